From an optimization exercise on the open Yosys and OpenROAD flow, aimed at small area; shortcuts taken in it are not production practice. At most, simulation tests tie the RTL to the original design; equivalence was not proved. Order is by start time. A run may have started before the one above it ended, and the first run may already hold edits. The series may have gaps, and a smaller design here may also do less where the tests do not look. Function not checked in run 3: the RTL went through the layout flow alone. The clock port is modelled as an ideal driver; clocking choices that lean on that would not hold on a real chip. No activity file was given, so power comes from the tool's default toggle rates.

==> design/flow/design.v <==
module divider(
    input CP,            
    input _CR,           
    output en_1Hz,       
    output en_1KHz,      
    output en_10Hz       
    );
  reg CP_1Hz;    
  reg CP_1KHz;   
  reg CP_10Hz;   
  reg [31:0] counter_1Hz;   
  reg [31:0] counter_1KHz;  
  reg [31:0] counter_10Hz;  
  parameter CLK_Freq_1Hz = 4000, CLK_Freq_1KHz = 4, CLK_Freq_10Hz = 600;
  assign en_1Hz  = (counter_1Hz  == CLK_Freq_1Hz/2 - 1)  & ~CP_1Hz;
  assign en_1KHz = (counter_1KHz == CLK_Freq_1KHz/2 - 1) & ~CP_1KHz;
  assign en_10Hz = (counter_10Hz == CLK_Freq_10Hz/2 - 1) & ~CP_10Hz;
  always @(posedge CP or negedge _CR) begin
    if (~_CR) begin       
      counter_1Hz <= 32'h0;
      counter_10Hz <= 32'h0;
      counter_1KHz <= 32'h0;
      CP_1Hz <= 0;
      CP_1KHz <= 0;
      CP_10Hz <= 0;
    end else begin
      if (counter_1Hz == CLK_Freq_1Hz/2 - 1) begin
        CP_1Hz <= ~CP_1Hz;
        counter_1Hz <= 32'h0;
      end else begin
        counter_1Hz <= counter_1Hz + 1;  
      end
      if (counter_10Hz == CLK_Freq_10Hz/2 - 1) begin
        CP_10Hz <= ~CP_10Hz;
        counter_10Hz <= 32'h0;
      end else begin
        counter_10Hz <= counter_10Hz + 1;  
      end
      if (counter_1KHz == CLK_Freq_1KHz/2 - 1) begin
        CP_1KHz <= ~CP_1KHz;
        counter_1KHz <= 32'h0;
      end else begin
        counter_1KHz <= counter_1KHz + 1;  
      end
    end
  end
endmodule
module counter_sec(
    input CP,
    input en_1Hz,
    input adjust,
    input _CR,
    input mode,
    input PE,
    input [7:0] pre_sec,
    output reg [7:0] show_sec,
    output reg cin_sec,
    output tick_min          
    );
    wire [7:0] next_sec = show_sec + 8'd1;
    wire count = en_1Hz & ~PE & (~adjust | mode);
    assign tick_min = count & (next_sec == 8'd60);
    always @(posedge CP, negedge _CR) begin
        if(~_CR) begin   
            show_sec <= 0;
            cin_sec <= 0;
        end
        else if(PE) begin    
            show_sec <= pre_sec;
            cin_sec <= 0;
        end
        else if(count)begin    
            if(next_sec == 8'd60) begin
                show_sec <= 0;
                cin_sec <= 1;
            end
            else begin
                show_sec <= next_sec;
                cin_sec <= 0;
            end
        end
    end
endmodule
module counter_min(
    input CP,
    input tick_min,          
    input [7:0] pre_min,
    input _CR,
    input PE,
    output reg cin_min,
    output reg [7:0] show_min,
    output tick_hour         
    );
    wire [7:0] next_min = show_min + 8'd1;
    assign tick_hour = tick_min & ~PE & (next_min == 8'd60);
    always@(posedge CP, negedge _CR) begin
        if(~_CR) begin   
            show_min <= 0;
            cin_min <= 0;
        end
        else if(PE) begin    
            show_min <= pre_min;
            cin_min <= 0;
        end
        else if(tick_min) begin           
            if(next_min == 8'd60) begin
                show_min <= 0;
                cin_min <= 1;
            end
            else begin
                show_min <= next_min;
                cin_min <= 0;
            end
        end
    end
endmodule
module counter_hour(
    input CP,
    input tick_hour,         
    input PE,
    input _CR,
    input [7:0] pre_hour,
    output reg [7:0] show_hour
    );
    wire [7:0] next_hour = show_hour + 8'd1;
    always@(posedge CP, negedge _CR)begin
        if(~_CR) begin   
            show_hour <= 0;
        end
        else if(PE) begin    
            show_hour <= pre_hour;
        end
        else if(tick_hour) begin           
            if(next_hour == 8'd24) show_hour <= 0;
            else show_hour <= next_hour;
        end
    end
endmodule
module alarm(
    input CP,
    input _CR,
    input PE,
    input [7:0] pre_min,
    input [7:0] pre_hour,
    input active_alarm,
    input [7:0] show_hour,
    input [7:0] show_min,
    input [7:0] show_sec,
    output start_light_alarm,
    output reg [31:0] alarm_time
    );
    always@(posedge CP, negedge _CR)begin
        if(~_CR) alarm_time <= 0;
        else if(PE) alarm_time <= {pre_hour,pre_min,16'b0};
    end
    assign start_light_alarm = ~PE & active_alarm & (alarm_time == {show_hour,show_min,show_sec,8'b0});
endmodule
module select_control(
    input _CR,
    input mode,
    input CP,
    input en_10Hz,
    input adjust,
    input [31:0] show_time,
    input [31:0] alarm_time,
    input left,
    input right,
    input up,
    input down,
    input apply,
    input time_mode,
    output reg [63:0] display_time,
    output reg [31:0] set_time,
    output reg [3:0]index,
    output reg PE
    );
    parameter s0 = 4'b0000,
              s1 = 4'b0001,
              s2 = 4'b0010,
              s3 = 4'b0011,
              s4 = 4'b0100,
              s5 = 4'b0101,
              s6 = 4'b0110,
              s7 = 4'b0111,
              s8 = 4'b1000,
              s9 = 4'b1001,
              sA = 4'b1010,
              sP = 4'b1011,
              sB = 4'b1100,
              sE = 4'b1101,
              sL = 4'b1110,
              sExcept = 4'b1111;
    parameter L0 = 8'b11000000,
              L1 = 8'b11111001,
              L2 = 8'b10100100,
              L3 = 8'b10110000,
              L4 = 8'b10011001,
              L5 = 8'b10010010,
              L6 = 8'b10000010,
              L7 = 8'b11111000,
              L8 = 8'b10000000,
              L9 = 8'b10010000,
              LA = 8'b10001000,
              LP = 8'b10001100,
              LB = 8'b10000011,
              LE = 8'b10000110,
              LL = 8'b11000111,
              LExcept = 8'b11111111;
    reg[31:0] temp_time;
    reg [31:0] n_temp_time;
    reg [63:0] n_display_time;
    reg [31:0] n_set_time;
    reg [3:0] n_index;
    reg n_PE;
    always@(*) begin
        n_display_time = display_time;
        n_set_time = set_time;
        n_index = index;
        n_temp_time = temp_time;
        n_PE = PE;
        begin
            if(adjust) begin     
                if(left) begin
                    case(n_index)
                        4'd0: begin if(mode) n_index = 4'd4; else n_index = time_mode ? 4'd5 : 4'd7; end
                        4'd1: begin n_index = 4'd0; end
                        4'd2: begin n_index = 4'd1; end
                        4'd3: begin n_index = 4'd2;  end
                        4'd4: begin n_index = 4'd3;  end
                        4'd5: begin n_index = 4'd4;  end
                        4'd7: begin n_index = 4'd5;  end
                        default begin n_index = 0; end
                    endcase
                end
                else if(right) begin
                    case(n_index)
                        4'd0: begin n_index = 4'd1; end
                        4'd1: begin n_index = 4'd2; end
                        4'd2: begin n_index = 4'd3; end
                        4'd3: begin if(mode) n_index = 4'd0; else n_index = 4'd4;  end
                        4'd4: begin n_index = 4'd5;  end
                        4'd5: begin n_index = time_mode ? 4'd0 : 4'd7;  end
                        4'd7: begin n_index = 4'd0;  end
                        default begin n_index = 0; end
                    endcase
                end
                else if(up) begin
                    case(n_index)
                        4'd0:begin  if(mode || time_mode)begin
                                        if(n_temp_time[27:24] < 4) n_temp_time[31:28] = n_temp_time[31:28] == s2 ? s0 : n_temp_time[31:28] +1; 
                                        else n_temp_time[31:28] = n_temp_time[31:28] == s1 ? s0 : n_temp_time[31:28] +1; 
                                    end
                                    else begin
                                        if(n_temp_time[27:24] > 2) n_temp_time[31:28] = 0;
                                        else n_temp_time[31:28] = n_temp_time[31:28] == s1 ? s0 : s1; 
                                    end 
                            end
                        4'd1:begin 
                            if(mode || time_mode) begin
                                if(n_temp_time[31:28] == 4'd2)begin n_temp_time[27:24] = n_temp_time[27:24] == s3 ? s0 : n_temp_time[27:24] + 4'd1;end 
                                else n_temp_time[27:24] = n_temp_time[27:24] == s9 ? s0 : n_temp_time[27:24] +4'd1;
                            end
                            else begin
                                if(n_temp_time[31:28] == 4'd1)begin 
                                    n_temp_time[27:24] = n_temp_time[27:24] == s2 ? s0 : n_temp_time[27:24] + 1;
                                end 
                                else n_temp_time[27:24] = n_temp_time[27:24] == s9 ? s0 : n_temp_time[27:24] +1;
                            end
                            end
                        4'd2:begin n_temp_time[23:20] = n_temp_time[23:20] == s5 ? s0 : n_temp_time[23:20] +1;end 
                        4'd3:begin n_temp_time[19:16] = n_temp_time[19:16] == s9 ? s0 : n_temp_time[19:16] +1;end
                        4'd4:if(~mode)begin n_temp_time[15:12] = n_temp_time[15:12] == s5 ? s0 : n_temp_time[15:12] +1;end
                        4'd5:if(~mode)begin n_temp_time[11:8]  = n_temp_time[11:8]  == s9 ? s0 : n_temp_time[11:8]  +1;end
                        4'd7:begin n_temp_time[3:0] = n_temp_time[3:0] == sA ? sP : sA;end
                        default: ;
                    endcase
                end
                else if(down) begin
                    case(n_index)
                        4'd0:begin  if(mode || time_mode)begin
                                        if(n_temp_time[27:24] < 4) n_temp_time[31:28] = n_temp_time[31:28] == s0 ? s2 : n_temp_time[31:28] - 1; 
                                        else n_temp_time[31:28] = n_temp_time[31:28] == s0 ? s1 : n_temp_time[31:28] - 1; 
                                    end
                                    else begin
                                        if(n_temp_time[27:24] > 2) n_temp_time[31:28] = 0;
                                        else n_temp_time[31:28] = n_temp_time[31:28] == s1 ? s0 : s1; 
                                    end 
                            end
                        4'd1:begin 
                            if(mode || time_mode) begin
                                if(n_temp_time[31:28] == 4'd2)begin n_temp_time[27:24] = n_temp_time[27:24] == s0 ? s3 : n_temp_time[27:24] - 4'd1;end 
                                else n_temp_time[27:24] = n_temp_time[27:24] == s0 ? s9 : n_temp_time[27:24] - 4'd1;
                            end
                            else begin
                                if(n_temp_time[31:28] == 4'd1)begin 
                                    n_temp_time[27:24] = n_temp_time[27:24] == s0 ? s2 : n_temp_time[27:24] - 1;
                                end 
                                else n_temp_time[27:24] = n_temp_time[27:24] == s0 ? s9 : n_temp_time[27:24] - 1;
                            end
                            end
                        4'd2:begin n_temp_time[23:20] = n_temp_time[23:20] == s0 ? s5 : n_temp_time[23:20] -1;end 
                        4'd3:begin n_temp_time[19:16] = n_temp_time[19:16] == s0 ? s9 : n_temp_time[19:16] -1;end
                        4'd4:if(~mode)begin n_temp_time[15:12] = n_temp_time[15:12] == s0 ? s5 : n_temp_time[15:12] -1;end
                        4'd5:if(~mode)begin n_temp_time[11:8]  = n_temp_time[11:8]  == s0 ? s9 : n_temp_time[11:8]  -1;end
                        4'd7:begin n_temp_time[3:0] = n_temp_time[3:0] == sA ? sP : sA;end
                        default: ;
                    endcase
                end
            if(mode) begin   
                    case(n_temp_time[31:28]) 
                        s0:begin n_set_time[31:28] = s0; n_display_time[63:56] = L0; end
                        s1:begin n_set_time[31:28] = s1; n_display_time[63:56] = L1; end
                        s2:begin n_set_time[31:28] = s2; n_display_time[63:56] = L2; end
                        default:begin n_set_time[31:28] = s0; n_display_time[63:56] = L0; end
                    endcase
                    case(n_temp_time[27:24]) 
                        s0:begin n_set_time[27:24] = s0; n_display_time[55:48] = L0; end
                        s1:begin n_set_time[27:24] = s1; n_display_time[55:48] = L1; end
                        s2:begin n_set_time[27:24] = s2; n_display_time[55:48] = L2; end
                        s3:begin n_set_time[27:24] = s3; n_display_time[55:48] = L3; end
                        s4:begin n_set_time[27:24] = s4; n_display_time[55:48] = L4; end
                        s5:begin n_set_time[27:24] = s5; n_display_time[55:48] = L5; end
                        s6:begin n_set_time[27:24] = s6; n_display_time[55:48] = L6; end
                        s7:begin n_set_time[27:24] = s7; n_display_time[55:48] = L7; end
                        s8:begin n_set_time[27:24] = s8; n_display_time[55:48] = L8; end
                        s9:begin n_set_time[27:24] = s9; n_display_time[55:48] = L9; end
                        default:begin n_set_time[27:24] = s0; n_display_time[55:48] = L0; end
                    endcase
                    case(n_temp_time[23:20]) 
                        s0:begin n_set_time[23:20] = s0; n_display_time[47:40] = L0; end
                        s1:begin n_set_time[23:20] = s1; n_display_time[47:40] = L1; end
                        s2:begin n_set_time[23:20] = s2; n_display_time[47:40] = L2; end
                        s3:begin n_set_time[23:20] = s3; n_display_time[47:40] = L3; end
                        s4:begin n_set_time[23:20] = s4; n_display_time[47:40] = L4; end
                        s5:begin n_set_time[23:20] = s5; n_display_time[47:40] = L5; end
                        default:begin n_set_time[23:20] = s0; n_display_time[47:40] = L0; end
                    endcase
                    case(n_temp_time[19:16]) 
                        s0:begin n_set_time[19:16] = s0; n_display_time[39:32] = L0; end
                        s1:begin n_set_time[19:16] = s1; n_display_time[39:32] = L1; end
                        s2:begin n_set_time[19:16] = s2; n_display_time[39:32] = L2; end
                        s3:begin n_set_time[19:16] = s3; n_display_time[39:32] = L3; end
                        s4:begin n_set_time[19:16] = s4; n_display_time[39:32] = L4; end
                        s5:begin n_set_time[19:16] = s5; n_display_time[39:32] = L5; end
                        s6:begin n_set_time[19:16] = s6; n_display_time[39:32] = L6; end
                        s7:begin n_set_time[19:16] = s7; n_display_time[39:32] = L7; end
                        s8:begin n_set_time[19:16] = s8; n_display_time[39:32] = L8; end
                        s9:begin n_set_time[19:16] = s9; n_display_time[39:32] = L9; end
                        default:begin n_set_time[19:16] = s0; n_display_time[39:32] = L0; end
                    endcase
                    n_set_time[15:0] = {sB,sE,sL,sL};
                    n_display_time[31:0] = {LB,LE,LL,LL};
            end
            else begin       
                    if(time_mode) n_display_time[15:0] = {LExcept,LExcept};
                    else  begin
                        n_set_time[7:0] = n_temp_time[7:0];
                        n_display_time[16:0] = {LExcept,n_temp_time[3:0] == sA ? LA : LP};
                    end
                    case(n_temp_time[31:28]) 
                        s0:begin n_set_time[31:28] = s0; n_display_time[63:56] = L0; end
                        s1:begin n_set_time[31:28] = s1; n_display_time[63:56] = L1; end
                        s2:begin n_set_time[31:28] = s2; n_display_time[63:56] = L2; end
                        default:begin n_set_time[31:28] = s0; n_display_time[63:56] = L0; end
                    endcase
                    case(n_temp_time[27:24]) 
                        s0:begin n_set_time[27:24] = s0; n_display_time[55:48] = L0; end
                        s1:begin n_set_time[27:24] = s1; n_display_time[55:48] = L1; end
                        s2:begin n_set_time[27:24] = s2; n_display_time[55:48] = L2; end
                        s3:begin n_set_time[27:24] = s3; n_display_time[55:48] = L3; end
                        s4:begin n_set_time[27:24] = s4; n_display_time[55:48] = L4; end
                        s5:begin n_set_time[27:24] = s5; n_display_time[55:48] = L5; end
                        s6:begin n_set_time[27:24] = s6; n_display_time[55:48] = L6; end
                        s7:begin n_set_time[27:24] = s7; n_display_time[55:48] = L7; end
                        s8:begin n_set_time[27:24] = s8; n_display_time[55:48] = L8; end
                        s9:begin n_set_time[27:24] = s9; n_display_time[55:48] = L9; end
                        default:begin n_set_time[27:24] = s0; n_display_time[55:48] = L0; end
                    endcase
                    case(n_temp_time[23:20]) 
                        s0:begin n_set_time[23:20] = s0; n_display_time[47:40] = L0; end
                        s1:begin n_set_time[23:20] = s1; n_display_time[47:40] = L1; end
                        s2:begin n_set_time[23:20] = s2; n_display_time[47:40] = L2; end
                        s3:begin n_set_time[23:20] = s3; n_display_time[47:40] = L3; end
                        s4:begin n_set_time[23:20] = s4; n_display_time[47:40] = L4; end
                        s5:begin n_set_time[23:20] = s5; n_display_time[47:40] = L5; end
                        default:begin n_set_time[23:20] = s0; n_display_time[47:40] = L0; end
                    endcase
                    case(n_temp_time[19:16]) 
                        s0:begin n_set_time[19:16] = s0; n_display_time[39:32] = L0; end
                        s1:begin n_set_time[19:16] = s1; n_display_time[39:32] = L1; end
                        s2:begin n_set_time[19:16] = s2; n_display_time[39:32] = L2; end
                        s3:begin n_set_time[19:16] = s3; n_display_time[39:32] = L3; end
                        s4:begin n_set_time[19:16] = s4; n_display_time[39:32] = L4; end
                        s5:begin n_set_time[19:16] = s5; n_display_time[39:32] = L5; end
                        s6:begin n_set_time[19:16] = s6; n_display_time[39:32] = L6; end
                        s7:begin n_set_time[19:16] = s7; n_display_time[39:32] = L7; end
                        s8:begin n_set_time[19:16] = s8; n_display_time[39:32] = L8; end
                        s9:begin n_set_time[19:16] = s9; n_display_time[39:32] = L9; end
                        default:begin n_set_time[19:16] = s0; n_display_time[39:32] = L0; end
                    endcase
                    case(n_temp_time[15:12]) 
                        s0:begin n_set_time[15:12] = s0; n_display_time[31:24] = L0; end
                        s1:begin n_set_time[15:12] = s1; n_display_time[31:24] = L1; end
                        s2:begin n_set_time[15:12] = s2; n_display_time[31:24] = L2; end
                        s3:begin n_set_time[15:12] = s3; n_display_time[31:24] = L3; end
                        s4:begin n_set_time[15:12] = s4; n_display_time[31:24] = L4; end
                        s5:begin n_set_time[15:12] = s5; n_display_time[31:24] = L5; end
                        default:begin n_set_time[15:12] = s0; n_display_time[31:24] = L0; end
                    endcase
                    case(n_temp_time[11:8]) 
                        s0:begin n_set_time[11:8] = s0; n_display_time[23:16] = L0; end
                        s1:begin n_set_time[11:8] = s1; n_display_time[23:16] = L1; end
                        s2:begin n_set_time[11:8] = s2; n_display_time[23:16] = L2; end
                        s3:begin n_set_time[11:8] = s3; n_display_time[23:16] = L3; end
                        s4:begin n_set_time[11:8] = s4; n_display_time[23:16] = L4; end
                        s5:begin n_set_time[11:8] = s5; n_display_time[23:16] = L5; end
                        s6:begin n_set_time[11:8] = s6; n_display_time[23:16] = L6; end
                        s7:begin n_set_time[11:8] = s7; n_display_time[23:16] = L7; end
                        s8:begin n_set_time[11:8] = s8; n_display_time[23:16] = L8; end
                        s9:begin n_set_time[11:8] = s9; n_display_time[23:16] = L9; end
                        default:begin n_set_time[11:8] = s0; n_display_time[23:16] = L0; end
                    endcase
                end    
            end
            else begin
                n_index = 0;          
                if(mode) begin   
                    n_temp_time = n_set_time;
                    case(alarm_time[31:24] / 10) 
                        s0:begin n_set_time[31:28] = s0; n_display_time[63:56] = L0; end
                        s1:begin n_set_time[31:28] = s1; n_display_time[63:56] = L1; end
                        s2:begin n_set_time[31:28] = s2; n_display_time[63:56] = L2; end
                        default:begin n_set_time[31:28] = s0; n_display_time[63:56] = L0; end
                    endcase
                    case(alarm_time[31:24] % 10) 
                        s0:begin n_set_time[27:24] = s0; n_display_time[55:48] = L0; end
                        s1:begin n_set_time[27:24] = s1; n_display_time[55:48] = L1; end
                        s2:begin n_set_time[27:24] = s2; n_display_time[55:48] = L2; end
                        s3:begin n_set_time[27:24] = s3; n_display_time[55:48] = L3; end
                        s4:begin n_set_time[27:24] = s4; n_display_time[55:48] = L4; end
                        s5:begin n_set_time[27:24] = s5; n_display_time[55:48] = L5; end
                        s6:begin n_set_time[27:24] = s6; n_display_time[55:48] = L6; end
                        s7:begin n_set_time[27:24] = s7; n_display_time[55:48] = L7; end
                        s8:begin n_set_time[27:24] = s8; n_display_time[55:48] = L8; end
                        s9:begin n_set_time[27:24] = s9; n_display_time[55:48] = L9; end
                        default:begin n_set_time[27:24] = s0; n_display_time[55:48] = L0; end
                    endcase
                    case(alarm_time[23:16] / 10) 
                        s0:begin n_set_time[23:20] = s0; n_display_time[47:40] = L0; end
                        s1:begin n_set_time[23:20] = s1; n_display_time[47:40] = L1; end
                        s2:begin n_set_time[23:20] = s2; n_display_time[47:40] = L2; end
                        s3:begin n_set_time[23:20] = s3; n_display_time[47:40] = L3; end
                        s4:begin n_set_time[23:20] = s4; n_display_time[47:40] = L4; end
                        s5:begin n_set_time[23:20] = s5; n_display_time[47:40] = L5; end
                        default:begin n_set_time[23:20] = s0; n_display_time[47:40] = L0; end
                    endcase
                    case(alarm_time[23:16] % 10) 
                        s0:begin n_set_time[19:16] = s0; n_display_time[39:32] = L0; end
                        s1:begin n_set_time[19:16] = s1; n_display_time[39:32] = L1; end
                        s2:begin n_set_time[19:16] = s2; n_display_time[39:32] = L2; end
                        s3:begin n_set_time[19:16] = s3; n_display_time[39:32] = L3; end
                        s4:begin n_set_time[19:16] = s4; n_display_time[39:32] = L4; end
                        s5:begin n_set_time[19:16] = s5; n_display_time[39:32] = L5; end
                        s6:begin n_set_time[19:16] = s6; n_display_time[39:32] = L6; end
                        s7:begin n_set_time[19:16] = s7; n_display_time[39:32] = L7; end
                        s8:begin n_set_time[19:16] = s8; n_display_time[39:32] = L8; end
                        s9:begin n_set_time[19:16] = s9; n_display_time[39:32] = L9; end
                        default:begin n_set_time[19:16] = s0; n_display_time[39:32] = L0; end
                    endcase
                    n_set_time[15:0] = {sB,sE,sL,sL};
                    n_display_time[31:0] = {LB,LE,LL,LL};
                end
                else begin       
                    if(time_mode) begin
                        n_display_time[15:0] = {LExcept,LExcept};
                        n_set_time[7:0] = 0;
                        case(show_time[31:24] / 10) 
                            s0:begin n_set_time[31:28] = s0; n_display_time[63:56] = L0; end
                            s1:begin n_set_time[31:28] = s1; n_display_time[63:56] = L1; end
                            s2:begin n_set_time[31:28] = s2; n_display_time[63:56] = L2; end
                            default:begin n_set_time[31:28] = s0; n_display_time[63:56] = L0; end
                        endcase
                        case(show_time[31:24] % 10) 
                            s0:begin n_set_time[27:24] = s0; n_display_time[55:48] = L0; end
                            s1:begin n_set_time[27:24] = s1; n_display_time[55:48] = L1; end
                            s2:begin n_set_time[27:24] = s2; n_display_time[55:48] = L2; end
                            s3:begin n_set_time[27:24] = s3; n_display_time[55:48] = L3; end
                            s4:begin n_set_time[27:24] = s4; n_display_time[55:48] = L4; end
                            s5:begin n_set_time[27:24] = s5; n_display_time[55:48] = L5; end
                            s6:begin n_set_time[27:24] = s6; n_display_time[55:48] = L6; end
                            s7:begin n_set_time[27:24] = s7; n_display_time[55:48] = L7; end
                            s8:begin n_set_time[27:24] = s8; n_display_time[55:48] = L8; end
                            s9:begin n_set_time[27:24] = s9; n_display_time[55:48] = L9; end
                            default:begin n_set_time[27:24] = s0; n_display_time[55:48] = L0; end
                        endcase
                    end
                    else begin
                        if(show_time[31:24] == 8'd12) begin n_set_time[31:24] = {s1,s2}; n_display_time[63:48] = {L1,L2}; n_display_time[7:0] = LP; n_set_time[7:0] = {s0,sP}; end
                        else if(show_time[31:24] == 8'd0) begin n_set_time[31:24] = {s1,s2}; n_display_time[63:48] = {L1,L2}; n_display_time[7:0] = LA; n_set_time[7:0] = {s0,sA};end
                        else begin
                            n_display_time[7:0] = show_time[31:24] > 8'd12 ? LP : LA;
                            n_set_time[7:0] = {s0,show_time[31:24] > 8'd12 ? sP : sA};
                        case((show_time[31:24] % 12) / 10) 
                            s0:begin n_set_time[31:28] = s0; n_display_time[63:56] = L0; end
                            s1:begin n_set_time[31:28] = s1; n_display_time[63:56] = L1; end
                            default:begin n_set_time[31:28] = s0; n_display_time[63:56] = L0; end
                        endcase
                        case((show_time[31:24] % 12) % 10) 
                            s0:begin n_set_time[27:24] = s0; n_display_time[55:48] = L0; end
                            s1:begin n_set_time[27:24] = s1; n_display_time[55:48] = L1; end
                            s2:begin n_set_time[27:24] = s2; n_display_time[55:48] = L2; end
                            s3:begin n_set_time[27:24] = s3; n_display_time[55:48] = L3; end
                            s4:begin n_set_time[27:24] = s4; n_display_time[55:48] = L4; end
                            s5:begin n_set_time[27:24] = s5; n_display_time[55:48] = L5; end
                            s6:begin n_set_time[27:24] = s6; n_display_time[55:48] = L6; end
                            s7:begin n_set_time[27:24] = s7; n_display_time[55:48] = L7; end
                            s8:begin n_set_time[27:24] = s8; n_display_time[55:48] = L8; end
                            s9:begin n_set_time[27:24] = s9; n_display_time[55:48] = L9; end
                            default:begin n_set_time[27:24] = s0; n_display_time[55:48] = L0; end
                        endcase
                        end
                    end
                    case(show_time[23:16] / 10) 
                        s0:begin n_set_time[23:20] = s0; n_display_time[47:40] = L0; end
                        s1:begin n_set_time[23:20] = s1; n_display_time[47:40] = L1; end
                        s2:begin n_set_time[23:20] = s2; n_display_time[47:40] = L2; end
                        s3:begin n_set_time[23:20] = s3; n_display_time[47:40] = L3; end
                        s4:begin n_set_time[23:20] = s4; n_display_time[47:40] = L4; end
                        s5:begin n_set_time[23:20] = s5; n_display_time[47:40] = L5; end
                        default:begin n_set_time[23:20] = s0; n_display_time[47:40] = L0; end
                    endcase
                    case(show_time[23:16] % 10) 
                        s0:begin n_set_time[19:16] = s0; n_display_time[39:32] = L0; end
                        s1:begin n_set_time[19:16] = s1; n_display_time[39:32] = L1; end
                        s2:begin n_set_time[19:16] = s2; n_display_time[39:32] = L2; end
                        s3:begin n_set_time[19:16] = s3; n_display_time[39:32] = L3; end
                        s4:begin n_set_time[19:16] = s4; n_display_time[39:32] = L4; end
                        s5:begin n_set_time[19:16] = s5; n_display_time[39:32] = L5; end
                        s6:begin n_set_time[19:16] = s6; n_display_time[39:32] = L6; end
                        s7:begin n_set_time[19:16] = s7; n_display_time[39:32] = L7; end
                        s8:begin n_set_time[19:16] = s8; n_display_time[39:32] = L8; end
                        s9:begin n_set_time[19:16] = s9; n_display_time[39:32] = L9; end
                        default:begin n_set_time[19:16] = s0; n_display_time[39:32] = L0; end
                    endcase
                    case(show_time[15:8] / 10) 
                        s0:begin n_set_time[15:12] = s0; n_display_time[31:24] = L0; end
                        s1:begin n_set_time[15:12] = s1; n_display_time[31:24] = L1; end
                        s2:begin n_set_time[15:12] = s2; n_display_time[31:24] = L2; end
                        s3:begin n_set_time[15:12] = s3; n_display_time[31:24] = L3; end
                        s4:begin n_set_time[15:12] = s4; n_display_time[31:24] = L4; end
                        s5:begin n_set_time[15:12] = s5; n_display_time[31:24] = L5; end
                        default:begin n_set_time[15:12] = s0; n_display_time[31:24] = L0; end
                    endcase
                    case(show_time[15:8] % 10) 
                        s0:begin n_set_time[11:8] = s0; n_display_time[23:16] = L0; end
                        s1:begin n_set_time[11:8] = s1; n_display_time[23:16] = L1; end
                        s2:begin n_set_time[11:8] = s2; n_display_time[23:16] = L2; end
                        s3:begin n_set_time[11:8] = s3; n_display_time[23:16] = L3; end
                        s4:begin n_set_time[11:8] = s4; n_display_time[23:16] = L4; end
                        s5:begin n_set_time[11:8] = s5; n_display_time[23:16] = L5; end
                        s6:begin n_set_time[11:8] = s6; n_display_time[23:16] = L6; end
                        s7:begin n_set_time[11:8] = s7; n_display_time[23:16] = L7; end
                        s8:begin n_set_time[11:8] = s8; n_display_time[23:16] = L8; end
                        s9:begin n_set_time[11:8] = s9; n_display_time[23:16] = L9; end
                        default:begin n_set_time[11:8] = s0; n_display_time[23:16] = L0; end
                    endcase
                    n_display_time[15:8] = LExcept;
                    n_temp_time = n_set_time;
                end
            end
            n_PE = adjust & apply;
        end
    end
    always@(posedge CP, negedge _CR) begin
        if(~_CR) begin
            PE <= 0;
            display_time <= 64'hffffffff;
            set_time <= 0;
            index <= 0;
            temp_time <= 0;
        end
        else if(en_10Hz) begin
            PE <= n_PE;
            display_time <= n_display_time;
            set_time <= n_set_time;
            index <= n_index;
            temp_time <= n_temp_time;
        end
    end
endmodule
module splitter(
    input [31:0] display_time,
    input time_mode,
    input mode,
    input PE,
    output reg [7:0] pre_sec,
    output reg [7:0] pre_min,
    output reg [7:0] pre_hour,
    output reg PE_alarm,
    output reg PE_counter
    );
    parameter s0 = 4'b0000,
              s1 = 4'b0001,
              s2 = 4'b0010,
              s3 = 4'b0011,
              s4 = 4'b0100,
              s5 = 4'b0101,
              s6 = 4'b0110,
              s7 = 4'b0111,
              s8 = 4'b1000,
              s9 = 4'b1001,
              sA = 4'b1010,
              sP = 4'b1011,
              sB = 4'b1100,
              sE = 4'b1101,
              sL = 4'b1110,
              sExcept = 4'b1111;
    always @(*) begin
        pre_sec = 0;
        pre_min = 0;
        pre_hour = 0;
        PE_alarm = 0;
        PE_counter = 0;
        if(PE) begin
            if(mode) begin   
                pre_hour = display_time[31:28]*10 + display_time[27:24];
                pre_min = display_time[23:20]*10 + display_time[19:16];
                PE_counter = 0;
                PE_alarm = 1;
            end
            else begin       
                if(time_mode) begin      
                    pre_hour = display_time[31:28]*10 + display_time[27:24];
                end
                else begin               
                    if(display_time[31:24] == {s1,s2}) begin
                        pre_hour = display_time[3:0] == sP ? 4'd12 : 4'd0;
                    end
                    else begin
                        pre_hour = display_time[31:28]*10 + display_time[27:24] + (display_time[3:0] == sP ? 4'd12 : 4'd0);
                    end
                end
                pre_min = display_time[23:20]*10 + display_time[19:16];
                pre_sec = display_time[15:12]*10 + display_time[11:8];
                PE_alarm = 0;
                PE_counter = 1;
            end
        end
    end
endmodule
module decoder(
    input _CR,
    input [63:0] display_time,
    input [3:0]index,    
    input adjust,
    input CP,
    input en_1KHz,
    output reg [7:0] select_light,
    output reg [7:0] display_char
    );
    reg [3:0] cnt_normal;
    reg [31:0] cnt_adjust;
    reg twinkle;
    always@(posedge CP, negedge _CR)begin
        if(~_CR) begin
            select_light = 8'hff;
            display_char = 8'hff;
            cnt_normal = 0;
            cnt_adjust = 0;
            twinkle = 0;
        end 
        else if(en_1KHz) begin
            if(adjust) begin    
                cnt_adjust = cnt_adjust + 1;
                if(cnt_adjust == 9'd500) begin
                    cnt_adjust = 0;
                    twinkle = ~twinkle;
                end 
            end
            else twinkle = 0;
            cnt_normal = cnt_normal + 1;
            if(cnt_normal == 4'd8) cnt_normal = 0; 
            if(cnt_normal == index & twinkle) cnt_normal = cnt_normal + 1;
            case(cnt_normal)
                4'd0:begin select_light = 8'b01111111; display_char = display_time[63:56]; end
                4'd1:begin select_light = 8'b10111111; display_char = display_time[55:48]; end
                4'd2:begin select_light = 8'b11011111; display_char = display_time[47:40]; end
                4'd3:begin select_light = 8'b11101111; display_char = display_time[39:32]; end
                4'd4:begin select_light = 8'b11110111; display_char = display_time[31:24]; end
                4'd5:begin select_light = 8'b11111011; display_char = display_time[23:16]; end
                4'd6:begin select_light = 8'b11111101; display_char = display_time[15:8]; end
                4'd7:begin select_light = 8'b11111110; display_char = display_time[7:0]; end
                default:begin select_light = 8'b11111111; display_char = 8'b11111111; end
            endcase
        end
   end
endmodule
module reminder(
    input _CR,
    input CP,
    input en_1Hz,
    input start_light_hour,
    input start_light_alarm,
    input [7:0] show_sec,
    input[7:0] show_hour,
    input active_alarm,
    output reg [15:0] start_light    
);
    reg[7:0] clock_cnt;
    reg[4:0] alarm_cnt;
    always @(posedge CP, negedge _CR) begin
        if(~_CR) begin
            start_light = 0;    
            clock_cnt = 0;
            alarm_cnt = 0;
        end
        else if(en_1Hz) begin
            if(((start_light_hour && show_sec == 0) | clock_cnt) && (show_hour != 0))begin
                if(clock_cnt == show_hour) begin clock_cnt = 0; start_light[1:0] = 0; end
                else if(clock_cnt % 2 == 0)begin start_light[1:0] = 2'b01; clock_cnt = clock_cnt + 1; end
                else if(clock_cnt % 2 == 1)begin start_light[1:0] = 2'b10; clock_cnt = clock_cnt + 1; end
            end
            else begin clock_cnt = 0; start_light[1:0] = 0; end
            if(active_alarm & (start_light_alarm || (alarm_cnt != 0))) begin
                    alarm_cnt = alarm_cnt + 1;
                case (alarm_cnt)
                    5'd1: start_light[15:2] = 16'b10000000000001;
                    5'd2: start_light[15:2] = 16'b11000000000011;
                    5'd3: start_light[15:2] = 16'b11100000000111;
                    5'd4: start_light[15:2] = 16'b11110000001111;
                    5'd5: start_light[15:2] = 16'b11111000011111;
                    5'd6: start_light[15:2] = 16'b11111100111111;
                    5'd7: start_light[15:2] = 16'b11111111111111;
                    5'd8: start_light[15:2] = 16'b10111111111101;
                    5'd9: start_light[15:2] = 16'b10011111111001;
                    5'd10: start_light[15:2] =16'b10001111110001; 
                    5'd11: start_light[15:2] = 16'b10001111000001;
                    5'd12: start_light[15:2] = 16'b10000110000001;
                    5'd13: start_light[15:2] = 16'b11001100110011;
                    5'd14: start_light[15:2] = 16'b00110011001100;
                    5'd15: start_light[15:2] = 16'b01010101010101;
                    5'd16: start_light[15:2] = 16'b10101010101010;
                    5'd17: start_light[15:2] = 16'b00000011111100;
                    5'd18: start_light[15:2] = 16'b11111100000011;
                    5'd19: start_light[15:2] = 16'b10101001111101;
                    5'd20: start_light[15:2] = 16'b01010110000010;
                    5'd21: start_light[15:2] = 16'b00001111110000;
                    5'd22: start_light[15:2] = 16'b11110000001111;
                    5'd23: start_light[15:2] = 16'b11000011100001;
                    5'd24: start_light[15:2] = 16'b01100110011000;
                    5'd25: start_light[15:2] = 16'b10011001100111;
                    5'd26: start_light[15:2] = 16'b00011110000011;
                    5'd27: start_light[15:2] = 16'b11100001111100;
                    5'd28: start_light[15:2] = 16'b01010111101010;
                    5'd29: start_light[15:2] = 16'b10101000010101;
                    5'd30: start_light[15:2] = 16'b01111100000111;
                    5'd31: start_light[15:2] = 16'b11111111111111;
                    default: begin start_light[15:2] = 0; alarm_cnt = 0; end
                endcase
            end
            else begin
                alarm_cnt = 0;
                start_light[15:2] = 0;
            end 
        end
    end
endmodule
module clock(
    input CP,                    
    input _CR,                   
    input mode,                  
    input adjust,                
    input time_mode,             
    input active_alarm,          
    input left,                  
    input right,                 
    input up,                    
    input down,                  
    input apply,                 
    output [15:0] start_light,   
    output [7:0] select_light,   
    output [7:0] display_char    
    );
    wire en_1Hz, en_1KHz, en_10Hz;      
    wire PE;                             
    wire cin_sec, cin_min;               
    wire tick_min, tick_hour;            
    wire PE_alarm, PE_counter;           
    wire [3:0]index;                     
    wire [7:0] pre_sec;
    wire [7:0] pre_min;
    wire [7:0] pre_hour;     
    wire [7:0] show_sec;
    wire [7:0] show_min;
    wire [7:0] show_hour;    
    wire[31:0] alarm_time;   
    wire[63:0] display_time; 
    wire[31:0] set_time;     
    wire start_light_alarm;    
    divider divider_u0(         
        ._CR(_CR),
        .CP(CP),
        .en_1Hz(en_1Hz),
        .en_1KHz(en_1KHz),
        .en_10Hz(en_10Hz)
    );
    counter_sec counter_sec_u0(
        .CP(CP),
        .en_1Hz(en_1Hz),
        .adjust(adjust),
        ._CR(_CR),
        .mode(mode),
        .PE(PE_counter),
        .pre_sec(pre_sec),
        .show_sec(show_sec),
        .cin_sec(cin_sec),
        .tick_min(tick_min)
    );
    counter_min counter_min_u0(
        .CP(CP),
        .tick_min(tick_min),
        .pre_min(pre_min),
        ._CR(_CR),
        .PE(PE_counter),
        .cin_min(cin_min),
        .show_min(show_min),
        .tick_hour(tick_hour)
    );
    counter_hour counter_hour_u0(
        .CP(CP),
        .tick_hour(tick_hour),
        .pre_hour(pre_hour),
        .PE(PE_counter),
        ._CR(_CR),
        .show_hour(show_hour)
    );
    alarm alarm_u0(
        .CP(CP),
        ._CR(_CR),
        .PE(PE_alarm),
        .pre_min(pre_min),
        .pre_hour(pre_hour),
        .active_alarm(active_alarm),
        .show_hour(show_hour),
        .show_min(show_min),
        .show_sec(show_sec),
        .start_light_alarm(start_light_alarm),
        .alarm_time(alarm_time)
    );
    select_control select_control_u0(
        ._CR(_CR),
        .mode(mode),
        .CP(CP),
        .en_10Hz(en_10Hz),
        .adjust(adjust),
        .show_time({show_hour,show_min,show_sec,8'b0}),
        .alarm_time(alarm_time),
        .left(left),
        .right(right),
        .up(up),
        .down(down),
        .apply(apply),
        .time_mode(time_mode),
        .display_time(display_time),
        .set_time(set_time),
        .index(index),
        .PE(PE)
    );
    splitter splitter_u0(
        .display_time(set_time),
        .time_mode(time_mode),
        .mode(mode),
        .PE(PE),
        .pre_sec(pre_sec),
        .pre_min(pre_min),
        .pre_hour(pre_hour),
        .PE_alarm(PE_alarm),
        .PE_counter(PE_counter)
    );
    decoder decoder_u0(
        ._CR(_CR),
        .display_time(display_time),
        .index(index),
        .adjust(adjust),
        .CP(CP),
        .en_1KHz(en_1KHz),
        .select_light(select_light),
        .display_char(display_char)
    );
    reminder reminder_u0(
        ._CR(_CR),
        .CP(CP),
        .en_1Hz(en_1Hz),
        .start_light_hour(cin_min),
        .start_light_alarm(start_light_alarm),
        .show_hour(show_hour),
        .show_sec(show_sec),
        .active_alarm(active_alarm),
        .start_light(start_light)
    );
endmodule
==> design/flow/run.sh <==
#!/bin/bash
# synth_recipe.tcl (not shown) runs the flow's synth.tcl, then flattens the netlist and writes it again
# the make line also repeats each setting of config.mk as NAME=value (left out here)
make -C /OpenROAD-flow-scripts/flow DESIGN_CONFIG=/design/flow/config.mk WORK_HOME=/design/flow/orfs CLKGATE_MAP_FILE= SYNTH_SCRIPT=/design/flow/synth_recipe.tcl finish
==> design/flow/config.mk <==
export PLATFORM = sky130hd
export DESIGN_NAME = clock
export DESIGN_NICKNAME = clock
export VERILOG_FILES = /design/flow/design.v
export SDC_FILE = /design/flow/constraint.sdc
export NUM_CORES = 4
export LEC_CHECK = 0
export CAP_MARGIN = 20
export CORE_MARGIN = 2
export CORE_UTILIZATION = 40
export SLEW_MARGIN = 20
==> design/flow/constraint.sdc <==
create_clock -name core_clock -period 10.0 [get_ports {CP}]
set_input_delay 2.0000 -clock core_clock [delete_from_list [all_inputs] [get_ports {CP}]]
set_output_delay 2.0000 -clock core_clock [all_outputs]
set_load 0.01 [all_outputs]
==> metrics.yaml, run 1 <==
outcome:
  outcome: "finished clean"
yosys:
  async_flop_share_pct: 100.0
  synth.cell_area_um2: 27850
  ys_seq_area_share_pct: 28.82
  yosysWarningCount: 9
  synthFlopType: "dfrtp_1"
  synth_most_common_cell: "nand2_1"
  yosys.area.top_type: "dfrtp_1"
  syn-mean-instance-area_um2: 7.918
  synth_edf_count: 0
  netlist_instances: 3517
  ys_seq_elements: 319
  synth_common_cells: "nand2_1 (359), nor2_1 (312), dfrtp_1 (285)"
  yosysTopAreaCellShare_pct: 25.61
  synth_nets: 3638
  synth.distinct_cells: 120
  netlist_top_cells_area: "dfrtp_1 (26%), xnor2_1 (5.8%), nand2_1 (4.8%), ha_1 (4.7%), nor2_1 (4.2%)"
setup_path:
  critPathCapture: "select_control_u0.display_time[36]"
  startpoint_type: "flip-flop"
  critPathCaptureType: "flip-flop"
  crit_path_start: "counter_min_u0.show_min[6]"
  critPathArrivalTime_ns: 6.50
  reg2reg_depth: 18
  reg2reg_from: "counter_min_u0.show_min[6]"
  path_class: "flip-flop to flip-flop"
  r2r_end: "select_control_u0.display_time[36]"
  crit_fanout: 16
  worstPathRequired_ns: 10.51
  r2r_setup_slack_ns: 4.02
placed_design:
  io_buffers: 42
  placedInstanceArea_um2: 28850
  hpwlAfterDp_mm: 57.62
  place_congestion: 0.9341
drt:
  top_layer: "met5"
  wl_met1_mm: 38.51
  drc: 0
  wl_per_cell_um: 18.62
  routed_wl_mm: 81.69
  routed-via-count: 26470
  postRouteAntennaNets: 0
  route.met2.wl_mm: 36.30
  dr_wl_met3_mm: 4.595
  drt-initial-drc-count: 2350
  viasPerCell: 6.034
  dr.pass1.iters: 6
power:
  power.internal_mw: 2.873
  p_leak_nw: 12.06
  finalPower_mw: 4.434
  peakVddDrop_v: 0.00009815
  powerDensity_nw_per_um2: 146.2
  pwr-share-comb_pct: 30.7
  p_sw_mw: 1.560
  swShare_pct: 35.20
  clkPwrFrac_pct: 36.1
  seq_power_share_pct: 33.2
floorplanning:
  ios: 43
  row_count: 96
  core_area_um2: 68710
  start_util_pct: 40.53
  dieArea_um2: 71740
  die_y_um: 267.9
  die_w_um: 267.9
cells_and_area:
  area_growth_pct: 8.901
  drive_gt1_share_pct: 7.670
  finalNetCount: 3543
  finalInstanceArea_um2: 30330
  postLayoutCoreUtil_pct: 44.14
timing:
  fmax_mhz: 167.1
  fin_crit_ns: 5.984
  rsz0062_at_grt: "no"
  fin_crit_sh_pct: 59.84
  tightest_slew_ns: 1.044
  fin_skew_ns: 0.04570
  hold_slack_ns: 0.4660
  setup_viol: 0
  hold_viol: 0
  fin_setup_tns_ns: 0
  slew_violations: 0
  slew-limit-headroom_pct: 30.23
clocking:
  numCtsBuffers: 42
  root_buffer: "clkbuf_16"
  clkSinkCount: 319
  cts_tree: "yes"
  clk_path_buf_depth: 3
  h-tree-depth: 2
  postCtsSetupBuffers: 0
  holdBufCountCts: 0
  clk_latency_ns: 0.59
  clkTransAtPathRegs_ns: 0.06
  ctsResizeCount: 0
global_route:
  grt_max_degree: 140
  grt_pass1_wl_mm: 132.7
  antenna_found_initial: 1
  gr-usage-all-layers_pct: 22.40
  grt_pass1_vias: 24030
  overflow: 0
job:
  max_cap_violations: 0
hold_path:
  hold_path.class: "flip-flop to flip-flop"
[cells in the final DEF, fill, tap and decap left out, types with 28 or more instances in the layout]
cell,n
xnor2_1,185
o22ai_1,30
ha_1,105
a21oi_1,206
o211ai_1,38
xor2_1,53
nor2_1,311
nor4_1,49
mux2_2,28
o31ai_1,39
clkbuf_16,44
nor2b_1,44
buf_4,43
nand2b_1,44
a21o_1,37
a211oi_1,55
nand2_1,359
and2_1,36
o21ai_0,229
or3_1,37
clkdlybuf4s50_1,39
inv_1,108
nand4_1,68
mux2i_1,35
nor3_1,103
a31oi_1,71
and3_1,41
nand3_1,154
dfrtp_1,285
dfstp_2,34
[worst min path at each step]
stage	start	endpoint	depth (start not counted)
floorplan	divider_u0.counter_1Hz[0]	divider_u0.counter_1Hz[0]	1
global placement	divider_u0.counter_1Hz[0]	divider_u0.counter_1Hz[0]	1
detailed placement	divider_u0.counter_1Hz[0]	divider_u0.counter_1Hz[0]	1
CTS	divider_u0.counter_1Hz[0]	divider_u0.counter_1Hz[0]	1
global route	select_control_u0.display_time[29]	select_control_u0.display_time[29]	2
finish	select_control_u0.display_time[29]	select_control_u0.display_time[29]	2
[power by group through the flow]
stage	Sequential (mW)	Clock, mW	Combinational, mW
CTS	1.47	1.65	1.35
global placement	1.49	0	1.35
global route	1.48	1.69	1.51
finish	1.47	1.60	1.36
detailed placement	1.49	0	1.35
floorplan	1.46	0	0.999
[registers in the layout, summed over array words and instances, names as in the netlist, 16 cells and up]
| name | flops |
|---|---|
| decoder_u0.cnt_adjust | 32 |
| divider_u0.counter_10Hz | 32 |
| divider_u0.counter_1Hz | 32 |
| divider_u0.counter_1KHz | 32 |
| reminder_u0.start_light | 16 |
| select_control_u0.display_time | 42 |
| select_control_u0.set_time | 24 |
| select_control_u0.temp_time | 28 |
[cells by family after synthesis]
logic type / Yosys count / share of synthesized area, %
xor+xnor: 240 / 7.625
flops: 319 / 28.82
mux: 64 / 2.440
compound gates: 1033 / 25.37
buf+inv: 337 / 4.871
simple gates: 1408 / 25.58
fa+ha+maj: 116 / 5.297
[per-stage QoR]
step	std cells	setup slack [ns]
final	4387	4.016
after global routing	4386	3.456
after CTS	4386	4.075
after detailed placement	4309	3.973
after global placement	4309	4.065
after floorplan	3517	5.264
[final cells by class]
type / instances / area, um2
tap: 931 / 1165
clock buffer: 56 / 1216
clock inverter: 21 / 252.7
sequential: 319 / 8025
antenna: 1 / 2.502
inverter: 112 / 420.4
fill: 6906 / 38380
timing repair buffer: 86 / 758.2
multi-input combinational: 2861 / 18490
[critical path, stage by stage, from the launching register on]
cell and delay (ns):
dfrtp_1 0.56, or2_1 0.37, ha_1 0.32, nor2b_1 0.25, o21ai_0 0.16, o21ai_1 0.66, nor4_1 0.19, a311oi_2 0.45
and2_0 0.41, xor2_1 0.35, ha_1 0.25, maj3_1 0.16, nand4_1 0.11, a31oi_1 0.19, a211oi_1 0.09, nor4_1 0.60
nand3_1 0.32, o221ai_1 0.30, o22a_1 0.15
[routing by layer]
layer / GRT usage [%] / vias up
met1: 32.49 / 12720
met5: 0 / -
met4: 6.628 / 2
li1: - / 12830
met2: 34.81 / 794
met3: 2.722 / 127
==> inputs of run 2 (changes only) <==
==> design/flow/design.v (replaced) <==
module divider(
    input CP,
    input _CR,
    output en_1Hz,
    output en_1KHz,
    output en_10Hz,
    output reg early,
    output init
    );
    reg [7:0] c;     
    reg [4:0] a;     
    reg [1:0] b;     
    wire c_199 = c[7] & c[6] & c[2] & c[1] & c[0];
    wire c_99  = c[6] & c[5] & ~c[4] & ~c[3] & ~c[2] & c[1] & c[0];
    wire c_101 = c[6] & c[5] & ~c[4] & ~c[3] & c[2] & ~c[1] & c[0];
    assign en_1KHz = ~c[1] & c[0];
    assign en_10Hz = c_99 & b[0];
    assign en_1Hz  = c_199 & a[3] & ~a[2] & ~a[1] & a[0];
    assign init    = early & ~b[0] & (c[7:1] == 7'd0);
    always @(posedge CP or negedge _CR) begin
        if (~_CR) begin
            c <= 0;
            a <= 0;
            b <= 0;
            early <= 1'b1;
        end else begin
            if (c_199) begin
                c <= 0;
                a <= (a[4] & a[1] & a[0]) ? 5'd0 : a + 5'd1;
                b <= b[1] ? 2'd0 : b + 2'd1;
            end else begin
                c <= c + 8'd1;
            end
            if (c_101 & b[0]) early <= 1'b0;
        end
    end
endmodule
module counter_sec(
    input CP,
    input _CR,
    input count,             
    input PE,                
    input [4:0] pre_st,
    input [3:0] pre_su,
    output reg [4:0] st,
    output reg [3:0] su,
    output tick_min          
    );
    wire is59  = (st == 5'd5) & (su == 4'd9);
    wire is255 = (st == 5'd25) & (su == 4'd5);
    assign tick_min = count & is59;
    always @(posedge CP, negedge _CR) begin
        if (~_CR) begin
            st <= 0;
            su <= 0;
        end else if (PE) begin
            st <= pre_st;
            su <= pre_su;
        end else if (count) begin
            if (is59 | is255) begin
                st <= 0;
                su <= 0;
            end else if (su == 4'd9) begin
                st <= st + 5'd1;
                su <= 0;
            end else begin
                su <= su + 4'd1;
            end
        end
    end
endmodule
module counter_min(
    input CP,
    input _CR,
    input tick_min,          
    input PE,
    input [2:0] pre_mt,
    input [3:0] pre_mu,
    output reg cin_min,
    output reg [2:0] mt,
    output reg [3:0] mu,
    output tick_hour         
    );
    wire is59 = (mt == 3'd5) & (mu == 4'd9);
    assign tick_hour = tick_min & is59;
    always @(posedge CP, negedge _CR) begin
        if (~_CR) begin
            mt <= 0;
            mu <= 0;
            cin_min <= 0;
        end else if (PE) begin
            mt <= pre_mt;
            mu <= pre_mu;
            cin_min <= 0;
        end else if (tick_min) begin
            cin_min <= is59;
            if (is59) begin
                mt <= 0;
                mu <= 0;
            end else if (mu == 4'd9) begin
                mt <= mt + 3'd1;
                mu <= 0;
            end else begin
                mu <= mu + 4'd1;
            end
        end
    end
endmodule
module counter_hour(
    input CP,
    input _CR,
    input tick_hour,         
    input PE,
    input [4:0] pre_ht,
    input [3:0] pre_hu,
    output reg [4:0] ht,
    output reg [3:0] hu
    );
    wire is23  = (ht == 5'd2) & (hu == 4'd3);
    wire is255 = (ht == 5'd25) & (hu == 4'd5);
    always @(posedge CP, negedge _CR) begin
        if (~_CR) begin
            ht <= 0;
            hu <= 0;
        end else if (PE) begin
            ht <= pre_ht;
            hu <= pre_hu;
        end else if (tick_hour) begin
            if (is23 | is255) begin
                ht <= 0;
                hu <= 0;
            end else if (hu == 4'd9) begin
                ht <= ht + 5'd1;
                hu <= 0;
            end else begin
                hu <= hu + 4'd1;
            end
        end
    end
endmodule
module alarm(
    input CP,
    input _CR,
    input PE,                
    input en_10Hz,
    input adjust,
    input [1:0] pre_h1,      
    input [3:0] pre_h0,
    input [2:0] pre_m1,
    input [3:0] pre_m0,
    input active_alarm,
    input [4:0] ht,
    input [3:0] hu,
    input [2:0] mt,
    input [3:0] mu,
    input [4:0] st,
    input [3:0] su,
    output start_light_alarm,
    output reg [1:0] ah1,
    output reg [3:0] ah0,
    output reg [2:0] am1,
    output reg [3:0] am0
    );
    reg pending;
    wire hold = en_10Hz & ~adjust;
    always @(posedge CP, negedge _CR) begin
        if (~_CR) begin
            ah1 <= 0;
            ah0 <= 0;
            am1 <= 0;
            am0 <= 0;
            pending <= 0;
        end else begin
            if ((PE & ~hold) | (en_10Hz & pending)) begin
                ah1 <= pre_h1;
                ah0 <= pre_h0;
                am1 <= pre_m1;
                am0 <= pre_m0;
            end
            if (en_10Hz) pending <= PE & ~adjust;
        end
    end
    wire [1:0] eh1 = pending ? pre_h1 : ah1;
    wire [3:0] eh0 = pending ? pre_h0 : ah0;
    wire [2:0] em1 = pending ? pre_m1 : am1;
    wire [3:0] em0 = pending ? pre_m0 : am0;
    assign start_light_alarm = ~PE & active_alarm &
        (ht == {3'b000, eh1}) & (hu == eh0) & (mt == em1) & (mu == em0) &
        (st == 5'd0) & (su == 4'd0);
endmodule
module select_control(
    input _CR,
    input mode,
    input CP,
    input en_10Hz,
    input adjust,
    input [4:0] ht,          
    input [3:0] hu,
    input [2:0] mt,
    input [3:0] mu,
    input [4:0] st,
    input [3:0] su,
    input [1:0] ah1,         
    input [3:0] ah0,
    input [2:0] am1,
    input [3:0] am0,
    input left,
    input right,
    input up,
    input down,
    input apply,
    input time_mode,
    output [31:0] disp,      
    output [1:0] set_h1,     
    output [3:0] set_h0,
    output [2:0] set_m1,
    output [3:0] set_m0,
    output set_bell,         
    output [2:0] set_s1,
    output [3:0] set_s0,
    output set_p,            
    output reg [2:0] index,
    output reg PE
    );
    localparam SA = 4'd10, SP = 4'd11, SB = 4'd12, SE = 4'd13, SL = 4'd14, SX = 4'd15;
    reg [3:0] th1, th0;      
    reg [2:0] tm1;           
    reg [3:0] tm0;           
    reg [3:0] ts1, ts0;      
    reg [1:0] tap;           
    reg [1:0] sap;           
    reg lmode, ltm, ladj;    
    wire naa = lmode & ~ladj;    
    wire [1:0] ch1 = (th1 == 4'd1) ? 2'd1 : (th1 == 4'd2) ? 2'd2 : 2'd0;
    wire [3:0] ch0 = (th0 > 4'd9) ? 4'd0 : th0;
    wire [2:0] cs1 = (ts1 > 4'd5) ? 3'd0 : ts1[2:0];
    wire [3:0] cs0 = (ts0 > 4'd9) ? 4'd0 : ts0;
    assign set_h1 = ch1;
    assign set_h0 = ch0;
    assign set_m1 = tm1;
    assign set_m0 = tm0;
    assign set_bell = lmode;
    assign set_s1 = cs1;
    assign set_s0 = cs0;
    assign set_p = sap[1];
    wire [1:0] g_h1 = naa ? ah1 : ch1;
    wire [3:0] g_h0 = naa ? ah0 : ch0;
    wire [2:0] g_m1 = naa ? am1 : tm1;
    wire [3:0] g_m0 = naa ? am0 : tm0;
    assign disp[31:28] = {2'b00, g_h1};
    assign disp[27:24] = g_h0;
    assign disp[23:20] = {1'b0, g_m1};
    assign disp[19:16] = g_m0;
    assign disp[15:12] = lmode ? SB : {1'b0, cs1};
    assign disp[11:8]  = lmode ? SE : cs0;
    assign disp[7:4]   = lmode ? SL : SX;
    assign disp[3:0]   = lmode ? SL : ltm ? SX : (sap == 2'd1) ? SA : SP;
    reg [3:0] b10;
    always @(*) begin
        case (ht)
            5'd0, 5'd6, 5'd12, 5'd18, 5'd24: b10 = 4'd0;
            5'd1, 5'd7, 5'd13, 5'd19, 5'd25: b10 = 4'd10;
            5'd2, 5'd8, 5'd14, 5'd20:        b10 = 4'd8;
            5'd3, 5'd9, 5'd15, 5'd21:        b10 = 4'd6;
            5'd4, 5'd10, 5'd16, 5'd22:       b10 = 4'd4;
            default:                         b10 = 4'd2;
        endcase
    end
    wire [4:0] rs = b10 + hu;
    wire [3:0] r12 = (rs >= 5'd12) ? rs - 5'd12 : rs[3:0];
    wire h_is0  = (ht == 5'd0) & (hu == 4'd0);
    wire h_is12 = (ht == 5'd1) & (hu == 4'd2);
    wire h_gt12 = (ht > 5'd1) | ((ht == 5'd1) & (hu > 4'd2));
    reg [3:0] n_th1, n_th0, n_ts1, n_ts0, n_tm0;
    reg [2:0] n_tm1, n_index;
    reg [1:0] n_tap, n_sap;
    always @(*) begin
        n_th1 = th1; n_th0 = th0; n_tm1 = tm1; n_tm0 = tm0;
        n_ts1 = ts1; n_ts0 = ts0; n_tap = tap; n_sap = sap;
        n_index = index;
        if (adjust) begin
            if (left) begin
                case (index)
                    3'd0: n_index = mode ? 3'd4 : time_mode ? 3'd5 : 3'd7;
                    3'd1: n_index = 3'd0;
                    3'd2: n_index = 3'd1;
                    3'd3: n_index = 3'd2;
                    3'd4: n_index = 3'd3;
                    3'd5: n_index = 3'd4;
                    3'd7: n_index = 3'd5;
                    default: n_index = 3'd0;
                endcase
            end else if (right) begin
                case (index)
                    3'd0: n_index = 3'd1;
                    3'd1: n_index = 3'd2;
                    3'd2: n_index = 3'd3;
                    3'd3: n_index = mode ? 3'd0 : 3'd4;
                    3'd4: n_index = 3'd5;
                    3'd5: n_index = time_mode ? 3'd0 : 3'd7;
                    3'd7: n_index = 3'd0;
                    default: n_index = 3'd0;
                endcase
            end else if (up) begin
                case (index)
                    3'd0: if (mode | time_mode) begin
                              if (th0 < 4'd4) n_th1 = (th1 == 4'd2) ? 4'd0 : th1 + 4'd1;
                              else            n_th1 = (th1 == 4'd1) ? 4'd0 : th1 + 4'd1;
                          end else begin
                              if (th0 > 4'd2) n_th1 = 4'd0;
                              else            n_th1 = (th1 == 4'd1) ? 4'd0 : 4'd1;
                          end
                    3'd1: if (mode | time_mode) begin
                              if (th1 == 4'd2) n_th0 = (th0 == 4'd3) ? 4'd0 : th0 + 4'd1;
                              else             n_th0 = (th0 == 4'd9) ? 4'd0 : th0 + 4'd1;
                          end else begin
                              if (th1 == 4'd1) n_th0 = (th0 == 4'd2) ? 4'd0 : th0 + 4'd1;
                              else             n_th0 = (th0 == 4'd9) ? 4'd0 : th0 + 4'd1;
                          end
                    3'd2: n_tm1 = (tm1 == 3'd5) ? 3'd0 : tm1 + 3'd1;
                    3'd3: n_tm0 = (tm0 == 4'd9) ? 4'd0 : tm0 + 4'd1;
                    3'd4: if (~mode) n_ts1 = (ts1 == 4'd5) ? 4'd0 : ts1 + 4'd1;
                    3'd5: if (~mode) n_ts0 = (ts0 == 4'd9) ? 4'd0 : ts0 + 4'd1;
                    3'd7: n_tap = (tap == 2'd1) ? 2'd2 : 2'd1;
                    default: ;
                endcase
            end else if (down) begin
                case (index)
                    3'd0: if (mode | time_mode) begin
                              if (th0 < 4'd4) n_th1 = (th1 == 4'd0) ? 4'd2 : th1 - 4'd1;
                              else            n_th1 = (th1 == 4'd0) ? 4'd1 : th1 - 4'd1;
                          end else begin
                              if (th0 > 4'd2) n_th1 = 4'd0;
                              else            n_th1 = (th1 == 4'd1) ? 4'd0 : 4'd1;
                          end
                    3'd1: if (mode | time_mode) begin
                              if (th1 == 4'd2) n_th0 = (th0 == 4'd0) ? 4'd3 : th0 - 4'd1;
                              else             n_th0 = (th0 == 4'd0) ? 4'd9 : th0 - 4'd1;
                          end else begin
                              if (th1 == 4'd1) n_th0 = (th0 == 4'd0) ? 4'd2 : th0 - 4'd1;
                              else             n_th0 = (th0 == 4'd0) ? 4'd9 : th0 - 4'd1;
                          end
                    3'd2: n_tm1 = (tm1 == 3'd0) ? 3'd5 : tm1 - 3'd1;
                    3'd3: n_tm0 = (tm0 == 4'd0) ? 4'd9 : tm0 - 4'd1;
                    3'd4: if (~mode) n_ts1 = (ts1 == 4'd0) ? 4'd5 : ts1 - 4'd1;
                    3'd5: if (~mode) n_ts0 = (ts0 == 4'd0) ? 4'd9 : ts0 - 4'd1;
                    3'd7: n_tap = (tap == 2'd1) ? 2'd2 : 2'd1;
                    default: ;
                endcase
            end
            if (mode) n_sap = 2'd0;
            else if (~time_mode) n_sap = n_tap;
        end else begin
            n_index = 3'd0;
            if (mode) begin
                n_th1 = {2'b00, g_h1};
                n_th0 = g_h0;
                n_tm1 = g_m1;
                n_tm0 = g_m0;
                n_ts1 = lmode ? SB : {1'b0, cs1};
                n_ts0 = lmode ? SE : cs0;
                n_tap = sap;
                n_sap = 2'd0;
            end else begin
                if (time_mode) begin
                    n_th1 = (ht > 5'd2) ? 4'd0 : {2'b00, ht[1:0]};
                    n_th0 = hu;
                    n_sap = 2'd0;
                end else if (h_is12 | h_is0) begin
                    n_th1 = 4'd1;
                    n_th0 = 4'd2;
                    n_sap = h_is12 ? 2'd2 : 2'd1;
                end else begin
                    n_th1 = (r12 >= 4'd10) ? 4'd1 : 4'd0;
                    n_th0 = (r12 >= 4'd10) ? r12 - 4'd10 : r12;
                    n_sap = h_gt12 ? 2'd2 : 2'd1;
                end
                n_tm1 = mt;
                n_tm0 = mu;
                n_ts1 = (st > 5'd5) ? 4'd0 : {1'b0, st[2:0]};
                n_ts0 = su;
                n_tap = n_sap;
            end
        end
    end
    always @(posedge CP, negedge _CR) begin
        if (~_CR) begin
            PE <= 0;
            index <= 0;
            th1 <= 0; th0 <= 0; tm1 <= 0; tm0 <= 0; ts1 <= 0; ts0 <= 0;
            tap <= 0; sap <= 0;
            lmode <= 0; ltm <= 0; ladj <= 0;
        end else if (en_10Hz) begin
            PE <= adjust & apply;
            index <= n_index;
            th1 <= n_th1; th0 <= n_th0; tm1 <= n_tm1; tm0 <= n_tm0;
            ts1 <= n_ts1; ts0 <= n_ts0;
            tap <= n_tap; sap <= n_sap;
            lmode <= mode; ltm <= time_mode; ladj <= adjust;
        end
    end
endmodule
module splitter(
    input time_mode,
    input mode,
    input PE,
    input [1:0] set_h1,
    input [3:0] set_h0,
    input [2:0] set_m1,
    input [3:0] set_m0,
    input set_bell,
    input [2:0] set_s1,
    input [3:0] set_s0,
    input set_p,
    output reg [4:0] pre_st,
    output reg [3:0] pre_su,
    output [2:0] pre_mt,
    output [3:0] pre_mu,
    output reg [4:0] pre_ht,
    output reg [3:0] pre_hu,
    output PE_alarm,
    output PE_counter
    );
    assign PE_alarm = PE & mode;
    assign PE_counter = PE & ~mode;
    assign pre_mt = set_m1;
    assign pre_mu = set_m0;
    always @(*) begin
        if (set_bell) begin
            pre_st = 5'd13;
            pre_su = 4'd3;
        end else begin
            pre_st = {2'b00, set_s1};
            pre_su = set_s0;
        end
        if (time_mode | ~set_p) begin
            if (~time_mode & (set_h1 == 2'd1) & (set_h0 == 4'd2)) begin
                pre_ht = 5'd0;       
                pre_hu = 4'd0;
            end else begin
                pre_ht = {3'b000, set_h1};
                pre_hu = set_h0;
            end
        end else begin
            if ((set_h1 == 2'd1) & (set_h0 == 4'd2)) begin
                pre_ht = 5'd1;       
                pre_hu = 4'd2;
            end else if (set_h0 > 4'd7) begin
                pre_ht = set_h1 + 5'd2;
                pre_hu = set_h0 - 4'd8;
            end else begin
                pre_ht = set_h1 + 5'd1;
                pre_hu = set_h0 + 4'd2;
            end
        end
    end
endmodule
module decoder(
    input _CR,
    input [31:0] disp,
    input [2:0] index,
    input adjust,
    input CP,
    input en_1KHz,
    input early,
    input init,
    output [7:0] select_light,
    output [7:0] display_char
    );
    reg [3:0] cnt_normal;
    reg [8:0] cnt_adjust;
    reg twinkle;
    reg [3:0] code;
    wire [8:0] ca_inc = cnt_adjust + 9'd1;
    wire ca_wrap = ca_inc == 9'd500;
    wire n_twinkle = adjust ? twinkle ^ ca_wrap : 1'b0;
    wire [3:0] cn_inc = (cnt_normal == 4'd7) ? 4'd0 : cnt_normal + 4'd1;
    wire [3:0] n_cnt = cn_inc + {3'b000, (cn_inc == {1'b0, index}) & n_twinkle};
    reg [3:0] n_code;
    always @(*) begin
        case (n_cnt)
            4'd0: n_code = disp[31:28];
            4'd1: n_code = disp[27:24];
            4'd2: n_code = disp[23:20];
            4'd3: n_code = disp[19:16];
            4'd4: n_code = disp[15:12];
            4'd5: n_code = disp[11:8];
            4'd6: n_code = disp[7:4];
            4'd7: n_code = disp[3:0];
            default: n_code = 4'd15;
        endcase
    end
    always @(posedge CP, negedge _CR) begin
        if (~_CR) begin
            cnt_normal <= 0;
            cnt_adjust <= 0;
            twinkle <= 0;
        end else if (en_1KHz) begin
            if (adjust) cnt_adjust <= ca_wrap ? 9'd0 : ca_inc;
            twinkle <= n_twinkle;
            cnt_normal <= n_cnt;
        end
    end
    always @(posedge CP) begin
        if (en_1KHz) code <= n_code;
    end
    assign select_light = (init | cnt_normal[3]) ? 8'hff : ~(8'h80 >> cnt_normal[2:0]);
    reg [7:0] seg;
    always @(*) begin
        case (code)
            4'd0:  seg = 8'b11000000;
            4'd1:  seg = 8'b11111001;
            4'd2:  seg = 8'b10100100;
            4'd3:  seg = 8'b10110000;
            4'd4:  seg = 8'b10011001;
            4'd5:  seg = 8'b10010010;
            4'd6:  seg = 8'b10000010;
            4'd7:  seg = 8'b11111000;
            4'd8:  seg = 8'b10000000;
            4'd9:  seg = 8'b10010000;
            4'd10: seg = 8'b10001000;
            4'd11: seg = 8'b10001100;
            4'd12: seg = 8'b10000011;
            4'd13: seg = 8'b10000110;
            4'd14: seg = 8'b11000111;
            default: seg = 8'b11111111;
        endcase
    end
    assign display_char = early ? ((~init & (cnt_normal[3:2] == 2'b00)) ? 8'h00 : 8'hff) : seg;
endmodule
module reminder(
    input _CR,
    input CP,
    input en_1Hz,
    input start_light_hour,
    input start_light_alarm,
    input [4:0] st,
    input [3:0] su,
    input [4:0] ht,
    input [3:0] hu,
    input active_alarm,
    output [15:0] start_light    
);
    reg [4:0] ct;
    reg [3:0] cu;
    reg lit1;
    reg [4:0] alarm_cnt;
    reg [13:0] pattern;
    wire sec0  = (st == 5'd0) & (su == 4'd0);
    wire hour0 = (ht == 5'd0) & (hu == 4'd0);
    wire cnt0  = (ct == 5'd0) & (cu == 4'd0);
    always @(posedge CP, negedge _CR) begin
        if (~_CR) begin
            ct <= 0;
            cu <= 0;
            lit1 <= 0;
            alarm_cnt <= 0;
        end else if (en_1Hz) begin
            if (((start_light_hour & sec0) | ~cnt0) & ~hour0) begin
                if ((ct == ht) & (cu == hu)) begin
                    ct <= 0; cu <= 0; lit1 <= 0;
                end else begin
                    lit1 <= cu[0];
                    if ((ct == 5'd25) & (cu == 4'd5)) begin
                        ct <= 0; cu <= 0;
                    end else if (cu == 4'd9) begin
                        ct <= ct + 5'd1; cu <= 0;
                    end else begin
                        cu <= cu + 4'd1;
                    end
                end
            end else begin
                ct <= 0; cu <= 0; lit1 <= 0;
            end
            if (active_alarm & (start_light_alarm | (alarm_cnt != 0)))
                alarm_cnt <= alarm_cnt + 5'd1;
            else
                alarm_cnt <= 0;
        end
    end
    always @(*) begin
        case (alarm_cnt)
            5'd1:  pattern = 14'b10000000000001;
            5'd2:  pattern = 14'b11000000000011;
            5'd3:  pattern = 14'b11100000000111;
            5'd4:  pattern = 14'b11110000001111;
            5'd5:  pattern = 14'b11111000011111;
            5'd6:  pattern = 14'b11111100111111;
            5'd7:  pattern = 14'b11111111111111;
            5'd8:  pattern = 14'b10111111111101;
            5'd9:  pattern = 14'b10011111111001;
            5'd10: pattern = 14'b10001111110001;
            5'd11: pattern = 14'b10001111000001;
            5'd12: pattern = 14'b10000110000001;
            5'd13: pattern = 14'b11001100110011;
            5'd14: pattern = 14'b00110011001100;
            5'd15: pattern = 14'b01010101010101;
            5'd16: pattern = 14'b10101010101010;
            5'd17: pattern = 14'b00000011111100;
            5'd18: pattern = 14'b11111100000011;
            5'd19: pattern = 14'b10101001111101;
            5'd20: pattern = 14'b01010110000010;
            5'd21: pattern = 14'b00001111110000;
            5'd22: pattern = 14'b11110000001111;
            5'd23: pattern = 14'b11000011100001;
            5'd24: pattern = 14'b01100110011000;
            5'd25: pattern = 14'b10011001100111;
            5'd26: pattern = 14'b00011110000011;
            5'd27: pattern = 14'b11100001111100;
            5'd28: pattern = 14'b01010111101010;
            5'd29: pattern = 14'b10101000010101;
            5'd30: pattern = 14'b01111100000111;
            5'd31: pattern = 14'b11111111111111;
            default: pattern = 14'b0;
        endcase
    end
    assign start_light = {pattern, lit1, cu[0]};
endmodule
module clock(
    input CP,                    
    input _CR,                   
    input mode,                  
    input adjust,                
    input time_mode,             
    input active_alarm,          
    input left,                  
    input right,                 
    input up,                    
    input down,                  
    input apply,                 
    output [15:0] start_light,   
    output [7:0] select_light,   
    output [7:0] display_char    
    );
    wire en_1Hz, en_1KHz, en_10Hz;       
    wire early, init;                    
    wire PE, PE_alarm, PE_counter;       
    wire cin_min;                        
    wire tick_min, tick_hour;            
    wire [2:0] index;                    
    wire [4:0] ht, st;
    wire [3:0] hu, mu, su;
    wire [2:0] mt;
    wire [1:0] ah1;
    wire [3:0] ah0, am0;
    wire [2:0] am1;
    wire [1:0] set_h1;
    wire [3:0] set_h0, set_m0, set_s0;
    wire [2:0] set_m1, set_s1;
    wire set_bell, set_p;
    wire [4:0] pre_ht, pre_st;
    wire [3:0] pre_hu, pre_mu, pre_su;
    wire [2:0] pre_mt;
    wire [31:0] disp;
    wire start_light_alarm;
    divider divider_u0(
        ._CR(_CR),
        .CP(CP),
        .en_1Hz(en_1Hz),
        .en_1KHz(en_1KHz),
        .en_10Hz(en_10Hz),
        .early(early),
        .init(init)
    );
    counter_sec counter_sec_u0(
        .CP(CP),
        ._CR(_CR),
        .count(en_1Hz & ~PE_counter & (~adjust | mode)),
        .PE(PE_counter),
        .pre_st(pre_st),
        .pre_su(pre_su),
        .st(st),
        .su(su),
        .tick_min(tick_min)
    );
    counter_min counter_min_u0(
        .CP(CP),
        ._CR(_CR),
        .tick_min(tick_min),
        .PE(PE_counter),
        .pre_mt(pre_mt),
        .pre_mu(pre_mu),
        .cin_min(cin_min),
        .mt(mt),
        .mu(mu),
        .tick_hour(tick_hour)
    );
    counter_hour counter_hour_u0(
        .CP(CP),
        ._CR(_CR),
        .tick_hour(tick_hour),
        .PE(PE_counter),
        .pre_ht(pre_ht),
        .pre_hu(pre_hu),
        .ht(ht),
        .hu(hu)
    );
    alarm alarm_u0(
        .CP(CP),
        ._CR(_CR),
        .PE(PE_alarm),
        .en_10Hz(en_10Hz),
        .adjust(adjust),
        .pre_h1(set_h1),
        .pre_h0(set_h0),
        .pre_m1(set_m1),
        .pre_m0(set_m0),
        .active_alarm(active_alarm),
        .ht(ht), .hu(hu), .mt(mt), .mu(mu), .st(st), .su(su),
        .start_light_alarm(start_light_alarm),
        .ah1(ah1), .ah0(ah0), .am1(am1), .am0(am0)
    );
    select_control select_control_u0(
        ._CR(_CR),
        .mode(mode),
        .CP(CP),
        .en_10Hz(en_10Hz),
        .adjust(adjust),
        .ht(ht), .hu(hu), .mt(mt), .mu(mu), .st(st), .su(su),
        .ah1(ah1), .ah0(ah0), .am1(am1), .am0(am0),
        .left(left),
        .right(right),
        .up(up),
        .down(down),
        .apply(apply),
        .time_mode(time_mode),
        .disp(disp),
        .set_h1(set_h1), .set_h0(set_h0), .set_m1(set_m1), .set_m0(set_m0),
        .set_bell(set_bell), .set_s1(set_s1), .set_s0(set_s0), .set_p(set_p),
        .index(index),
        .PE(PE)
    );
    splitter splitter_u0(
        .time_mode(time_mode),
        .mode(mode),
        .PE(PE),
        .set_h1(set_h1), .set_h0(set_h0), .set_m1(set_m1), .set_m0(set_m0),
        .set_bell(set_bell), .set_s1(set_s1), .set_s0(set_s0), .set_p(set_p),
        .pre_st(pre_st), .pre_su(pre_su),
        .pre_mt(pre_mt), .pre_mu(pre_mu),
        .pre_ht(pre_ht), .pre_hu(pre_hu),
        .PE_alarm(PE_alarm),
        .PE_counter(PE_counter)
    );
    decoder decoder_u0(
        ._CR(_CR),
        .disp(disp),
        .index(index),
        .adjust(adjust),
        .CP(CP),
        .en_1KHz(en_1KHz),
        .early(early),
        .init(init),
        .select_light(select_light),
        .display_char(display_char)
    );
    reminder reminder_u0(
        ._CR(_CR),
        .CP(CP),
        .en_1Hz(en_1Hz),
        .start_light_hour(cin_min),
        .start_light_alarm(start_light_alarm),
        .st(st), .su(su),
        .ht(ht), .hu(hu),
        .active_alarm(active_alarm),
        .start_light(start_light)
    );
endmodule
==> run 2 against run 1 <==
- clock skew down 0.039 ns
- via count down 63%
- core utilization up 1.1 points
- critical path type is now flip-flop to output pin
- highest routed layer is now met4
==> metrics.yaml, run 2 <==
outcome:
  outcome: "finished clean"
global_route:
  grt_max_degree: 66  # -53%
  grt_pass1_wl_mm: 46.78  # -65%
  gr-usage-all-layers_pct: 20.33  # -2.1 points
  overflow: 0  # unchanged
  grt_pass1_vias: 8987  # -63%
  antenna_found_initial: 0  # -1
hold_path:
  hold_path.class: "flip-flop to flip-flop"
  hold_depth: 2  # unchanged
clocking:
  cts_tree: "yes"
  ctsResizeCount: 0  # unchanged
  clk_latency_ns: 0.43  # -0.16 ns
  holdBufCountCts: 0  # unchanged
  clk_path_buf_depth: 2  # -1
  postCtsSetupBuffers: 0  # unchanged
  clkSinkCount: 130  # -59%
  h-tree-depth: 4  # +2
  clkTransAtPathRegs_ns: 0.06  # about the same
  root_buffer: "clkbuf_16"
  numCtsBuffers: 17  # -60%
timing:
  rsz0062_at_grt: "no"
  tightest_slew_ns: 0.9079  # -0.1361 ns
  setup_viol: 0  # unchanged
  fmax_mhz: 189.3  # +13%
  hold_slack_ns: 0.4787  # +0.01267 ns
  fin_crit_sh_pct: 52.84  # -7.0 points
  slew_violations: 0  # unchanged
  fin_skew_ns: 0.007124  # -0.03858 ns
  fin_setup_tns_ns: 0  # unchanged
  hold_viol: 0  # unchanged
  slew-limit-headroom_pct: 38.62  # +8.4 points
  fin_crit_ns: 5.284  # -0.7000 ns
yosys:
  synth.distinct_cells: 83  # -31%
  synth_edf_count: 4  # +4
  netlist_top_cells_area: "dfrtp_1 (28%), ha_1 (7.4%), o21ai_0 (6.1%), nand2_1 (5.3%), a21oi_1 (3.7%)"
  synth_most_common_cell: "nand2_1"
  synth_nets: 1414  # -61%
  synth.cell_area_um2: 10720  # -62%
  netlist_instances: 1339  # -62%
  synthFlopType: "dfrtp_1"
  async_flop_share_pct: 91.54  # -8.5 points
  ys_seq_area_share_pct: 30.23  # +1.4 points
  synth_common_cells: "nand2_1 (150), o21ai_0 (130), dfrtp_1 (118)"
  syn-mean-instance-area_um2: 8.003  # +1.1%
  yosysTopAreaCellShare_pct: 27.55  # +1.9 points
  yosysWarningCount: 9  # unchanged
  yosys.area.top_type: "dfrtp_1"
  ys_seq_elements: 130  # -59%
cells_and_area:
  largest_register: "decoder_u0.cnt_adjust"
  largest_reg_flops: 9  # -79%
  drive_gt1_share_pct: 6.787  # -0.88 points
  postLayoutCoreUtil_pct: 45.24  # +1.1 points
  final_cells: 1661  # -62%
  finalInstanceArea_um2: 11860  # -61%
  antenna_cells: 0  # -1
  final_cell_mix: "nand2_1 (150), o21ai_0 (130), dfrtp_1 (118), nor2_1 (103), a21oi_1 (80)"
  finalNetCount: 1388  # -61%
  area_growth_pct: 10.64
  final_common_cell: "nand2_1"
  fillers: 2533  # -63%
setup_path:
  worstPathRequired_ns: 8.00  # -2.51 ns
  startpoint_type: "flip-flop"
  path_cells: "clkinv_1 > ha_1 > nor2b_1 > a31oi_1 > nor2_1 > a21oi_1 > clkdlybuf4s50_1"
  cp.depth: 7  # -11
  critPathMaxStageDelay_ns: 0.93  # +0.27 ns
  critPathArrivalTime_ns: 3.28  # -3.22 ns
  slowest_stage: "dfrtp_1"
  crit_buf_inv: 2  # +2
  reg2reg_depth: 14  # -4
  critPathCaptureType: "output pin"
  crit_fanout: 32  # +16
  path_class: "flip-flop to output pin"
  cp_top_family: "buffers and inverters"
drt:
  drc: 0  # unchanged
  dr.pass1.iters: 7  # +1
  routed-via-count: 9754  # -63%
  drt-initial-drc-count: 769  # -67%
  wl_per_cell_um: 17.12  # -8.0%
  viasPerCell: 5.872  # -2.7%
  postRouteAntennaNets: 0  # unchanged
  routed_wl_mm: 28.44  # -65%
floorplanning:
  dieArea_um2: 28120  # -61%
  core_area_um2: 26210  # -62%
  ios: 43  # unchanged
  die_y_um: 167.7  # -37%
  die_w_um: 167.7  # -37%
  row_count: 59  # -39%
  start_util_pct: 40.89  # +0.36 points
placed_design:
  io_buffers: 42  # unchanged
  place_inst: 1629  # -62%
  placedInstanceArea_um2: 11220  # -61%
  hpwlAfterDp_mm: 20.11  # -65%
  place_congestion: 0.8574  # -8.2%
power:
  powerDensity_nw_per_um2: 138.7  # -5.1%
  p_leak_nw: 4.937  # -59%
  peakVddDrop_v: 0.0001260  # +28%
job:
  max_cap_violations: 0  # unchanged
-- run 2: cell types whose count changed in the layout (fill, tap and decap cells not counted), moves of 40 or more --
| cell | before | now |
|---|---|---|
| a21oi_1 | 206 | 80 |
| xnor2_1 | 185 | 32 |
| dfrtp_1 | 285 | 118 |
| nor2_1 | 311 | 103 |
| ha_1 | 105 | 63 |
| nand3_1 | 154 | 38 |
| o21ai_0 | 229 | 130 |
| nand4_1 | 68 | 19 |
| a31oi_1 | 71 | 30 |
| nor3_1 | 103 | 27 |
| nand2_1 | 359 | 150 |
| nor4_1 | 49 | 9 |
-- run 2: tightest hold or removal path, stage by stage (launching register included) --
cell     delay [ns]
dfrtp_1        0.34
nand2_1        0.05
nand2_1        0.05
-- run 2: through the flow --
stage	setup slack, ns	power (mW)
2_1_floorplan	4.505	0.8650
4_1_cts	4.729	1.650
6_report	4.716	1.644
3_3_place_gp	4.796	0.9541
3_5_place_dp	4.738	0.9578
5_1_grt	4.451	1.724
-- run 2: cell type report --
cell class / instances / area (um2) / share of cell area, %
multi-input cells: 1040 / 6804 / 57.39
flip-flops and latches: 130 / 3239 / 27.32
repair buffers: 51 / 480.5 / 4.052
clock buffers: 19 / 442.9 / 3.736
well taps: 335 / 419.2 / 3.535
inverters: 73 / 274.0 / 2.311
clock inverters: 13 / 196.4 / 1.657
-- run 2: cell families (layout without fill, tap and decap cells) --
family                   count (synthesis)  after routing  share of synthesized area, %
flip-flops                             130            130                         30.23
XOR/XNOR                                47             47                         3.841
AO/OA/AOI/OAI                          424            424                         25.46
multiplexers                            66             66                         6.795
AND/OR/NAND/NOR                        439            439                         19.85
adder cells (fa/ha/maj)                 64             64                         7.542
buffers and inverters                  169            156                         6.281
-- run 2: final timing paths --
| check | startpoint | endpoint | slack, ns |
|---|---|---|---|
| max in group asynchronous | _CR | select_control_u0.index[0] | 6.98 |
| worst max-delay path | reminder_u0.alarm_cnt[2] | start_light[4] | 4.72 |
| min in group asynchronous | _CR | divider_u0.a[4] | 1.70 |
| worst min-delay path | divider_u0.b[1] | divider_u0.b[1] | 0.48 |
| worst min register to register | divider_u0.b[1] | divider_u0.b[1] | 0.48 |
| worst max register to register | decoder_u0.cnt_adjust[0] | decoder_u0.seg[4] | 5.10 |
-- run 2: per-layer routing --
metal | share of wire (%) | GRT usage, %
met5 | 0 | 0
met4 | 1.8 | 6.389
met3 | 3.6 | 2.954
met2 | 46 | 33.41
met1 | 48 | 27.69
-- run 2: power by group --
group / switching [mW] / leakage, nW / internal [mW]
Combinational: 0.198 / 3.07 / 0.135
Sequential: 0.0626 / 1.56 / 0.558
Clock: 0.262 / 0.306 / 0.429
Total: 0.522 / 4.94 / 1.12
==> inputs of run 3 (changes only) <==
--- a/design/flow/design.v
+++ b/design/flow/design.v
@@ -273,2 +273,25 @@
     wire h_gt12 = (ht > 5'd1) | ((ht == 5'd1) & (hu > 4'd2));
+    wire mt24 = mode | time_mode;
+    reg [3:0] x, lim;
+    always @(*) begin
+        case (index)
+            3'd0: begin x = th1; lim = (th0 < 4'd4) ? 4'd2 : 4'd1; end
+            3'd1: begin x = th0; lim = (mt24 ? (th1 == 4'd2) : (th1 == 4'd1)) ? (mt24 ? 4'd3 : 4'd2) : 4'd9; end
+            3'd2: begin x = {1'b0, tm1}; lim = 4'd5; end
+            3'd3: begin x = tm0; lim = 4'd9; end
+            3'd4: begin x = ts1; lim = 4'd5; end
+            default: begin x = ts0; lim = 4'd9; end
+        endcase
+    end
+    wire [3:0] step = up ? ((x == lim) ? 4'd0 : x + 4'd1)
+                         : ((x == 4'd0) ? lim : x - 4'd1);
+    wire [3:0] h1_12 = ((th0 > 4'd2) | (th1 == 4'd1)) ? 4'd0 : 4'd1;
+    wire edit = adjust & ~left & ~right & (up | down);
+    wire e_h1 = edit & (index == 3'd0);
+    wire e_h0 = edit & (index == 3'd1);
+    wire e_m1 = edit & (index == 3'd2);
+    wire e_m0 = edit & (index == 3'd3);
+    wire e_s1 = edit & (index == 3'd4) & ~mode;
+    wire e_s0 = edit & (index == 3'd5) & ~mode;
+    wire e_ap = edit & (index == 3'd7);
     reg [3:0] n_th1, n_th0, n_ts1, n_ts0, n_tm0;
@@ -303,49 +326,10 @@
                 endcase
-            end else if (up) begin
-                case (index)
-                    3'd0: if (mode | time_mode) begin
-                              if (th0 < 4'd4) n_th1 = (th1 == 4'd2) ? 4'd0 : th1 + 4'd1;
-                              else            n_th1 = (th1 == 4'd1) ? 4'd0 : th1 + 4'd1;
-                          end else begin
-                              if (th0 > 4'd2) n_th1 = 4'd0;
-                              else            n_th1 = (th1 == 4'd1) ? 4'd0 : 4'd1;
-                          end
-                    3'd1: if (mode | time_mode) begin
-                              if (th1 == 4'd2) n_th0 = (th0 == 4'd3) ? 4'd0 : th0 + 4'd1;
-                              else             n_th0 = (th0 == 4'd9) ? 4'd0 : th0 + 4'd1;
-                          end else begin
-                              if (th1 == 4'd1) n_th0 = (th0 == 4'd2) ? 4'd0 : th0 + 4'd1;
-                              else             n_th0 = (th0 == 4'd9) ? 4'd0 : th0 + 4'd1;
-                          end
-                    3'd2: n_tm1 = (tm1 == 3'd5) ? 3'd0 : tm1 + 3'd1;
-                    3'd3: n_tm0 = (tm0 == 4'd9) ? 4'd0 : tm0 + 4'd1;
-                    3'd4: if (~mode) n_ts1 = (ts1 == 4'd5) ? 4'd0 : ts1 + 4'd1;
-                    3'd5: if (~mode) n_ts0 = (ts0 == 4'd9) ? 4'd0 : ts0 + 4'd1;
-                    3'd7: n_tap = (tap == 2'd1) ? 2'd2 : 2'd1;
-                    default: ;
-                endcase
-            end else if (down) begin
-                case (index)
-                    3'd0: if (mode | time_mode) begin
-                              if (th0 < 4'd4) n_th1 = (th1 == 4'd0) ? 4'd2 : th1 - 4'd1;
-                              else            n_th1 = (th1 == 4'd0) ? 4'd1 : th1 - 4'd1;
-                          end else begin
-                              if (th0 > 4'd2) n_th1 = 4'd0;
-                              else            n_th1 = (th1 == 4'd1) ? 4'd0 : 4'd1;
-                          end
-                    3'd1: if (mode | time_mode) begin
-                              if (th1 == 4'd2) n_th0 = (th0 == 4'd0) ? 4'd3 : th0 - 4'd1;
-                              else             n_th0 = (th0 == 4'd0) ? 4'd9 : th0 - 4'd1;
-                          end else begin
-                              if (th1 == 4'd1) n_th0 = (th0 == 4'd0) ? 4'd2 : th0 - 4'd1;
-                              else             n_th0 = (th0 == 4'd0) ? 4'd9 : th0 - 4'd1;
-                          end
-                    3'd2: n_tm1 = (tm1 == 3'd0) ? 3'd5 : tm1 - 3'd1;
-                    3'd3: n_tm0 = (tm0 == 4'd0) ? 4'd9 : tm0 - 4'd1;
-                    3'd4: if (~mode) n_ts1 = (ts1 == 4'd0) ? 4'd5 : ts1 - 4'd1;
-                    3'd5: if (~mode) n_ts0 = (ts0 == 4'd0) ? 4'd9 : ts0 - 4'd1;
-                    3'd7: n_tap = (tap == 2'd1) ? 2'd2 : 2'd1;
-                    default: ;
-                endcase
             end
+            if (e_h1) n_th1 = mt24 ? step : h1_12;
+            if (e_h0) n_th0 = step;
+            if (e_m1) n_tm1 = step[2:0];
+            if (e_m0) n_tm0 = step;
+            if (e_s1) n_ts1 = step;
+            if (e_s0) n_ts0 = step;
+            if (e_ap) n_tap = (tap == 2'd1) ? 2'd2 : 2'd1;
             if (mode) n_sap = 2'd0;
--- a/design/flow/config.mk
+++ b/design/flow/config.mk
@@ -10,2 +10,5 @@
 export CORE_UTILIZATION = 40
+export CTS_BUF_LIST = sky130_fd_sc_hd__clkbuf_2 sky130_fd_sc_hd__clkbuf_4 sky130_fd_sc_hd__clkbuf_8
+export CTS_CLUSTER_DIAMETER = 200
+export CTS_CLUSTER_SIZE = 40
 export SLEW_MARGIN = 20
==> run 3 against run 2 <==
- register-to-register slack lost 0.04 ns
- clock skew is 0.0040 ns higher
- largest cell class unchanged
- core utilization down 0.91 points
- maximum frequency fell by 11%
- final cell count is 1.5% lower
- wire length is 3.8% higher
==> metrics.yaml, run 3 <==
clocking:
  ctsResizeCount: 0  # unchanged
  clk_latency_ns: 0.46  # +0.03 ns
  postCtsSetupBuffers: 0  # unchanged
  clk_path_buf_depth: 2  # unchanged
  clkSinkCount: 130  # unchanged
  holdBufCountCts: 0  # unchanged
  numCtsBuffers: 17  # unchanged
  clkTransAtPathRegs_ns: 0.08  # +0.02 ns
  h-tree-depth: 4  # unchanged
  cts_tree: "yes"
  root_buffer: "clkbuf_8"
floorplanning:
  row_count: 59  # unchanged
  die_y_um: 166.1  # -0.97%
  dieArea_um2: 27570  # -1.9%
  ios: 43  # unchanged
  core_area_um2: 25910  # -1.1%
  die_w_um: 166.1  # -0.97%
  start_util_pct: 40.54  # -0.35 points
setup_path:
  path_class: "input pin to flip-flop"
  worstPathRequired_ns: 10.37  # +2.37 ns
  critPathCaptureType: "flip-flop"
  crit_top_cell: "mux2i_1"
  critPathArrivalTime_ns: 6.29  # +3.01 ns
  critPathMaxStageDelay_ns: 0.83  # -0.10 ns
  slowest_stage: "mux2i_1"
  startpoint_type: "input pin"
  crit_fanout: 36  # +13%
  path_cells: "clkdlybuf4s50_1 > buf_4 > a21bo_2 > nor4_1 > ha_1 > xor2_1 > nor2_1 > nor4b_1 > a221oi_1 > o311ai_1 > mux2i_1 > mux2i_1 > a221oi_2"
placed_design:
  io_buffers: 42  # unchanged
  place_congestion: 0.8970  # +4.6%
  place_inst: 1603  # -1.6%
  hpwlAfterDp_mm: 21.23  # +5.6%
drt:
  routed_wl_mm: 29.53  # +3.8%
  dr.pass1.iters: 5  # -2
  drt-initial-drc-count: 999  # +30%
  viasPerCell: 5.919  # +0.80%
  postRouteAntennaNets: 0  # unchanged
  wl_per_cell_um: 18.05  # +5.4%
  drc: 0  # unchanged
  routed-via-count: 9684  # -0.72%
power:
  power.internal_mw: 1.117  # -0.44%
  clkPwrFrac_pct: 23.2  # -19 points
  p_leak_nw: 4.796  # -2.9%
  powerDensity_nw_per_um2: 164.7  # +19%
  p_sw_mw: 0.7742  # +48%
  swShare_pct: 40.93  # +9.2 points
  pwr-share-comb_pct: 43.1  # +23 points
  peakVddDrop_v: 0.0001016  # -19%
  seq_power_share_pct: 33.6  # -4.2 points
cells_and_area:
  final_cell_mix: "nand2_1 (137), dfrtp_1 (118), o21ai_0 (113), nor2_1 (109), a21oi_1 (73)"
  area_growth_pct: 9.351
  finalNetCount: 1357  # -2.2%
  final_cells: 1636  # -1.5%
  drive_gt1_share_pct: 7.763  # +0.98 points
  largest_register: "decoder_u0.cnt_adjust"
  final_common_cell: "nand2_1"
  largest_reg_flops: 9  # unchanged
  antenna_cells: 0  # unchanged
yosys:
  synthFlopType: "dfrtp_1"
  ys_seq_area_share_pct: 30.84  # +0.61 points
  async_flop_share_pct: 91.54  # unchanged
  synth_most_common_cell: "nand2_1"
  synth_common_cells: "nand2_1 (137), dfrtp_1 (118), o21ai_0 (113)"
  syn-mean-instance-area_um2: 8.130  # +1.6%
  synth_edf_count: 4  # unchanged
  synth_nets: 1361  # -3.7%
  yosysTopAreaCellShare_pct: 28.11  # +0.56 points
  ys_seq_elements: 130  # unchanged
  netlist_top_cells_area: "dfrtp_1 (28%), ha_1 (6.8%), o21ai_0 (5.4%), nand2_1 (4.9%), nor2_1 (3.9%)"
  netlist_instances: 1292  # -3.5%
  synth.distinct_cells: 94  # +13%
  yosys.area.top_type: "dfrtp_1"
  synth.cell_area_um2: 10500  # -2.0%
  yosysWarningCount: 9  # unchanged
outcome:
  outcome: "finished clean"
timing:
  rsz0062_at_grt: "no"
  fin_setup_tns_ns: 0  # unchanged
  fin_skew_ns: 0.01115  # +0.004023 ns
  hold_viol: 0  # unchanged
  fin_crit_sh_pct: 59.22  # +6.4 points
  fin_crit_ns: 5.922  # +0.6386 ns
  tightest_slew_ns: 1.009  # +0.1009 ns
  slew_violations: 0  # unchanged
  fmax_mhz: 168.9  # -11%
  setup_viol: 0  # unchanged
  slew-limit-headroom_pct: 30.83  # -7.8 points
global_route:
  antenna_found_initial: 0  # unchanged
  grt_pass1_vias: 9036  # +0.55%
  gr-usage-all-layers_pct: 21.47  # +1.1 points
  grt_max_degree: 70  # +6.1%
  overflow: 0  # unchanged
  grt_pass1_wl_mm: 48.55  # +3.8%
job:
  max_cap_violations: 0  # unchanged
hold_path:
  hold_path.class: "flip-flop to flip-flop"
==> run 3: layer usage <==
metal  global-route usage (%)  vias to the layer above  part of all wire [%]  wire [um]
li1                         -                     4722                     -          -
met1                    30.70                     4632                    48      14040
met2                    33.29                      291                    45      13300
met3                    3.670                       39                   5.6       1650
met4                    6.503                        0                   1.8        533
met5                        0                        -                     0          0
==> run 3: power groups by stage <==
stage                     Clock (mW)  Combinational [mW]  Sequential [mW]
after floorplan                    0               0.645            0.619
after global placement             0               0.789            0.645
after detailed placement           0               0.802            0.645
after CTS                      0.453               0.807            0.635
after global routing           0.473               0.919            0.644
final                          0.440               0.816            0.636
==> run 3: stage by stage <==
stage                     util, %  power (mW)  setup slack [ns]  hold WS [ns]  cell area, um2
after floorplan                 -       1.264             5.054        0.4400           10500
after global placement      42.84       1.433             3.826        0.4577           11100
after detailed placement    42.84       1.447             3.679        0.4635           11100
after CTS                   44.29       1.895             4.168        0.4816           11480
after global routing        44.33       2.036             3.758        0.5013           11490
final                       44.33       1.892             4.078        0.4722           11490
==> run 3: cell families (layout without fill, tap and decap cells) <==
group                      after synthesis  in the layout  share of synthesized area, %
AOI/OAI and AO/OA                      394            394                         24.25
xor gates and xnor gates                45             45                         3.752
adders and majority gates               58             58                         6.980
buffers and inverters                  137            146                         5.289
DFF                                    130            130                         30.84
muxes                                   63             63                         6.897
and+or+nand+nor                        465            465                         21.99
==> run 3: critical path: cells and delay by family <==
family | cells | cell delay [ns]
xor+xnor | 1 | 0.45
fa+ha+maj | 1 | 0.26
compound gates | 4 | 1.09
mux | 2 | 1.03
buf+inv | 2 | 0.81
simple gates | 3 | 0.64
==> run 3: final timing paths <==
path | startpoint | to | slack, ns | cells after the start
worst min-delay path | reminder_u0.lit1 | reminder_u0.lit1 | 0.47 | 2
worst max register to register | decoder_u0.cnt_normal[0] | decoder_u0.seg[6] | 5.06 | 14
worst max-delay path | adjust | decoder_u0.seg[6] | 4.08 | 13
min in group asynchronous | _CR | counter_hour_u0.ht[1] | 1.58 | 1
worst min register to register | reminder_u0.lit1 | reminder_u0.lit1 | 0.47 | 2
max in group asynchronous | _CR | divider_u0.c[1] | 7.03 | 2
==> run 3: final cells by class <==
cell class                      count  area [um2]
Inverter                           60       225.2
Timing Repair Buffer               54       503.0
Tap cell                          335       419.2
Multi-Input combinational cell   1025        6723
Clock buffer                       18       247.7
Fill cell                        2552       14430
Clock inverter                     14       128.9
Sequential cell                   130        3239
==> inputs of run 4 (changes only) <==
--- a/design/flow/design.v
+++ b/design/flow/design.v
@@ -491,23 +491,8 @@
     assign select_light = (init | cnt_normal[3]) ? 8'hff : ~(8'h80 >> cnt_normal[2:0]);
-    reg [7:0] seg;
-    always @(*) begin
-        case (code)
-            4'd0:  seg = 8'b11000000;
-            4'd1:  seg = 8'b11111001;
-            4'd2:  seg = 8'b10100100;
-            4'd3:  seg = 8'b10110000;
-            4'd4:  seg = 8'b10011001;
-            4'd5:  seg = 8'b10010010;
-            4'd6:  seg = 8'b10000010;
-            4'd7:  seg = 8'b11111000;
-            4'd8:  seg = 8'b10000000;
-            4'd9:  seg = 8'b10010000;
-            4'd10: seg = 8'b10001000;
-            4'd11: seg = 8'b10001100;
-            4'd12: seg = 8'b10000011;
-            4'd13: seg = 8'b10000110;
-            4'd14: seg = 8'b11000111;
-            default: seg = 8'b11111111;
-        endcase
-    end
+    localparam [127:0] SEGS = {
+        8'b11111111, 8'b11000111, 8'b10000110, 8'b10000011,    
+        8'b10001100, 8'b10001000, 8'b10010000, 8'b10000000,    
+        8'b11111000, 8'b10000010, 8'b10010010, 8'b10011001,    
+        8'b10110000, 8'b10100100, 8'b11111001, 8'b11000000};   
+    wire [7:0] seg = SEGS[{code, 3'b000} +: 8];
     assign display_char = early ? ((~init & (cnt_normal[3:2] == 2'b00)) ? 8'h00 : 8'hff) : seg;
@@ -531,3 +516,2 @@
     reg [4:0] alarm_cnt;
-    reg [13:0] pattern;
     wire sec0  = (st == 5'd0) & (su == 4'd0);
@@ -564,38 +548,12 @@
     end
-    always @(*) begin
-        case (alarm_cnt)
-            5'd1:  pattern = 14'b10000000000001;
-            5'd2:  pattern = 14'b11000000000011;
-            5'd3:  pattern = 14'b11100000000111;
-            5'd4:  pattern = 14'b11110000001111;
-            5'd5:  pattern = 14'b11111000011111;
-            5'd6:  pattern = 14'b11111100111111;
-            5'd7:  pattern = 14'b11111111111111;
-            5'd8:  pattern = 14'b10111111111101;
-            5'd9:  pattern = 14'b10011111111001;
-            5'd10: pattern = 14'b10001111110001;
-            5'd11: pattern = 14'b10001111000001;
-            5'd12: pattern = 14'b10000110000001;
-            5'd13: pattern = 14'b11001100110011;
-            5'd14: pattern = 14'b00110011001100;
-            5'd15: pattern = 14'b01010101010101;
-            5'd16: pattern = 14'b10101010101010;
-            5'd17: pattern = 14'b00000011111100;
-            5'd18: pattern = 14'b11111100000011;
-            5'd19: pattern = 14'b10101001111101;
-            5'd20: pattern = 14'b01010110000010;
-            5'd21: pattern = 14'b00001111110000;
-            5'd22: pattern = 14'b11110000001111;
-            5'd23: pattern = 14'b11000011100001;
-            5'd24: pattern = 14'b01100110011000;
-            5'd25: pattern = 14'b10011001100111;
-            5'd26: pattern = 14'b00011110000011;
-            5'd27: pattern = 14'b11100001111100;
-            5'd28: pattern = 14'b01010111101010;
-            5'd29: pattern = 14'b10101000010101;
-            5'd30: pattern = 14'b01111100000111;
-            5'd31: pattern = 14'b11111111111111;
-            default: pattern = 14'b0;
-        endcase
-    end
+    localparam [447:0] PATS = {
+        14'b11111111111111, 14'b01111100000111, 14'b10101000010101, 14'b01010111101010,
+        14'b11100001111100, 14'b00011110000011, 14'b10011001100111, 14'b01100110011000,
+        14'b11000011100001, 14'b11110000001111, 14'b00001111110000, 14'b01010110000010,
+        14'b10101001111101, 14'b11111100000011, 14'b00000011111100, 14'b10101010101010,
+        14'b01010101010101, 14'b00110011001100, 14'b11001100110011, 14'b10000110000001,
+        14'b10001111000001, 14'b10001111110001, 14'b10011111111001, 14'b10111111111101,
+        14'b11111111111111, 14'b11111100111111, 14'b11111000011111, 14'b11110000001111,
+        14'b11100000000111, 14'b11000000000011, 14'b10000000000001, 14'b00000000000000};
+    wire [13:0] pattern = PATS[alarm_cnt * 14 +: 14];
     assign start_light = {pattern, lit1, cu[0]};
==> design/flow/config.mk (replaced) <==
export PLATFORM = sky130hd
export DESIGN_NAME = clock
export DESIGN_NICKNAME = clock
export VERILOG_FILES = /design/flow/design.v
export SDC_FILE = /design/flow/constraint.sdc
export NUM_CORES = 4
export LEC_CHECK = 0
export ABC_AREA = 1
export CAP_MARGIN = 20
export CORE_MARGIN = 2
export CORE_UTILIZATION = 40
export CTS_BUF_LIST = sky130_fd_sc_hd__clkbuf_4 sky130_fd_sc_hd__clkbuf_8
export CTS_CLUSTER_DIAMETER = 50
export CTS_CLUSTER_SIZE = 20
export SLEW_MARGIN = 20
==> run 4 against run 3 <==
- flip-flop and latch count down 7
- core utilization up 0.73 points
- global-route usage up 0.38 points
- power down 13%
- final cell count up 11%
- non-clock buffer count down 9
- clock power up 4%
- clock skew up 0.0055 ns
- sequential power down 4.7%
- sequential share of layout area up 0.077 points
- via count down 0.36%
- die area down 5.4%
==> metrics.yaml, run 4 <==
outcome:
  outcome: "finished clean"
drt:
  wl_per_cell_um: 15.36  # -15%
  dr.pass1.iters: 5  # unchanged
  routed_wl_mm: 27.81  # -5.8%
  drc: 0  # unchanged
  routed-via-count: 9649  # -0.36%
  drt-initial-drc-count: 883  # -12%
  viasPerCell: 5.328  # -10%
  postRouteAntennaNets: 0  # unchanged
timing:
  fin_skew_ns: 0.01668  # +0.005531 ns
  fin_crit_ns: 5.338  # -0.5844 ns
  rsz0062_at_grt: "no"
  fin_crit_sh_pct: 53.38  # -5.8 points
  hold_viol: 0  # unchanged
  slew_violations: 0  # unchanged
  tightest_slew_ns: 0.9665  # -0.04226 ns
  fin_setup_tns_ns: 0  # unchanged
  setup_viol: 0  # unchanged
  fin_ws_ns: 4.662  # +0.5844 ns
  fmax_mhz: 187.3  # +11%
  slew-limit-headroom_pct: 35.57  # +4.7 points
floorplanning:
  dieArea_um2: 26100  # -5.4%
  core_area_um2: 24320  # -6.1%
  start_util_pct: 40.82  # +0.29 points
  die_w_um: 161.5  # -2.7%
  ios: 43  # unchanged
  die_y_um: 161.5  # -2.7%
  row_count: 57  # -3.4%
global_route:
  gr-usage-all-layers_pct: 21.85  # +0.38 points
  use_met2_pct: 34.91  # +1.6 points
  use_met3_pct: 2.773  # -0.90 points
  overflow: 0  # unchanged
  grt_max_degree: 70  # unchanged
  grt_pass1_wl_mm: 46.27  # -4.7%
  grt_pass1_vias: 9055  # +0.21%
  gr-usage-met1_pct: 30.82  # +0.12 points
  antenna_found_initial: 0  # unchanged
  top_usage_layer: "met2"
yosys:
  ys_seq_elements: 123  # -5.4%
  netlist_top_cells_area: "dfrtp_1 (30%), nand2_1 (11%), o21ai_0 (7.4%), inv_1 (7.4%), ha_1 (7.3%)"
  synthAdderAreaFrac_pct: 7.511  # +0.53 points
  yosysTopAreaCellShare_pct: 29.74  # +1.6 points
  syn-mean-instance-area_um2: 6.833  # -16%
  synthFlopType: "dfrtp_1"
  netlist_instances: 1453  # +12%
  ys_seq_area_share_pct: 31.22  # +0.38 points
  synth_common_cells: "nand2_1 (294), inv_1 (195), nor2_1 (161)"
  synth_top_family_by_area: "simple AND/OR/NAND/NOR gates"
  synth_compound_area_share_pct: 18.58  # -5.7 points
  synth_nets: 1523  # +12%
  synth.cell_area_um2: 9928  # -5.5%
  synth_xor_area_share_pct: 3.869  # +0.12 points
  synth.distinct_cells: 62  # -34%
  muxShareOfSynthArea_pct: 0  # -6.9 points
  yosys.area.top_type: "dfrtp_1"
  async_flop_share_pct: 96.75  # +5.2 points
  synth_most_common_cell: "nand2_1"
  yosysWarningCount: 9  # unchanged
  yosys.area_share.simple_pct: 28.80  # +6.8 points
  synth_edf_count: 4  # unchanged
job:
  max_cap_violations: 0  # unchanged
cells_and_area:
  area_growth_pct: 10.38
  antenna_cells: 0  # unchanged
  final_cells: 1811  # +11%
  final_cell_mix: "nand2_1 (294), inv_1 (195), nor2_1 (161), o21ai_0 (147), dfrtp_1 (118)"
  drive_gt1_share_pct: 5.245  # -2.5 points
  final_common_cell: "nand2_1"
  largest_reg_flops: 9  # unchanged
  largest_register: "decoder_u0.cnt_adjust"
  finalNetCount: 1544  # +14%
clocking:
  numCtsBuffers: 17  # unchanged
  clk_path_buf_depth: 2  # unchanged
  ctsResizeCount: 0  # unchanged
  clkTransAtPathRegs_ns: 0.08  # about the same
  h-tree-depth: 4  # unchanged
  postCtsSetupBuffers: 0  # unchanged
  cts_tree: "yes"
  clk_latency_ns: 0.45  # about the same
  root_buffer: "clkbuf_8"
  holdBufCountCts: 0  # unchanged
  clkSinkCount: 123  # -5.4%
power:
  peakVddDrop_v: 0.00007032  # -31%
  finalPower_mw: 1.652  # -13%
  powerDensity_nw_per_um2: 150.7  # -8.5%
  p_leak_nw: 5.268  # +9.9%
setup_path:
  path_class: "flip-flop to output pin"
  crit_path_start: "reminder_u0.alarm_cnt[3]"
  critPathArrivalTime_ns: 3.34  # -2.95 ns
  worstPathRequired_ns: 8.00  # -2.37 ns
  reg2reg_from: "decoder_u0.cnt_adjust[0]"
  startpoint_type: "flip-flop"
  critPathCaptureType: "output pin"
  crit_fanout: 22  # -39%
placed_design:
  dp_slack_ns: 5.054  # +1.375 ns
  hpwlAfterDp_mm: 21.41  # +0.84%
  place_congestion: 0.9171  # +2.2%
  place_inst: 1779  # +11%
  io_buffers: 42  # unchanged
hold_path:
  hold_path.class: "flip-flop to flip-flop"
  min_from: "select_control_u0.ltm"
run 4: final timing paths:
| check | endpoint | slack (ns) | depth (start not counted) |
|---|---|---|---|
| worst min-delay path | select_control_u0.ltm | 0.49 | 2 |
| max in group asynchronous | alarm_u0.ah0[0] | 7.07 | 2 |
| worst min register to register | select_control_u0.ltm | 0.49 | 2 |
| worst max register to register | decoder_u0.code[3] | 6.47 | 21 |
| min in group asynchronous | decoder_u0.cnt_adjust[4] | 1.56 | 1 |
| worst max-delay path | start_light[2] | 4.66 | 7 |
run 4: power by group:
part           switching [mW]  internal (mW)
Clock                   0.227          0.230
Sequential             0.0582          0.548
Combinational           0.375          0.213
run 4: cell families (layout without fill, tap and decap cells):
| logic type | after synthesis | count (layout) |
|---|---|---|
| AND/OR/NAND/NOR | 658 | 658 |
| buffers and inverters | 250 | 284 |
| XOR/XNOR | 43 | 43 |
| adder cells (fa/ha/maj) | 59 | 59 |
| flip-flops | 123 | 123 |
| AO/OA/AOI/OAI | 320 | 320 |
run 4: metal layers:
layer | vias to the layer above | routed length, um
met2 | 257 | 12600
met5 | - | 0
met4 | 0 | 659
met3 | 44 | 1441
li1 | 4887 | -
met1 | 4461 | 13120
run 4: final cells by class:
type,count,area (um2)
Clock inverter,14,160.2
Clock buffer,18,241.5
Timing Repair Buffer,45,440.4
Fill cell,2513,13360
Multi-Input combinational cell,1080,5833
Inverter,207,779.5
Sequential cell,123,3099
Tap cell,324,405.4
run 4: critical path: stages, from the launching register on:
cell and delay (ns):
dfrtp_1 0.74, clkinv_1 0.57, o21ai_0 0.54, o21ai_0 0.23
o21ai_0 0.13, a21oi_1 0.09, inv_1 0.07, clkdlybuf4s50_1 0.52
run 4: metrics by stage:
stage                     area, um2  util [%]  hold WS [ns]
after floorplan                9928         -        0.4520
after global placement        10560     43.41        0.4683
after detailed placement      10560     43.41        0.4793
after CTS                     10960     45.06        0.4997
after global routing          10960     45.06        0.5302
final                         10960     45.06        0.4939
==> inputs of run 5 (changes only) <==
--- a/design/flow/config.mk
+++ b/design/flow/config.mk
@@ -11,5 +11,3 @@
 export CORE_UTILIZATION = 40
-export CTS_BUF_LIST = sky130_fd_sc_hd__clkbuf_4 sky130_fd_sc_hd__clkbuf_8
-export CTS_CLUSTER_DIAMETER = 50
-export CTS_CLUSTER_SIZE = 20
+export CTS_BUF_LIST = sky130_fd_sc_hd__clkbuf_8
 export SLEW_MARGIN = 20
==> run 5 against run 4 <==
- power shrank 0.20%
- count of clock-buffer cells in the layout shrank 1
- first-iteration DRC count is the same
- final area is essentially flat
- maximum frequency is essentially flat
- combinational power is essentially flat
- clock skew is essentially flat
- core utilization is essentially flat
- clock power is essentially flat
- wire length is essentially flat
- hold slack is essentially flat
- area after synthesis is the same
- highest routed layer unchanged
==> metrics.yaml, run 5 <==
yosys:
  yosysTopAreaCellShare_pct: 29.74  # unchanged
  synth.cell_area_um2: 9928  # unchanged
  async_flop_share_pct: 96.75  # unchanged
  ys_seq_elements: 123  # unchanged
  synth_common_cells: "nand2_1 (294), inv_1 (195), nor2_1 (161)"
  yosys.area.top_type: "dfrtp_1"
  syn-mean-instance-area_um2: 6.833  # unchanged
  ys_seq_area_share_pct: 31.22  # unchanged
  synth.distinct_cells: 62  # unchanged
  synth_most_common_cell: "nand2_1"
  synth_nets: 1523  # unchanged
  netlist_top_cells_area: "dfrtp_1 (30%), nand2_1 (11%), o21ai_0 (7.4%), inv_1 (7.4%), ha_1 (7.3%)"
  synth_edf_count: 4  # unchanged
  yosysWarningCount: 9  # unchanged
  netlist_instances: 1453  # unchanged
  synthFlopType: "dfrtp_1"
timing:
  fin_crit_sh_pct: 53.43  # about the same
  rsz0062_at_grt: "no"
  tightest_slew_ns: 0.9674  # +0.0008905 ns
  hold_viol: 0  # unchanged
  setup_viol: 0  # unchanged
  slew-limit-headroom_pct: 35.51  # -0.059 points
  fin_setup_tns_ns: 0  # unchanged
  slew_violations: 0  # unchanged
  fin_skew_ns: 0.01677  # +0.00009670 ns
  fin_crit_ns: 5.343  # +0.005060 ns
  fmax_mhz: 187.2  # about the same
setup_path:
  startpoint_type: "flip-flop"
  crit_buf_inv: 3  # unchanged
  cp_top_family: "buffers and inverters"
  crit_top_cell: "o21ai_0"
  critPathCaptureType: "output pin"
  path_class: "flip-flop to output pin"
  critPathArrivalTime_ns: 3.34  # about the same
  critPathMaxStageDelay_ns: 0.74  # about the same
  worstPathRequired_ns: 8.00  # about the same
  crit_fanout: 22  # unchanged
  path_cells: "clkinv_1 > o21ai_0 > o21ai_0 > o21ai_0 > a21oi_1 > inv_1 > clkdlybuf4s50_1"
  slowest_stage: "dfrtp_1"
power:
  powerDensity_nw_per_um2: 150.4  # -0.17%
  p_leak_nw: 5.269  # about the same
  peakVddDrop_v: 0.00007037  # about the same
drt:
  routed_wl_mm: 27.82  # about the same
  drc: 0  # unchanged
  dr.pass1.iters: 5  # unchanged
  routed-via-count: 9699  # +0.52%
  viasPerCell: 5.356  # +0.52%
  wl_per_cell_um: 15.36  # about the same
  postRouteAntennaNets: 0  # unchanged
  drt-initial-drc-count: 883  # unchanged
floorplanning:
  die_w_um: 161.5  # unchanged
  start_util_pct: 40.82  # unchanged
  row_count: 57  # unchanged
  die_y_um: 161.5  # unchanged
  core_area_um2: 24320  # unchanged
  dieArea_um2: 26100  # unchanged
  ios: 43  # unchanged
cells_and_area:
  antenna_cells: 0  # unchanged
  drive_gt1_share_pct: 5.178  # -0.067 points
  largest_reg_flops: 9  # unchanged
  final_cell_mix: "nand2_1 (294), inv_1 (196), nor2_1 (161), o21ai_0 (147), dfrtp_1 (118)"
  final_common_cell: "nand2_1"
  largest_register: "decoder_u0.cnt_adjust"
  final_cells: 1811  # unchanged
  finalNetCount: 1544  # unchanged
  area_growth_pct: 10.35  # about the same
  postLayoutCoreUtil_pct: 45.05  # about the same
global_route:
  antenna_found_initial: 0  # unchanged
  grt_pass1_wl_mm: 46.27  # unchanged
  grt_max_degree: 70  # unchanged
  gr-usage-all-layers_pct: 21.85  # unchanged
  grt_pass1_vias: 9055  # unchanged
  overflow: 0  # unchanged
outcome:
  outcome: "finished clean"
placed_design:
  hpwlAfterDp_mm: 21.41  # unchanged
  io_buffers: 42  # unchanged
  place_congestion: 0.9171  # unchanged
  place_inst: 1779  # unchanged
clocking:
  h-tree-depth: 4  # unchanged
  root_buffer: "clkbuf_8"
  ctsResizeCount: 0  # unchanged
  cts_tree: "yes"
  postCtsSetupBuffers: 0  # unchanged
  clk_path_buf_depth: 2  # unchanged
  holdBufCountCts: 0  # unchanged
  numCtsBuffers: 17  # unchanged
  clkSinkCount: 123  # unchanged
  clk_latency_ns: 0.46  # about the same
  clkTransAtPathRegs_ns: 0.08  # about the same
job:
  max_cap_violations: 0  # unchanged
hold_path:
  hold_path.class: "flip-flop to flip-flop"
==> run 5: layout make-up <==
type / count / area [um2]
fillers: 2512 / 13360
inverters: 207 / 779.5
clock inverters: 15 / 163.9
multi-input cells: 1080 / 5833
repair buffers: 45 / 440.4
flip-flops and latches: 123 / 3099
clock buffers: 17 / 234.0
well taps: 324 / 405.4
==> run 5: logic make-up after synthesis <==
group,Yosys count,synth area share [%]
DFF,123,31.22
buffers and inverters,250,10.03
and+or+nand+nor,658,28.80
xor gates and xnor gates,43,3.869
AOI/OAI and AO/OA,320,18.58
adders and majority gates,59,7.511
==> run 5: per-layer routing <==
| layer | GRT usage (%) | routed length [um] | vias up |
|---|---|---|---|
| met2 | 34.91 | 12600 | 274 |
| met4 | 6.899 | 667 | 0 |
| met1 | 30.82 | 13090 | 4484 |
| met5 | 0 | 0 | - |
| li1 | - | - | 4891 |
| met3 | 2.773 | 1465 | 50 |
==> run 5: final timing paths <==
path	startpoint	to	slack, ns	depth (start not counted)
setup / recovery	reminder_u0.alarm_cnt[3]	start_light[2]	4.66	7
hold / removal	select_control_u0.ltm	select_control_u0.ltm	0.49	2
setup reg to reg	decoder_u0.cnt_adjust[0]	decoder_u0.code[3]	6.47	21
hold reg to reg	select_control_u0.ltm	select_control_u0.ltm	0.49	2
max in group asynchronous	_CR	alarm_u0.ah0[0]	7.07	2
min in group asynchronous	_CR	decoder_u0.cnt_adjust[4]	1.56	1
==> run 5: tightest hold or removal path, cell delays in order, from the launching register on <==
cell and delay [ns]:
dfrtp_1 0.35, nand2_1 0.05, o21ai_0 0.06
==> run 5: stage by stage <==
stage / hold WS (ns) / power [mW] / area [um2] / setup WS, ns
after CTS: 0.4997 / 1.657 / 10960 / 4.687
after global placement: 0.4683 / 1.196 / 10560 / 5.140
after detailed placement: 0.4793 / 1.202 / 10560 / 5.054
after floorplan: 0.4520 / 1.042 / 9928 / 5.863
final: 0.4939 / 1.648 / 10960 / 4.657
after global routing: 0.5302 / 1.778 / 10960 / 4.384
==> run 5: where the power goes <==
part | switching, mW | internal [mW]
combinational | 0.375 | 0.213
sequential | 0.0582 | 0.548
clock | 0.228 | 0.226
total | 0.661 | 0.987
==> inputs of run 6 (changes only) <==
--- a/design/flow/design.v
+++ b/design/flow/design.v
@@ -548,12 +548,12 @@
     end
-    localparam [447:0] PATS = {
-        14'b11111111111111, 14'b01111100000111, 14'b10101000010101, 14'b01010111101010,
-        14'b11100001111100, 14'b00011110000011, 14'b10011001100111, 14'b01100110011000,
-        14'b11000011100001, 14'b11110000001111, 14'b00001111110000, 14'b01010110000010,
-        14'b10101001111101, 14'b11111100000011, 14'b00000011111100, 14'b10101010101010,
-        14'b01010101010101, 14'b00110011001100, 14'b11001100110011, 14'b10000110000001,
-        14'b10001111000001, 14'b10001111110001, 14'b10011111111001, 14'b10111111111101,
-        14'b11111111111111, 14'b11111100111111, 14'b11111000011111, 14'b11110000001111,
-        14'b11100000000111, 14'b11000000000011, 14'b10000000000001, 14'b00000000000000};
-    wire [13:0] pattern = PATS[alarm_cnt * 14 +: 14];
+    localparam [511:0] PATS = {
+        16'b0011111111111111, 16'b0001111100000111, 16'b0010101000010101, 16'b0001010111101010,
+        16'b0011100001111100, 16'b0000011110000011, 16'b0010011001100111, 16'b0001100110011000,
+        16'b0011000011100001, 16'b0011110000001111, 16'b0000001111110000, 16'b0001010110000010,
+        16'b0010101001111101, 16'b0011111100000011, 16'b0000000011111100, 16'b0010101010101010,
+        16'b0001010101010101, 16'b0000110011001100, 16'b0011001100110011, 16'b0010000110000001,
+        16'b0010001111000001, 16'b0010001111110001, 16'b0010011111111001, 16'b0010111111111101,
+        16'b0011111111111111, 16'b0011111100111111, 16'b0011111000011111, 16'b0011110000001111,
+        16'b0011100000000111, 16'b0011000000000011, 16'b0010000000000001, 16'b0000000000000000};
+    wire [13:0] pattern = PATS[{alarm_cnt, 4'b0000} +: 14];
     assign start_light = {pattern, lit1, cu[0]};
==> design/flow/flow/run.sh (new file) <==
#!/bin/bash
# Own flow: the standard layout (standard.sh) with these ORFS changes:
#  - synthesis maps logic with an area-only ABC script (flow/area.abc) and
#    without the half/full adder cell extraction (ADDER_MAP_FILE empty);
#  - ports are buffered with sky130_fd_sc_hd__buf_1;
#  - CTS without dummy loads.
# Each tool's output stays in orfs/logs; make's output goes to standard.log.
set -euo pipefail
here=$(pwd)
rm -rf "$here/scripts"
cp -r "$FLOW_HOME/scripts" "$here/scripts"
cp "$here/flow/area.abc" "$here/scripts/abc_area.script"
export SCRIPTS_DIR="$here/scripts"
export ADDER_MAP_FILE=
export BUFFER_PORTS_ARGS="-buffer_cell sky130_fd_sc_hd__buf_1"
export CTS_ARGS="-sink_clustering_enable -repair_clock_nets -buf_list sky130_fd_sc_hd__clkbuf_8 -dont_use_dummy_load"
bash standard.sh > "$here/standard.log" 2>&1
==> design/flow/flow/area.abc (new file) <==
strash
dch -f
amap
topo
==> design/flow/standard.sh (new file) <==
#!/bin/bash
# synth_recipe.tcl (not shown) runs the flow's synth.tcl, then flattens the netlist and writes it again
# the make line also repeats each setting of config.mk as NAME=value (left out here)
make -C /OpenROAD-flow-scripts/flow DESIGN_CONFIG=/design/flow/config.mk WORK_HOME=/design/flow/orfs CLKGATE_MAP_FILE= SYNTH_SCRIPT=/design/flow/synth_recipe.tcl "${@:-finish}"
--- a/design/flow/config.mk
+++ b/design/flow/config.mk
@@ -11,3 +11,2 @@
 export CORE_UTILIZATION = 40
-export CTS_BUF_LIST = sky130_fd_sc_hd__clkbuf_8
 export SLEW_MARGIN = 20
removed: design/flow/run.sh
==> run 6 against run 5 <==
- final area decreased by 19%
- maximum frequency rose by 9.4%
- wire length decreased by 8.0%
- non-clock buffer count grew 6
- largest cell class unchanged
- largest power group unchanged
==> metrics.yaml, run 6 <==
floorplanning:
  start_util_pct: 41.12  # +0.29 points
  row_count: 51  # -11%
  ios: 43  # unchanged
  core_area_um2: 19590  # -19%
  die_w_um: 145.9  # -9.7%
  dieArea_um2: 21290  # -18%
  die_y_um: 145.9  # -9.7%
outcome:
  outcome: "finished clean"
yosys:
  async_flop_share_pct: 96.75  # unchanged
  synth_xor_area_share_pct: 0.1087  # -3.8 points
  synth_top_family_by_area: "compound AO/OA/AOI/OAI gates"
  ys_seq_elements: 123  # unchanged
  ys_seq_area_share_pct: 38.47  # +7.3 points
  synth.cell_area_um2: 8055  # -19%
  yosys.area_share.simple_pct: 22.12  # -6.7 points
  synth.distinct_cells: 43  # -31%
  synth_edf_count: 4  # unchanged
  synth_most_common_cell: "nor2_1"
  yosys.area.top_type: "dfrtp_1"
  netlist_instances: 1097  # -25%
  syn-mean-instance-area_um2: 7.343  # +7.5%
  synth_nets: 1108  # -27%
  synthFlopType: "dfrtp_1"
  yosysTopAreaCellShare_pct: 36.66  # +6.9 points
  yosysWarningCount: 9  # unchanged
  synth_compound_area_share_pct: 31.52  # +13 points
  synth_common_cells: "nor2_1 (218), clkinv_1 (163), dfrtp_1 (118)"
  muxShareOfSynthArea_pct: 0  # unchanged
  synthAdderAreaFrac_pct: 0  # -7.5 points
  netlist_top_cells_area: "dfrtp_1 (37%), nor2_1 (10%), o22ai_1 (7.7%), clkinv_1 (7.6%), a21oi_1 (5.1%)"
setup_path:
  worstPathRequired_ns: 10.36  # +2.36 ns
  crit_fanout: 16  # -27%
  critPathArrivalTime_ns: 5.25  # +1.91 ns
  startpoint_type: "input pin"
  critPathMaxStageDelay_ns: 0.68  # -0.06 ns
  slowest_stage: "buf_1"
  critPathCaptureType: "flip-flop"
  path_class: "input pin to flip-flop"
  path_cells: "buf_1 > clkinv_1 > nor3_1 > o21ai_0 > or2_0 > o21ai_0 > clkinv_1 > a32oi_1"
timing:
  tightest_slew_ns: 1.094  # +0.1270 ns
  fin_skew_ns: 0.02471  # +0.007932 ns
  slew_violations: 0  # unchanged
  slew-limit-headroom_pct: 26.60  # -8.9 points
  fin_setup_tns_ns: 0  # unchanged
  fin_crit_ns: 4.883  # -0.4598 ns
  rsz0062_at_grt: "no"
  hold_slack_ns: 0.4547  # -0.03924 ns
  fmax_mhz: 204.8  # +9.4%
  setup_viol: 0  # unchanged
  fin_crit_sh_pct: 48.83  # -4.6 points
  hold_viol: 0  # unchanged
clocking:
  postCtsSetupBuffers: 0  # unchanged
  clk_path_buf_depth: 2  # unchanged
  clk_latency_ns: 0.46  # about the same
  holdBufCountCts: 0  # unchanged
  cts_tree: "yes"
  h-tree-depth: 4  # unchanged
  clkSinkCount: 123  # unchanged
  ctsResizeCount: 0  # unchanged
  numCtsBuffers: 17  # unchanged
  root_buffer: "clkbuf_8"
  clkTransAtPathRegs_ns: 0.06  # -0.02 ns
cells_and_area:
  drive_gt1_share_pct: 2.408  # -2.8 points
  area_growth_pct: 9.677
  final_cells: 1428  # -21%
  final_cell_mix: "nor2_1 (218), clkinv_1 (163), dfrtp_1 (118), o22ai_1 (99), nand2_1 (85)"
  final_common_cell: "nor2_1"
  largest_reg_flops: 9  # unchanged
  finalNetCount: 1176  # -24%
  finalInstanceArea_um2: 8835  # -19%
  largest_register: "decoder_u0.cnt_adjust"
  antenna_cells: 0  # unchanged
global_route:
  grt_max_degree: 65  # -7.1%
  use_met3_pct: 5.078  # +2.3 points
  gr-usage-met1_pct: 31.92  # +1.1 points
  overflow: 0  # unchanged
  gr-usage-all-layers_pct: 24.02  # +2.2 points
  grt_pass1_wl_mm: 41.04  # -11%
  top_usage_layer: "met2"
  use_met2_pct: 38.35  # +3.4 points
  grt_pass1_vias: 7963  # -12%
  antenna_found_initial: 0  # unchanged
drt:
  dr.pass1.iters: 6  # +1
  postRouteAntennaNets: 0  # unchanged
  viasPerCell: 6.041  # +13%
  routed_wl_mm: 25.61  # -8.0%
  wl_per_cell_um: 17.93  # +17%
  drc: 0  # unchanged
  drt-initial-drc-count: 680  # -23%
  routed-via-count: 8627  # -11%
placed_design:
  hpwlAfterDp_mm: 19.39  # -9.5%
  io_buffers: 42  # unchanged
  place_inst: 1411  # -21%
  placedInstanceArea_um2: 8601  # -19%
  place_congestion: 0.9949  # +8.5%
power:
  powerDensity_nw_per_um2: 183.9  # +22%
  peakVddDrop_v: 0.00007726  # +9.8%
  finalPower_mw: 1.624  # -1.4%
  p_leak_nw: 3.155  # -40%
hold_path:
  hold_path.class: "flip-flop to flip-flop"
job:
  max_cap_violations: 0  # unchanged
[run 6: through the flow]
stage | util (%) | setup WS [ns]
2_1_floorplan | - | 5.356
3_3_place_gp | 43.90 | 4.838
3_5_place_dp | 43.90 | 4.741
4_1_cts | 45.10 | 5.211
5_1_grt | 45.10 | 4.797
6_report | 45.10 | 5.117
[run 6: worst paths after layout]
kind,from,endpoint,slack [ns],cells past startpoint
max in group asynchronous,_CR,counter_min_u0.cin_min,6.97,2
worst min-delay path,divider_u0.c[0],divider_u0.c[1],0.45,1
worst max-delay path,adjust,select_control_u0.th1[0],5.12,8
worst max register to register,counter_hour_u0.ht[0],select_control_u0.th1[0],5.66,21
min in group asynchronous,_CR,decoder_u0.cnt_adjust[7],1.65,1
worst min register to register,divider_u0.c[0],divider_u0.c[1],0.45,1
[run 6: cell families (layout without fill, tap and decap cells)]
| family | Yosys count | after routing |
|---|---|---|
| AOI/OAI and AO/OA | 391 | 391 |
| xor gates and xnor gates | 1 | 1 |
| buffers and inverters | 165 | 231 |
| DFF | 123 | 123 |
| and+or+nand+nor | 417 | 417 |
[run 6: final cells by class]
type,count,area (um2)
Clock buffer,17,234.0
Timing Repair Buffer,51,229.0
Multi-Input combinational cell,809,4329
Tap cell,265,331.6
Fill cell,2055,10760
Sequential cell,123,3099
Inverter,163,611.8
[run 6: metal layers]
metal,share of wire (%),vias up
li1,-,4185
met1,44,4018
met2,46,353
met3,7.7,71
met4,2.6,0
met5,0,-
[run 6: where the power goes]
part / total, mW / leakage [nW] / switching (mW) / internal [mW]
logic: 0.637 / 1.57 / 0.419 / 0.218
registers: 0.659 / 1.46 / 0.0864 / 0.572
clock network: 0.329 / 0.122 / 0.180 / 0.149
total: 1.62 / 3.16 / 0.685 / 0.939
[run 6: worst max-delay path: cells and delay by family]
| kind | cells | cell delay (ns) |
|---|---|---|
| and+or+nand+nor | 2 | 0.68 |
| AOI/OAI and AO/OA | 3 | 1.02 |
| buffers and inverters | 3 | 1.54 |
==> inputs of run 7 (changes only) <==
--- a/design/flow/flow/run.sh
+++ b/design/flow/flow/run.sh
@@ -15,3 +15,3 @@
 export BUFFER_PORTS_ARGS="-buffer_cell sky130_fd_sc_hd__buf_1"
-export CTS_ARGS="-sink_clustering_enable -repair_clock_nets -buf_list sky130_fd_sc_hd__clkbuf_8 -dont_use_dummy_load"
+export CTS_ARGS="-sink_clustering_enable -repair_clock_nets -buf_list sky130_fd_sc_hd__clkbuf_4 -root_buf sky130_fd_sc_hd__clkbuf_8 -dont_use_dummy_load"
 bash standard.sh > "$here/standard.log" 2>&1
==> design/flow/flow/area.abc (replaced) <==
strash
dc2
dch -f
amap
strash
dc2
dch -f
amap
topo
==> run 7 against run 6 <==
- power fell by 14%
- final cell count grew 0.14%
- global-route usage up 0.36 points
- clock skew grew 0.012 ns
- combinational power shrank 16%
==> metrics.yaml, run 7 <==
outcome:
  outcome: "finished clean"
setup_path:
  worstPathRequired_ns: 10.26  # -0.10 ns
  r2r_end: "decoder_u0.code[0]"
  reg2reg_depth: 16  # -24%
  critPathCaptureType: "flip-flop"
  slowest_stage: "clkinv_1"
  critPathArrivalTime_ns: 6.16  # +0.91 ns
  critPathMaxStageDelay_ns: 0.67  # about the same
  reg2reg_from: "decoder_u0.cnt_adjust[3]"
  crit_path_start: "adjust"
  r2r_setup_slack_ns: 5.20  # -0.46 ns
  path_cells: "buf_1 > clkinv_1 > or4_1 > a2111oi_0 > nor2_1 > a21oi_1 > clkinv_1 > or3_1 > or3_1 > a31oi_1 > nor3_1 > o221ai_1"
  crit_fanout: 15  # -1
  path_class: "input pin to flip-flop"
  startpoint_type: "input pin"
yosys:
  synth.distinct_cells: 48  # +12%
  yosysTopAreaCellShare_pct: 36.63  # about the same
  synth_common_cells: "nor2_1 (223), clkinv_1 (177), dfrtp_1 (118)"
  yosysWarningCount: 9  # unchanged
  async_flop_share_pct: 96.75  # unchanged
  synthFlopType: "dfrtp_1"
  yosys.area.top_type: "dfrtp_1"
  netlist_top_cells_area: "dfrtp_1 (37%), nor2_1 (10%), clkinv_1 (8.2%), o22ai_1 (7.5%), o21ai_0 (4.2%)"
  netlist_instances: 1099  # +0.18%
  ys_seq_area_share_pct: 38.45  # about the same
  syn-mean-instance-area_um2: 7.334  # -0.12%
  synth_edf_count: 4  # unchanged
  ys_seq_elements: 123  # unchanged
  synth_nets: 1110  # +0.18%
  synth.cell_area_um2: 8060  # about the same
  synth_most_common_cell: "nor2_1"
clocking:
  postCtsSetupBuffers: 0  # unchanged
  numCtsBuffers: 17  # unchanged
  clkSinkCount: 123  # unchanged
  holdBufCountCts: 0  # unchanged
  clk_path_buf_depth: 2  # unchanged
  ctsResizeCount: 0  # unchanged
  h-tree-depth: 4  # unchanged
  root_buffer: "clkbuf_8"
  clk_latency_ns: 0.43  # -0.03 ns
  clkTransAtPathRegs_ns: 0.10  # +0.04 ns
  cts_tree: "yes"
cells_and_area:
  drive_gt1_share_pct: 2.403  # -0.0041 points
  largest_reg_flops: 9  # unchanged
  finalNetCount: 1178  # +0.17%
  area_growth_pct: 8.429
  postLayoutCoreUtil_pct: 44.61  # -0.49 points
  regArea_um2: 3099  # unchanged
  final_common_cell: "nor2_1"
  fillers: 2046  # -0.44%
  largest_register: "decoder_u0.cnt_adjust"
  multi_input_area_um2: 4282  # -1.1%
  antenna_cells: 0  # unchanged
  final_cell_mix: "nor2_1 (223), clkinv_1 (177), dfrtp_1 (118), o22ai_1 (97), o21ai_0 (68)"
drt:
  dr.pass1.iters: 6  # unchanged
  dr_wl_met3_mm: 1.855  # -6.1%
  top_layer: "met4"
  postRouteAntennaNets: 0  # unchanged
  routed-via-count: 8528  # -1.1%
  wl_per_cell_um: 18.08  # +0.80%
  viasPerCell: 5.964  # -1.3%
  wl_met1_mm: 12.06  # +7.6%
  route.met2.wl_mm: 11.20  # -4.7%
  drc: 0  # unchanged
  routed_wl_mm: 25.85  # +0.94%
  drt-initial-drc-count: 977  # +44%
placed_design:
  place_congestion: 0.9378  # -5.7%
  io_buffers: 42  # unchanged
  hpwlAfterDp_mm: 19.70  # +1.6%
  dp_slack_ns: 3.745  # -0.9961 ns
power:
  finalPower_mw: 1.394  # -14%
  pwr-share-comb_pct: 38.2  # -1.0 points
  powerDensity_nw_per_um2: 159.5  # -13%
  swShare_pct: 41.44  # -0.74 points
  p_leak_nw: 3.131  # -0.78%
  power.internal_mw: 0.8166  # -13%
  seq_power_share_pct: 44.1  # +3.6 points
  clkPwrFrac_pct: 17.8  # -2.5 points
  p_sw_mw: 0.5778  # -16%
  peakVddDrop_v: 0.00007609  # -1.5%
floorplanning:
  ios: 43  # unchanged
  die_y_um: 146.0  # about the same
  dieArea_um2: 21300  # about the same
  core_area_um2: 19590  # unchanged
  row_count: 51  # unchanged
  die_w_um: 146.0  # about the same
  start_util_pct: 41.14  # about the same
global_route:
  gr-usage-all-layers_pct: 24.38  # +0.36 points
  grt_pass1_vias: 7730  # -2.9%
  grt_max_degree: 44  # -32%
  overflow: 0  # unchanged
  antenna_found_initial: 0  # unchanged
  grt_pass1_wl_mm: 41.85  # +2.0%
timing:
  fin_skew_ns: 0.03713  # +0.01242 ns
  fin_ws_ns: 4.099  # -1.017 ns
  setup_viol: 0  # unchanged
  tightest_slew_ns: 1.122  # +0.02789 ns
  fin_crit_ns: 5.901  # +1.017 ns
  slew-limit-headroom_pct: 24.20  # -2.4 points
  fin_setup_tns_ns: 0  # unchanged
  hold_slack_ns: 0.4858  # +0.03112 ns
  hold_viol: 0  # unchanged
  slew_violations: 0  # unchanged
  rsz0062_at_grt: "no"
  fin_crit_sh_pct: 59.01  # +10 points
  fmax_mhz: 169.5  # -17%
job:
  max_cap_violations: 0  # unchanged
hold_path:
  hold_end: "divider_u0.c[0]"
  hold_path.class: "flip-flop to flip-flop"
  min_from: "divider_u0.c[0]"
  hold_depth: 1  # unchanged
run 7: cell count changes in the layout (fill, tap and decap cells not counted), sizes merged, moves of 6 or more:
cell,change
or3,+8
o21ai,-10
clkinv,+14
nor3,+15
o21a,+7
a31oi,+7
o32a,-8
a21oi,-15
nand2,-19
o31ai,-6
run 7: area by class of cell:
class	count	area share [%]
clock buffers	17	1.532
multi-input cells	797	48.99
inverters	177	7.602
well taps	265	3.794
repair buffers	51	2.620
flip-flops and latches	123	35.46
run 7: through the flow:
step                      instance area [um2]  cells
final                                    8740   1430
after global routing                     8740   1430
after CTS                                8740   1430
after detailed placement                 8606   1413
after global placement                   8606   1413
after floorplan                          8060   1099
run 7: worst max-delay path: cells and delay by family:
kind	cells	cell delay (ns)
AND/OR/NAND/NOR	5	1.58
buffers and inverters	3	1.40
AO/OA/AOI/OAI	4	1.18
run 7: worst max-delay path by stage:
stage | end | slack, ns | cells after the start
global route | decoder_u0.code[0] | 3.76 | 12
global placement | decoder_u0.code[0] | 3.87 | 12
floorplan | decoder_u0.code[0] | 5.01 | 11
detailed placement | decoder_u0.code[0] | 3.74 | 12
CTS | decoder_u0.code[0] | 4.18 | 12
finish | decoder_u0.code[0] | 4.10 | 12
run 7: power by group through the flow:
| stage | logic, mW | registers [mW] | clock network (mW) |
|---|---|---|---|
| after global placement | 0.517 | 0.622 | 0 |
| after CTS | 0.524 | 0.612 | 0.255 |
| after detailed placement | 0.522 | 0.622 | 0 |
| final | 0.532 | 0.614 | 0.248 |
| after floorplan | 0.381 | 0.603 | 0 |
| after global routing | 0.594 | 0.621 | 0.278 |
run 7: cells by family after synthesis:
group	Yosys count	share of synthesized area, %
simple gates	430	23.27
compound gates	367	29.85
buf+inv	179	8.429
flops	123	38.45
run 7: routing by layer:
metal	global-route usage [%]	up-vias
met5	0	-
met4	8.627	0
met3	4.890	42
met2	35.64	346
met1	35.75	3980
li1	-	4160
==> inputs of run 8 (changes only) <==
--- a/design/flow/design.v
+++ b/design/flow/design.v
@@ -257,15 +257,15 @@
     assign disp[3:0]   = lmode ? SL : ltm ? SX : (sap == 2'd1) ? SA : SP;
-    reg [3:0] b10;
+    reg [2:0] m6;
     always @(*) begin
         case (ht)
-            5'd0, 5'd6, 5'd12, 5'd18, 5'd24: b10 = 4'd0;
-            5'd1, 5'd7, 5'd13, 5'd19, 5'd25: b10 = 4'd10;
-            5'd2, 5'd8, 5'd14, 5'd20:        b10 = 4'd8;
-            5'd3, 5'd9, 5'd15, 5'd21:        b10 = 4'd6;
-            5'd4, 5'd10, 5'd16, 5'd22:       b10 = 4'd4;
-            default:                         b10 = 4'd2;
+            5'd0, 5'd6, 5'd12, 5'd18, 5'd24: m6 = 3'd0;
+            5'd1, 5'd7, 5'd13, 5'd19, 5'd25: m6 = 3'd1;
+            5'd2, 5'd8, 5'd14, 5'd20:        m6 = 3'd2;
+            5'd3, 5'd9, 5'd15, 5'd21:        m6 = 3'd3;
+            5'd4, 5'd10, 5'd16, 5'd22:       m6 = 3'd4;
+            default:                         m6 = 3'd5;
         endcase
     end
-    wire [4:0] rs = b10 + hu;
-    wire [3:0] r12 = (rs >= 5'd12) ? rs - 5'd12 : rs[3:0];
+    wire [4:0] rd = {1'b0, hu} - {1'b0, m6, 1'b0};
+    wire [3:0] r12 = rd[4] ? rd[3:0] + 4'd12 : rd[3:0];
     wire h_is0  = (ht == 5'd0) & (hu == 4'd0);
--- a/design/flow/flow/run.sh
+++ b/design/flow/flow/run.sh
@@ -5,3 +5,3 @@
 #  - ports are buffered with sky130_fd_sc_hd__buf_1;
-#  - CTS without dummy loads.
+#  - CTS with clkbuf_4 (clkbuf_8 at the root) and without dummy loads.
 # Each tool's output stays in orfs/logs; make's output goes to standard.log.
==> design/flow/flow/area.abc (replaced) <==
strash
&get -n
&deepsyn -T 60
&put
dch -f
amap
topo
--- a/design/flow/config.mk
+++ b/design/flow/config.mk
@@ -11,2 +11,3 @@
 export CORE_UTILIZATION = 40
+export GPL_TIMING_DRIVEN = 0
 export SLEW_MARGIN = 20
==> run 8 against run 7 <==
- combinational power is 53% lower
- final cell count is 3.3% lower
- worst setup slack worse by 0.44 ns
- critical path type unchanged
- via count is 2.3% lower
- clock power hardly changed
==> metrics.yaml, run 8 <==
setup_path:
  crit_buf_inv: 4  # +1
  critPathArrivalTime_ns: 6.68  # +0.52 ns
  slowest_stage: "a22oi_1"
  worstPathRequired_ns: 10.34  # +0.08 ns
  r2r_setup_slack_ns: 4.32  # -0.88 ns
  crit_top_cell: "nor2_1"
  path_class: "input pin to flip-flop"
  crit_fanout: 18  # +3
  critPathMaxStageDelay_ns: 0.71  # +0.04 ns
  reg2reg_from: "divider_u0.c[1]"
  r2r_end: "counter_hour_u0.ht[4]"
  startpoint_type: "input pin"
  path_cells: "buf_1 > nor2_2 > clkinv_1 > a22oi_1 > nand2_1 > clkinv_1 > nand2_1 > o21ai_0 > nor2_1 > nand2_1 > nor2_1 > nand3_1 > nor2_1 > nor2_1 > a31oi_1 > o221ai_1 > nand3_1 > nor2_1 > clkinv_1 > nor2_1 > o21ai_0 > a21oi_1"
  reg2reg_depth: 28  # +12
  critPathCaptureType: "flip-flop"
  cp_top_family: "simple AND/OR/NAND/NOR gates"
timing:
  fin_crit_ns: 6.343  # +0.4423 ns
  slew-limit-headroom_pct: 28.26  # +4.1 points
  hold_viol: 0  # unchanged
  tightest_slew_ns: 1.061  # -0.06113 ns
  setup_viol: 0  # unchanged
  fmax_mhz: 157.7  # -7.0%
  hold_slack_ns: 0.4788  # -0.007053 ns
  fin_crit_sh_pct: 63.43  # +4.4 points
  fin_setup_tns_ns: 0  # unchanged
  rsz0062_at_grt: "no"
  slew_violations: 0  # unchanged
  fin_skew_ns: 0.04152  # +0.004392 ns
drt:
  dr.pass1.iters: 5  # -1
  routed-via-count: 8335  # -2.3%
  routed_wl_mm: 25.09  # -2.9%
  viasPerCell: 6.027  # +1.1%
  drt-initial-drc-count: 851  # -13%
  postRouteAntennaNets: 0  # unchanged
  drc: 0  # unchanged
  wl_per_cell_um: 18.14  # +0.38%
yosys:
  yosys.area.top_type: "dfrtp_1"
  synth_compound_area_share_pct: 29.50  # -0.35 points
  synth_edf_count: 4  # unchanged
  syn-mean-instance-area_um2: 7.396  # +0.84%
  synthFlopType: "dfrtp_1"
  synth_top_family_by_area: "compound AO/OA/AOI/OAI gates"
  netlist_instances: 1054  # -4.1%
  async_flop_share_pct: 96.75  # unchanged
  yosys.area_share.simple_pct: 22.79  # -0.48 points
  ys_seq_elements: 123  # unchanged
  synth_common_cells: "nor2_1 (213), clkinv_1 (161), dfrtp_1 (118)"
  ys_seq_area_share_pct: 39.76  # +1.3 points
  yosysTopAreaCellShare_pct: 37.88  # +1.2 points
  muxShareOfSynthArea_pct: 0  # unchanged
  synthAdderAreaFrac_pct: 0  # unchanged
  synth_nets: 1065  # -4.1%
  netlist_top_cells_area: "dfrtp_1 (38%), nor2_1 (10%), clkinv_1 (7.8%), o21ai_0 (5.1%), o22ai_1 (4.9%)"
  synth_xor_area_share_pct: 0  # unchanged
  yosysWarningCount: 9  # unchanged
  synth.cell_area_um2: 7795  # -3.3%
  synth.distinct_cells: 48  # unchanged
  synth_most_common_cell: "nor2_1"
cells_and_area:
  finalNetCount: 1131  # -4.0%
  final_common_cell: "nor2_1"
  final_cell_mix: "nor2_1 (212), clkinv_1 (161), dfrtp_1 (118), nand2_1 (89), o21ai_0 (80)"
  largest_reg_flops: 9  # unchanged
  area_growth_pct: 9.262
  antenna_cells: 0  # unchanged
  drive_gt1_share_pct: 2.415  # +0.012 points
  largest_register: "decoder_u0.cnt_adjust"
clocking:
  clkSinkCount: 123  # unchanged
  clk_path_buf_depth: 2  # unchanged
  numCtsBuffers: 17  # unchanged
  clk_latency_ns: 0.43  # about the same
  cts_tree: "yes"
  ctsResizeCount: 0  # unchanged
  clkTransAtPathRegs_ns: 0.09  # about the same
  postCtsSetupBuffers: 0  # unchanged
  holdBufCountCts: 0  # unchanged
  h-tree-depth: 4  # unchanged
  root_buffer: "clkbuf_8"
global_route:
  antenna_found_initial: 0  # unchanged
  grt_pass1_vias: 7769  # +0.50%
  gr-usage-all-layers_pct: 25.11  # +0.73 points
  grt_max_degree: 32  # -27%
  grt_pass1_wl_mm: 40.52  # -3.2%
  overflow: 0  # unchanged
floorplanning:
  dieArea_um2: 20620  # -3.2%
  row_count: 51  # unchanged
  die_y_um: 143.6  # -1.6%
  ios: 43  # unchanged
  core_area_um2: 19270  # -1.6%
  die_w_um: 143.6  # -1.6%
  start_util_pct: 40.45  # -0.70 points
hold_path:
  hold_depth: 1  # unchanged
  hold_end: "divider_u0.c[0]"
  hold_path.class: "flip-flop to flip-flop"
  min_from: "divider_u0.c[0]"
job:
  max_cap_violations: 0  # unchanged
power:
  powerDensity_nw_per_um2: 125.9  # -21%
  peakVddDrop_v: 0.00006111  # -20%
  p_leak_nw: 3.136  # +0.16%
placed_design:
  hpwlAfterDp_mm: 19.09  # -3.1%
  io_buffers: 42  # unchanged
  place_congestion: 0.9413  # +0.37%
outcome:
  outcome: "finished clean"
==> run 8: cell count changes in the layout (fill, tap and decap cells not counted), sizes merged, moves of 6 or more <==
cell,delta
nor3,-26
o22ai,-36
nor2b,-9
clkinv,-16
nor2,-10
a221oi,+7
nand3,+8
nand2,+23
o21ai,+12
o221ai,+6
o32a,-6
==> run 8: area by class of cell <==
cell class	instances	area [um2]
clock buffer	17	133.9
tap	265	331.6
inverter	161	604.3
sequential	123	3099
timing repair buffer	47	254.0
multi-input combinational	768	4079
fill	2056	10750
buffer	2	15.01
==> run 8: how the worst max path moves through the flow <==
stage | to | slack [ns] | start | cells past startpoint
3_3_place_gp | reminder_u0.ct[3] | 1.38 | _CR | 1
3_5_place_dp | counter_hour_u0.ht[4] | 3.41 | mode | 22
5_1_grt | counter_hour_u0.ht[4] | 3.26 | mode | 22
6_report | counter_hour_u0.ht[4] | 3.66 | mode | 22
2_1_floorplan | counter_hour_u0.ht[4] | 4.72 | mode | 21
4_1_cts | counter_hour_u0.ht[4] | 3.84 | mode | 22
==> run 8: layer usage <==
layer / GRT usage, % / routed length (um) / share of wire [%]
met3: 6.098 / 1968 / 7.8
met5: 0 / 0 / 0
met4: 9.443 / 778 / 3.1
met2: 37.52 / 10940 / 44
met1: 35.20 / 11400 / 45
==> run 8: cells by family after synthesis <==
family                 after synthesis
AND/OR/NAND/NOR                    416
AO/OA/AOI/OAI                      352
buffers and inverters              163
flip-flops                         123
==> run 8: per-stage QoR <==
stage	instance area (um2)	instances	power [mW]	util [%]	setup slack [ns]
2_1_floorplan	7795	1054	0.7357	-	4.719
3_3_place_gp	8284	1361	0.8219	42.99	1.381
3_5_place_dp	8383	1366	0.8270	43.50	3.405
4_1_cts	8517	1383	1.075	44.20	3.838
5_1_grt	8517	1383	1.135	44.20	3.261
6_report	8517	1383	1.073	44.20	3.657
==> run 8: power by group <==
| group | switching (mW) | total, mW | internal (mW) | leakage [nW] |
|---|---|---|---|---|
| clock network | 0.166 | 0.249 | 0.0834 | 0.0808 |
| registers | 0.0437 | 0.576 | 0.532 | 1.50 |
| logic | 0.164 | 0.248 | 0.0834 | 1.55 |
==> inputs of run 9 (changes only) <==
--- a/design/flow/flow/run.sh
+++ b/design/flow/flow/run.sh
@@ -5,3 +5,4 @@
 #  - ports are buffered with sky130_fd_sc_hd__buf_1;
-#  - CTS with clkbuf_4 (clkbuf_8 at the root) and without dummy loads.
+#  - the largest buffers are left out of repair (DONT_USE_CELLS);
+#  - CTS with small clock buffers and without dummy loads.
 # Each tool's output stays in orfs/logs; make's output goes to standard.log.
@@ -14,4 +15,5 @@
 export ADDER_MAP_FILE=
+export DONT_USE_CELLS="sky130_fd_sc_hd__buf_8 sky130_fd_sc_hd__buf_12 sky130_fd_sc_hd__buf_16 sky130_fd_sc_hd__bufbuf_8 sky130_fd_sc_hd__bufbuf_16"
 export BUFFER_PORTS_ARGS="-buffer_cell sky130_fd_sc_hd__buf_1"
-export CTS_ARGS="-sink_clustering_enable -repair_clock_nets -buf_list sky130_fd_sc_hd__clkbuf_4 -root_buf sky130_fd_sc_hd__clkbuf_8 -dont_use_dummy_load"
+export CTS_ARGS="-sink_clustering_enable -repair_clock_nets -buf_list sky130_fd_sc_hd__clkbuf_4 -root_buf sky130_fd_sc_hd__clkbuf_8 -sink_clustering_size 10 -dont_use_dummy_load"
 bash standard.sh > "$here/standard.log" 2>&1
==> run 9 against run 8 <==
- largest power group unchanged
- clock skew unchanged
- first-iteration DRC count unchanged
- clock power is essentially flat
- critical path depth stayed put
- still clean on timing, DRC and antenna
- synthesized cell count stayed put
- final area did not move
- count of clock-buffer cells in the layout stayed put
==> metrics.yaml, run 9 <==
yosys:
  ys_seq_elements: 123  # unchanged
  synth_edf_count: 4  # unchanged
  synth_nets: 1065  # unchanged
  synth_common_cells: "nor2_1 (213), clkinv_1 (161), dfrtp_1 (118)"
  netlist_top_cells_area: "dfrtp_1 (38%), nor2_1 (10%), clkinv_1 (7.8%), o21ai_0 (5.1%), o22ai_1 (4.9%)"
  syn-mean-instance-area_um2: 7.396  # unchanged
  synth.cell_area_um2: 7795  # unchanged
  yosysTopAreaCellShare_pct: 37.88  # unchanged
  synth_most_common_cell: "nor2_1"
  ys_seq_area_share_pct: 39.76  # unchanged
  synth.distinct_cells: 48  # unchanged
  async_flop_share_pct: 96.75  # unchanged
  yosys.area.top_type: "dfrtp_1"
  netlist_instances: 1054  # unchanged
  yosysWarningCount: 9  # unchanged
  synthFlopType: "dfrtp_1"
drt:
  routed-via-count: 8335  # unchanged
  drt-initial-drc-count: 851  # unchanged
  wl_per_cell_um: 18.14  # unchanged
  viasPerCell: 6.027  # unchanged
  postRouteAntennaNets: 0  # unchanged
  dr.pass1.iters: 5  # unchanged
  drc: 0  # unchanged
  routed_wl_mm: 25.09  # unchanged
timing:
  rsz0062_at_grt: "no"
  tightest_slew_ns: 1.061  # unchanged
  setup_viol: 0  # unchanged
  fin_crit_sh_pct: 63.43  # unchanged
  slew-limit-headroom_pct: 28.26  # unchanged
  hold_slack_ns: 0.4788  # unchanged
  fmax_mhz: 157.7  # unchanged
  slew_violations: 0  # unchanged
  fin_skew_ns: 0.04152  # unchanged
  fin_setup_tns_ns: 0  # unchanged
  fin_crit_ns: 6.343  # unchanged
  hold_viol: 0  # unchanged
cells_and_area:
  finalNetCount: 1131  # unchanged
  area_growth_pct: 9.262  # unchanged
  largest_reg_flops: 9  # unchanged
  final_cell_mix: "nor2_1 (212), clkinv_1 (161), dfrtp_1 (118), nand2_1 (89), o21ai_0 (80)"
  drive_gt1_share_pct: 2.415  # unchanged
  final_common_cell: "nor2_1"
  antenna_cells: 0  # unchanged
  fillers: 2056  # unchanged
  largest_register: "decoder_u0.cnt_adjust"
global_route:
  gr-usage-all-layers_pct: 25.11  # unchanged
  grt_pass1_vias: 7769  # unchanged
  antenna_found_initial: 0  # unchanged
  overflow: 0  # unchanged
  grt_max_degree: 32  # unchanged
  grt_pass1_wl_mm: 40.52  # unchanged
setup_path:
  startpoint_type: "input pin"
  worstPathRequired_ns: 10.34  # about the same
  path_cells: "buf_1 > nor2_2 > clkinv_1 > a22oi_1 > nand2_1 > clkinv_1 > nand2_1 > o21ai_0 > nor2_1 > nand2_1 > nor2_1 > nand3_1 > nor2_1 > nor2_1 > a31oi_1 > o221ai_1 > nand3_1 > nor2_1 > clkinv_1 > nor2_1 > o21ai_0 > a21oi_1"
  crit_top_cell: "nor2_1"
  critPathArrivalTime_ns: 6.68  # about the same
  crit_buf_inv: 4  # unchanged
  crit_fanout: 18  # unchanged
  path_class: "input pin to flip-flop"
  critPathMaxStageDelay_ns: 0.71  # about the same
  slowest_stage: "a22oi_1"
  cp_top_family: "simple AND/OR/NAND/NOR gates"
  critPathCaptureType: "flip-flop"
outcome:
  outcome: "finished clean"
clocking:
  clk_latency_ns: 0.43  # about the same
  ctsResizeCount: 0  # unchanged
  numCtsBuffers: 17  # unchanged
  root_buffer: "clkbuf_8"
  h-tree-depth: 4  # unchanged
  cts_tree: "yes"
  postCtsSetupBuffers: 0  # unchanged
  clk_path_buf_depth: 2  # unchanged
  clkTransAtPathRegs_ns: 0.09  # about the same
  holdBufCountCts: 0  # unchanged
  clkSinkCount: 123  # unchanged
floorplanning:
  start_util_pct: 40.45  # unchanged
  core_area_um2: 19270  # unchanged
  ios: 43  # unchanged
  dieArea_um2: 20620  # unchanged
  die_y_um: 143.6  # unchanged
  row_count: 51  # unchanged
  die_w_um: 143.6  # unchanged
job:
  max_cap_violations: 0  # unchanged
placed_design:
  hpwlAfterDp_mm: 19.09  # unchanged
  io_buffers: 42  # unchanged
  place_congestion: 0.9413  # unchanged
power:
  p_leak_nw: 3.136  # unchanged
  powerDensity_nw_per_um2: 125.9  # unchanged
  finalPower_mw: 1.073  # unchanged
  peakVddDrop_v: 0.00006111  # unchanged
hold_path:
  hold_path.class: "flip-flop to flip-flop"
-- run 9: cell counts in the layout (fill, tap and decap cells not counted) --
Identical to the previous run, type by type.
-- run 9: worst paths after layout --
kind	from	endpoint	slack (ns)	cells after the start
max	mode	counter_hour_u0.ht[4]	3.66	22
min	divider_u0.c[0]	divider_u0.c[0]	0.48	1
max reg2reg	divider_u0.c[1]	counter_hour_u0.ht[4]	4.32	28
min reg2reg	divider_u0.c[0]	divider_u0.c[0]	0.48	1
max in group asynchronous	_CR	counter_hour_u0.hu[1]	7.95	3
min in group asynchronous	_CR	decoder_u0.cnt_adjust[2]	1.36	1
-- run 9: cell families after synthesis --
group	after synthesis	share of synthesized area, %
simple gates	416	22.79
compound gates	352	29.50
buf+inv	163	7.945
flops	123	39.76
-- run 9: cell type report --
type | count | area (um2) | area share, %
tap | 265 | 331.6 | 3.893
clock buffer | 17 | 133.9 | 1.572
multi-input combinational | 768 | 4079 | 47.89
sequential | 123 | 3099 | 36.39
buffer | 2 | 15.01 | 0.1763
inverter | 161 | 604.3 | 7.096
timing repair buffer | 47 | 254.0 | 2.982
-- run 9: report_power, final --
| group | switching [mW] | total (mW) | internal [mW] |
|---|---|---|---|
| logic | 0.164 | 0.248 | 0.0834 |
| clock network | 0.166 | 0.249 | 0.0834 |
| registers | 0.0437 | 0.576 | 0.532 |
| total | 0.374 | 1.07 | 0.699 |
-- run 9: worst reg2reg max path, delay by kind of cell (launching register included) --
| family | cells | cell delay, ns |
|---|---|---|
| buffers and inverters | 5 | 0.65 |
| AOI/OAI and AO/OA | 7 | 1.72 |
| and+or+nand+nor | 16 | 2.90 |
| DFF | 1 | 0.37 |
-- run 9: stage by stage --
stage / util, % / std cells / setup slack, ns / instance area, um2
after floorplan: - / 1054 / 4.719 / 7795
after global placement: 42.99 / 1361 / 1.381 / 8284
after detailed placement: 43.50 / 1366 / 3.405 / 8383
after CTS: 44.20 / 1383 / 3.838 / 8517
after global routing: 44.20 / 1383 / 3.261 / 8517
final: 44.20 / 1383 / 3.657 / 8517
-- run 9: routing by layer --
metal | track usage [%] | part of all wire (%)
met2 | 37.52 | 44
met5 | 0 | 0
met4 | 9.443 | 3.1
met3 | 6.098 | 7.8
met1 | 35.20 | 45
==> inputs of run 10 (changes only) <==
--- a/design/flow/flow/run.sh
+++ b/design/flow/flow/run.sh
@@ -17,3 +17,3 @@
 export BUFFER_PORTS_ARGS="-buffer_cell sky130_fd_sc_hd__buf_1"
-export CTS_ARGS="-sink_clustering_enable -repair_clock_nets -buf_list sky130_fd_sc_hd__clkbuf_4 -root_buf sky130_fd_sc_hd__clkbuf_8 -sink_clustering_size 10 -dont_use_dummy_load"
+export CTS_ARGS="-sink_clustering_enable -repair_clock_nets -buf_list {sky130_fd_sc_hd__clkbuf_4 sky130_fd_sc_hd__clkbuf_8} -root_buf sky130_fd_sc_hd__clkbuf_8 -dont_use_dummy_load"
 bash standard.sh > "$here/standard.log" 2>&1
==> run 10 against run 9 <==
- clock skew down 0.014 ns
- final cell count unchanged
- wire length down 0.14%
- largest power group unchanged
- area after synthesis unchanged
- critical endpoint unchanged
- core utilization up 0.52 points
- clock power up 31%
- still clean on timing, DRC and antenna
- first-iteration DRC count down 4.0%
==> metrics.yaml, run 10 <==
clocking:
  cts_tree: "yes"
  ctsResizeCount: 0  # unchanged
  holdBufCountCts: 0  # unchanged
  clk_path_buf_depth: 2  # unchanged
  h-tree-depth: 4  # unchanged
  numCtsBuffers: 17  # unchanged
  clkSinkCount: 123  # unchanged
  postCtsSetupBuffers: 0  # unchanged
  root_buffer: "clkbuf_8"
  clkTransAtPathRegs_ns: 0.06  # -0.03 ns
  clk_latency_ns: 0.46  # +0.03 ns
setup_path:
  crit_fanout: 18  # unchanged
  critPathCaptureType: "flip-flop"
  slowest_stage: "a22oi_1"
  critPathArrivalTime_ns: 6.64  # -0.04 ns
  cp_top_family: "simple AND/OR/NAND/NOR gates"
  startpoint_type: "input pin"
  crit_top_cell: "nor2_1"
  critPathMaxStageDelay_ns: 0.69  # -0.02 ns
  path_class: "input pin to flip-flop"
  worstPathRequired_ns: 10.37  # +0.03 ns
  crit_buf_inv: 4  # unchanged
  path_cells: "buf_1 > nor2_2 > clkinv_1 > a22oi_1 > nand2_1 > clkinv_1 > nand2_1 > o21ai_0 > nor2_1 > nand2_1 > nor2_1 > nand3_1 > nor2_1 > nor2_1 > a31oi_1 > o221ai_1 > nand3_1 > nor2_1 > clkinv_1 > nor2_1 > o21ai_0 > a21oi_1"
cells_and_area:
  final_common_cell: "nor2_1"
  fillers: 2039  # -0.83%
  largest_register: "decoder_u0.cnt_adjust"
  largest_reg_flops: 9  # unchanged
  antenna_cells: 0  # unchanged
  finalNetCount: 1131  # unchanged
  final_cells: 1383  # unchanged
  drive_gt1_share_pct: 2.415  # unchanged
  final_cell_mix: "nor2_1 (212), clkinv_1 (161), dfrtp_1 (118), nand2_1 (89), o21ai_0 (80)"
  area_growth_pct: 10.55
  finalInstanceArea_um2: 8617  # +1.2%
hold_path:
  hold_path.class: "flip-flop to flip-flop"
floorplanning:
  dieArea_um2: 20620  # unchanged
  die_y_um: 143.6  # unchanged
  row_count: 51  # unchanged
  ios: 43  # unchanged
  core_area_um2: 19270  # unchanged
  start_util_pct: 40.45  # unchanged
  die_w_um: 143.6  # unchanged
placed_design:
  placedInstanceArea_um2: 8383  # unchanged
  place_inst: 1366  # unchanged
  io_buffers: 42  # unchanged
  hpwlAfterDp_mm: 19.09  # unchanged
  place_congestion: 0.9413  # unchanged
yosys:
  synth.distinct_cells: 48  # unchanged
  yosys.area_share.simple_pct: 22.79  # unchanged
  synth_xor_area_share_pct: 0  # unchanged
  synth_nets: 1065  # unchanged
  synth_common_cells: "nor2_1 (213), clkinv_1 (161), dfrtp_1 (118)"
  synth_most_common_cell: "nor2_1"
  ys_seq_area_share_pct: 39.76  # unchanged
  netlist_instances: 1054  # unchanged
  yosys.area.top_type: "dfrtp_1"
  yosysWarningCount: 9  # unchanged
  ys_seq_elements: 123  # unchanged
  yosysTopAreaCellShare_pct: 37.88  # unchanged
  async_flop_share_pct: 96.75  # unchanged
  synth_top_family_by_area: "compound AO/OA/AOI/OAI gates"
  synthAdderAreaFrac_pct: 0  # unchanged
  syn-mean-instance-area_um2: 7.396  # unchanged
  synthFlopType: "dfrtp_1"
  synth_edf_count: 4  # unchanged
  synth.cell_area_um2: 7795  # unchanged
  synth_compound_area_share_pct: 29.50  # unchanged
  muxShareOfSynthArea_pct: 0  # unchanged
  netlist_top_cells_area: "dfrtp_1 (38%), nor2_1 (10%), clkinv_1 (7.8%), o21ai_0 (5.1%), o22ai_1 (4.9%)"
power:
  finalPower_mw: 1.151  # +7.3%
  powerDensity_nw_per_um2: 133.6  # +6.1%
  p_leak_nw: 3.177  # +1.3%
  peakVddDrop_v: 0.00007741  # +27%
global_route:
  overflow: 0  # unchanged
  gr-usage-all-layers_pct: 25.11  # unchanged
  grt_pass1_vias: 7743  # -0.33%
  grt_max_degree: 32  # unchanged
  antenna_found_initial: 0  # unchanged
  grt_pass1_wl_mm: 40.40  # -0.29%
drt:
  viasPerCell: 6.038  # +0.18%
  postRouteAntennaNets: 0  # unchanged
  dr.pass1.iters: 5  # unchanged
  routed_wl_mm: 25.06  # -0.14%
  drt-initial-drc-count: 817  # -4.0%
  drc: 0  # unchanged
  wl_per_cell_um: 18.12  # -0.14%
  routed-via-count: 8350  # +0.18%
job:
  max_cap_violations: 0  # unchanged
outcome:
  outcome: "finished clean"
timing:
  fin_crit_ns: 6.269  # -0.07417 ns
  setup_viol: 0  # unchanged
  slew_violations: 0  # unchanged
  tightest_slew_ns: 1.083  # +0.02183 ns
  fmax_mhz: 159.5  # +1.2%
  fin_crit_sh_pct: 62.69  # -0.74 points
  fin_skew_ns: 0.02799  # -0.01353 ns
  slew-limit-headroom_pct: 27.54  # -0.73 points
  hold_viol: 0  # unchanged
  rsz0062_at_grt: "no"
  fin_setup_tns_ns: 0  # unchanged
[run 10: where the power goes]
part	leakage [nW]	total [mW]	switching [mW]	internal [mW]
logic	1.55	0.247	0.164	0.0834
registers	1.50	0.577	0.0435	0.533
clock network	0.122	0.327	0.178	0.149
total	3.18	1.15	0.386	0.766
[run 10: worst paths after layout]
path | from | endpoint | slack, ns | depth (start not counted)
worst max-delay path | mode | counter_hour_u0.ht[4] | 3.73 | 22
worst min-delay path | divider_u0.c[0] | divider_u0.c[0] | 0.47 | 1
worst max register to register | divider_u0.c[1] | counter_hour_u0.ht[4] | 4.33 | 28
worst min register to register | divider_u0.c[0] | divider_u0.c[0] | 0.47 | 1
max in group asynchronous | _CR | counter_hour_u0.hu[1] | 7.99 | 3
min in group asynchronous | _CR | decoder_u0.cnt_adjust[2] | 1.35 | 1
[run 10: logic make-up (layout without fill, tap and decap cells)]
family | Yosys count | in the layout
buffers and inverters | 163 | 227
AO/OA/AOI/OAI | 352 | 352
flip-flops | 123 | 123
AND/OR/NAND/NOR | 416 | 416
[run 10: worst register-to-register path, delay by kind of cell (launching register included)]
family | cells | cell delay [ns]
simple gates | 16 | 2.91
compound gates | 7 | 1.70
flops | 1 | 0.36
buf+inv | 5 | 0.63
[run 10: layout make-up]
type                       instances  area (um2)  area share [%]
buffer                             2       15.01          0.1742
sequential                       123        3099           35.97
multi-input combinational        768        4079           47.34
clock buffer                      17       234.0           2.715
timing repair buffer              47       254.0           2.948
inverter                         161       604.3           7.013
tap                              265       331.6           3.848
[run 10: routing by layer]
metal / share of wire, % / track usage (%) / vias to the layer above / wire, um
met5: 0 / 0 / - / 0
met4: 3.3 / 10.73 / 0 / 839
met3: 8.3 / 5.565 / 64 / 2075
met2: 43 / 37.32 / 381 / 10880
met1: 45 / 35.18 / 3942 / 11270
li1: - / - / 3963 / -
[run 10: stage by stage]
step                      worst slack, ns  utilization [%]  hold WS (ns)
after floorplan                     4.719                -        0.4396
after global placement              1.381            42.99        0.4609
after detailed placement            3.405            43.50        0.4631
after CTS                           3.875            44.71        0.4769
after global routing                3.269            44.71        0.4960
final                               3.731            44.71        0.4731
==> inputs of run 11 (changes only) <==
==> design/flow/flow/run.sh (replaced) <==
#!/bin/bash
# Own flow: the standard layout (standard.sh) with these ORFS changes:
#  - synthesis maps logic with an area-only ABC script (flow/area.abc) and
#    without the half/full adder cell extraction (ADDER_MAP_FILE empty);
#  - ports are buffered with sky130_fd_sc_hd__buf_1;
#  - repair does not use the largest buffers (added to each step's dont-use list);
#  - CTS with clkbuf_4 (clkbuf_8 at the root) and without dummy loads.
# ORFS's scripts are copied to ./scripts and used from there (SCRIPTS_DIR).
# Each tool's output stays in orfs/logs; make's output goes to standard.log.
set -euo pipefail
here=$(pwd)
rm -rf "$here/scripts"
cp -r "$FLOW_HOME/scripts" "$here/scripts"
cp "$here/flow/area.abc" "$here/scripts/abc_area.script"
extra="sky130_fd_sc_hd__buf_8 sky130_fd_sc_hd__buf_12 sky130_fd_sc_hd__buf_16 sky130_fd_sc_hd__bufbuf_8 sky130_fd_sc_hd__bufbuf_16"
for f in floorplan global_place resize cts global_route repair_timing_post_place; do
  sed -i "s/^\(\s*\)set_dont_use \$::env(DONT_USE_CELLS)/\1set_dont_use \$::env(DONT_USE_CELLS)\n\1set_dont_use {$extra}/" "$here/scripts/$f.tcl"
done
grep -n "set_dont_use" "$here/scripts"/*.tcl > "$here/dont_use_patch.log" || true
export SCRIPTS_DIR="$here/scripts"
export ADDER_MAP_FILE=
export BUFFER_PORTS_ARGS="-buffer_cell sky130_fd_sc_hd__buf_1"
export CTS_ARGS="-sink_clustering_enable -repair_clock_nets -buf_list sky130_fd_sc_hd__clkbuf_4 -root_buf sky130_fd_sc_hd__clkbuf_8 -sink_buffer_max_cap_derate 0.5 -dont_use_dummy_load"
bash standard.sh > "$here/standard.log" 2>&1
--- a/design/flow/config.mk
+++ b/design/flow/config.mk
@@ -10,3 +10,3 @@
 export CORE_MARGIN = 2
-export CORE_UTILIZATION = 40
+export CORE_UTILIZATION = 55
 export GPL_TIMING_DRIVEN = 0
==> run 11 against run 10 <==
- still clean on timing, DRC and antenna
- hold slack better by 0.0077 ns
- power is 7.1% lower
- via count rose by 0.60%
- sequential share of layout area increased by 1.1 points
- final cell count fell by 6.2%
- final area is 2.9% lower
- flip-flop and latch count stayed put
- synthesized cell count did not move
- core utilization grew 16 points
- register-to-register slack better by 0.43 ns
- wire length down 2.9%
==> metrics.yaml, run 11 <==
outcome:
  outcome: "finished clean"
yosys:
  synth.distinct_cells: 48  # unchanged
  netlist_instances: 1054  # unchanged
  synth_edf_count: 4  # unchanged
  synth.cell_area_um2: 7795  # unchanged
  yosysWarningCount: 9  # unchanged
  ys_seq_elements: 123  # unchanged
  synth_compound_area_share_pct: 29.50  # unchanged
  synth_xor_area_share_pct: 0  # unchanged
  synth_nets: 1065  # unchanged
  yosys.area.top_type: "dfrtp_1"
  muxShareOfSynthArea_pct: 0  # unchanged
  synthAdderAreaFrac_pct: 0  # unchanged
  synthFlopType: "dfrtp_1"
  syn-mean-instance-area_um2: 7.396  # unchanged
  yosysTopAreaCellShare_pct: 37.88  # unchanged
  async_flop_share_pct: 96.75  # unchanged
  ys_seq_area_share_pct: 39.76  # unchanged
  synth_most_common_cell: "nor2_1"
  synth_common_cells: "nor2_1 (213), clkinv_1 (161), dfrtp_1 (118)"
  netlist_top_cells_area: "dfrtp_1 (38%), nor2_1 (10%), clkinv_1 (7.8%), o21ai_0 (5.1%), o22ai_1 (4.9%)"
  synth_top_family_by_area: "compound AO/OA/AOI/OAI gates"
  yosys.area_share.simple_pct: 22.79  # unchanged
drt:
  postRouteAntennaNets: 0  # unchanged
  routed_wl_mm: 24.33  # -2.9%
  viasPerCell: 6.476  # +7.3%
  dr_wl_met3_mm: 2.323  # +12%
  dr.pass1.iters: 14  # +9
  drt-initial-drc-count: 982  # +20%
  wl_met1_mm: 10.84  # -3.8%
  wl_per_cell_um: 18.76  # +3.5%
  top_layer: "met4"
  drc: 0  # unchanged
  routed-via-count: 8400  # +0.60%
  route.met2.wl_mm: 10.56  # -2.9%
cells_and_area:
  largest_reg_flops: 9  # unchanged
  antenna_cells: 0  # unchanged
  final_common_cell: "nor2_1"
  largest_register: "decoder_u0.cnt_adjust"
  drive_gt1_share_pct: 2.417  # about the same
  final_cell_mix: "nor2_1 (212), clkinv_1 (161), dfrtp_1 (118), nand2_1 (89), o21ai_0 (80)"
  finalNetCount: 1130  # -0.088%
  area_growth_pct: 7.335
  finalInstanceArea_um2: 8367  # -2.9%
timing:
  fin_skew_ns: 0.03575  # +0.007760 ns
  hold_viol: 0  # unchanged
  slew-limit-headroom_pct: 26.50  # -1.0 points
  rsz0062_at_grt: "no"
  fmax_mhz: 153.2  # -4.0%
  tightest_slew_ns: 1.103  # +0.01957 ns
  fin_setup_tns_ns: 0  # unchanged
  fin_crit_ns: 6.529  # +0.2606 ns
  fin_crit_sh_pct: 65.29  # +2.6 points
  setup_viol: 0  # unchanged
  fin_ws_ns: 3.471  # -0.2606 ns
  slew_violations: 0  # unchanged
setup_path:
  critPathCaptureType: "flip-flop"
  worstPathRequired_ns: 10.34  # -0.03 ns
  reg2reg_depth: 28  # unchanged
  crit_fanout: 18  # unchanged
  path_class: "input pin to flip-flop"
  critPathArrivalTime_ns: 6.87  # +0.23 ns
  startpoint_type: "input pin"
clocking:
  clkTransAtPathRegs_ns: 0.08  # +0.02 ns
  clk_path_buf_depth: 2  # unchanged
  numCtsBuffers: 17  # unchanged
  h-tree-depth: 4  # unchanged
  clkSinkCount: 123  # unchanged
  cts_tree: "yes"
  clk_latency_ns: 0.45  # about the same
  postCtsSetupBuffers: 0  # unchanged
  root_buffer: "clkbuf_8"
  holdBufCountCts: 0  # unchanged
  ctsResizeCount: 0  # unchanged
global_route:
  antenna_found_initial: 0  # unchanged
  grt_pass1_vias: 7607  # -1.8%
  grt_max_degree: 33  # +3.1%
  overflow: 0  # unchanged
  gr-usage-all-layers_pct: 32.99  # +7.9 points
  grt_pass1_wl_mm: 38.66  # -4.3%
power:
  swShare_pct: 34.87  # +1.4 points
  p_sw_mw: 0.3730  # -3.3%
  p_leak_nw: 3.115  # -2.0%
  peakVddDrop_v: 0.00009001  # +16%
  powerDensity_nw_per_um2: 127.8  # -4.3%
  seq_power_share_pct: 53.8  # +3.7 points
  pwr-share-comb_pct: 22.9  # +1.4 points
  power.internal_mw: 0.6967  # -9.0%
  clkPwrFrac_pct: 23.3  # -5.1 points
placed_design:
  hpwlAfterDp_mm: 18.37  # -3.8%
  placedInstanceArea_um2: 8227  # -1.9%
  io_buffers: 42  # unchanged
  dp_slack_ns: 3.192  # -0.2134 ns
  place_congestion: 0.9766  # +3.8%
job:
  max_cap_violations: 0  # unchanged
floorplanning:
  row_count: 43  # -16%
  ios: 43  # unchanged
  start_util_pct: 56.16  # +16 points
  die_y_um: 123.1  # -14%
  die_w_um: 123.1  # -14%
  core_area_um2: 13880  # -28%
  dieArea_um2: 15140  # -27%
hold_path:
  hold_path.class: "flip-flop to flip-flop"
  hold_depth: 1  # unchanged
[run 11: kinds of logic (layout without fill, tap and decap cells)]
kind of cell | count (synthesis) | count (layout)
AOI/OAI and AO/OA | 352 | 352
buffers and inverters | 163 | 226
and+or+nand+nor | 416 | 416
DFF | 123 | 123
[run 11: worst paths after layout]
check	startpoint	end	slack (ns)
hold / removal	counter_sec_u0.st[4]	counter_sec_u0.st[4]	0.48
hold reg to reg	counter_sec_u0.st[4]	counter_sec_u0.st[4]	0.48
max in group asynchronous	_CR	counter_hour_u0.ht[2]	7.49
setup / recovery	mode	counter_hour_u0.ht[4]	3.47
min in group asynchronous	_CR	divider_u0.c[0]	1.33
setup reg to reg	divider_u0.c[1]	counter_hour_u0.ht[4]	4.76
[run 11: power by group through the flow]
stage                     clock, mW  combinational, mW  sequential, mW
after floorplan                   0              0.167           0.569
after global placement            0              0.234           0.583
final                         0.250              0.245           0.575
after CTS                     0.253              0.239           0.573
after detailed placement          0              0.238           0.582
after global routing          0.273              0.272           0.579
[run 11: area by class of cell]
class / instances / area, um2
timing repair buffer: 46 / 203.9
fill: 1330 / 5514
clock buffer: 17 / 133.9
buffer: 2 / 15.01
inverter: 161 / 604.3
sequential: 123 / 3099
tap: 180 / 225.2
multi-input combinational: 768 / 4085
[run 11: worst max-delay path, stage by stage]
cell and delay [ns]:
buf_1 0.33, nor2_2 0.77, clkinv_1 0.76, a22oi_1 0.53
nand2_1 0.14, clkinv_1 0.09, nand2_1 0.08, o21ai_0 0.13
nor2_1 0.09, nand2_1 0.11, nor2_1 0.08, nand3_1 0.17
nor2_1 0.13, nor2_1 0.17, a31oi_1 0.12, o221ai_1 0.30
nand3_1 0.18, nor2_1 0.18, clkinv_1 0.10, nor2_1 0.16
o21ai_0 0.10, a21oi_1 0.12
[run 11: routing by layer]
| metal | GRT usage (%) | vias up |
|---|---|---|
| li1 | - | 3952 |
| met1 | 47.63 | 3950 |
| met5 | 0 | - |
| met2 | 49.03 | 437 |
| met4 | 11.08 | 0 |
| met3 | 7.518 | 61 |
[run 11: through the flow]
stage | cells | util [%] | power, mW | hold WS [ns]
detailed placement | 1280 | 59.27 | 0.8203 | 0.4706
finish | 1297 | 60.28 | 1.070 | 0.4808
floorplan | 1054 | - | 0.7357 | 0.4396
global route | 1297 | 60.28 | 1.123 | 0.5080
global placement | 1276 | 58.91 | 0.8168 | 0.4606
CTS | 1297 | 60.23 | 1.065 | 0.4844
==> inputs of run 12 (changes only) <==
--- a/design/flow/flow/run.sh
+++ b/design/flow/flow/run.sh
@@ -22,3 +22,3 @@
 export BUFFER_PORTS_ARGS="-buffer_cell sky130_fd_sc_hd__buf_1"
-export CTS_ARGS="-sink_clustering_enable -repair_clock_nets -buf_list sky130_fd_sc_hd__clkbuf_4 -root_buf sky130_fd_sc_hd__clkbuf_8 -sink_buffer_max_cap_derate 0.5 -dont_use_dummy_load"
+export CTS_ARGS="-sink_clustering_enable -repair_clock_nets -buf_list sky130_fd_sc_hd__clkbuf_4 -root_buf sky130_fd_sc_hd__clkbuf_8 -dont_use_dummy_load"
 bash standard.sh > "$here/standard.log" 2>&1
==> run 12 against run 11 <==
- still clean on timing, DRC and antenna
- combinational power is essentially flat
- area after synthesis is the same
- via count is the same
==> metrics.yaml, run 12 <==
outcome:
  outcome: "finished clean"
floorplanning:
  start_util_pct: 56.16  # unchanged
  row_count: 43  # unchanged
  core_area_um2: 13880  # unchanged
  die_y_um: 123.1  # unchanged
  die_w_um: 123.1  # unchanged
  dieArea_um2: 15140  # unchanged
  ios: 43  # unchanged
clocking:
  clk_path_buf_depth: 2  # unchanged
  root_buffer: "clkbuf_8"
  clk_latency_ns: 0.45  # about the same
  clkSinkCount: 123  # unchanged
  numCtsBuffers: 17  # unchanged
  clkTransAtPathRegs_ns: 0.08  # about the same
  cts_tree: "yes"
  ctsResizeCount: 0  # unchanged
  postCtsSetupBuffers: 0  # unchanged
  h-tree-depth: 4  # unchanged
  holdBufCountCts: 0  # unchanged
setup_path:
  worstPathRequired_ns: 10.34  # about the same
  critPathCaptureType: "flip-flop"
  crit_fanout: 18  # unchanged
  path_class: "input pin to flip-flop"
  startpoint_type: "input pin"
  critPathArrivalTime_ns: 6.87  # about the same
power:
  power.internal_mw: 0.6967  # unchanged
  powerDensity_nw_per_um2: 127.8  # unchanged
  swShare_pct: 34.87  # unchanged
  p_leak_nw: 3.115  # unchanged
  seq_power_share_pct: 53.8  # about the same
  pwr-share-comb_pct: 22.9  # about the same
  p_sw_mw: 0.3730  # unchanged
  finalPower_mw: 1.070  # unchanged
  clkPwrFrac_pct: 23.3  # about the same
  peakVddDrop_v: 0.00009001  # unchanged
yosys:
  ys_seq_area_share_pct: 39.76  # unchanged
  netlist_instances: 1054  # unchanged
  synth.cell_area_um2: 7795  # unchanged
  synth_most_common_cell: "nor2_1"
  syn-mean-instance-area_um2: 7.396  # unchanged
  yosysWarningCount: 9  # unchanged
  synth.distinct_cells: 48  # unchanged
  synth_nets: 1065  # unchanged
  yosys.area.top_type: "dfrtp_1"
  ys_seq_elements: 123  # unchanged
  netlist_top_cells_area: "dfrtp_1 (38%), nor2_1 (10%), clkinv_1 (7.8%), o21ai_0 (5.1%), o22ai_1 (4.9%)"
  synthFlopType: "dfrtp_1"
  async_flop_share_pct: 96.75  # unchanged
  synth_common_cells: "nor2_1 (213), clkinv_1 (161), dfrtp_1 (118)"
  yosysTopAreaCellShare_pct: 37.88  # unchanged
  synth_edf_count: 4  # unchanged
cells_and_area:
  final_cell_mix: "nor2_1 (212), clkinv_1 (161), dfrtp_1 (118), nand2_1 (89), o21ai_0 (80)"
  drive_gt1_share_pct: 2.417  # unchanged
  finalInstanceArea_um2: 8367  # unchanged
  largest_register: "decoder_u0.cnt_adjust"
  finalNetCount: 1130  # unchanged
  antenna_cells: 0  # unchanged
  postLayoutCoreUtil_pct: 60.28  # unchanged
  final_common_cell: "nor2_1"
  area_growth_pct: 7.335  # unchanged
  largest_reg_flops: 9  # unchanged
timing:
  hold_viol: 0  # unchanged
  slew-limit-headroom_pct: 26.50  # unchanged
  fmax_mhz: 153.2  # unchanged
  tightest_slew_ns: 1.103  # unchanged
  setup_viol: 0  # unchanged
  fin_setup_tns_ns: 0  # unchanged
  fin_ws_ns: 3.471  # unchanged
  fin_skew_ns: 0.03575  # unchanged
  slew_violations: 0  # unchanged
  rsz0062_at_grt: "no"
  fin_crit_ns: 6.529  # unchanged
  fin_crit_sh_pct: 65.29  # unchanged
global_route:
  top_usage_layer: "met2"
  grt_max_degree: 33  # unchanged
  gr-usage-all-layers_pct: 32.99  # unchanged
  use_met2_pct: 49.03  # unchanged
  grt_pass1_vias: 7607  # unchanged
  overflow: 0  # unchanged
  use_met3_pct: 7.518  # unchanged
  antenna_found_initial: 0  # unchanged
  gr-usage-met1_pct: 47.63  # unchanged
  grt_pass1_wl_mm: 38.66  # unchanged
drt:
  drc: 0  # unchanged
  routed-via-count: 8400  # unchanged
  routed_wl_mm: 24.33  # unchanged
  drt-initial-drc-count: 982  # unchanged
  postRouteAntennaNets: 0  # unchanged
  viasPerCell: 6.476  # unchanged
  wl_per_cell_um: 18.76  # unchanged
  dr.pass1.iters: 14  # unchanged
hold_path:
  hold_path.class: "flip-flop to flip-flop"
placed_design:
  io_buffers: 42  # unchanged
  hpwlAfterDp_mm: 18.37  # unchanged
  dp_slack_ns: 3.192  # unchanged
  placedInstanceArea_um2: 8227  # unchanged
  place_congestion: 0.9766  # unchanged
job:
  max_cap_violations: 0  # unchanged
-- run 12: cell counts after synthesis --
No cell type changed its count.
-- run 12: routing by layer --
metal / part of all wire [%] / wire [um]
met1: 45 / 10840
met2: 43 / 10560
met3: 9.5 / 2323
met4: 2.5 / 605
met5: 0 / 0
-- run 12: power groups by stage --
| stage | combinational (mW) | clock [mW] | sequential, mW |
|---|---|---|---|
| floorplan | 0.167 | 0 | 0.569 |
| finish | 0.245 | 0.250 | 0.575 |
| CTS | 0.239 | 0.253 | 0.573 |
| global placement | 0.234 | 0 | 0.583 |
| detailed placement | 0.238 | 0 | 0.582 |
| global route | 0.272 | 0.273 | 0.579 |
-- run 12: layout make-up --
type,instances,area (um2)
Clock buffer,17,133.9
Multi-Input combinational cell,768,4085
Tap cell,180,225.2
Sequential cell,123,3099
Timing Repair Buffer,46,203.9
Fill cell,1330,5514
Buffer,2,15.01
Inverter,161,604.3
-- run 12: path summary, 6_finish.rpt --
path / depth (start not counted) / startpoint / slack, ns / to
hold reg to reg: 1 / counter_sec_u0.st[4] / 0.48 / counter_sec_u0.st[4]
setup / recovery: 22 / mode / 3.47 / counter_hour_u0.ht[4]
hold / removal: 1 / counter_sec_u0.st[4] / 0.48 / counter_sec_u0.st[4]
setup reg to reg: 28 / divider_u0.c[1] / 4.76 / counter_hour_u0.ht[4]
min in group asynchronous: 1 / _CR / 1.33 / divider_u0.c[0]
max in group asynchronous: 4 / _CR / 7.49 / counter_hour_u0.ht[2]
-- run 12: cells by family (layout without fill, tap and decap cells) --
family / count (synthesis) / in the layout / share of synthesized area (%)
AND/OR/NAND/NOR: 416 / 416 / 22.79
AO/OA/AOI/OAI: 352 / 352 / 29.50
buffers and inverters: 163 / 226 / 7.945
flip-flops: 123 / 123 / 39.76
-- run 12: worst max-delay path: stages --
cell      delay, ns
buf_1          0.33
nor2_2         0.77
clkinv_1       0.76
a22oi_1        0.53
nand2_1        0.14
clkinv_1       0.09
nand2_1        0.08
o21ai_0        0.13
nor2_1         0.09
nand2_1        0.11
nor2_1         0.08
nand3_1        0.17
nor2_1         0.13
nor2_1         0.17
a31oi_1        0.12
o221ai_1       0.30
nand3_1        0.18
nor2_1         0.18
clkinv_1       0.10
nor2_1         0.16
o21ai_0        0.10
a21oi_1        0.12
-- run 12: metrics by stage --
stage,cells,hold slack [ns]
floorplan,1054,0.4396
finish,1297,0.4808
detailed placement,1280,0.4706
global route,1297,0.5080
CTS,1297,0.4844
global placement,1276,0.4606
==> inputs of run 13 (changes only) <==
--- a/design/flow/flow/run.sh
+++ b/design/flow/flow/run.sh
@@ -14,3 +14,3 @@
 cp "$here/flow/area.abc" "$here/scripts/abc_area.script"
-extra="sky130_fd_sc_hd__buf_8 sky130_fd_sc_hd__buf_12 sky130_fd_sc_hd__buf_16 sky130_fd_sc_hd__bufbuf_8 sky130_fd_sc_hd__bufbuf_16"
+extra="sky130_fd_sc_hd__buf_6 sky130_fd_sc_hd__buf_8 sky130_fd_sc_hd__buf_12 sky130_fd_sc_hd__buf_16 sky130_fd_sc_hd__bufbuf_8 sky130_fd_sc_hd__bufbuf_16"
 for f in floorplan global_place resize cts global_route repair_timing_post_place; do
==> design/flow/flow/area.abc (replaced) <==
strash
&get -n
&deepsyn -T 240
&put
dch -f
amap
topo
==> run 13 against run 12 <==
- global-route usage shrank 0.67 points
- final cell count is essentially flat
- synthesized cell count is essentially flat
- worst setup slack lost 0.62 ns
- area after synthesis grew 0.74%
- core utilization is essentially flat
- clock skew shrank 0.0041 ns
- largest cell class unchanged
- largest power group unchanged
- highest routed layer is now met5
==> metrics.yaml, run 13 <==
clocking:
  h-tree-depth: 4  # unchanged
  clk_path_buf_depth: 2  # unchanged
  ctsResizeCount: 0  # unchanged
  clk_latency_ns: 0.43  # -0.02 ns
  holdBufCountCts: 0  # unchanged
  postCtsSetupBuffers: 0  # unchanged
  clkSinkCount: 123  # unchanged
  numCtsBuffers: 17  # unchanged
  cts_tree: "yes"
  clkTransAtPathRegs_ns: 0.11  # +0.03 ns
  root_buffer: "clkbuf_8"
drt:
  viasPerCell: 6.445  # -0.48%
  wl_per_cell_um: 18.28  # -2.6%
  postRouteAntennaNets: 0  # unchanged
  drc: 0  # unchanged
  dr.pass1.iters: 5  # -9
  drt-initial-drc-count: 872  # -11%
  routed_wl_mm: 23.73  # -2.5%
  routed-via-count: 8366  # -0.40%
floorplanning:
  start_util_pct: 56.35  # +0.20 points
  die_w_um: 123.5  # +0.35%
  die_y_um: 123.5  # +0.35%
  dieArea_um2: 15250  # +0.71%
  row_count: 43  # unchanged
  core_area_um2: 13930  # +0.39%
  ios: 43  # unchanged
yosys:
  synth.cell_area_um2: 7853  # +0.74%
  synthFlopType: "dfrtp_1"
  synth_nets: 1066  # +0.094%
  yosysWarningCount: 9  # unchanged
  synth_most_common_cell: "nor2_1"
  ys_seq_area_share_pct: 39.47  # -0.29 points
  ys_seq_elements: 123  # unchanged
  yosysTopAreaCellShare_pct: 37.60  # -0.28 points
  netlist_instances: 1055  # +0.095%
  syn-mean-instance-area_um2: 7.443  # +0.64%
  synth_edf_count: 4  # unchanged
  synth.distinct_cells: 48  # unchanged
  async_flop_share_pct: 96.75  # unchanged
  netlist_top_cells_area: "dfrtp_1 (38%), nor2_1 (10%), clkinv_1 (8.7%), o22ai_1 (5.3%), o21ai_0 (4.1%)"
  synth_common_cells: "nor2_1 (216), clkinv_1 (181), dfrtp_1 (118)"
  yosys.area.top_type: "dfrtp_1"
timing:
  setup_viol: 0  # unchanged
  tightest_slew_ns: 1.125  # +0.02197 ns
  fin_skew_ns: 0.03161  # -0.004141 ns
  fin_ws_ns: 2.846  # -0.6246 ns
  rsz0062_at_grt: "no"
  hold_slack_ns: 0.4760  # -0.004866 ns
  fin_crit_ns: 7.154  # +0.6246 ns
  fin_crit_sh_pct: 71.54  # +6.2 points
  slew_violations: 0  # unchanged
  slew-limit-headroom_pct: 25.03  # -1.5 points
  fin_setup_tns_ns: 0  # unchanged
  fmax_mhz: 139.8  # -8.7%
  hold_viol: 0  # unchanged
placed_design:
  dp_slack_ns: 2.576  # -0.6153 ns
  place_congestion: 0.9566  # -2.0%
  hpwlAfterDp_mm: 17.79  # -3.1%
  io_buffers: 42  # unchanged
cells_and_area:
  largest_register: "decoder_u0.cnt_adjust"
  final_common_cell: "nor2_1"
  multi_input_area_um2: 4063  # -0.55%
  finalNetCount: 1131  # +0.088%
  area_growth_pct: 6.995
  regArea_um2: 3099  # unchanged
  drive_gt1_share_pct: 2.326  # -0.092 points
  antenna_cells: 0  # unchanged
  fillers: 1327  # -0.23%
  largest_reg_flops: 9  # unchanged
  final_cell_mix: "nor2_1 (215), clkinv_1 (181), dfrtp_1 (118), o22ai_1 (67), o21ai_0 (65)"
setup_path:
  crit_fanout: 16  # -2
  slowest_stage: "clkinv_1"
  startpoint_type: "input pin"
  critPathCaptureType: "flip-flop"
  worstPathRequired_ns: 10.37  # +0.03 ns
  critPathMaxStageDelay_ns: 0.77  # about the same
  critPathArrivalTime_ns: 7.52  # +0.65 ns
  path_class: "input pin to flip-flop"
  path_cells: "buf_1 > clkinv_1 > a21oi_1 > nand2_1 > clkinv_1 > nand2_1 > nor4_1 > nand2_1 > nor2_1 > nand3_1 > nor2_1 > clkinv_1 > nor3_1 > nand2_1 > nor2_1 > nand2_1 > or3_1 > nor2_1 > clkinv_1 > nor2_1 > o21ai_0 > a21oi_1"
global_route:
  antenna_found_initial: 1  # +1
  gr-usage-all-layers_pct: 32.33  # -0.67 points
  grt_max_degree: 33  # unchanged
  overflow: 0  # unchanged
  grt_pass1_vias: 7399  # -2.7%
  grt_pass1_wl_mm: 38.07  # -1.5%
power:
  p_leak_nw: 3.099  # -0.51%
  seq_power_share_pct: 55.8  # +2.0 points
  p_sw_mw: 0.3359  # -9.9%
  pwr-share-comb_pct: 19.9  # -3.0 points
  clkPwrFrac_pct: 24.3  # +1.0 points
  peakVddDrop_v: 0.0001005  # +12%
  powerDensity_nw_per_um2: 121.1  # -5.3%
  swShare_pct: 33.02  # -1.8 points
  finalPower_mw: 1.017  # -4.9%
  power.internal_mw: 0.6813  # -2.2%
hold_path:
  hold_path.class: "flip-flop to flip-flop"
job:
  max_cap_violations: 0  # unchanged
outcome:
  outcome: "finished clean"
## run 13: cell types whose count changed in the layout (fill, tap and decap cells not counted), moves of 5 or more
cell,change
clkinv_1,+20
or3_1,+5
nor3_1,+8
nand3_1,-9
o22ai_1,+6
o21ai_0,-15
nand2_1,-25
a31oi_1,+5
nor4_1,-5
a21oi_1,-6
and3_1,+6
## run 13: through the flow
stage	utilization [%]	instance area (um2)	std cells
2_1_floorplan	-	7853	1055
5_1_grt	60.29	8402	1298
3_3_place_gp	59.10	8235	1277
6_report	60.29	8402	1298
4_1_cts	60.29	8401	1298
3_5_place_dp	59.32	8267	1281
## run 13: cells by family (layout without fill, tap and decap cells)
kind of cell | Yosys count | count (layout) | synth area share (%)
compound gates | 355 | 355 | 30.15
buf+inv | 183 | 246 | 8.843
flops | 123 | 123 | 39.47
simple gates | 394 | 394 | 21.54
## run 13: routing by layer
| metal | vias to the layer above | GRT usage, % | routed length (um) |
|---|---|---|---|
| li1 | 3981 | - | - |
| met1 | 3847 | 47.15 | 10400 |
| met2 | 479 | 47.53 | 10340 |
| met3 | 57 | 7.242 | 2475 |
| met4 | 2 | 10.65 | 497 |
| met5 | - | 0 | 11 |
## run 13: area by class of cell
type	count	share of cell area [%]
Sequential cell	123	36.89
Buffer	2	0.1787
Multi-Input combinational cell	749	48.35
Clock buffer	17	1.593
Inverter	181	8.086
Timing Repair Buffer	46	2.219
Tap cell	180	2.681
## run 13: worst paths after layout
path                                                  to  cells after the start  slack [ns]       startpoint
worst max-delay path               counter_hour_u0.ht[4]                     22        2.85             mode
worst min-delay path                     divider_u0.b[1]                      1        0.48  divider_u0.b[1]
worst max register to register     counter_hour_u0.ht[4]                     26        3.71  divider_u0.c[2]
worst min register to register           divider_u0.b[1]                      1        0.48  divider_u0.b[1]
max in group asynchronous       select_control_u0.th1[1]                      2        7.47              _CR
min in group asynchronous                divider_u0.c[3]                      1        1.60              _CR
## run 13: power groups by stage
stage                     sequential [mW]  clock (mW)  combinational, mW
after detailed placement            0.576           0              0.198
after global placement              0.575           0              0.195
after floorplan                     0.564           0              0.139
final                               0.568       0.247              0.203
after CTS                           0.566       0.250              0.199
after global routing                0.572       0.270              0.224
## run 13: worst max-delay path: cells and delay by family
family | cells | cell delay, ns
AO/OA/AOI/OAI | 3 | 0.62
buffers and inverters | 5 | 1.61
AND/OR/NAND/NOR | 14 | 3.27
==> inputs of run 14 (changes only) <==
--- a/design/flow/flow/run.sh
+++ b/design/flow/flow/run.sh
@@ -6,3 +6,3 @@
 #  - repair does not use the largest buffers (added to each step's dont-use list);
-#  - CTS with clkbuf_4 (clkbuf_8 at the root) and without dummy loads.
+#  - CTS with clkbuf_8 and without dummy loads.
 # ORFS's scripts are copied to ./scripts and used from there (SCRIPTS_DIR).
@@ -22,3 +22,3 @@
 export BUFFER_PORTS_ARGS="-buffer_cell sky130_fd_sc_hd__buf_1"
-export CTS_ARGS="-sink_clustering_enable -repair_clock_nets -buf_list sky130_fd_sc_hd__clkbuf_4 -root_buf sky130_fd_sc_hd__clkbuf_8 -dont_use_dummy_load"
+export CTS_ARGS="-sink_clustering_enable -repair_clock_nets -buf_list sky130_fd_sc_hd__clkbuf_8 -root_buf sky130_fd_sc_hd__clkbuf_8 -dont_use_dummy_load"
 bash standard.sh > "$here/standard.log" 2>&1
==> design/flow/flow/area.abc (replaced) <==
strash
&get -n
&deepsyn -T 60
&put
dch -f
amap
topo
==> run 14 against run 13 <==
- still clean on timing, DRC and antenna
- clock skew is 0.0055 ns lower
- sequential power is 1% higher
- final area is 0.51% higher
- maximum frequency is 10% higher
- register-to-register slack better by 1.1 ns
- final cell count is 0.15% lower
- sequential share of layout area is 0.19 points lower
- flip-flop and latch count stayed put
- first-iteration DRC count is 13% higher
- critical path depth stayed put
==> metrics.yaml, run 14 <==
outcome:
  outcome: "finished clean"
yosys:
  async_flop_share_pct: 96.75  # unchanged
  ys_seq_elements: 123  # unchanged
  synth_edf_count: 4  # unchanged
  yosys.area.top_type: "dfrtp_1"
  synth_nets: 1065  # -0.094%
  syn-mean-instance-area_um2: 7.396  # -0.64%
  ys_seq_area_share_pct: 39.76  # +0.29 points
  netlist_instances: 1054  # -0.095%
  synth.cell_area_um2: 7795  # -0.73%
  yosysWarningCount: 9  # unchanged
  synth_most_common_cell: "nor2_1"
  yosysTopAreaCellShare_pct: 37.88  # +0.28 points
  synthFlopType: "dfrtp_1"
  synth.distinct_cells: 48  # unchanged
  netlist_top_cells_area: "dfrtp_1 (38%), nor2_1 (10%), clkinv_1 (7.8%), o21ai_0 (5.1%), o22ai_1 (4.9%)"
  synth_common_cells: "nor2_1 (213), clkinv_1 (161), dfrtp_1 (118)"
timing:
  tightest_slew_ns: 1.113  # -0.01105 ns
  fin_setup_tns_ns: 0  # unchanged
  fin_crit_ns: 6.493  # -0.6610 ns
  slew_violations: 0  # unchanged
  fin_skew_ns: 0.02607  # -0.005540 ns
  fin_crit_sh_pct: 64.93  # -6.6 points
  fmax_mhz: 154.0  # +10%
  hold_viol: 0  # unchanged
  setup_viol: 0  # unchanged
  rsz0062_at_grt: "no"
  slew-limit-headroom_pct: 25.77  # +0.74 points
clocking:
  ctsResizeCount: 0  # unchanged
  clkTransAtPathRegs_ns: 0.07  # -0.04 ns
  clk_path_buf_depth: 2  # unchanged
  clk_latency_ns: 0.46  # +0.03 ns
  root_buffer: "clkbuf_8"
  h-tree-depth: 4  # unchanged
  cts_tree: "yes"
  clkSinkCount: 123  # unchanged
  numCtsBuffers: 17  # unchanged
  postCtsSetupBuffers: 0  # unchanged
  holdBufCountCts: 0  # unchanged
cells_and_area:
  final_common_cell: "nor2_1"
  finalNetCount: 1129  # -0.18%
  largest_register: "decoder_u0.cnt_adjust"
  postLayoutCoreUtil_pct: 60.83  # +0.54 points
  antenna_cells: 0  # unchanged
  final_cell_mix: "nor2_1 (212), clkinv_1 (161), dfrtp_1 (118), nand2_1 (89), o21ai_0 (80)"
  largest_reg_flops: 9  # unchanged
  fillers: 1285  # -3.2%
  finalInstanceArea_um2: 8444  # +0.51%
  drive_gt1_share_pct: 2.330  # +0.0042 points
  area_growth_pct: 8.331
placed_design:
  placedInstanceArea_um2: 8204  # -0.76%
  hpwlAfterDp_mm: 18.34  # +3.0%
  io_buffers: 42  # unchanged
  place_congestion: 0.9766  # +2.1%
floorplanning:
  ios: 43  # unchanged
  die_w_um: 123.1  # -0.35%
  dieArea_um2: 15140  # -0.70%
  die_y_um: 123.1  # -0.35%
  core_area_um2: 13880  # -0.39%
  row_count: 43  # unchanged
  start_util_pct: 56.16  # -0.20 points
setup_path:
  reg2reg_from: "divider_u0.c[0]"
  critPathCaptureType: "flip-flop"
  critPathArrivalTime_ns: 6.86  # -0.66 ns
  crit_fanout: 18  # +2
  worstPathRequired_ns: 10.37  # about the same
  path_class: "input pin to flip-flop"
  startpoint_type: "input pin"
  crit_path_start: "mode"
drt:
  dr.pass1.iters: 6  # +1
  drt-initial-drc-count: 988  # +13%
  drc: 0  # unchanged
  viasPerCell: 6.464  # +0.29%
  routed-via-count: 8377  # +0.13%
  routed_wl_mm: 24.13  # +1.7%
  wl_per_cell_um: 18.62  # +1.9%
  postRouteAntennaNets: 0  # unchanged
global_route:
  grt_pass1_wl_mm: 38.45  # +1.0%
  grt_pass1_vias: 7523  # +1.7%
  gr-usage-all-layers_pct: 32.85  # +0.52 points
  grt_max_degree: 34  # +3.0%
  antenna_found_initial: 0  # -1
  overflow: 0  # unchanged
power:
  peakVddDrop_v: 0.0001069  # +6.3%
  finalPower_mw: 1.145  # +13%
  powerDensity_nw_per_um2: 135.6  # +12%
  p_leak_nw: 3.147  # +1.5%
hold_path:
  hold_path.class: "flip-flop to flip-flop"
  min_from: "divider_u0.b[1]"
job:
  max_cap_violations: 0  # unchanged
run 14: final cells by class:
cell class / instances / area [um2] / share of cell area, %
multi-input cells: 768 / 4085 / 48.38
flip-flops and latches: 123 / 3099 / 36.70
inverters: 161 / 604.3 / 7.157
clock buffers: 17 / 234.0 / 2.771
well taps: 180 / 225.2 / 2.667
repair buffers: 45 / 181.4 / 2.148
plain buffers: 2 / 15.01 / 0.1778
run 14: kinds of logic after synthesis:
family | count (synthesis) | synth area share (%)
and+or+nand+nor | 416 | 22.79
AOI/OAI and AO/OA | 352 | 29.50
buffers and inverters | 163 | 7.945
DFF | 123 | 39.76
run 14: metrics by stage:
step / std cells / hold WS, ns / worst slack (ns)
after floorplan: 1054 / 0.4396 / 4.719
after global placement: 1276 / 0.4606 / 1.575
after detailed placement: 1279 / 0.4713 / 3.198
after CTS: 1296 / 0.4804 / 3.650
after global routing: 1296 / 0.5062 / 2.919
final: 1296 / 0.4735 / 3.507
run 14: per-layer routing:
layer | vias to the layer above | wire (um) | track usage [%] | part of all wire [%]
met1 | 3900 | 10790 | 47.55 | 45
met2 | 460 | 10460 | 49.00 | 43
met3 | 66 | 2286 | 6.550 | 9.5
met4 | 0 | 595 | 11.79 | 2.5
li1 | 3951 | - | - | -
met5 | - | 0 | 0 | 0
run 14: path summary, 6_finish.rpt:
kind / end / slack, ns / depth (start not counted)
hold / removal: divider_u0.b[1] / 0.47 / 1
setup / recovery: counter_hour_u0.ht[4] / 3.51 / 22
max in group asynchronous: counter_hour_u0.ht[2] / 7.02 / 3
setup reg to reg: counter_hour_u0.ht[4] / 4.77 / 28
min in group asynchronous: divider_u0.c[1] / 1.61 / 1
hold reg to reg: divider_u0.b[1] / 0.47 / 1
run 14: power breakdown:
group	internal (mW)	switching [mW]	total (mW)
registers	0.533	0.0428	0.576
logic	0.0806	0.162	0.243
clock network	0.149	0.178	0.327
run 14: worst max-delay path, cell delays in order:
cell      delay (ns)
buf_1           0.33
nor2_2          0.76
clkinv_1        0.76
a22oi_1         0.52
nand2_1         0.14
clkinv_1        0.09
nand2_1         0.08
o21ai_0         0.13
nor2_1          0.09
nand2_1         0.11
nor2_1          0.08
nand3_1         0.17
nor2_1          0.13
nor2_1          0.17
a31oi_1         0.12
o221ai_1        0.32
nand3_1         0.18
nor2_1          0.18
clkinv_1        0.10
nor2_1          0.16
o21ai_0         0.10
a21oi_1         0.12
==> inputs of run 15 (changes only) <==
--- a/design/flow/flow/run.sh
+++ b/design/flow/flow/run.sh
@@ -6,3 +6,5 @@
 #  - repair does not use the largest buffers (added to each step's dont-use list);
-#  - CTS with clkbuf_8 and without dummy loads.
+#  - CTS with clkbuf_4 (clkbuf_8 at the root) and without dummy loads; leaf
+#    clock buffers that drive 9 or more pins are then upsized to clkbuf_8
+#    (flow/cts_leaf.tcl, run inside cts.tcl before its detailed placement).
 # ORFS's scripts are copied to ./scripts and used from there (SCRIPTS_DIR).
@@ -19,2 +21,4 @@
 grep -n "set_dont_use" "$here/scripts"/*.tcl > "$here/dont_use_patch.log" || true
+sed -i "s|^log_cmd clock_tree_synthesis {\*}\$cts_args|&\nsource $here/flow/cts_leaf.tcl|" "$here/scripts/cts.tcl"
+grep -n -A1 "log_cmd clock_tree_synthesis" "$here/scripts/cts.tcl" > "$here/cts_patch.log" || true
 export SCRIPTS_DIR="$here/scripts"
@@ -22,3 +26,3 @@
 export BUFFER_PORTS_ARGS="-buffer_cell sky130_fd_sc_hd__buf_1"
-export CTS_ARGS="-sink_clustering_enable -repair_clock_nets -buf_list sky130_fd_sc_hd__clkbuf_8 -root_buf sky130_fd_sc_hd__clkbuf_8 -dont_use_dummy_load"
+export CTS_ARGS="-sink_clustering_enable -repair_clock_nets -buf_list sky130_fd_sc_hd__clkbuf_4 -root_buf sky130_fd_sc_hd__clkbuf_8 -dont_use_dummy_load"
 bash standard.sh > "$here/standard.log" 2>&1
==> design/flow/flow/cts_leaf.tcl (new file) <==
# After clock_tree_synthesis: leaf clock buffers (clkbuf_4) that drive 9 or
# more pins get the next size up (clkbuf_8), so that the flip-flop clock
# pins they drive keep a low slew. detailed_placement in cts.tcl legalizes.
set my_big [[ord::get_db] findMaster sky130_fd_sc_hd__clkbuf_8]
set my_n 0
foreach inst [[ord::get_db_block] getInsts] {
  if { [[$inst getMaster] getName] eq "sky130_fd_sc_hd__clkbuf_4" } {
    set onet [[$inst findITerm X] getNet]
    if { $onet ne "NULL" && [llength [$onet getITerms]] > 9 } {
      $inst swapMaster $my_big
      incr my_n
    }
  }
}
puts "cts_leaf: upsized $my_n leaf clock buffers to clkbuf_8"
==> run 15 against run 14 <==
- core utilization down 0.52 points
- power shrank 4.9%
- sequential share of layout area up 0.32 points
- largest power group unchanged
- final cell count hardly changed
- final area decreased by 0.86%
==> metrics.yaml, run 15 <==
floorplanning:
  ios: 43  # unchanged
  row_count: 43  # unchanged
  start_util_pct: 56.16  # unchanged
  die_w_um: 123.1  # unchanged
  core_area_um2: 13880  # unchanged
  dieArea_um2: 15140  # unchanged
  die_y_um: 123.1  # unchanged
drt:
  dr.pass1.iters: 7  # +1
  drc: 0  # unchanged
  routed-via-count: 8337  # -0.48%
  viasPerCell: 6.428  # -0.55%
  wl_per_cell_um: 18.58  # -0.24%
  drt-initial-drc-count: 934  # -5.5%
  routed_wl_mm: 24.09  # -0.16%
  postRouteAntennaNets: 0  # unchanged
placed_design:
  hpwlAfterDp_mm: 18.34  # unchanged
  io_buffers: 42  # unchanged
  place_congestion: 0.9766  # unchanged
  placedInstanceArea_um2: 8204  # unchanged
  dp_slack_ns: 3.198  # unchanged
yosys:
  netlist_instances: 1054  # unchanged
  netlist_top_cells_area: "dfrtp_1 (38%), nor2_1 (10%), clkinv_1 (7.8%), o21ai_0 (5.1%), o22ai_1 (4.9%)"
  synthFlopType: "dfrtp_1"
  yosysWarningCount: 9  # unchanged
  synth_nets: 1065  # unchanged
  synth.distinct_cells: 48  # unchanged
  ys_seq_area_share_pct: 39.76  # unchanged
  syn-mean-instance-area_um2: 7.396  # unchanged
  synth_edf_count: 4  # unchanged
  yosysTopAreaCellShare_pct: 37.88  # unchanged
  yosys.area.top_type: "dfrtp_1"
  synth.cell_area_um2: 7795  # unchanged
  synth_common_cells: "nor2_1 (213), clkinv_1 (161), dfrtp_1 (118)"
  synth_most_common_cell: "nor2_1"
  ys_seq_elements: 123  # unchanged
  async_flop_share_pct: 96.75  # unchanged
global_route:
  grt_pass1_wl_mm: 38.38  # -0.20%
  antenna_found_initial: 0  # unchanged
  overflow: 0  # unchanged
  grt_pass1_vias: 7505  # -0.24%
  grt_max_degree: 34  # unchanged
  gr-usage-all-layers_pct: 32.88  # about the same
timing:
  fin_crit_sh_pct: 64.68  # -0.25 points
  fin_ws_ns: 3.532  # +0.02454 ns
  fin_setup_tns_ns: 0  # unchanged
  slew_violations: 0  # unchanged
  hold_slack_ns: 0.4734  # -0.00003600 ns
  fmax_mhz: 154.6  # +0.38%
  setup_viol: 0  # unchanged
  tightest_slew_ns: 1.147  # +0.03358 ns
  slew-limit-headroom_pct: 23.53  # -2.2 points
  rsz0062_at_grt: "no"
  fin_crit_ns: 6.468  # -0.02454 ns
  hold_viol: 0  # unchanged
  fin_skew_ns: 0.03330  # +0.007233 ns
cells_and_area:
  finalInstanceArea_um2: 8372  # -0.86%
  fillers: 1292  # +0.54%
  drive_gt1_share_pct: 2.330  # unchanged
  postLayoutCoreUtil_pct: 60.31  # -0.52 points
  largest_register: "decoder_u0.cnt_adjust"
  final_cell_mix: "nor2_1 (212), clkinv_1 (161), dfrtp_1 (118), nand2_1 (89), o21ai_0 (80)"
  finalNetCount: 1129  # unchanged
  final_common_cell: "nor2_1"
  largest_reg_flops: 9  # unchanged
  area_growth_pct: 7.400
clocking:
  ctsResizeCount: 0  # unchanged
  cts_tree: "yes"
  clkSinkCount: 123  # unchanged
  postCtsSetupBuffers: 0  # unchanged
  numCtsBuffers: 17  # unchanged
  holdBufCountCts: 0  # unchanged
  clkTransAtPathRegs_ns: 0.08  # about the same
  clk_latency_ns: 0.46  # about the same
setup_path:
  reg2reg_depth: 25  # -11%
  critPathArrivalTime_ns: 6.80  # -0.06 ns
  startpoint_type: "input pin"
  critPathMaxStageDelay_ns: 0.75  # about the same
  path_class: "input pin to flip-flop"
  path_cells: "buf_1 > nor2_2 > clkinv_1 > a22oi_1 > nand2_1 > nor2_1 > nand2_1 > nor2_1 > nand3_1 > nor2_1 > nor2_1 > a31oi_1 > o221ai_1 > nand3_1 > nor2_1 > clkinv_1 > nor2_1 > o21ai_0 > a21oi_1"
  crit_top_cell: "nor2_1"
  slowest_stage: "nor2_2"
  critPathCaptureType: "flip-flop"
  worstPathRequired_ns: 10.33  # -0.04 ns
  crit_fanout: 18  # unchanged
job:
  max_cap_violations: 0  # unchanged
hold_path:
  hold_depth: 1  # unchanged
  hold_path.class: "flip-flop to flip-flop"
power:
  p_leak_nw: 3.116  # -0.99%
  peakVddDrop_v: 0.0001066  # -0.22%
  powerDensity_nw_per_um2: 130.1  # -4.1%
outcome:
  outcome: "finished clean"
## run 15: cell families after synthesis
| group | count (synthesis) | share of synthesized area, % |
|---|---|---|
| compound gates | 352 | 29.50 |
| buf+inv | 163 | 7.945 |
| flops | 123 | 39.76 |
| simple gates | 416 | 22.79 |
## run 15: worst paths after layout
kind,start,end,slack (ns)
setup reg to reg,divider_u0.c[0],counter_hour_u0.ht[4],4.80
hold / removal,divider_u0.b[1],divider_u0.b[1],0.47
hold reg to reg,divider_u0.b[1],divider_u0.b[1],0.47
setup / recovery,mode,counter_hour_u0.ht[4],3.53
max in group asynchronous,_CR,reminder_u0.cu[3],7.01
min in group asynchronous,_CR,decoder_u0.cnt_normal[0],1.60
## run 15: per-stage QoR
step,power (mW),cells
after floorplan,0.7357,1054
after global placement,0.8168,1276
after detailed placement,0.8186,1279
after CTS,1.083,1296
after global routing,1.143,1296
final,1.089,1297
## run 15: layout make-up
type | count | area (um2) | area share [%]
well taps | 180 | 225.2 | 2.690
flip-flops and latches | 123 | 3099 | 37.02
multi-input cells | 768 | 4085 | 48.80
inverters | 161 | 604.3 | 7.219
repair buffers | 45 | 181.4 | 2.167
diodes | 1 | 2.502 | 0.02989
clock buffers | 17 | 158.9 | 1.898
plain buffers | 2 | 15.01 | 0.1793
## run 15: where the power goes
group | total, mW | switching, mW | internal [mW]
sequential | 0.576 | 0.0432 | 0.532
combinational | 0.242 | 0.162 | 0.0806
clock | 0.271 | 0.172 | 0.0996
## run 15: critical path: cells and delay by family
kind / cells / cell delay (ns)
AOI/OAI and AO/OA: 5 / 1.35
buffers and inverters: 3 / 1.13
and+or+nand+nor: 11 / 2.30
## run 15: layer usage
metal	GRT usage (%)	part of all wire (%)	up-vias
met3	8.487	9.5	63
met1	46.86	45	3895
met4	11.15	2.5	0
met2	48.76	43	428
met5	0	0	-
li1	-	-	3951

==> what the ideal ports hide <==
The flow's constraints put no driver on any port. The routed layouts listed below were extracted and timed again, unchanged, in two steps. Step 1 (the two cells are an assumption about what drives the block):
set clk [get_ports {CP}]
set_driving_cell -lib_cell sky130_fd_sc_hd__clkbuf_16 $clk
set_driving_cell -lib_cell sky130_fd_sc_hd__buf_2 [delete_from_list [all_inputs] $clk]
Step 2 also shifts input and output timing later by t, the mid clock arrival at the registers, as if the neighbouring blocks saw the same clock. a / b / c = ideal / step 1 / step 2; a / b = the first two.
run | t (ns) | setup WS [ns] | latest minus earliest clock arrival (ns) | slew at the worst register clock pin (ns)
run 1 | 0.631 | 4.016 / 4.016 / 3.849 | 0.046 / 0.046 | 0.07 / 0.07
run 2 | 0.471 | 4.716 / 4.669 / 4.747 | 0.007 / 0.007 | 0.06 / 0.06
run 3 | 0.496 | 4.078 / 4.096 / 3.600 | 0.012 / 0.012 | 0.09 / 0.09
run 4 | 0.483 | 4.662 / 4.624 / 5.037 | 0.017 / 0.016 | 0.09 / 0.09
run 5 | 0.485 | 4.657 / 4.620 / 5.037 | 0.017 / 0.017 | 0.09 / 0.09
run 6 | 0.492 | 5.117 / 5.133 / 4.641 | 0.031 / 0.031 | 0.08 / 0.08
run 7 | 0.455 | 4.099 / 4.115 / 3.660 | 0.037 / 0.037 | 0.11 / 0.11
run 8 | 0.447 | 3.657 / 3.677 / 3.230 | 0.046 / 0.046 | 0.12 / 0.12
run 9 | 0.447 | 3.657 / 3.677 / 3.230 | 0.046 / 0.046 | 0.12 / 0.12
run 10 | 0.483 | 3.731 / 3.753 / 3.270 | 0.034 / 0.034 | 0.08 / 0.08
run 11 | 0.467 | 3.471 / 3.489 / 3.023 | 0.037 / 0.037 | 0.12 / 0.12
run 12 | 0.467 | 3.471 / 3.489 / 3.023 | 0.037 / 0.037 | 0.12 / 0.12
run 13 | 0.461 | 2.846 / 2.863 / 2.403 | 0.031 / 0.031 | 0.11 / 0.11
run 14 | 0.483 | 3.507 / 3.527 / 3.044 | 0.027 / 0.027 | 0.08 / 0.08
run 15 | 0.476 | 3.532 / 3.551 / 3.076 | 0.037 / 0.037 | 0.10 / 0.10
After both steps every run listed still meets setup and hold. The setup slack of run 3, which loses most, moves by +0.018 ns with the drivers and by -0.478 ns with both steps.
